From an optimization exercise on the open Yosys and OpenROAD flow, aimed at low power; shortcuts taken in it are not production practice.
At most, simulation tests tie the RTL to the original design; equivalence was not proved.
Order is by start time. A run may have started before the one above it ended, and the first run may already hold edits.
Not every run is shown, and edits may drop behaviour that the tests do not exercise.
Only the layout flow was run in run 14; the RTL was not checked for function there.

$ cat flow/run.sh
#!/bin/bash
# synth_recipe.tcl (not shown) runs the flow's synth.tcl, then flattens the netlist and writes it again
# the make line also repeats each setting of config.mk as NAME=value (left out here)
make -C /OpenROAD-flow-scripts/flow DESIGN_CONFIG=/design/flow/config.mk WORK_HOME=/design/flow/orfs CLKGATE_MAP_FILE= SYNTH_SCRIPT=/design/flow/synth_recipe.tcl finish
$ cat flow/config.mk
export PLATFORM = sky130hd
export DESIGN_NAME = pipeline_md5
export DESIGN_NICKNAME = pipeline_md5
export VERILOG_FILES = /design/flow/design.v
export SDC_FILE = /design/flow/constraint.sdc
export NUM_CORES = 8
export LEC_CHECK = 0
export CAP_MARGIN = 20
export CORE_MARGIN = 2
export CORE_UTILIZATION = 40
export SLEW_MARGIN = 20
$ cat flow/constraint.sdc
create_clock -name core_clock -period 9.0 [get_ports {clk}]
set_input_delay 1.8000 -clock core_clock [delete_from_list [all_inputs] [get_ports {clk}]]
set_output_delay 1.8000 -clock core_clock [all_outputs]
set_load 0.01 [all_outputs]
$ cat flow/design.v
`timescale 1ns / 1ps
module pipeline_md5(
    input clk,
    input [63:0] num,
    output reg[127:0] answer,
    output reg [63:0] currnum
    );
reg [31:0] a,a0, a1, a2, a3, a4, a5, a6, a7, a8, a9,a10,a11,a12,a13,a14,a15,a16,
              a17,a18,a19,a20,a21,a22,a23,a24,a25,a26,a27,a28,a29,a30,a31,a32,
              a33,a34,a35,a36,a37,a38,a39,a40,a41,a42,a43,a44,a45,a46,a47,a48,
              a49,a50,a51,a52,a53,a54,a55,a56,a57,a58,a59,a60,a61,a62,a63,a64;
reg [31:0] b,b0, b1, b2, b3, b4, b5, b6, b7, b8, b9,b10,b11,b12,b13,b14,b15,b16,
              b17,b18,b19,b20,b21,b22,b23,b24,b25,b26,b27,b28,b29,b30,b31,b32,
              b33,b34,b35,b36,b37,b38,b39,b40,b41,b42,b43,b44,b45,b46,b47,b48,
              b49,b50,b51,b52,b53,b54,b55,b56,b57,b58,b59,b60,b61,b62,b63,b64;
reg [31:0] c,c0, c1, c2, c3, c4, c5, c6, c7, c8, c9,c10,c11,c12,c13,c14,c15,c16,
              c17,c18,c19,c20,c21,c22,c23,c24,c25,c26,c27,c28,c29,c30,c31,c32,
              c33,c34,c35,c36,c37,c38,c39,c40,c41,c42,c43,c44,c45,c46,c47,c48,
              c49,c50,c51,c52,c53,c54,c55,c56,c57,c58,c59,c60,c61,c62,c63,c64;
reg [31:0] d,d0, d1, d2, d3, d4, d5, d6, d7, d8, d9,d10,d11,d12,d13,d14,d15,d16,
              d17,d18,d19,d20,d21,d22,d23,d24,d25,d26,d27,d28,d29,d30,d31,d32,
              d33,d34,d35,d36,d37,d38,d39,d40,d41,d42,d43,d44,d45,d46,d47,d48,
              d49,d50,d51,d52,d53,d54,d55,d56,d57,d58,d59,d60,d61,d62,d63,d64;
reg [63:0] n,n0, n1, n2, n3, n4, n5, n6, n7, n8, n9,n10,n11,n12,n13,n14,n15,n16,
              n17,n18,n19,n20,n21,n22,n23,n24,n25,n26,n27,n28,n29,n30,n31,n32,
              n33,n34,n35,n36,n37,n38,n39,n40,n41,n42,n43,n44,n45,n46,n47,n48,
              n49,n50,n51,n52,n53,n54,n55,n56,n57,n58,n59,n60,n61,n62,n63,n64;
wire [31:0] e0 = 32'h00000080;        
wire [31:0] e1 = 32'h00000040;
always@(posedge clk) begin 
        answer <= {a64[7:0],a64[15:8],a64[23:16],a64[31:24],
                 b64[7:0],b64[15:8],b64[23:16],b64[31:24],
                 c64[7:0],c64[15:8],c64[23:16],c64[31:24],
                 d64[7:0],d64[15:8],d64[23:16],d64[31:24]};
        currnum <= {n64[39:32],n64[47:40],n64[55:48],n64[63:56],
                  n64[7:0],n64[15:8],n64[23:16],n64[31:24]};
        a <= 32'h67452301;
        b <= 32'hefcdab89;
        c <= 32'h98badcfe;
        d <= 32'h10325476;
        n <= {num[39:32],num[47:40],num[55:48],num[63:56],
              num[7:0],num[15:8],num[23:16],num[31:24]};
        a10 <= d9; a9 <= d8; a8 <= d7; a7 <= d6; a6 <= d5; a5 <= d4; a4 <= d3; a3 <= d2; a2 <= d1; a1 <= d0; a0 <= d;
        a20 <= d19; a19 <= d18; a18 <= d17; a17 <= d16; a16 <= d15; a15 <= d14; a14 <= d13; a13 <= d12; a12 <= d11; a11 <= d10;
        a30 <= d29; a29 <= d28; a28 <= d27; a27 <= d26; a26 <= d25; a25 <= d24; a24 <= d23; a23 <= d22; a22 <= d21; a21 <= d20;
        a40 <= d39; a39 <= d38; a38 <= d37; a37 <= d36; a36 <= d35; a35 <= d34; a34 <= d33; a33 <= d32; a32 <= d31; a31 <= d30;
        a50 <= d49; a49 <= d48; a48 <= d47; a47 <= d46; a46 <= d45; a45 <= d44; a44 <= d43; a43 <= d42; a42 <= d41; a41 <= d40;
        a60 <= d59; a59 <= d58; a58 <= d57; a57 <= d56; a56 <= d55; a55 <= d54; a54 <= d53; a53 <= d52; a52 <= d51; a51 <= d50;
        a63 <= d62; a62 <= d61; a61 <= d60;
        c10 <= b9; c9 <= b8; c8 <= b7; c7 <= b6; c6 <= b5; c5 <= b4; c4 <= b3; c3 <= b2; c2 <= b1; c1 <= b0; c0 <= b;
        c20 <= b19; c19 <= b18; c18 <= b17; c17 <= b16; c16 <= b15; c15 <= b14; c14 <= b13; c13 <= b12; c12 <= b11; c11 <= b10;
        c30 <= b29; c29 <= b28; c28 <= b27; c27 <= b26; c26 <= b25; c25 <= b24; c24 <= b23; c23 <= b22; c22 <= b21; c21 <= b20;
        c40 <= b39; c39 <= b38; c38 <= b37; c37 <= b36; c36 <= b35; c35 <= b34; c34 <= b33; c33 <= b32; c32 <= b31; c31 <= b30;
        c50 <= b49; c49 <= b48; c48 <= b47; c47 <= b46; c46 <= b45; c45 <= b44; c44 <= b43; c43 <= b42; c42 <= b41; c41 <= b40;
        c60 <= b59; c59 <= b58; c58 <= b57; c57 <= b56; c56 <= b55; c55 <= b54; c54 <= b53; c53 <= b52; c52 <= b51; c51 <= b50;
        c63 <= b62; c62 <= b61; c61 <= b60;
        d10 <= c9; d9 <= c8; d8 <= c7; d7 <= c6; d6 <= c5; d5 <= c4; d4 <= c3; d3 <= c2; d2 <= c1; d1 <= c0; d0 <= c;
        d20 <= c19; d19 <= c18; d18 <= c17; d17 <= c16; d16 <= c15; d15 <= c14; d14 <= c13; d13 <= c12; d12 <= c11; d11 <= c10;
        d30 <= c29; d29 <= c28; d28 <= c27; d27 <= c26; d26 <= c25; d25 <= c24; d24 <= c23; d23 <= c22; d22 <= c21; d21 <= c20;
        d40 <= c39; d39 <= c38; d38 <= c37; d37 <= c36; d36 <= c35; d35 <= c34; d34 <= c33; d33 <= c32; d32 <= c31; d31 <= c30;
        d50 <= c49; d49 <= c48; d48 <= c47; d47 <= c46; d46 <= c45; d45 <= c44; d44 <= c43; d43 <= c42; d42 <= c41; d41 <= c40;
        d60 <= c59; d59 <= c58; d58 <= c57; d57 <= c56; d56 <= c55; d55 <= c54; d54 <= c53; d53 <= c52; d52 <= c51; d51 <= c50;
        d63 <= c62; d62 <= c61; d61 <= c60;
        n0 <= n;
        n1 <= n0; n2 <= n1; n3 <= n2; n4 <= n3;
        n5 <= n4; n6 <= n5; n7 <= n6; n8 <= n7;
        n9 <= n8; n10 <= n9; n11 <= n10; n12 <= n11;
        n13 <= n12; n14 <= n13; n15 <= n14; n16 <= n15;
        n17 <= n16; n18 <= n17; n19 <= n18; n20 <= n19;
        n30 <= n29; n29 <= n28; n28 <= n27; n27 <= n26; n26 <= n25; n25 <= n24; n24 <= n23; n23 <= n22; n22 <= n21; n21 <= n20;
        n40 <= n39; n39 <= n38; n38 <= n37; n37 <= n36; n36 <= n35; n35 <= n34; n34 <= n33; n33 <= n32; n32 <= n31; n31 <= n30;
        n50 <= n49; n49 <= n48; n48 <= n47; n47 <= n46; n46 <= n45; n45 <= n44; n44 <= n43; n43 <= n42; n42 <= n41; n41 <= n40;
        n60 <= n59; n59 <= n58; n58 <= n57; n57 <= n56; n56 <= n55; n55 <= n54; n54 <= n53; n53 <= n52; n52 <= n51; n51 <= n50;
        n63 <= n62; n62 <= n61; n61 <= n60;
        n64 <= n63;
        b0 <= b + ((((a + ((b&c) | ((~b)&d)) + 32'hd76aa478 + n[63:32])) << 7) | (((a + ((b&c) | ((~b)&d)) + 32'hd76aa478 + n[63:32])) >> 32 - 7));
        b1 <= b0 + ((((a0 + ((b0&c0) | ((~b0)&d0)) + 32'he8c7b756 + n0[31:0])) << 12) | (((a0 + ((b0&c0) | ((~b0)&d0)) + 32'he8c7b756 + n0[31:0])) >> 32 - 12));
        b2 <= b1 + ((((a1 + ((b1&c1) | ((~b1)&d1)) + 32'h242070db + e0)) << 17) | (((a1 + ((b1&c1) | ((~b1)&d1)) + 32'h242070db + e0)) >> 32 - 17));
        b3 <= b2 + ((((a2 + ((b2&c2) | ((~b2)&d2)) + 32'hc1bdceee + 0)) << 22) | (((a2 + ((b2&c2) | ((~b2)&d2)) + 32'hc1bdceee + 0)) >> 32 - 22));
        b4 <= b3 + ((((a3 + ((b3&c3) | ((~b3)&d3)) + 32'hf57c0faf + 0)) << 7) | (((a3 + ((b3&c3) | ((~b3)&d3)) + 32'hf57c0faf + 0)) >> 32 - 7));
        b5 <= b4 + ((((a4 + ((b4&c4) | ((~b4)&d4)) + 32'h4787c62a + 0)) << 12) | (((a4 + ((b4&c4) | ((~b4)&d4)) + 32'h4787c62a + 0)) >> 32 - 12));
        b6 <= b5 + ((((a5 + ((b5&c5) | ((~b5)&d5)) + 32'ha8304613 + 0)) << 17) | (((a5 + ((b5&c5) | ((~b5)&d5)) + 32'ha8304613 + 0)) >> 32 - 17));
        b7 <= b6 + ((((a6 + ((b6&c6) | ((~b6)&d6)) + 32'hfd469501 + 0)) << 22) | (((a6 + ((b6&c6) | ((~b6)&d6)) + 32'hfd469501 + 0)) >> 32 - 22));
        b8 <= b7 + ((((a7 + ((b7&c7) | ((~b7)&d7)) + 32'h698098d8 + 0)) << 7) | (((a7 + ((b7&c7) | ((~b7)&d7)) + 32'h698098d8 + 0)) >> 32 - 7));
        b9 <= b8 + ((((a8 + ((b8&c8) | ((~b8)&d8)) + 32'h8b44f7af + 0)) << 12) | (((a8 + ((b8&c8) | ((~b8)&d8)) + 32'h8b44f7af + 0)) >> 32 - 12));
        b10 <= b9 + ((((a9 + ((b9&c9) | ((~b9)&d9)) + 32'hffff5bb1 + 0)) << 17) | (((a9 + ((b9&c9) | ((~b9)&d9)) + 32'hffff5bb1 + 0)) >> 32 - 17));
        b11 <= b10 + ((((a10 + ((b10&c10) | ((~b10)&d10)) + 32'h895cd7be + 0)) << 22) | (((a10 + ((b10&c10) | ((~b10)&d10)) + 32'h895cd7be + 0)) >> 32 - 22));
        b12 <= b11 + ((((a11 + ((b11&c11) | ((~b11)&d11)) + 32'h6b901122 + 0)) << 7) | (((a11 + ((b11&c11) | ((~b11)&d11)) + 32'h6b901122 + 0)) >> 32 - 7));
        b13 <= b12 + ((((a12 + ((b12&c12) | ((~b12)&d12)) + 32'hfd987193 + 0)) << 12) | (((a12 + ((b12&c12) | ((~b12)&d12)) + 32'hfd987193 + 0)) >> 32 - 12));
        b14 <= b13 + ((((a13 + ((b13&c13) | ((~b13)&d13)) + 32'ha679438e + e1)) << 17) | (((a13 + ((b13&c13) | ((~b13)&d13)) + 32'ha679438e + e1)) >> 32 - 17));
        b15 <= b14 + ((((a14 + ((b14&c14) | ((~b14)&d14)) + 32'h49b40821 + 0)) << 22) | (((a14 + ((b14&c14) | ((~b14)&d14)) + 32'h49b40821 + 0)) >> 32 - 22));
        b16 <= b15 + ((((a15 + ((d15 & b15) | ((~d15) & c15)) + 32'hf61e2562 + n15[31:0])) << 5) | (((a15 + ((d15 & b15) | ((~d15) & c15)) + 32'hf61e2562 + n15[31:0])) >> 32 - 5));  
        b17 <= b16 + ((((a16 + ((d16 & b16) | ((~d16) & c16)) + 32'hc040b340 + 0)) << 9) | (((a16 + ((d16 & b16) | ((~d16) & c16)) + 32'hc040b340 + 0)) >> 32 - 9));
        b18 <= b17 + ((((a17 + ((d17 & b17) | ((~d17) & c17)) + 32'h265e5a51 + 0)) << 14) | (((a17 + ((d17 & b17) | ((~d17) & c17)) + 32'h265e5a51 + 0)) >> 32 - 14));
        b19 <= b18 + ((((a18 + ((d18 & b18) | ((~d18) & c18)) + 32'he9b6c7aa + n18[63:32])) << 20) | (((a18 + ((d18 & b18) | ((~d18) & c18)) + 32'he9b6c7aa + n18[63:32])) >> 32 - 20));  
        b20 <= b19 + ((((a19 + ((d19 & b19) | ((~d19) & c19)) + 32'hd62f105d + 0)) << 5) | (((a19 + ((d19 & b19) | ((~d19) & c19)) + 32'hd62f105d + 0)) >> 32 - 5));
        b21 <= b20 + ((((a20 + ((d20 & b20) | ((~d20) & c20)) + 32'h02441453 + 0)) << 9) | (((a20 + ((d20 & b20) | ((~d20) & c20)) + 32'h02441453 + 0)) >> 32 - 9));
        b22 <= b21 + ((((a21 + ((d21 & b21) | ((~d21) & c21)) + 32'hd8a1e681 + 0)) << 14) | (((a21 + ((d21 & b21) | ((~d21) & c21)) + 32'hd8a1e681 + 0)) >> 32 - 14));
        b23 <= b22 + ((((a22 + ((d22 & b22) | ((~d22) & c22)) + 32'he7d3fbc8 + 0)) << 20) | (((a22 + ((d22 & b22) | ((~d22) & c22)) + 32'he7d3fbc8 + 0)) >> 32 - 20));
        b24 <= b23 + ((((a23 + ((d23 & b23) | ((~d23) & c23)) + 32'h21e1cde6 + 0)) << 5) | (((a23 + ((d23 & b23) | ((~d23) & c23)) + 32'h21e1cde6 + 0)) >> 32 - 5));
        b25 <= b24 + ((((a24 + ((d24 & b24) | ((~d24) & c24)) + 32'hc33707d6 + e1)) << 9) | (((a24 + ((d24 & b24) | ((~d24) & c24)) + 32'hc33707d6 + e1)) >> 32 - 9));
        b26 <= b25 + ((((a25 + ((d25 & b25) | ((~d25) & c25)) + 32'hf4d50d87 + 0)) << 14) | (((a25 + ((d25 & b25) | ((~d25) & c25)) + 32'hf4d50d87 + 0)) >> 32 - 14));
        b27 <= b26 + ((((a26 + ((d26 & b26) | ((~d26) & c26)) + 32'h455a14ed + 0)) << 20) | (((a26 + ((d26 & b26) | ((~d26) & c26)) + 32'h455a14ed + 0)) >> 32 - 20));
        b28 <= b27 + ((((a27 + ((d27 & b27) | ((~d27) & c27)) + 32'ha9e3e905 + 0)) << 5) | (((a27 + ((d27 & b27) | ((~d27) & c27)) + 32'ha9e3e905 + 0)) >> 32 - 5));
        b29 <= b28 + ((((a28 + ((d28 & b28) | ((~d28) & c28)) + 32'hfcefa3f8 + e0)) << 9) | (((a28 + ((d28 & b28) | ((~d28) & c28)) + 32'hfcefa3f8 + e0)) >> 32 - 9));
        b30 <= b29 + ((((a29 + ((d29 & b29) | ((~d29) & c29)) + 32'h676f02d9 + 0)) << 14) | (((a29 + ((d29 & b29) | ((~d29) & c29)) + 32'h676f02d9 + 0)) >> 32 - 14));
        b31 <= b30 + ((((a30 + ((d30 & b30) | ((~d30) & c30)) + 32'h8d2a4c8a + 0)) << 20) | (((a30 + ((d30 & b30) | ((~d30) & c30)) + 32'h8d2a4c8a + 0)) >> 32 - 20));
        b32 <= b31 + ((((a31 + (b31 ^ c31 ^ d31) + 32'hfffa3942 + 0)) << 4) | (((a31 + (b31 ^ c31 ^ d31) + 32'hfffa3942 + 0)) >> 32 - 4)); 
        b33 <= b32 + ((((a32 + (b32 ^ c32 ^ d32) + 32'h8771f681 + 0)) << 11) | (((a32 + (b32 ^ c32 ^ d32) + 32'h8771f681 + 0)) >> 32 - 11));
        b34 <= b33 + ((((a33 + (b33 ^ c33 ^ d33) + 32'h6d9d6122 + 0)) << 16) | (((a33 + (b33 ^ c33 ^ d33) + 32'h6d9d6122 + 0)) >> 32 - 16));
        b35 <= b34 + ((((a34 + (b34 ^ c34 ^ d34) + 32'hfde5380c + e1)) << 23) | (((a34 + (b34 ^ c34 ^ d34) + 32'hfde5380c + e1)) >> 32 - 23));
        b36 <= b35 + ((((a35 + (b35 ^ c35 ^ d35) + 32'ha4beea44 + n35[31:0])) << 4) | (((a35 + (b35 ^ c35 ^ d35) + 32'ha4beea44 + n35[31:0])) >> 32 - 4));   
        b37 <= b36 + ((((a36 + (b36 ^ c36 ^ d36) + 32'h4bdecfa9 + 0)) << 11) | (((a36 + (b36 ^ c36 ^ d36) + 32'h4bdecfa9 + 0)) >> 32 - 11));
        b38 <= b37 + ((((a37 + (b37 ^ c37 ^ d37) + 32'hf6bb4b60 + 0)) << 16) | (((a37 + (b37 ^ c37 ^ d37) + 32'hf6bb4b60 + 0)) >> 32 - 16));
        b39 <= b38 + ((((a38 + (b38 ^ c38 ^ d38) + 32'hbebfbc70 + 0)) << 23) | (((a38 + (b38 ^ c38 ^ d38) + 32'hbebfbc70 + 0)) >> 32 - 23));
        b40 <= b39 + ((((a39 + (b39 ^ c39 ^ d39) + 32'h289b7ec6 + 0)) << 4) | (((a39 + (b39 ^ c39 ^ d39) + 32'h289b7ec6 + 0)) >> 32 - 4));
        b41 <= b40 + ((((a40 + (b40 ^ c40 ^ d40) + 32'heaa127fa + n40[63:32])) << 11) | (((a40 + (b40 ^ c40 ^ d40) + 32'heaa127fa + n40[63:32])) >> 32 - 11));  
        b42 <= b41 + ((((a41 + (b41 ^ c41 ^ d41) + 32'hd4ef3085 + 0)) << 16) | (((a41 + (b41 ^ c41 ^ d41) + 32'hd4ef3085 + 0)) >> 32 - 16));
        b43 <= b42 + ((((a42 + (b42 ^ c42 ^ d42) + 32'h04881d05 + 0)) << 23) | (((a42 + (b42 ^ c42 ^ d42) + 32'h04881d05 + 0)) >> 32 - 23));
        b44 <= b43 + ((((a43 + (b43 ^ c43 ^ d43) + 32'hd9d4d039 + 0)) << 4) | (((a43 + (b43 ^ c43 ^ d43) + 32'hd9d4d039 + 0)) >> 32 - 4));
        b45 <= b44 + ((((a44 + (b44 ^ c44 ^ d44) + 32'he6db99e5 + 0)) << 11) | (((a44 + (b44 ^ c44 ^ d44) + 32'he6db99e5 + 0)) >> 32 - 11)); 
        b46 <= b45 + ((((a45 + (b45 ^ c45 ^ d45) + 32'h1fa27cf8 + 0)) << 16) | (((a45 + (b45 ^ c45 ^ d45) + 32'h1fa27cf8 + 0)) >> 32 - 16));
        b47 <= b46 + ((((a46 + (b46 ^ c46 ^ d46) + 32'hc4ac5665 + e0)) << 23) | (((a46 + (b46 ^ c46 ^ d46) + 32'hc4ac5665 + e0)) >> 32 - 23));
        b48 <= b47 + ((((a47 + (c47 ^ (b47 | (~d47))) + 32'hf4292244 + n47[63:32])) << 6) | (((a47 + (c47 ^ (b47 | (~d47))) + 32'hf4292244 + n47[63:32])) >> 32 - 6));  
        b49 <= b48 + ((((a48 + (c48 ^ (b48 | (~d48))) + 32'h432aff97 + 0)) << 10) | (((a48 + (c48 ^ (b48 | (~d48))) + 32'h432aff97 + 0)) >> 32 - 10));
        b50 <= b49 + ((((a49 + (c49 ^ (b49 | (~d49))) + 32'hab9423a7 + e1)) << 15) | (((a49 + (c49 ^ (b49 | (~d49))) + 32'hab9423a7 + e1)) >> 32 - 15));
        b51 <= b50 + ((((a50 + (c50 ^ (b50 | (~d50))) + 32'hfc93a039 + 0)) << 21) | (((a50 + (c50 ^ (b50 | (~d50))) + 32'hfc93a039 + 0)) >> 32 - 21));
        b52 <= b51 + ((((a51 + (c51 ^ (b51 | (~d51))) + 32'h655b59c3 + 0)) << 6) | (((a51 + (c51 ^ (b51 | (~d51))) + 32'h655b59c3 + 0)) >> 32 - 6)); 
        b53 <= b52 + ((((a52 + (c52 ^ (b52 | (~d52))) + 32'h8f0ccc92 + 0)) << 10) | (((a52 + (c52 ^ (b52 | (~d52))) + 32'h8f0ccc92 + 0)) >> 32 - 10));
        b54 <= b53 + ((((a53 + (c53 ^ (b53 | (~d53))) + 32'hffeff47d + 0)) << 15) | (((a53 + (c53 ^ (b53 | (~d53))) + 32'hffeff47d + 0)) >> 32 - 15));
        b55 <= b54 + ((((a54 + (c54 ^ (b54 | (~d54))) + 32'h85845dd1 + n54[31:0])) << 21) | (((a54 + (c54 ^ (b54 | (~d54))) + 32'h85845dd1 + n54[31:0])) >> 32 - 21));  
        b56 <= b55 + ((((a55 + (c55 ^ (b55 | (~d55))) + 32'h6fa87e4f + 0)) << 6) | (((a55 + (c55 ^ (b55 | (~d55))) + 32'h6fa87e4f + 0)) >> 32 - 6)); 
        b57 <= b56 + ((((a56 + (c56 ^ (b56 | (~d56))) + 32'hfe2ce6e0 + 0)) << 10) | (((a56 + (c56 ^ (b56 | (~d56))) + 32'hfe2ce6e0 + 0)) >> 32 - 10));
        b58 <= b57 + ((((a57 + (c57 ^ (b57 | (~d57))) + 32'ha3014314 + 0)) << 15) | (((a57 + (c57 ^ (b57 | (~d57))) + 32'ha3014314 + 0)) >> 32 - 15));
        b59 <= b58 + ((((a58 + (c58 ^ (b58 | (~d58))) + 32'h4e0811a1 + 0)) << 21) | (((a58 + (c58 ^ (b58 | (~d58))) + 32'h4e0811a1 + 0)) >> 32 - 21)); 
        b60 <= b59 + ((((a59 + (c59 ^ (b59 | (~d59))) + 32'hf7537e82 + 0)) << 6) | (((a59 + (c59 ^ (b59 | (~d59))) + 32'hf7537e82 + 0)) >> 32 - 6)); 
        b61 <= b60 + ((((a60 + (c60 ^ (b60 | (~d60))) + 32'hbd3af235 + 0)) << 10) | (((a60 + (c60 ^ (b60 | (~d60))) + 32'hbd3af235 + 0)) >> 32 - 10));
        b62 <= b61 + ((((a61 + (c61 ^ (b61 | (~d61))) + 32'h2ad7d2bb + e0)) << 15) | (((a61 + (c61 ^ (b61 | (~d61))) + 32'h2ad7d2bb + e0)) >> 32 - 15));
        b63 <= b62 + ((((a62 + (c62 ^ (b62 | (~d62))) + 32'heb86d391 + 0)) << 21) | (((a62 + (c62 ^ (b62 | (~d62))) + 32'heb86d391 + 0)) >> 32 - 21)); 
        a64 <= 32'h67452301 + a63;
        b64 <= 32'hefcdab89 + b63;
        c64 <= 32'h98badcfe + c63;
        d64 <= 32'h10325476 + d63;
end
endmodule
==> run_results.csv, run 1 <==
group,metric,value,unit
yosys,synth-adder-area-share,15.8,%
die,die_w,1.11,mm
final_layout,layout_commonest_cell,"dfxtp_1",
yosys,synth_top_cell_by_area,"dfxtp_1",
route,first_pass_iters,9,
global_routing,antenna_found_initial,144,
run_status,outcome,"no timing/DRC/antenna violations",
die,io_pins,257,
critical_path,regToRegStartpoint,"d15[0]$_DFF_P_",
yosys,synthCells,44400,
flow_run,drv_cap,0,
die,core,1220000,um^2
yosys,synthXorXnorAreaFrac,9.38,%
cts,cts_tree,"done",
die,start_util,40.1,%
yosys,synth_area_leaders,"dfxtp_1 51%, ha_1 14%, xnor2_1 7.1%",
timing,whs,0.247,ns
yosys,synth_area,489000,um^2
global_routing,grtUsageTotal,23.0,%
yosys,ys_ff_latch,12500,
final_layout,fin_nets,52000,
timing,tightest_slew,1.13,ns
route,drt_wl_total,1470,mm
cts,clk_path_buf_depth,6,
timing,rsz0062_at_grt,"no",
final_layout,regMostFlops,"answer",
critical_path,crit_fanout,4,
critical_path,r2r_cells,32,
yosys,synth_top_area_share,51.4,%
final_layout,drive_above_1_share,6.35,%
yosys,synth_top_family_by_area,"adder cells",
timing,min_period,8.53,ns
yosys,synthArstFlopShare,0,%
yosys,synth-main-ff-cell,"dfxtp_1",
die,design.die.area,1230000,um^2
final_layout,fin_util,45.8,%
cts,numCtsBuffers,1365,
route,route.antenna.remaining_nets,0,
global_routing,grt_pass1_vias,313000,
yosys,syn_nets,50400,
global_routing,grt_max_degree,17,
critical_path,crit_start,"d15[0]$_DFF_P_",
cts,ctsHtreeMaxLevel,7,
cts,postCtsSetupBuffers,0,
min_path,hold_start,"n16[32]$_DFF_P_",
final_layout,finalNonFillerCells,63500,
placed_design,numPortBuffers,256,
min_path,hold-path-endpoint,"n17[32]$_DFF_P_",
yosys,ys_types,92,
critical_path,crit_path_end_kind,"flop",
route,drc,0,
min_path,hold_class,"flop to flop",
timing,skew,0.145,ns
yosys,synth-simple-area-share,7.15,%
cts,clk_latency,1.28,ns
yosys,avgSynthCellArea,11.0,um^2
timing,slew_headroom,23.8,%
final_layout,layout_common_cells,"12500 x dfxtp_1, 5663 x ha_1, 4109 x inv_1",
critical_path,r2r_slack,0.47,ns
yosys,synth_compound_area_share,11.1,%
critical_path,startpoint_type,"flop",
route,drt-initial-drc-count,20000,
timing,fin_crit_sh,94.8,%
yosys,synthMuxAreaShare,2.05,%
global_routing,grt-ovfl-total,0,
timing,totalNegativeSetupSlack,0,ns
die,die_h,1.11,mm
timing,timing_hold_violations_final,0,
final_layout,syn_to_final_growth,14.3,%
timing,slew_viol_final,0,
global_routing,grt_first_pass_wirelength,2100,mm
min_path,hold-path-cell-count,0,
route,vias,316000,
yosys,synth-warning-count,1,
yosys,synth-edff-count,0,
cts,cts.sink_count,12500,
route,viasPerCell,4.98,
route,wl_per_cell,23.1,um
cts,clk_pin_slew_worst_paths,0.06,ns
timing,setup_violations,0,
cts,cts-root-buf,"clkbuf_16",
cts,holdBufCountCts,0,
critical_path,critPathKind,"flop to flop",
critical_path,slowest_delay,0.49,ns
critical_path,critPathArrivalTime,9.66,ns
final_layout,largest_register_ffs,128,
placed_design,dp.cells,61000,
placed_design,gp_congestion,0.966,
die,rows,406,
critical_path,slowest_stage,"fa_1",
critical_path,reg2reg_to,"b16[31]$_DFF_P_",
yosys,synth_seq_area_share,51.4,%
placed_design,hpwl,1230,mm
timing,max_freq,117,MHz
critical_path,required,10.13,ns
## stage by stage
step | area (um^2) | setup slack [ns]
after global placement | 512000 | 0.438
after global routing | 559000 | 0.0831
after CTS | 558000 | 0.596
after floorplan | 489000 | 1.87
final | 559000 | 0.472
after detailed placement | 512000 | 0.666
## critical path, delay by kind of cell (launching register included)
family / cells / cell delay (ns)
compound gates: 20 / 5.15
fa+ha+maj: 5 / 1.60
xor+xnor: 2 / 0.48
buf+inv: 3 / 0.39
mux: 1 / 0.35
flops: 1 / 0.33
simple gates: 1 / 0.11
## synthesized netlist by cell type, types with 119 or more instances
| library cell | instances |
|---|---|
| o21ai_0 | 1419 |
| or2_2 | 119 |
| o21a_1 | 593 |
| nor2b_1 | 672 |
| xnor2_1 | 3938 |
| or3_1 | 197 |
| and3_1 | 280 |
| nand3_1 | 587 |
| and2_1 | 142 |
| nand2b_1 | 781 |
| a211oi_1 | 255 |
| nor2_1 | 1982 |
| xor2_1 | 1295 |
| a31oi_1 | 296 |
| nand2_1 | 1276 |
| o21bai_1 | 499 |
| inv_1 | 4109 |
| fa_1 | 309 |
| ha_1 | 5663 |
| mux2_2 | 460 |
| o211ai_1 | 155 |
| o31ai_1 | 127 |
| nor3_1 | 591 |
| dfxtp_1 | 12500 |
| a21o_1 | 1284 |
| nand4_1 | 159 |
| a21oi_1 | 2750 |
| mux2i_1 | 483 |
## area by class of cell
type / instances / area (um^2)
inverter: 4109 / 15400
clock inverter: 605 / 8230
antenna: 143 / 358
sequential: 12500 / 251000
multi-input combinational: 27700 / 222000
fill: 113000 / 661000
tap: 16300 / 20400
clock buffer: 1774 / 38000
timing repair buffer: 312 / 2980
## worst max-delay path by stage
stage	end	slack, ns
3_5_place_dp	b16[31]$_DFF_P_	0.67
5_1_grt	b17[28]$_DFF_P_	0.08
4_1_cts	b16[31]$_DFF_P_	0.60
6_report	b16[31]$_DFF_P_	0.47
2_1_floorplan	b32[30]$_DFF_P_	1.87
3_3_place_gp	b44[30]$_DFF_P_	0.44
## layer usage
metal | up-vias | part of all wire (%) | global-route usage, % | routed length (um)
met3 | 2865 | 4.2 | 2.56 | 61200
met1 | 150000 | 42 | 28.0 | 611000
met4 | 22 | 5.5 | 10.9 | 81200
met5 | - | 0.011 | 0 | 159
li1 | 155000 | - | - | -
met2 | 8297 | 49 | 40.8 | 712000
## logic make-up after synthesis
| logic type | after synthesis |
|---|---|
| flops | 12500 |
| compound gates | 8467 |
| simple gates | 7062 |
| fa+ha+maj | 5974 |
| xor+xnor | 5233 |
| buf+inv | 4154 |
| mux | 943 |
## what timing repair did
| item | in CTS | in global routing |
|---|---|---|
| resized for setup | 0 | 2 |
| endpoints found under the setup margin | 0 | 2 |
| hold endpoints to repair | 0 | 0 |
Power of run 1 is not shown: default switching activity piles up to over one toggle a cycle in this logic, so the estimate is an artifact.
==> inputs of run 2 (changes only) <==
==> flow/design.v (replaced) <==
module pipeline_md5(
    input clk,
    input [63:0] num,
    output reg [127:0] answer,
    output reg [63:0] currnum
    );
function [31:0] add_bk(input [31:0] a, input [31:0] b);
  reg [31:0] G, P, p0; integer i, s;
  begin
    p0 = a ^ b; G = a & b; P = p0;
    for (s = 1; s < 32; s = s * 2)
      for (i = 2 * s - 1; i < 32; i = i + 2 * s) begin
        G[i] = G[i] | (P[i] & G[i - s]); P[i] = P[i] & P[i - s];
      end
    for (s = 8; s >= 1; s = s / 2)
      for (i = 3 * s - 1; i < 32; i = i + 2 * s) begin
        G[i] = G[i] | (P[i] & G[i - s]); P[i] = P[i] & P[i - s];
      end
    add_bk = p0 ^ {G[30:0], 1'b0};
  end
endfunction
function [31:0] add_rc(input [31:0] a, input [31:0] b);
  reg c; integer i; reg [31:0] y;
  begin
    c = 1'b0;
    for (i = 0; i < 32; i = i + 1) begin
      y[i] = a[i] ^ b[i] ^ c;
      c = (a[i] & b[i]) | (a[i] & c) | (b[i] & c);
    end
    add_rc = y;
  end
endfunction
function [31:0] add3_bk(input [31:0] a, input [31:0] b, input [31:0] k);
  begin
    add3_bk = add_bk(a ^ b ^ k, {(a[30:0] & b[30:0]) | (a[30:0] & k[30:0]) | (b[30:0] & k[30:0]), 1'b0});
  end
endfunction
function [31:0] add3_ks(input [31:0] a, input [31:0] b, input [31:0] k);
  begin
    add3_ks = a + b + k;
  end
endfunction
reg [31:0] b0;
reg [31:0] u0;
reg [63:0] n0;
reg [31:0] b1;
reg [31:0] c1;
reg [31:0] u1;
reg [63:0] n1;
reg [31:0] b2;
reg [31:0] c2;
reg [31:0] d2;
reg [31:0] u2;
reg [63:0] n2;
reg [31:0] b3;
reg [31:0] c3;
reg [31:0] d3;
reg [31:0] u3;
reg [63:0] n3;
reg [31:0] b4;
reg [31:0] c4;
reg [31:0] d4;
reg [31:0] u4;
reg [63:0] n4;
reg [31:0] b5;
reg [31:0] c5;
reg [31:0] d5;
reg [31:0] u5;
reg [63:0] n5;
reg [31:0] b6;
reg [31:0] c6;
reg [31:0] d6;
reg [31:0] u6;
reg [63:0] n6;
reg [31:0] b7;
reg [31:0] c7;
reg [31:0] d7;
reg [31:0] u7;
reg [63:0] n7;
reg [31:0] b8;
reg [31:0] c8;
reg [31:0] d8;
reg [31:0] u8;
reg [63:0] n8;
reg [31:0] b9;
reg [31:0] c9;
reg [31:0] d9;
reg [31:0] u9;
reg [63:0] n9;
reg [31:0] b10;
reg [31:0] c10;
reg [31:0] d10;
reg [31:0] u10;
reg [63:0] n10;
reg [31:0] b11;
reg [31:0] c11;
reg [31:0] d11;
reg [31:0] u11;
reg [63:0] n11;
reg [31:0] b12;
reg [31:0] c12;
reg [31:0] d12;
reg [31:0] u12;
reg [63:0] n12;
reg [31:0] b13;
reg [31:0] c13;
reg [31:0] d13;
reg [31:0] u13;
reg [63:0] n13;
reg [31:0] b14;
reg [31:0] c14;
reg [31:0] d14;
reg [31:0] u14;
reg [63:0] n14;
reg [31:0] b15;
reg [31:0] c15;
reg [31:0] d15;
reg [31:0] u15;
reg [63:0] n15;
reg [31:0] b16;
reg [31:0] c16;
reg [31:0] d16;
reg [31:0] u16;
reg [63:0] n16;
reg [31:0] b17;
reg [31:0] c17;
reg [31:0] d17;
reg [31:0] u17;
reg [63:0] n17;
reg [31:0] b18;
reg [31:0] c18;
reg [31:0] d18;
reg [31:0] u18;
reg [63:0] n18;
reg [31:0] b19;
reg [31:0] c19;
reg [31:0] d19;
reg [31:0] u19;
reg [63:0] n19;
reg [31:0] b20;
reg [31:0] c20;
reg [31:0] d20;
reg [31:0] u20;
reg [63:0] n20;
reg [31:0] b21;
reg [31:0] c21;
reg [31:0] d21;
reg [31:0] u21;
reg [63:0] n21;
reg [31:0] b22;
reg [31:0] c22;
reg [31:0] d22;
reg [31:0] u22;
reg [63:0] n22;
reg [31:0] b23;
reg [31:0] c23;
reg [31:0] d23;
reg [31:0] u23;
reg [63:0] n23;
reg [31:0] b24;
reg [31:0] c24;
reg [31:0] d24;
reg [31:0] u24;
reg [63:0] n24;
reg [31:0] b25;
reg [31:0] c25;
reg [31:0] d25;
reg [31:0] u25;
reg [63:0] n25;
reg [31:0] b26;
reg [31:0] c26;
reg [31:0] d26;
reg [31:0] u26;
reg [63:0] n26;
reg [31:0] b27;
reg [31:0] c27;
reg [31:0] d27;
reg [31:0] u27;
reg [63:0] n27;
reg [31:0] b28;
reg [31:0] c28;
reg [31:0] d28;
reg [31:0] u28;
reg [63:0] n28;
reg [31:0] b29;
reg [31:0] c29;
reg [31:0] d29;
reg [31:0] u29;
reg [63:0] n29;
reg [31:0] b30;
reg [31:0] c30;
reg [31:0] d30;
reg [31:0] u30;
reg [63:0] n30;
reg [31:0] b31;
reg [31:0] c31;
reg [31:0] d31;
reg [31:0] u31;
reg [63:0] n31;
reg [31:0] b32;
reg [31:0] c32;
reg [31:0] d32;
reg [31:0] u32;
reg [63:0] n32;
reg [31:0] b33;
reg [31:0] c33;
reg [31:0] d33;
reg [31:0] u33;
reg [63:0] n33;
reg [31:0] b34;
reg [31:0] c34;
reg [31:0] d34;
reg [31:0] u34;
reg [63:0] n34;
reg [31:0] b35;
reg [31:0] c35;
reg [31:0] d35;
reg [31:0] u35;
reg [63:0] n35;
reg [31:0] b36;
reg [31:0] c36;
reg [31:0] d36;
reg [31:0] u36;
reg [63:0] n36;
reg [31:0] b37;
reg [31:0] c37;
reg [31:0] d37;
reg [31:0] u37;
reg [63:0] n37;
reg [31:0] b38;
reg [31:0] c38;
reg [31:0] d38;
reg [31:0] u38;
reg [63:0] n38;
reg [31:0] b39;
reg [31:0] c39;
reg [31:0] d39;
reg [31:0] u39;
reg [63:0] n39;
reg [31:0] b40;
reg [31:0] c40;
reg [31:0] d40;
reg [31:0] u40;
reg [63:0] n40;
reg [31:0] b41;
reg [31:0] c41;
reg [31:0] d41;
reg [31:0] u41;
reg [63:0] n41;
reg [31:0] b42;
reg [31:0] c42;
reg [31:0] d42;
reg [31:0] u42;
reg [63:0] n42;
reg [31:0] b43;
reg [31:0] c43;
reg [31:0] d43;
reg [31:0] u43;
reg [63:0] n43;
reg [31:0] b44;
reg [31:0] c44;
reg [31:0] d44;
reg [31:0] u44;
reg [63:0] n44;
reg [31:0] b45;
reg [31:0] c45;
reg [31:0] d45;
reg [31:0] u45;
reg [63:0] n45;
reg [31:0] b46;
reg [31:0] c46;
reg [31:0] d46;
reg [31:0] u46;
reg [63:0] n46;
reg [31:0] b47;
reg [31:0] c47;
reg [31:0] d47;
reg [31:0] u47;
reg [63:0] n47;
reg [31:0] b48;
reg [31:0] c48;
reg [31:0] d48;
reg [31:0] u48;
reg [63:0] n48;
reg [31:0] b49;
reg [31:0] c49;
reg [31:0] d49;
reg [31:0] u49;
reg [63:0] n49;
reg [31:0] b50;
reg [31:0] c50;
reg [31:0] d50;
reg [31:0] u50;
reg [63:0] n50;
reg [31:0] b51;
reg [31:0] c51;
reg [31:0] d51;
reg [31:0] u51;
reg [63:0] n51;
reg [31:0] b52;
reg [31:0] c52;
reg [31:0] d52;
reg [31:0] u52;
reg [63:0] n52;
reg [31:0] b53;
reg [31:0] c53;
reg [31:0] d53;
reg [31:0] u53;
reg [63:0] n53;
reg [31:0] b54;
reg [31:0] c54;
reg [31:0] d54;
reg [31:0] u54;
reg [63:0] n54;
reg [31:0] b55;
reg [31:0] c55;
reg [31:0] d55;
reg [31:0] u55;
reg [63:0] n55;
reg [31:0] b56;
reg [31:0] c56;
reg [31:0] d56;
reg [31:0] u56;
reg [63:0] n56;
reg [31:0] b57;
reg [31:0] c57;
reg [31:0] d57;
reg [31:0] u57;
reg [63:0] n57;
reg [31:0] b58;
reg [31:0] c58;
reg [31:0] d58;
reg [31:0] u58;
reg [63:0] n58;
reg [31:0] b59;
reg [31:0] c59;
reg [31:0] d59;
reg [31:0] u59;
reg [63:0] n59;
reg [31:0] b60;
reg [31:0] c60;
reg [31:0] d60;
reg [31:0] u60;
reg [63:0] n60;
reg [31:0] b61;
reg [31:0] c61;
reg [31:0] d61;
reg [31:0] u61;
reg [63:0] n61;
reg [31:0] b62;
reg [31:0] c62;
reg [31:0] d62;
reg [31:0] u62;
reg [63:0] n62;
wire [31:0] u0in = add_bk({num[39:32], num[47:40], num[55:48], num[63:56]}, 32'hd76aa477);
wire [31:0] y0 = add_bk(32'hefcdab89, {u0in[24:0], u0in[31:25]});
always @(posedge clk) begin
  b0 <= y0;
  u0 <= add3_bk(32'h10325476, {num[7:0], num[15:8], num[23:16], num[31:24]}, 32'he8c7b756);
  n0 <= num;
end
wire [31:0] f1 = ((b0 & 32'hefcdab89) | (~b0 & 32'h98badcfe));
wire [31:0] t1 = add_bk(u0, f1);
wire [31:0] y1 = add_bk(b0, {t1[19:0], t1[31:20]});
always @(posedge clk) begin
  b1 <= y1;
  c1 <= b0;
  u1 <= add_rc(32'h98badcfe, 32'h2420715b);
  n1 <= n0;
end
wire [31:0] f2 = ((b1 & c1) | (~b1 & 32'hefcdab89));
wire [31:0] t2 = add_bk(u1, f2);
wire [31:0] y2 = add_bk(b1, {t2[14:0], t2[31:15]});
always @(posedge clk) begin
  b2 <= y2;
  c2 <= b1;
  d2 <= c1;
  u2 <= add_rc(32'hefcdab89, 32'hc1bdceee);
  n2 <= n1;
end
wire [31:0] f3 = ((b2 & c2) | (~b2 & d2));
wire [31:0] t3 = add_bk(u2, f3);
wire [31:0] y3 = add_bk(b2, {t3[9:0], t3[31:10]});
always @(posedge clk) begin
  b3 <= y3;
  c3 <= b2;
  d3 <= c2;
  u3 <= add_rc(d2, 32'hf57c0faf);
  n3 <= n2;
end
wire [31:0] f4 = ((b3 & c3) | (~b3 & d3));
wire [31:0] t4 = add_bk(u3, f4);
wire [31:0] y4 = add_bk(b3, {t4[24:0], t4[31:25]});
always @(posedge clk) begin
  b4 <= y4;
  c4 <= b3;
  d4 <= c3;
  u4 <= add_rc(d3, 32'h4787c62a);
  n4 <= n3;
end
wire [31:0] f5 = ((b4 & c4) | (~b4 & d4));
wire [31:0] t5 = add_bk(u4, f5);
wire [31:0] y5 = add_bk(b4, {t5[19:0], t5[31:20]});
always @(posedge clk) begin
  b5 <= y5;
  c5 <= b4;
  d5 <= c4;
  u5 <= add_rc(d4, 32'ha8304613);
  n5 <= n4;
end
wire [31:0] f6 = ((b5 & c5) | (~b5 & d5));
wire [31:0] t6 = add_bk(u5, f6);
wire [31:0] y6 = add_bk(b5, {t6[14:0], t6[31:15]});
always @(posedge clk) begin
  b6 <= y6;
  c6 <= b5;
  d6 <= c5;
  u6 <= add_rc(d5, 32'hfd469501);
  n6 <= n5;
end
wire [31:0] f7 = ((b6 & c6) | (~b6 & d6));
wire [31:0] t7 = add_bk(u6, f7);
wire [31:0] y7 = add_bk(b6, {t7[9:0], t7[31:10]});
always @(posedge clk) begin
  b7 <= y7;
  c7 <= b6;
  d7 <= c6;
  u7 <= add_rc(d6, 32'h698098d8);
  n7 <= n6;
end
wire [31:0] f8 = ((b7 & c7) | (~b7 & d7));
wire [31:0] t8 = add_bk(u7, f8);
wire [31:0] y8 = add_bk(b7, {t8[24:0], t8[31:25]});
always @(posedge clk) begin
  b8 <= y8;
  c8 <= b7;
  d8 <= c7;
  u8 <= add_rc(d7, 32'h8b44f7af);
  n8 <= n7;
end
wire [31:0] f9 = ((b8 & c8) | (~b8 & d8));
wire [31:0] t9 = add_bk(u8, f9);
wire [31:0] y9 = add_bk(b8, {t9[19:0], t9[31:20]});
always @(posedge clk) begin
  b9 <= y9;
  c9 <= b8;
  d9 <= c8;
  u9 <= add_rc(d8, 32'hffff5bb1);
  n9 <= n8;
end
wire [31:0] f10 = ((b9 & c9) | (~b9 & d9));
wire [31:0] t10 = add_bk(u9, f10);
wire [31:0] y10 = add_bk(b9, {t10[14:0], t10[31:15]});
always @(posedge clk) begin
  b10 <= y10;
  c10 <= b9;
  d10 <= c9;
  u10 <= add_rc(d9, 32'h895cd7be);
  n10 <= n9;
end
wire [31:0] f11 = ((b10 & c10) | (~b10 & d10));
wire [31:0] t11 = add_bk(u10, f11);
wire [31:0] y11 = add_bk(b10, {t11[9:0], t11[31:10]});
always @(posedge clk) begin
  b11 <= y11;
  c11 <= b10;
  d11 <= c10;
  u11 <= add_rc(d10, 32'h6b901122);
  n11 <= n10;
end
wire [31:0] f12 = ((b11 & c11) | (~b11 & d11));
wire [31:0] t12 = add_bk(u11, f12);
wire [31:0] y12 = add_bk(b11, {t12[24:0], t12[31:25]});
always @(posedge clk) begin
  b12 <= y12;
  c12 <= b11;
  d12 <= c11;
  u12 <= add_rc(d11, 32'hfd987193);
  n12 <= n11;
end
wire [31:0] f13 = ((b12 & c12) | (~b12 & d12));
wire [31:0] t13 = add_bk(u12, f13);
wire [31:0] y13 = add_bk(b12, {t13[19:0], t13[31:20]});
always @(posedge clk) begin
  b13 <= y13;
  c13 <= b12;
  d13 <= c12;
  u13 <= add_rc(d12, 32'ha67943ce);
  n13 <= n12;
end
wire [31:0] f14 = ((b13 & c13) | (~b13 & d13));
wire [31:0] t14 = add_bk(u13, f14);
wire [31:0] y14 = add_bk(b13, {t14[14:0], t14[31:15]});
always @(posedge clk) begin
  b14 <= y14;
  c14 <= b13;
  d14 <= c13;
  u14 <= add_rc(d13, 32'h49b40821);
  n14 <= n13;
end
wire [31:0] f15 = ((b14 & c14) | (~b14 & d14));
wire [31:0] t15 = add_bk(u14, f15);
wire [31:0] y15 = add_bk(b14, {t15[9:0], t15[31:10]});
always @(posedge clk) begin
  b15 <= y15;
  c15 <= b14;
  d15 <= c14;
  u15 <= add3_bk(d14, {n14[7:0], n14[15:8], n14[23:16], n14[31:24]}, 32'hf61e2562);
  n15 <= n14;
end
wire [31:0] f16 = ((d15 & b15) | (~d15 & c15));
wire [31:0] t16 = add_bk(u15, f16);
wire [31:0] y16 = add_bk(b15, {t16[26:0], t16[31:27]});
always @(posedge clk) begin
  b16 <= y16;
  c16 <= b15;
  d16 <= c15;
  u16 <= add_rc(d15, 32'hc040b340);
  n16 <= n15;
end
wire [31:0] f17 = ((d16 & b16) | (~d16 & c16));
wire [31:0] t17 = add_bk(u16, f17);
wire [31:0] y17 = add_bk(b16, {t17[22:0], t17[31:23]});
always @(posedge clk) begin
  b17 <= y17;
  c17 <= b16;
  d17 <= c16;
  u17 <= add_rc(d16, 32'h265e5a51);
  n17 <= n16;
end
wire [31:0] f18 = ((d17 & b17) | (~d17 & c17));
wire [31:0] t18 = add_bk(u17, f18);
wire [31:0] y18 = add_bk(b17, {t18[17:0], t18[31:18]});
always @(posedge clk) begin
  b18 <= y18;
  c18 <= b17;
  d18 <= c17;
  u18 <= add3_bk(d17, {n17[39:32], n17[47:40], n17[55:48], n17[63:56]}, 32'he9b6c7aa);
  n18 <= n17;
end
wire [31:0] f19 = ((d18 & b18) | (~d18 & c18));
wire [31:0] t19 = add_bk(u18, f19);
wire [31:0] y19 = add_bk(b18, {t19[11:0], t19[31:12]});
always @(posedge clk) begin
  b19 <= y19;
  c19 <= b18;
  d19 <= c18;
  u19 <= add_rc(d18, 32'hd62f105d);
  n19 <= n18;
end
wire [31:0] f20 = ((d19 & b19) | (~d19 & c19));
wire [31:0] t20 = add_bk(u19, f20);
wire [31:0] y20 = add_bk(b19, {t20[26:0], t20[31:27]});
always @(posedge clk) begin
  b20 <= y20;
  c20 <= b19;
  d20 <= c19;
  u20 <= add_rc(d19, 32'h02441453);
  n20 <= n19;
end
wire [31:0] f21 = ((d20 & b20) | (~d20 & c20));
wire [31:0] t21 = add_bk(u20, f21);
wire [31:0] y21 = add_bk(b20, {t21[22:0], t21[31:23]});
always @(posedge clk) begin
  b21 <= y21;
  c21 <= b20;
  d21 <= c20;
  u21 <= add_rc(d20, 32'hd8a1e681);
  n21 <= n20;
end
wire [31:0] f22 = ((d21 & b21) | (~d21 & c21));
wire [31:0] t22 = add_bk(u21, f22);
wire [31:0] y22 = add_bk(b21, {t22[17:0], t22[31:18]});
always @(posedge clk) begin
  b22 <= y22;
  c22 <= b21;
  d22 <= c21;
  u22 <= add_rc(d21, 32'he7d3fbc8);
  n22 <= n21;
end
wire [31:0] f23 = ((d22 & b22) | (~d22 & c22));
wire [31:0] t23 = add_bk(u22, f23);
wire [31:0] y23 = add_bk(b22, {t23[11:0], t23[31:12]});
always @(posedge clk) begin
  b23 <= y23;
  c23 <= b22;
  d23 <= c22;
  u23 <= add_rc(d22, 32'h21e1cde6);
  n23 <= n22;
end
wire [31:0] f24 = ((d23 & b23) | (~d23 & c23));
wire [31:0] t24 = add_bk(u23, f24);
wire [31:0] y24 = add_bk(b23, {t24[26:0], t24[31:27]});
always @(posedge clk) begin
  b24 <= y24;
  c24 <= b23;
  d24 <= c23;
  u24 <= add_rc(d23, 32'hc3370816);
  n24 <= n23;
end
wire [31:0] f25 = ((d24 & b24) | (~d24 & c24));
wire [31:0] t25 = add_bk(u24, f25);
wire [31:0] y25 = add_bk(b24, {t25[22:0], t25[31:23]});
always @(posedge clk) begin
  b25 <= y25;
  c25 <= b24;
  d25 <= c24;
  u25 <= add_rc(d24, 32'hf4d50d87);
  n25 <= n24;
end
wire [31:0] f26 = ((d25 & b25) | (~d25 & c25));
wire [31:0] t26 = add_bk(u25, f26);
wire [31:0] y26 = add_bk(b25, {t26[17:0], t26[31:18]});
always @(posedge clk) begin
  b26 <= y26;
  c26 <= b25;
  d26 <= c25;
  u26 <= add_rc(d25, 32'h455a14ed);
  n26 <= n25;
end
wire [31:0] f27 = ((d26 & b26) | (~d26 & c26));
wire [31:0] t27 = add_bk(u26, f27);
wire [31:0] y27 = add_bk(b26, {t27[11:0], t27[31:12]});
always @(posedge clk) begin
  b27 <= y27;
  c27 <= b26;
  d27 <= c26;
  u27 <= add_rc(d26, 32'ha9e3e905);
  n27 <= n26;
end
wire [31:0] f28 = ((d27 & b27) | (~d27 & c27));
wire [31:0] t28 = add_bk(u27, f28);
wire [31:0] y28 = add_bk(b27, {t28[26:0], t28[31:27]});
always @(posedge clk) begin
  b28 <= y28;
  c28 <= b27;
  d28 <= c27;
  u28 <= add_rc(d27, 32'hfcefa478);
  n28 <= n27;
end
wire [31:0] f29 = ((d28 & b28) | (~d28 & c28));
wire [31:0] t29 = add_bk(u28, f29);
wire [31:0] y29 = add_bk(b28, {t29[22:0], t29[31:23]});
always @(posedge clk) begin
  b29 <= y29;
  c29 <= b28;
  d29 <= c28;
  u29 <= add_rc(d28, 32'h676f02d9);
  n29 <= n28;
end
wire [31:0] f30 = ((d29 & b29) | (~d29 & c29));
wire [31:0] t30 = add_bk(u29, f30);
wire [31:0] y30 = add_bk(b29, {t30[17:0], t30[31:18]});
always @(posedge clk) begin
  b30 <= y30;
  c30 <= b29;
  d30 <= c29;
  u30 <= add_rc(d29, 32'h8d2a4c8a);
  n30 <= n29;
end
wire [31:0] f31 = ((d30 & b30) | (~d30 & c30));
wire [31:0] t31 = add_bk(u30, f31);
wire [31:0] y31 = add_bk(b30, {t31[11:0], t31[31:12]});
always @(posedge clk) begin
  b31 <= y31;
  c31 <= b30;
  d31 <= c30;
  u31 <= add_rc(d30, 32'hfffa3942);
  n31 <= n30;
end
wire [31:0] f32 = (b31 ^ c31 ^ d31);
wire [31:0] t32 = add_bk(u31, f32);
wire [31:0] y32 = add_bk(b31, {t32[27:0], t32[31:28]});
always @(posedge clk) begin
  b32 <= y32;
  c32 <= b31;
  d32 <= c31;
  u32 <= add_rc(d31, 32'h8771f681);
  n32 <= n31;
end
wire [31:0] f33 = (b32 ^ c32 ^ d32);
wire [31:0] t33 = add_bk(u32, f33);
wire [31:0] y33 = add_bk(b32, {t33[20:0], t33[31:21]});
always @(posedge clk) begin
  b33 <= y33;
  c33 <= b32;
  d33 <= c32;
  u33 <= add_rc(d32, 32'h6d9d6122);
  n33 <= n32;
end
wire [31:0] f34 = (b33 ^ c33 ^ d33);
wire [31:0] t34 = add_bk(u33, f34);
wire [31:0] y34 = add_bk(b33, {t34[15:0], t34[31:16]});
always @(posedge clk) begin
  b34 <= y34;
  c34 <= b33;
  d34 <= c33;
  u34 <= add_rc(d33, 32'hfde5384c);
  n34 <= n33;
end
wire [31:0] f35 = (b34 ^ c34 ^ d34);
wire [31:0] t35 = add_bk(u34, f35);
wire [31:0] y35 = add_bk(b34, {t35[8:0], t35[31:9]});
always @(posedge clk) begin
  b35 <= y35;
  c35 <= b34;
  d35 <= c34;
  u35 <= add3_bk(d34, {n34[7:0], n34[15:8], n34[23:16], n34[31:24]}, 32'ha4beea44);
  n35 <= n34;
end
wire [31:0] f36 = (b35 ^ c35 ^ d35);
wire [31:0] t36 = add_bk(u35, f36);
wire [31:0] y36 = add_bk(b35, {t36[27:0], t36[31:28]});
always @(posedge clk) begin
  b36 <= y36;
  c36 <= b35;
  d36 <= c35;
  u36 <= add_rc(d35, 32'h4bdecfa9);
  n36 <= n35;
end
wire [31:0] f37 = (b36 ^ c36 ^ d36);
wire [31:0] t37 = add_bk(u36, f37);
wire [31:0] y37 = add_bk(b36, {t37[20:0], t37[31:21]});
always @(posedge clk) begin
  b37 <= y37;
  c37 <= b36;
  d37 <= c36;
  u37 <= add_rc(d36, 32'hf6bb4b60);
  n37 <= n36;
end
wire [31:0] f38 = (b37 ^ c37 ^ d37);
wire [31:0] t38 = add_bk(u37, f38);
wire [31:0] y38 = add_bk(b37, {t38[15:0], t38[31:16]});
always @(posedge clk) begin
  b38 <= y38;
  c38 <= b37;
  d38 <= c37;
  u38 <= add_rc(d37, 32'hbebfbc70);
  n38 <= n37;
end
wire [31:0] f39 = (b38 ^ c38 ^ d38);
wire [31:0] t39 = add_bk(u38, f39);
wire [31:0] y39 = add_bk(b38, {t39[8:0], t39[31:9]});
always @(posedge clk) begin
  b39 <= y39;
  c39 <= b38;
  d39 <= c38;
  u39 <= add_rc(d38, 32'h289b7ec6);
  n39 <= n38;
end
wire [31:0] f40 = (b39 ^ c39 ^ d39);
wire [31:0] t40 = add_bk(u39, f40);
wire [31:0] y40 = add_bk(b39, {t40[27:0], t40[31:28]});
always @(posedge clk) begin
  b40 <= y40;
  c40 <= b39;
  d40 <= c39;
  u40 <= add3_bk(d39, {n39[39:32], n39[47:40], n39[55:48], n39[63:56]}, 32'heaa127fa);
  n40 <= n39;
end
wire [31:0] f41 = (b40 ^ c40 ^ d40);
wire [31:0] t41 = add_bk(u40, f41);
wire [31:0] y41 = add_bk(b40, {t41[20:0], t41[31:21]});
always @(posedge clk) begin
  b41 <= y41;
  c41 <= b40;
  d41 <= c40;
  u41 <= add_rc(d40, 32'hd4ef3085);
  n41 <= n40;
end
wire [31:0] f42 = (b41 ^ c41 ^ d41);
wire [31:0] t42 = add_bk(u41, f42);
wire [31:0] y42 = add_bk(b41, {t42[15:0], t42[31:16]});
always @(posedge clk) begin
  b42 <= y42;
  c42 <= b41;
  d42 <= c41;
  u42 <= add_rc(d41, 32'h04881d05);
  n42 <= n41;
end
wire [31:0] f43 = (b42 ^ c42 ^ d42);
wire [31:0] t43 = add_bk(u42, f43);
wire [31:0] y43 = add_bk(b42, {t43[8:0], t43[31:9]});
always @(posedge clk) begin
  b43 <= y43;
  c43 <= b42;
  d43 <= c42;
  u43 <= add_rc(d42, 32'hd9d4d039);
  n43 <= n42;
end
wire [31:0] f44 = (b43 ^ c43 ^ d43);
wire [31:0] t44 = add_bk(u43, f44);
wire [31:0] y44 = add_bk(b43, {t44[27:0], t44[31:28]});
always @(posedge clk) begin
  b44 <= y44;
  c44 <= b43;
  d44 <= c43;
  u44 <= add_rc(d43, 32'he6db99e5);
  n44 <= n43;
end
wire [31:0] f45 = (b44 ^ c44 ^ d44);
wire [31:0] t45 = add_bk(u44, f45);
wire [31:0] y45 = add_bk(b44, {t45[20:0], t45[31:21]});
always @(posedge clk) begin
  b45 <= y45;
  c45 <= b44;
  d45 <= c44;
  u45 <= add_rc(d44, 32'h1fa27cf8);
  n45 <= n44;
end
wire [31:0] f46 = (b45 ^ c45 ^ d45);
wire [31:0] t46 = add_bk(u45, f46);
wire [31:0] y46 = add_bk(b45, {t46[15:0], t46[31:16]});
always @(posedge clk) begin
  b46 <= y46;
  c46 <= b45;
  d46 <= c45;
  u46 <= add_rc(d45, 32'hc4ac56e5);
  n46 <= n45;
end
wire [31:0] f47 = (b46 ^ c46 ^ d46);
wire [31:0] t47 = add_bk(u46, f47);
wire [31:0] y47 = add_bk(b46, {t47[8:0], t47[31:9]});
always @(posedge clk) begin
  b47 <= y47;
  c47 <= b46;
  d47 <= c46;
  u47 <= add3_bk(d46, {n46[39:32], n46[47:40], n46[55:48], n46[63:56]}, 32'hf4292244);
  n47 <= n46;
end
wire [31:0] f48 = (c47 ^ (b47 | ~d47));
wire [31:0] t48 = add_bk(u47, f48);
wire [31:0] y48 = add_bk(b47, {t48[25:0], t48[31:26]});
always @(posedge clk) begin
  b48 <= y48;
  c48 <= b47;
  d48 <= c47;
  u48 <= add_rc(d47, 32'h432aff97);
  n48 <= n47;
end
wire [31:0] f49 = (c48 ^ (b48 | ~d48));
wire [31:0] t49 = add_bk(u48, f49);
wire [31:0] y49 = add_bk(b48, {t49[21:0], t49[31:22]});
always @(posedge clk) begin
  b49 <= y49;
  c49 <= b48;
  d49 <= c48;
  u49 <= add_rc(d48, 32'hab9423e7);
  n49 <= n48;
end
wire [31:0] f50 = (c49 ^ (b49 | ~d49));
wire [31:0] t50 = add_bk(u49, f50);
wire [31:0] y50 = add_bk(b49, {t50[16:0], t50[31:17]});
always @(posedge clk) begin
  b50 <= y50;
  c50 <= b49;
  d50 <= c49;
  u50 <= add_rc(d49, 32'hfc93a039);
  n50 <= n49;
end
wire [31:0] f51 = (c50 ^ (b50 | ~d50));
wire [31:0] t51 = add_bk(u50, f51);
wire [31:0] y51 = add_bk(b50, {t51[10:0], t51[31:11]});
always @(posedge clk) begin
  b51 <= y51;
  c51 <= b50;
  d51 <= c50;
  u51 <= add_rc(d50, 32'h655b59c3);
  n51 <= n50;
end
wire [31:0] f52 = (c51 ^ (b51 | ~d51));
wire [31:0] t52 = add_bk(u51, f52);
wire [31:0] y52 = add_bk(b51, {t52[25:0], t52[31:26]});
always @(posedge clk) begin
  b52 <= y52;
  c52 <= b51;
  d52 <= c51;
  u52 <= add_rc(d51, 32'h8f0ccc92);
  n52 <= n51;
end
wire [31:0] f53 = (c52 ^ (b52 | ~d52));
wire [31:0] t53 = add_bk(u52, f53);
wire [31:0] y53 = add_bk(b52, {t53[21:0], t53[31:22]});
always @(posedge clk) begin
  b53 <= y53;
  c53 <= b52;
  d53 <= c52;
  u53 <= add_rc(d52, 32'hffeff47d);
  n53 <= n52;
end
wire [31:0] f54 = (c53 ^ (b53 | ~d53));
wire [31:0] t54 = add_bk(u53, f54);
wire [31:0] y54 = add_bk(b53, {t54[16:0], t54[31:17]});
always @(posedge clk) begin
  b54 <= y54;
  c54 <= b53;
  d54 <= c53;
  u54 <= add3_bk(d53, {n53[7:0], n53[15:8], n53[23:16], n53[31:24]}, 32'h85845dd1);
  n54 <= n53;
end
wire [31:0] f55 = (c54 ^ (b54 | ~d54));
wire [31:0] t55 = add_bk(u54, f55);
wire [31:0] y55 = add_bk(b54, {t55[10:0], t55[31:11]});
always @(posedge clk) begin
  b55 <= y55;
  c55 <= b54;
  d55 <= c54;
  u55 <= add_rc(d54, 32'h6fa87e4f);
  n55 <= n54;
end
wire [31:0] f56 = (c55 ^ (b55 | ~d55));
wire [31:0] t56 = add_bk(u55, f56);
wire [31:0] y56 = add_bk(b55, {t56[25:0], t56[31:26]});
always @(posedge clk) begin
  b56 <= y56;
  c56 <= b55;
  d56 <= c55;
  u56 <= add_rc(d55, 32'hfe2ce6e0);
  n56 <= n55;
end
wire [31:0] f57 = (c56 ^ (b56 | ~d56));
wire [31:0] t57 = add_bk(u56, f57);
wire [31:0] y57 = add_bk(b56, {t57[21:0], t57[31:22]});
always @(posedge clk) begin
  b57 <= y57;
  c57 <= b56;
  d57 <= c56;
  u57 <= add_rc(d56, 32'ha3014314);
  n57 <= n56;
end
wire [31:0] f58 = (c57 ^ (b57 | ~d57));
wire [31:0] t58 = add_bk(u57, f58);
wire [31:0] y58 = add_bk(b57, {t58[16:0], t58[31:17]});
always @(posedge clk) begin
  b58 <= y58;
  c58 <= b57;
  d58 <= c57;
  u58 <= add_rc(d57, 32'h4e0811a1);
  n58 <= n57;
end
wire [31:0] f59 = (c58 ^ (b58 | ~d58));
wire [31:0] t59 = add_bk(u58, f59);
wire [31:0] y59 = add_bk(b58, {t59[10:0], t59[31:11]});
always @(posedge clk) begin
  b59 <= y59;
  c59 <= b58;
  d59 <= c58;
  u59 <= add_rc(d58, 32'hf7537e82);
  n59 <= n58;
end
wire [31:0] f60 = (c59 ^ (b59 | ~d59));
wire [31:0] t60 = add_bk(u59, f60);
wire [31:0] y60 = add_bk(b59, {t60[25:0], t60[31:26]});
always @(posedge clk) begin
  b60 <= y60;
  c60 <= b59;
  d60 <= c59;
  u60 <= add_rc(d59, 32'hbd3af235);
  n60 <= n59;
end
wire [31:0] f61 = (c60 ^ (b60 | ~d60));
wire [31:0] t61 = add_bk(u60, f61);
wire [31:0] y61 = add_bk(b60, {t61[21:0], t61[31:22]});
always @(posedge clk) begin
  b61 <= y61;
  c61 <= b60;
  d61 <= c60;
  u61 <= add_rc(d60, 32'h2ad7d33b);
  n61 <= n60;
end
wire [31:0] f62 = (c61 ^ (b61 | ~d61));
wire [31:0] t62 = add_bk(u61, f62);
wire [31:0] y62 = add_bk(b61, {t62[16:0], t62[31:17]});
always @(posedge clk) begin
  b62 <= y62;
  c62 <= b61;
  d62 <= c61;
  u62 <= add_rc(d61, 32'heb86d391);
  n62 <= n61;
end
wire [31:0] f63 = (c62 ^ (b62 | ~d62));
wire [31:0] t63 = add_bk(u62, f63);
wire [31:0] y63 = add3_bk(b62, {t63[10:0], t63[31:11]}, 32'hefcdab89);
wire [31:0] fa = add_rc(d62, 32'h67452301);
wire [31:0] fc = add_rc(b62, 32'h98badcfe);
wire [31:0] fd = add_rc(c62, 32'h10325476);
always @(posedge clk) begin
  answer <= {fa[7:0], fa[15:8], fa[23:16], fa[31:24],
             y63[7:0], y63[15:8], y63[23:16], y63[31:24],
             fc[7:0], fc[15:8], fc[23:16], fc[31:24],
             fd[7:0], fd[15:8], fd[23:16], fd[31:24]};
  currnum <= n62;
end
endmodule
==> run 2 against run 1 <==
Effect of this change:
- final area fell by 3.1%
- clock-buffer cell count decreased by 4
- area after synthesis decreased by 2.9%
- critical path depth is 6 lower
- synthesized cell count down 8.8%
- critical path type unchanged
- hold slack got worse by 0.044 ns
- still clean
- highest routed layer unchanged
==> run_results.csv, run 2 <==
group,metric,value,unit
yosys,ys_ff_latch,12100,
yosys,synthCells,40500,
yosys,synth_area_leaders,"dfxtp_1 51%, ha_1 15%, fa_1 8.8%",
timing,tightest_slew,1.21,ns
timing,max_freq,122,MHz
die,die_h,1.09,mm
timing,min_period,8.19,ns
die,design.die.area,1200000,um^2
route,drt_wl_total,1330,mm
route,route.antenna.remaining_nets,0,
global_routing,grtUsageTotal,21.8,%
critical_path,critPathKind,"flop to flop",
global_routing,antenna_found_initial,101,
cts,clk_latency,1.30,ns
route,wl_per_cell,22.6,um
cts,ctsHtreeMaxLevel,7,
cts,postCtsSetupBuffers,0,
final_layout,regMostFlops,"answer",
route,first_pass_iters,9,
cts,cts_tree,"done",
route,viasPerCell,4.72,
timing,timing_hold_violations_final,0,
die,die_w,1.09,mm
critical_path,critPathArrivalTime,9.32,ns
flow_run,drv_cap,0,
global_routing,grt_pass1_vias,290000,
timing,whs,0.203,ns
die,core,1180000,um^2
route,vias,277000,
yosys,synth-warning-count,1,
min_path,hold_class,"flop to flop",
run_status,outcome,"no timing/DRC/antenna violations",
yosys,synthArstFlopShare,0,%
yosys,synth-main-ff-cell,"dfxtp_1",
cts,numCtsBuffers,1323,
timing,slew_viol_final,0,
final_layout,layout_commonest_cell,"dfxtp_1",
yosys,synth-edff-count,0,
critical_path,required,10.13,ns
placed_design,gp_congestion,0.954,
global_routing,grt_max_degree,17,
timing,rsz0062_at_grt,"no",
route,drc,0,
yosys,yosysMostFrequentCell,"dfxtp_1",
yosys,synth_top_cell_by_area,"dfxtp_1",
cts,holdBufCountCts,0,
timing,setup_violations,0,
critical_path,startpoint_type,"flop",
placed_design,numPortBuffers,256,
critical_path,crit_path_end_kind,"flop",
global_routing,grt-ovfl-total,0,
critical_path,crit_top_cell,"xnor2_1",
critical_path,slowest_stage,"o21ai_0",
cts,cts_resized,0,
timing,skew,0.140,ns
final_layout,drive_above_1_share,6.20,%
timing,fin_crit_sh,91.0,%
yosys,ys_types,72,
cts,cts.sink_count,12100,
final_layout,syn_to_final_growth,14.1,%
cts,cts-root-buf,"clkbuf_16",
placed_design,hpwl,1120,mm
final_layout,layout_common_cells,"12100 x dfxtp_1, 7298 x inv_1, 5729 x ha_1",
final_layout,fin_nets,50000,
timing,slew_headroom,18.8,%
final_layout,largest_register_ffs,128,
yosys,syn_nets,48400,
critical_path,crit_fanout,3,
yosys,synth_top_area_share,51.2,%
timing,totalNegativeSetupSlack,0,ns
yosys,synth_area,475000,um^2
yosys,synth_commonest_cells,"12100 x dfxtp_1, 7298 x inv_1, 5729 x ha_1, 2967 x xnor2_1, 2081 x fa_1",
die,start_util,40.1,%
yosys,avgSynthCellArea,11.7,um^2
cts,clk_path_buf_depth,6,
yosys,synth_seq_area_share,51.2,%
critical_path,slowest_delay,0.64,ns
final_layout,n_fill_cell,108000,
global_routing,grt_first_pass_wirelength,1920,mm
die,io_pins,257,
die,rows,400,
route,drt-initial-drc-count,15500,
cts,clk_pin_slew_worst_paths,0.06,ns
-- run 2: cell types whose count changed after synthesis, sizes merged, moves of 508 or more --
cell / before / now
nor2: 1982 / 920
xor2: 1295 / 787
a21oi: 2750 / 1591
fa: 309 / 2081
inv: 4109 / 7298
nand2b: 781 / 161
xnor2: 3938 / 2967
o21ai: 1427 / 711
-- run 2: area by class of cell --
cell class,instances,area (um^2),share of cell area [%]
clock buffers,1770,37400,6.91
flip-flops and latches,12100,243000,44.8
clock inverters,513,7120,1.31
diodes,59,148,0.0273
well taps,15700,19600,3.62
inverters,7298,27400,5.06
multi-input cells,21100,204000,37.7
repair buffers,283,2770,0.511
-- run 2: critical path: cells and delay by family (launching register included) --
kind            cells  cell delay, ns
compound gates     12            3.56
simple gates        4            0.91
flops               1            0.43
fa+ha+maj           6            1.94
xor+xnor            4            1.17
-- run 2: kinds of logic after synthesis --
| family | after synthesis | synth area share [%] |
|---|---|---|
| xor+xnor | 3754 | 6.93 |
| fa+ha+maj | 7810 | 23.9 |
| compound gates | 4831 | 6.57 |
| buf+inv | 7298 | 5.77 |
| flops | 12100 | 51.2 |
| simple gates | 3909 | 3.97 |
| mux | 756 | 1.72 |
-- run 2: per-layer routing --
layer  GRT usage, %  wire (um)  up-vias
li1               -          -   134000
met1           27.3     565000   135000
met2           38.3     647000     6220
met3           2.83      57900     2181
met4           8.36      56900       18
met5              0        123        -
-- run 2: worst paths after layout --
kind | start | to | slack, ns | cells past startpoint
hold reg to reg | n7[20]$_DFF_P_ | n8[20]$_DFF_P_ | 0.20 | 0
hold / removal | n7[20]$_DFF_P_ | n8[20]$_DFF_P_ | 0.20 | 0
setup / recovery | b62[0]$_DFF_P_ | answer[71]$_DFF_P_ | 0.81 | 26
setup reg to reg | b62[0]$_DFF_P_ | answer[71]$_DFF_P_ | 0.81 | 26
-- run 2: through the flow --
| step | util [%] | setup slack (ns) | cell area [um^2] | instances |
|---|---|---|---|---|
| 2_1_floorplan | - | 2.50 | 475000 | 40500 |
| 5_1_grt | 45.7 | 0.507 | 542000 | 58700 |
| 3_5_place_dp | 42.0 | 0.982 | 497000 | 56400 |
| 3_3_place_gp | 41.9 | 1.11 | 497000 | 56400 |
| 6_report | 45.7 | 0.810 | 542000 | 58800 |
| 4_1_cts | 45.7 | 0.913 | 541000 | 58700 |
Power of run 2 is left out for the same reason.
==> inputs of run 3 (changes only) <==
--- a/flow/config.mk
+++ b/flow/config.mk
@@ -7,5 +7,6 @@
 export LEC_CHECK = 0
 export CAP_MARGIN = 20
 export CORE_MARGIN = 2
-export CORE_UTILIZATION = 40
+export CORE_UTILIZATION = 65
+export PLACE_DENSITY = 0.75
 export SLEW_MARGIN = 20
==> run 3 against run 2 <==
Effect of this change:
- critical endpoint is now b23[31]$_DFF_P_
- die area shrank 38%
- utilization is 27 points higher
- hold slack better by 0.058 ns
- via count increased by 3.7%
==> run_results.csv, run 3 <==
group,metric,value,unit
critical_path,regToRegStartpoint,"c22[0]$_DFF_P_",
cts,ctsHtreeMaxLevel,7,
cts,holdBufCountCts,0,
placed_design,dp_slack,1.17,ns
final_layout,drive_above_1_share,5.75,%
cts,clk_path_buf_depth,5,
global_routing,grt_busiest_layer,"met2",
critical_path,crit_path_end_kind,"flop",
global_routing,grtUsageTotal,35.7,%
yosys,yosysMostFrequentCell,"dfxtp_1",
critical_path,crit_fanout,3,
timing,setup_slack,0.988,ns
timing,max_freq,125,MHz
die,start_util,65.3,%
yosys,synth-warning-count,1,
timing,totalNegativeSetupSlack,0,ns
yosys,synth_area_leaders,"dfxtp_1 51%, ha_1 15%, fa_1 8.8%",
cts,cts_resized,0,
min_path,hold_class,"flop to flop",
global_routing,antenna_found_initial,119,
global_routing,met1_usage,45.0,%
min_path,hold-path-cell-count,0,
min_path,hold_start,"n56[22]$_DFF_P_",
timing,min_period,8.01,ns
route,route.antenna.remaining_nets,0,
yosys,ys_types,72,
final_layout,fin_nets,49900,
yosys,synth_top_cell_by_area,"dfxtp_1",
final_layout,layout_commonest_cell,"dfxtp_1",
cts,postCtsSetupBuffers,0,
final_layout,syn_to_final_growth,11.7,%
global_routing,grt_max_degree,18,
critical_path,startpoint_type,"flop",
timing,slew_viol_final,0,
placed_design,numPortBuffers,256,
die,io_pins,257,
cts,cts.sink_count,12100,
route,viasPerCell,5.47,
cts,cts-root-buf,"clkbuf_16",
route,drt_wl_total,1340,mm
critical_path,r2r_cells,27,
flow_run,drv_cap,0,
critical_path,critPathArrivalTime,9.13,ns
critical_path,critPathKind,"flop to flop",
global_routing,grtUsageMet3,6.67,%
yosys,synthCells,40500,
placed_design,gp_congestion,1.01,
global_routing,grt_pass1_vias,297000,
yosys,synth_area,475000,um^2
die,design.die.area,737000,um^2
final_layout,largest_register_ffs,128,
yosys,ys_ff_latch,12100,
timing,slew_headroom,12.3,%
yosys,synth-main-ff-cell,"dfxtp_1",
die,core,727000,um^2
route,vias,287000,
global_routing,grt_first_pass_wirelength,1920,mm
timing,rsz0062_at_grt,"no",
yosys,synth_seq_area_share,51.2,%
final_layout,regMostFlops,"answer",
run_status,outcome,"no timing/DRC/antenna violations",
critical_path,crit_start,"c22[0]$_DFF_P_",
yosys,avgSynthCellArea,11.7,um^2
timing,skew,0.0957,ns
final_layout,regArea,243000,um^2
cts,cts_tree,"done",
yosys,synthArstFlopShare,0,%
die,die_h,858,um
route,drc,0,
route,drt-initial-drc-count,22400,
timing,tightest_slew,1.31,ns
final_layout,layout_common_cells,"12100 x dfxtp_1, 7298 x inv_1, 5729 x ha_1",
yosys,synth_top_area_share,51.2,%
yosys,synth-edff-count,0,
die,rows,313,
die,die_w,858,um
final_layout,n_fill_cell,49200,
global_routing,grt_use_met2,58.5,%
route,first_pass_iters,8,
cts,clk_pin_slew_worst_paths,0.06,ns
cts,numCtsBuffers,1237,
route,wl_per_cell,25.5,um
timing,setup_violations,0,
global_routing,grt-ovfl-total,0,
yosys,syn_nets,48400,
timing,timing_hold_violations_final,0,
timing,fin_crit_sh,89.0,%
final_layout,multiInputGateArea,204000,um^2
yosys,synth_commonest_cells,"12100 x dfxtp_1, 7298 x inv_1, 5729 x ha_1, 2967 x xnor2_1, 2081 x fa_1",
cts,clk_latency,1.27,ns
critical_path,required,10.11,ns
placed_design,hpwl,1080,mm
[run 3: cell counts after synthesis]
Identical to the previous run, type by type.
[run 3: cells by family after synthesis]
| group | after synthesis | synth area share (%) |
|---|---|---|
| AO/OA/AOI/OAI | 4831 | 6.57 |
| multiplexers | 756 | 1.72 |
| flip-flops | 12100 | 51.2 |
| AND/OR/NAND/NOR | 3909 | 3.97 |
| buffers and inverters | 7298 | 5.77 |
| XOR/XNOR | 3754 | 6.93 |
| adder cells (fa/ha/maj) | 7810 | 23.9 |
[run 3: final cells by class]
type / instances / share of cell area [%]
Antenna cell: 55 / 0.0260
Multi-Input combinational cell: 21100 / 38.6
Timing Repair Buffer: 273 / 0.507
Inverter: 7298 / 5.17
Tap cell: 9607 / 2.27
Clock inverter: 418 / 1.03
Sequential cell: 12100 / 45.8
Clock buffer: 1705 / 6.66
[run 3: path summary, 6_finish.rpt]
| kind | slack (ns) | end |
|---|---|---|
| setup / recovery | 0.99 | b23[31]$_DFF_P_ |
| hold reg to reg | 0.26 | n57[22]$_DFF_P_ |
| setup reg to reg | 0.99 | b23[31]$_DFF_P_ |
| hold / removal | 0.26 | n57[22]$_DFF_P_ |
[run 3: worst max-delay path, cell delays in order, from the launching register on]
cell      delay, ns
dfxtp_1        0.51
mux2_2         0.22
ha_1           0.13
inv_1          0.05
fa_1           0.43
nor2b_1        0.12
o21ai_0        0.12
a21boi_0       0.32
o22ai_1        0.20
o41a_1         0.53
a21oi_1        0.37
a41oi_1        0.21
a211o_1        0.31
fa_1           0.41
xnor2_1        0.15
xnor2_1        0.68
ha_1           0.30
nand2_1        0.12
or3_1          0.41
a311oi_1       0.36
nand2_1        0.10
o31a_1         0.37
o21a_1         0.28
o21a_1         0.24
o21a_1         0.22
fa_1           0.42
xnor2_1        0.15
xnor2_1        0.18
[run 3: per-layer routing]
layer	part of all wire, %	vias to the layer above	wire (um)
li1	-	133000	-
met1	40	141000	538000
met2	46	9970	620000
met3	6.9	3266	92700
met4	6.5	34	86400
met5	0.016	-	208
[run 3: stage by stage]
step,utilization (%),instance area (um^2),instances,hold WS [ns]
after floorplan,-,475000,40500,0.310
after global placement,67.3,489000,50400,0.310
after detailed placement,67.3,489000,50400,0.312
after CTS,72.9,530000,52500,0.276
after global routing,72.9,530000,52500,0.273
final,72.9,530000,52500,0.261
Power of run 3 is left out for the same reason.
==> inputs of run 4 (changes only) <==
--- a/flow/config.mk
+++ b/flow/config.mk
@@ -7,6 +7,6 @@
 export LEC_CHECK = 0
 export CAP_MARGIN = 20
 export CORE_MARGIN = 2
-export CORE_UTILIZATION = 65
-export PLACE_DENSITY = 0.75
+export CORE_UTILIZATION = 40
+export CTS_BUF_LIST = sky130_fd_sc_hd__clkbuf_4 sky130_fd_sc_hd__clkbuf_8
 export SLEW_MARGIN = 20
==> run 4 against run 3 <==
Effect of this change:
- clock-buffer cell count rose by 1265
- critical endpoint is now answer[71]$_DFF_P_
- non-clock buffer count rose by 10
- critical path type unchanged
- worst setup slack got worse by 0.15 ns
- via count fell by 2.4%
- largest cell class unchanged
- still clean on timing, DRC and antenna
==> run_results.csv, run 4 <==
group,metric,value,unit
timing,max_freq,123,MHz
die,io_pins,257,
global_routing,grtUsageTotal,21.9,%
cts,clk_latency,1.52,ns
yosys,synth_top_cell_by_area,"dfxtp_1",
yosys,synth-warning-count,1,
route,viasPerCell,4.68,
placed_design,gp_congestion,0.954,
cts,holdBufCountCts,0,
critical_path,critPathKind,"flop to flop",
cts,cts-root-buf,"clkbuf_8",
yosys,ys_ff_latch,12100,
placed_design,numPortBuffers,256,
yosys,synthCells,40500,
final_layout,syn_to_final_growth,14.0,%
final_layout,layout_commonest_cell,"dfxtp_1",
cts,ctsHtreeMaxLevel,7,
die,rows,400,
die,core,1180000,um^2
final_layout,drive_above_1_share,9.23,%
cts,clk_path_buf_depth,6,
yosys,synth_top_family_by_area,"adder cells",
yosys,synth-simple-area-share,3.97,%
timing,timing_hold_violations_final,0,
global_routing,grt_max_degree,25,
global_routing,grt-ovfl-total,0,
timing,rsz0062_at_grt,"no",
final_layout,layout_common_cells,"12100 x dfxtp_1, 7298 x inv_1, 5729 x ha_1",
cts,cts_tree,"done",
yosys,yosysMostFrequentCell,"dfxtp_1",
timing,tightest_slew,1.21,ns
route,route.antenna.remaining_nets,0,
route,first_pass_iters,9,
critical_path,required,10.37,ns
global_routing,grt_pass1_vias,294000,
yosys,synth-edff-count,0,
yosys,synth_seq_area_share,51.2,%
final_layout,n_fill_cell,109000,
timing,slew_viol_final,0,
cts,cts.sink_count,12100,
timing,fin_crit_sh,90.7,%
final_layout,fin_nets,50600,
die,design.die.area,1200000,um^2
yosys,synthXorXnorAreaFrac,6.93,%
cts,postCtsSetupBuffers,0,
critical_path,crit_fanout,3,
die,start_util,40.1,%
final_layout,largest_register_ffs,128,
yosys,synth_commonest_cells,"12100 x dfxtp_1, 7298 x inv_1, 5729 x ha_1, 2967 x xnor2_1, 2081 x fa_1",
die,die_h,1.09,mm
critical_path,critPathArrivalTime,9.53,ns
yosys,synthMuxAreaShare,1.72,%
yosys,avgSynthCellArea,11.7,um^2
global_routing,antenna_found_initial,115,
run_status,outcome,"no timing/DRC/antenna violations",
critical_path,crit_path_end_kind,"flop",
cts,numCtsBuffers,1962,
route,wl_per_cell,22.2,um
yosys,synth_area_leaders,"dfxtp_1 51%, ha_1 15%, fa_1 8.8%",
yosys,synth-adder-area-share,23.9,%
timing,setup_violations,0,
min_path,hold-path-cell-count,0,
critical_path,r2r_cells,27,
yosys,synth-main-ff-cell,"dfxtp_1",
yosys,ys_types,72,
cts,clk_pin_slew_worst_paths,0.06,ns
die,die_w,1.09,mm
flow_run,drv_cap,0,
critical_path,startpoint_type,"flop",
yosys,synth_area,475000,um^2
yosys,synth_compound_area_share,6.57,%
route,drt-initial-drc-count,15000,
global_routing,grt_first_pass_wirelength,1930,mm
yosys,synthArstFlopShare,0,%
min_path,hold_class,"flop to flop",
final_layout,regMostFlops,"answer",
placed_design,hpwl,1120,mm
route,vias,281000,
final_layout,regArea,243000,um^2
yosys,synth_top_area_share,51.2,%
yosys,syn_nets,48400,
route,drt_wl_total,1330,mm
timing,slew_headroom,19.1,%
timing,min_period,8.16,ns
final_layout,multiInputGateArea,204000,um^2
cts,cts_resized,0,
route,drc,0,
timing,skew,0.219,ns
timing,totalNegativeSetupSlack,0,ns
[run 4: through the flow]
stage	std cells	worst slack (ns)	area [um^2]	util, %	hold WS, ns
global placement	56400	1.11	497000	41.9	0.310
CTS	59900	0.915	541000	45.6	0.188
global route	60000	0.475	541000	45.6	0.205
detailed placement	56400	0.982	497000	42.0	0.312
floorplan	40500	2.50	475000	-	0.310
finish	60000	0.840	541000	45.7	0.204
[run 4: final cells by class]
cell class / count / area share (%)
repair buffers: 283 / 0.511
clock inverters: 529 / 1.11
well taps: 15700 / 3.63
clock buffers: 2970 / 6.97
flip-flops and latches: 12100 / 44.9
diodes: 71 / 0.0329
inverters: 7298 / 5.07
multi-input cells: 21100 / 37.8
[run 4: metal layers]
layer	vias to the layer above	global-route usage, %	part of all wire (%)
met1	137000	27.1	43
met4	22	8.92	4.4
met3	2503	2.94	4.1
li1	135000	-	-
met2	6490	38.4	49
met5	-	0	0.011
[run 4: critical path: stages, from the launching register on]
cell and delay (ns):
dfxtp_1 0.37, inv_1 0.07, nor2_1 0.15, xnor2_1 0.10
ha_1 0.21, fa_1 0.46, a211oi_1 0.32, o21ai_0 0.29
nand3_1 0.24, a2111oi_0 0.21, o21ai_0 0.66, o22ai_1 0.22
nor4_1 0.46, o31ai_1 0.19, fa_1 0.40, xnor2_1 0.59
ha_1 0.40, ha_1 0.23, a21o_1 0.17, a21oi_1 0.29
nand3_1 0.13, a311o_1 0.39, a41o_1 0.27, o41a_1 0.37
a31oi_1 0.23, fa_1 0.23, xnor2_1 0.08, xnor2_1 0.31
[run 4: worst paths after layout]
path                        end  slack [ns]             from
max          answer[71]$_DFF_P_        0.84   d62[0]$_DFF_P_
min             n36[33]$_DFF_P_        0.20  n35[33]$_DFF_P_
max reg2reg  answer[71]$_DFF_P_        0.84   d62[0]$_DFF_P_
min reg2reg     n36[33]$_DFF_P_        0.20  n35[33]$_DFF_P_
[run 4: cells by family after synthesis]
| logic type | after synthesis |
|---|---|
| flops | 12100 |
| fa+ha+maj | 7810 |
| buf+inv | 7298 |
| compound gates | 4831 |
| simple gates | 3909 |
| xor+xnor | 3754 |
| mux | 756 |
Power of run 4 is left out for the same reason.
==> inputs of run 5 (changes only) <==
--- a/flow/design.v
+++ b/flow/design.v
@@ -40,6 +40,42 @@
     add3_ks = a + b + k;
   end
 endfunction
+function [31:0] add_sk(input [31:0] a, input [31:0] b);
+  reg [31:0] G, P, p0; integer i, l, j;
+  begin
+    p0 = a ^ b; G = a & b; P = p0;
+    for (l = 0; l < 5; l = l + 1)
+      for (i = 0; i < 32; i = i + 1)
+        if ((i >> l) & 1) begin
+          j = ((i >> l) << l) - 1;
+          G[i] = G[i] | (P[i] & G[j]); P[i] = P[i] & P[j];
+        end
+    add_sk = p0 ^ {G[30:0], 1'b0};
+  end
+endfunction
+function [31:0] add_hc(input [31:0] a, input [31:0] b);
+  reg [31:0] G, P, p0; integer i, s;
+  begin
+    p0 = a ^ b; G = a & b; P = p0;
+    for (s = 1; s < 32; s = s * 2)
+      for (i = 31; i >= 1; i = i - 1)
+        if ((i & 1) && i - s >= 0) begin
+          G[i] = G[i] | (P[i] & G[i - s]); P[i] = P[i] & P[i - s];
+        end
+    for (i = 2; i < 32; i = i + 2) begin
+      G[i] = G[i] | (P[i] & G[i - 1]); P[i] = P[i] & P[i - 1];
+    end
+    add_hc = p0 ^ {G[30:0], 1'b0};
+  end
+endfunction
+function [31:0] add_pr(input [31:0] a, input [31:0] b);
+  reg [31:0] p, g; reg [32:0] c; integer i;
+  begin
+    p = a ^ b; g = a & b; c[0] = 1'b0;
+    for (i = 0; i < 32; i = i + 1) c[i + 1] = g[i] | (p[i] & c[i]);
+    add_pr = p ^ c[31:0];
+  end
+endfunction
 reg [31:0] b0;
 reg [31:0] u0;
 reg [63:0] n0;
@@ -194,166 +230,166 @@
 reg [63:0] n30;
 reg [31:0] b31;
 reg [31:0] c31;
-reg [31:0] d31;
+reg [31:0] x31;
 reg [31:0] u31;
 reg [63:0] n31;
 reg [31:0] b32;
 reg [31:0] c32;
-reg [31:0] d32;
+reg [31:0] x32;
 reg [31:0] u32;
 reg [63:0] n32;
 reg [31:0] b33;
 reg [31:0] c33;
-reg [31:0] d33;
+reg [31:0] x33;
 reg [31:0] u33;
 reg [63:0] n33;
 reg [31:0] b34;
 reg [31:0] c34;
-reg [31:0] d34;
+reg [31:0] x34;
 reg [31:0] u34;
 reg [63:0] n34;
 reg [31:0] b35;
 reg [31:0] c35;
-reg [31:0] d35;
+reg [31:0] x35;
 reg [31:0] u35;
 reg [63:0] n35;
 reg [31:0] b36;
 reg [31:0] c36;
-reg [31:0] d36;
+reg [31:0] x36;
 reg [31:0] u36;
 reg [63:0] n36;
 reg [31:0] b37;
 reg [31:0] c37;
-reg [31:0] d37;
+reg [31:0] x37;
 reg [31:0] u37;
 reg [63:0] n37;
 reg [31:0] b38;
 reg [31:0] c38;
-reg [31:0] d38;
+reg [31:0] x38;
 reg [31:0] u38;
 reg [63:0] n38;
 reg [31:0] b39;
 reg [31:0] c39;
-reg [31:0] d39;
+reg [31:0] x39;
 reg [31:0] u39;
 reg [63:0] n39;
 reg [31:0] b40;
 reg [31:0] c40;
-reg [31:0] d40;
+reg [31:0] x40;
 reg [31:0] u40;
 reg [63:0] n40;
 reg [31:0] b41;
 reg [31:0] c41;
-reg [31:0] d41;
+reg [31:0] x41;
 reg [31:0] u41;
 reg [63:0] n41;
 reg [31:0] b42;
 reg [31:0] c42;
-reg [31:0] d42;
+reg [31:0] x42;
 reg [31:0] u42;
 reg [63:0] n42;
 reg [31:0] b43;
 reg [31:0] c43;
-reg [31:0] d43;
+reg [31:0] x43;
 reg [31:0] u43;
 reg [63:0] n43;
 reg [31:0] b44;
 reg [31:0] c44;
-reg [31:0] d44;
+reg [31:0] x44;
 reg [31:0] u44;
 reg [63:0] n44;
 reg [31:0] b45;
 reg [31:0] c45;
-reg [31:0] d45;
+reg [31:0] x45;
 reg [31:0] u45;
 reg [63:0] n45;
 reg [31:0] b46;
 reg [31:0] c46;
-reg [31:0] d46;
+reg [31:0] x46;
 reg [31:0] u46;
 reg [63:0] n46;
 reg [31:0] b47;
 reg [31:0] c47;
-reg [31:0] d47;
+reg [31:0] z47;
 reg [31:0] u47;
 reg [63:0] n47;
 reg [31:0] b48;
 reg [31:0] c48;
-reg [31:0] d48;
+reg [31:0] z48;
 reg [31:0] u48;
 reg [63:0] n48;
 reg [31:0] b49;
 reg [31:0] c49;
-reg [31:0] d49;
+reg [31:0] z49;
 reg [31:0] u49;
 reg [63:0] n49;
 reg [31:0] b50;
 reg [31:0] c50;
-reg [31:0] d50;
+reg [31:0] z50;
 reg [31:0] u50;
 reg [63:0] n50;
 reg [31:0] b51;
 reg [31:0] c51;
-reg [31:0] d51;
+reg [31:0] z51;
 reg [31:0] u51;
 reg [63:0] n51;
 reg [31:0] b52;
 reg [31:0] c52;
-reg [31:0] d52;
+reg [31:0] z52;
 reg [31:0] u52;
 reg [63:0] n52;
 reg [31:0] b53;
 reg [31:0] c53;
-reg [31:0] d53;
+reg [31:0] z53;
 reg [31:0] u53;
 reg [63:0] n53;
 reg [31:0] b54;
 reg [31:0] c54;
-reg [31:0] d54;
+reg [31:0] z54;
 reg [31:0] u54;
 reg [63:0] n54;
 reg [31:0] b55;
 reg [31:0] c55;
-reg [31:0] d55;
+reg [31:0] z55;
 reg [31:0] u55;
 reg [63:0] n55;
 reg [31:0] b56;
 reg [31:0] c56;
-reg [31:0] d56;
+reg [31:0] z56;
 reg [31:0] u56;
 reg [63:0] n56;
 reg [31:0] b57;
 reg [31:0] c57;
-reg [31:0] d57;
+reg [31:0] z57;
 reg [31:0] u57;
 reg [63:0] n57;
 reg [31:0] b58;
 reg [31:0] c58;
-reg [31:0] d58;
+reg [31:0] z58;
 reg [31:0] u58;
 reg [63:0] n58;
 reg [31:0] b59;
 reg [31:0] c59;
-reg [31:0] d59;
+reg [31:0] z59;
 reg [31:0] u59;
 reg [63:0] n59;
 reg [31:0] b60;
 reg [31:0] c60;
-reg [31:0] d60;
+reg [31:0] z60;
 reg [31:0] u60;
 reg [63:0] n60;
 reg [31:0] b61;
 reg [31:0] c61;
-reg [31:0] d61;
+reg [31:0] z61;
 reg [31:0] u61;
 reg [63:0] n61;
 reg [31:0] b62;
 reg [31:0] c62;
-reg [31:0] d62;
+reg [31:0] z62;
 reg [31:0] u62;
 reg [63:0] n62;
-wire [31:0] u0in = add_bk({num[39:32], num[47:40], num[55:48], num[63:56]}, 32'hd76aa477);
-wire [31:0] y0 = add_bk(32'hefcdab89, {u0in[24:0], u0in[31:25]});
+wire [31:0] t0 = add_bk({num[39:32], num[47:40], num[55:48], num[63:56]}, 32'hd76aa477);
+wire [31:0] y0 = add_bk(32'hefcdab89, {t0[24:0], t0[31:25]});
 always @(posedge clk) begin
   b0 <= y0;
   u0 <= add3_bk(32'h10325476, {num[7:0], num[15:8], num[23:16], num[31:24]}, 32'he8c7b756);
@@ -664,324 +700,356 @@
 always @(posedge clk) begin
   b31 <= y31;
   c31 <= b30;
-  d31 <= c30;
+  x31 <= b30 ^ c30;
   u31 <= add_rc(d30, 32'hfffa3942);
   n31 <= n30;
 end
-wire [31:0] f32 = (b31 ^ c31 ^ d31);
+wire [31:0] dd32 = x31 ^ c31;
+wire [31:0] f32 = (b31 ^ x31);
 wire [31:0] t32 = add_bk(u31, f32);
 wire [31:0] y32 = add_bk(b31, {t32[27:0], t32[31:28]});
 always @(posedge clk) begin
   b32 <= y32;
   c32 <= b31;
-  d32 <= c31;
-  u32 <= add_rc(d31, 32'h8771f681);
+  x32 <= b31 ^ c31;
+  u32 <= add_rc(dd32, 32'h8771f681);
   n32 <= n31;
 end
-wire [31:0] f33 = (b32 ^ c32 ^ d32);
+wire [31:0] dd33 = x32 ^ c32;
+wire [31:0] f33 = (b32 ^ x32);
 wire [31:0] t33 = add_bk(u32, f33);
 wire [31:0] y33 = add_bk(b32, {t33[20:0], t33[31:21]});
 always @(posedge clk) begin
   b33 <= y33;
   c33 <= b32;
-  d33 <= c32;
-  u33 <= add_rc(d32, 32'h6d9d6122);
+  x33 <= b32 ^ c32;
+  u33 <= add_rc(dd33, 32'h6d9d6122);
   n33 <= n32;
 end
-wire [31:0] f34 = (b33 ^ c33 ^ d33);
+wire [31:0] dd34 = x33 ^ c33;
+wire [31:0] f34 = (b33 ^ x33);
 wire [31:0] t34 = add_bk(u33, f34);
 wire [31:0] y34 = add_bk(b33, {t34[15:0], t34[31:16]});
 always @(posedge clk) begin
   b34 <= y34;
   c34 <= b33;
-  d34 <= c33;
-  u34 <= add_rc(d33, 32'hfde5384c);
+  x34 <= b33 ^ c33;
+  u34 <= add_rc(dd34, 32'hfde5384c);
   n34 <= n33;
 end
-wire [31:0] f35 = (b34 ^ c34 ^ d34);
+wire [31:0] dd35 = x34 ^ c34;
+wire [31:0] f35 = (b34 ^ x34);
 wire [31:0] t35 = add_bk(u34, f35);
 wire [31:0] y35 = add_bk(b34, {t35[8:0], t35[31:9]});
 always @(posedge clk) begin
   b35 <= y35;
   c35 <= b34;
-  d35 <= c34;
-  u35 <= add3_bk(d34, {n34[7:0], n34[15:8], n34[23:16], n34[31:24]}, 32'ha4beea44);
+  x35 <= b34 ^ c34;
+  u35 <= add3_bk(dd35, {n34[7:0], n34[15:8], n34[23:16], n34[31:24]}, 32'ha4beea44);
   n35 <= n34;
 end
-wire [31:0] f36 = (b35 ^ c35 ^ d35);
+wire [31:0] dd36 = x35 ^ c35;
+wire [31:0] f36 = (b35 ^ x35);
 wire [31:0] t36 = add_bk(u35, f36);
 wire [31:0] y36 = add_bk(b35, {t36[27:0], t36[31:28]});
 always @(posedge clk) begin
   b36 <= y36;
   c36 <= b35;
-  d36 <= c35;
-  u36 <= add_rc(d35, 32'h4bdecfa9);
+  x36 <= b35 ^ c35;
+  u36 <= add_rc(dd36, 32'h4bdecfa9);
   n36 <= n35;
 end
-wire [31:0] f37 = (b36 ^ c36 ^ d36);
+wire [31:0] dd37 = x36 ^ c36;
+wire [31:0] f37 = (b36 ^ x36);
 wire [31:0] t37 = add_bk(u36, f37);
 wire [31:0] y37 = add_bk(b36, {t37[20:0], t37[31:21]});
 always @(posedge clk) begin
   b37 <= y37;
   c37 <= b36;
-  d37 <= c36;
-  u37 <= add_rc(d36, 32'hf6bb4b60);
+  x37 <= b36 ^ c36;
+  u37 <= add_rc(dd37, 32'hf6bb4b60);
   n37 <= n36;
 end
-wire [31:0] f38 = (b37 ^ c37 ^ d37);
+wire [31:0] dd38 = x37 ^ c37;
+wire [31:0] f38 = (b37 ^ x37);
 wire [31:0] t38 = add_bk(u37, f38);
 wire [31:0] y38 = add_bk(b37, {t38[15:0], t38[31:16]});
 always @(posedge clk) begin
   b38 <= y38;
   c38 <= b37;
-  d38 <= c37;
-  u38 <= add_rc(d37, 32'hbebfbc70);
+  x38 <= b37 ^ c37;
+  u38 <= add_rc(dd38, 32'hbebfbc70);
   n38 <= n37;
 end
-wire [31:0] f39 = (b38 ^ c38 ^ d38);
+wire [31:0] dd39 = x38 ^ c38;
+wire [31:0] f39 = (b38 ^ x38);
 wire [31:0] t39 = add_bk(u38, f39);
 wire [31:0] y39 = add_bk(b38, {t39[8:0], t39[31:9]});
 always @(posedge clk) begin
   b39 <= y39;
   c39 <= b38;
-  d39 <= c38;
-  u39 <= add_rc(d38, 32'h289b7ec6);
+  x39 <= b38 ^ c38;
+  u39 <= add_rc(dd39, 32'h289b7ec6);
   n39 <= n38;
 end
-wire [31:0] f40 = (b39 ^ c39 ^ d39);
+wire [31:0] dd40 = x39 ^ c39;
+wire [31:0] f40 = (b39 ^ x39);
 wire [31:0] t40 = add_bk(u39, f40);
 wire [31:0] y40 = add_bk(b39, {t40[27:0], t40[31:28]});
 always @(posedge clk) begin
   b40 <= y40;
   c40 <= b39;
-  d40 <= c39;
-  u40 <= add3_bk(d39, {n39[39:32], n39[47:40], n39[55:48], n39[63:56]}, 32'heaa127fa);
+  x40 <= b39 ^ c39;
+  u40 <= add3_bk(dd40, {n39[39:32], n39[47:40], n39[55:48], n39[63:56]}, 32'heaa127fa);
   n40 <= n39;
 end
-wire [31:0] f41 = (b40 ^ c40 ^ d40);
+wire [31:0] dd41 = x40 ^ c40;
+wire [31:0] f41 = (b40 ^ x40);
 wire [31:0] t41 = add_bk(u40, f41);
 wire [31:0] y41 = add_bk(b40, {t41[20:0], t41[31:21]});
 always @(posedge clk) begin
   b41 <= y41;
   c41 <= b40;
-  d41 <= c40;
-  u41 <= add_rc(d40, 32'hd4ef3085);
+  x41 <= b40 ^ c40;
+  u41 <= add_rc(dd41, 32'hd4ef3085);
   n41 <= n40;
 end
-wire [31:0] f42 = (b41 ^ c41 ^ d41);
+wire [31:0] dd42 = x41 ^ c41;
+wire [31:0] f42 = (b41 ^ x41);
 wire [31:0] t42 = add_bk(u41, f42);
 wire [31:0] y42 = add_bk(b41, {t42[15:0], t42[31:16]});
 always @(posedge clk) begin
   b42 <= y42;
   c42 <= b41;
-  d42 <= c41;
-  u42 <= add_rc(d41, 32'h04881d05);
+  x42 <= b41 ^ c41;
+  u42 <= add_rc(dd42, 32'h04881d05);
   n42 <= n41;
 end
-wire [31:0] f43 = (b42 ^ c42 ^ d42);
+wire [31:0] dd43 = x42 ^ c42;
+wire [31:0] f43 = (b42 ^ x42);
 wire [31:0] t43 = add_bk(u42, f43);
 wire [31:0] y43 = add_bk(b42, {t43[8:0], t43[31:9]});
 always @(posedge clk) begin
   b43 <= y43;
   c43 <= b42;
-  d43 <= c42;
-  u43 <= add_rc(d42, 32'hd9d4d039);
+  x43 <= b42 ^ c42;
+  u43 <= add_rc(dd43, 32'hd9d4d039);
   n43 <= n42;
 end
-wire [31:0] f44 = (b43 ^ c43 ^ d43);
+wire [31:0] dd44 = x43 ^ c43;
+wire [31:0] f44 = (b43 ^ x43);
 wire [31:0] t44 = add_bk(u43, f44);
 wire [31:0] y44 = add_bk(b43, {t44[27:0], t44[31:28]});
 always @(posedge clk) begin
   b44 <= y44;
   c44 <= b43;
-  d44 <= c43;
-  u44 <= add_rc(d43, 32'he6db99e5);
+  x44 <= b43 ^ c43;
+  u44 <= add_rc(dd44, 32'he6db99e5);
   n44 <= n43;
 end
-wire [31:0] f45 = (b44 ^ c44 ^ d44);
+wire [31:0] dd45 = x44 ^ c44;
+wire [31:0] f45 = (b44 ^ x44);
 wire [31:0] t45 = add_bk(u44, f45);
 wire [31:0] y45 = add_bk(b44, {t45[20:0], t45[31:21]});
 always @(posedge clk) begin
   b45 <= y45;
   c45 <= b44;
-  d45 <= c44;
-  u45 <= add_rc(d44, 32'h1fa27cf8);
+  x45 <= b44 ^ c44;
+  u45 <= add_rc(dd45, 32'h1fa27cf8);
   n45 <= n44;
 end
-wire [31:0] f46 = (b45 ^ c45 ^ d45);
+wire [31:0] dd46 = x45 ^ c45;
+wire [31:0] f46 = (b45 ^ x45);
 wire [31:0] t46 = add_bk(u45, f46);
 wire [31:0] y46 = add_bk(b45, {t46[15:0], t46[31:16]});
 always @(posedge clk) begin
   b46 <= y46;
   c46 <= b45;
-  d46 <= c45;
-  u46 <= add_rc(d45, 32'hc4ac56e5);
+  x46 <= b45 ^ c45;
+  u46 <= add_rc(dd46, 32'hc4ac56e5);
   n46 <= n45;
 end
-wire [31:0] f47 = (b46 ^ c46 ^ d46);
+wire [31:0] dd47 = x46 ^ c46;
+wire [31:0] f47 = (b46 ^ x46);
 wire [31:0] t47 = add_bk(u46, f47);
 wire [31:0] y47 = add_bk(b46, {t47[8:0], t47[31:9]});
 always @(posedge clk) begin
   b47 <= y47;
   c47 <= b46;
-  d47 <= c46;
-  u47 <= add3_bk(d46, {n46[39:32], n46[47:40], n46[55:48], n46[63:56]}, 32'hf4292244);
+  z47 <= ~(b46 ^ c46);
+  u47 <= add3_bk(dd47, {n46[39:32], n46[47:40], n46[55:48], n46[63:56]}, 32'hf4292244);
   n47 <= n46;
 end
-wire [31:0] f48 = (c47 ^ (b47 | ~d47));
+wire [31:0] dd48 = ~(z47 ^ c47);
+wire [31:0] f48 = ((b47 & ~c47) | (~b47 & z47));
 wire [31:0] t48 = add_bk(u47, f48);
 wire [31:0] y48 = add_bk(b47, {t48[25:0], t48[31:26]});
 always @(posedge clk) begin
   b48 <= y48;
   c48 <= b47;
-  d48 <= c47;
-  u48 <= add_rc(d47, 32'h432aff97);
+  z48 <= ~(b47 ^ c47);
+  u48 <= add_rc(dd48, 32'h432aff97);
   n48 <= n47;
 end
-wire [31:0] f49 = (c48 ^ (b48 | ~d48));
+wire [31:0] dd49 = ~(z48 ^ c48);
+wire [31:0] f49 = ((b48 & ~c48) | (~b48 & z48));
 wire [31:0] t49 = add_bk(u48, f49);
 wire [31:0] y49 = add_bk(b48, {t49[21:0], t49[31:22]});
 always @(posedge clk) begin
   b49 <= y49;
   c49 <= b48;
-  d49 <= c48;
-  u49 <= add_rc(d48, 32'hab9423e7);
+  z49 <= ~(b48 ^ c48);
+  u49 <= add_rc(dd49, 32'hab9423e7);
   n49 <= n48;
 end
-wire [31:0] f50 = (c49 ^ (b49 | ~d49));
+wire [31:0] dd50 = ~(z49 ^ c49);
+wire [31:0] f50 = ((b49 & ~c49) | (~b49 & z49));
 wire [31:0] t50 = add_bk(u49, f50);
 wire [31:0] y50 = add_bk(b49, {t50[16:0], t50[31:17]});
 always @(posedge clk) begin
   b50 <= y50;
   c50 <= b49;
-  d50 <= c49;
-  u50 <= add_rc(d49, 32'hfc93a039);
+  z50 <= ~(b49 ^ c49);
+  u50 <= add_rc(dd50, 32'hfc93a039);
   n50 <= n49;
 end
-wire [31:0] f51 = (c50 ^ (b50 | ~d50));
+wire [31:0] dd51 = ~(z50 ^ c50);
+wire [31:0] f51 = ((b50 & ~c50) | (~b50 & z50));
 wire [31:0] t51 = add_bk(u50, f51);
 wire [31:0] y51 = add_bk(b50, {t51[10:0], t51[31:11]});
 always @(posedge clk) begin
   b51 <= y51;
   c51 <= b50;
-  d51 <= c50;
-  u51 <= add_rc(d50, 32'h655b59c3);
+  z51 <= ~(b50 ^ c50);
+  u51 <= add_rc(dd51, 32'h655b59c3);
   n51 <= n50;
 end
-wire [31:0] f52 = (c51 ^ (b51 | ~d51));
+wire [31:0] dd52 = ~(z51 ^ c51);
+wire [31:0] f52 = ((b51 & ~c51) | (~b51 & z51));
 wire [31:0] t52 = add_bk(u51, f52);
 wire [31:0] y52 = add_bk(b51, {t52[25:0], t52[31:26]});
 always @(posedge clk) begin
   b52 <= y52;
   c52 <= b51;
-  d52 <= c51;
-  u52 <= add_rc(d51, 32'h8f0ccc92);
+  z52 <= ~(b51 ^ c51);
+  u52 <= add_rc(dd52, 32'h8f0ccc92);
   n52 <= n51;
 end
-wire [31:0] f53 = (c52 ^ (b52 | ~d52));
+wire [31:0] dd53 = ~(z52 ^ c52);
+wire [31:0] f53 = ((b52 & ~c52) | (~b52 & z52));
 wire [31:0] t53 = add_bk(u52, f53);
 wire [31:0] y53 = add_bk(b52, {t53[21:0], t53[31:22]});
 always @(posedge clk) begin
   b53 <= y53;
   c53 <= b52;
-  d53 <= c52;
-  u53 <= add_rc(d52, 32'hffeff47d);
+  z53 <= ~(b52 ^ c52);
+  u53 <= add_rc(dd53, 32'hffeff47d);
   n53 <= n52;
 end
-wire [31:0] f54 = (c53 ^ (b53 | ~d53));
+wire [31:0] dd54 = ~(z53 ^ c53);
+wire [31:0] f54 = ((b53 & ~c53) | (~b53 & z53));
 wire [31:0] t54 = add_bk(u53, f54);
 wire [31:0] y54 = add_bk(b53, {t54[16:0], t54[31:17]});
 always @(posedge clk) begin
   b54 <= y54;
   c54 <= b53;
-  d54 <= c53;
-  u54 <= add3_bk(d53, {n53[7:0], n53[15:8], n53[23:16], n53[31:24]}, 32'h85845dd1);
+  z54 <= ~(b53 ^ c53);
+  u54 <= add3_bk(dd54, {n53[7:0], n53[15:8], n53[23:16], n53[31:24]}, 32'h85845dd1);
   n54 <= n53;
 end
-wire [31:0] f55 = (c54 ^ (b54 | ~d54));
+wire [31:0] dd55 = ~(z54 ^ c54);
+wire [31:0] f55 = ((b54 & ~c54) | (~b54 & z54));
 wire [31:0] t55 = add_bk(u54, f55);
 wire [31:0] y55 = add_bk(b54, {t55[10:0], t55[31:11]});
 always @(posedge clk) begin
   b55 <= y55;
   c55 <= b54;
-  d55 <= c54;
-  u55 <= add_rc(d54, 32'h6fa87e4f);
+  z55 <= ~(b54 ^ c54);
+  u55 <= add_rc(dd55, 32'h6fa87e4f);
   n55 <= n54;
 end
-wire [31:0] f56 = (c55 ^ (b55 | ~d55));
+wire [31:0] dd56 = ~(z55 ^ c55);
+wire [31:0] f56 = ((b55 & ~c55) | (~b55 & z55));
 wire [31:0] t56 = add_bk(u55, f56);
 wire [31:0] y56 = add_bk(b55, {t56[25:0], t56[31:26]});
 always @(posedge clk) begin
   b56 <= y56;
   c56 <= b55;
-  d56 <= c55;
-  u56 <= add_rc(d55, 32'hfe2ce6e0);
+  z56 <= ~(b55 ^ c55);
+  u56 <= add_rc(dd56, 32'hfe2ce6e0);
   n56 <= n55;
 end
-wire [31:0] f57 = (c56 ^ (b56 | ~d56));
+wire [31:0] dd57 = ~(z56 ^ c56);
+wire [31:0] f57 = ((b56 & ~c56) | (~b56 & z56));
 wire [31:0] t57 = add_bk(u56, f57);
 wire [31:0] y57 = add_bk(b56, {t57[21:0], t57[31:22]});
 always @(posedge clk) begin
   b57 <= y57;
   c57 <= b56;
-  d57 <= c56;
-  u57 <= add_rc(d56, 32'ha3014314);
+  z57 <= ~(b56 ^ c56);
+  u57 <= add_rc(dd57, 32'ha3014314);
   n57 <= n56;
 end
-wire [31:0] f58 = (c57 ^ (b57 | ~d57));
+wire [31:0] dd58 = ~(z57 ^ c57);
+wire [31:0] f58 = ((b57 & ~c57) | (~b57 & z57));
 wire [31:0] t58 = add_bk(u57, f58);
 wire [31:0] y58 = add_bk(b57, {t58[16:0], t58[31:17]});
 always @(posedge clk) begin
   b58 <= y58;
   c58 <= b57;
-  d58 <= c57;
-  u58 <= add_rc(d57, 32'h4e0811a1);
+  z58 <= ~(b57 ^ c57);
+  u58 <= add_rc(dd58, 32'h4e0811a1);
   n58 <= n57;
 end
-wire [31:0] f59 = (c58 ^ (b58 | ~d58));
+wire [31:0] dd59 = ~(z58 ^ c58);
+wire [31:0] f59 = ((b58 & ~c58) | (~b58 & z58));
 wire [31:0] t59 = add_bk(u58, f59);
 wire [31:0] y59 = add_bk(b58, {t59[10:0], t59[31:11]});
 always @(posedge clk) begin
   b59 <= y59;
   c59 <= b58;
-  d59 <= c58;
-  u59 <= add_rc(d58, 32'hf7537e82);
+  z59 <= ~(b58 ^ c58);
+  u59 <= add_rc(dd59, 32'hf7537e82);
   n59 <= n58;
 end
-wire [31:0] f60 = (c59 ^ (b59 | ~d59));
+wire [31:0] dd60 = ~(z59 ^ c59);
+wire [31:0] f60 = ((b59 & ~c59) | (~b59 & z59));
 wire [31:0] t60 = add_bk(u59, f60);
 wire [31:0] y60 = add_bk(b59, {t60[25:0], t60[31:26]});
 always @(posedge clk) begin
   b60 <= y60;
   c60 <= b59;
-  d60 <= c59;
-  u60 <= add_rc(d59, 32'hbd3af235);
+  z60 <= ~(b59 ^ c59);
+  u60 <= add_rc(dd60, 32'hbd3af235);
   n60 <= n59;
 end
-wire [31:0] f61 = (c60 ^ (b60 | ~d60));
+wire [31:0] dd61 = ~(z60 ^ c60);
+wire [31:0] f61 = ((b60 & ~c60) | (~b60 & z60));
 wire [31:0] t61 = add_bk(u60, f61);
 wire [31:0] y61 = add_bk(b60, {t61[21:0], t61[31:22]});
 always @(posedge clk) begin
   b61 <= y61;
   c61 <= b60;
-  d61 <= c60;
-  u61 <= add_rc(d60, 32'h2ad7d33b);
+  z61 <= ~(b60 ^ c60);
+  u61 <= add_rc(dd61, 32'h2ad7d33b);
   n61 <= n60;
 end
-wire [31:0] f62 = (c61 ^ (b61 | ~d61));
+wire [31:0] dd62 = ~(z61 ^ c61);
+wire [31:0] f62 = ((b61 & ~c61) | (~b61 & z61));
 wire [31:0] t62 = add_bk(u61, f62);
 wire [31:0] y62 = add_bk(b61, {t62[16:0], t62[31:17]});
 always @(posedge clk) begin
   b62 <= y62;
   c62 <= b61;
-  d62 <= c61;
-  u62 <= add_rc(d61, 32'heb86d391);
+  z62 <= ~(b61 ^ c61);
+  u62 <= add_rc(dd62, 32'heb86d391);
   n62 <= n61;
 end
-wire [31:0] f63 = (c62 ^ (b62 | ~d62));
+wire [31:0] dd63 = ~(z62 ^ c62);
+wire [31:0] f63 = ((b62 & ~c62) | (~b62 & z62));
 wire [31:0] t63 = add_bk(u62, f63);
 wire [31:0] y63 = add3_bk(b62, {t63[10:0], t63[31:11]}, 32'hefcdab89);
-wire [31:0] fa = add_rc(d62, 32'h67452301);
+wire [31:0] fa = add_rc(dd63, 32'h67452301);
 wire [31:0] fc = add_rc(b62, 32'h98badcfe);
 wire [31:0] fd = add_rc(c62, 32'h10325476);
 always @(posedge clk) begin
==> run 5 against run 4 <==
Effect of this change:
- non-clock buffer count shrank 2
- register-to-register slack gained 0.29 ns
- flip-flop and latch count is the same
- highest routed layer unchanged
- synthesized cell count grew 3.0%
- final area grew 2.2%
- final cell count grew 2.6%
- critical path depth shrank 3
- worst setup slack gained 0.29 ns
- maximum frequency grew 3.6%
- area after synthesis grew 2.3%
==> run_results.csv, run 5 <==
group,metric,value,unit
run_status,outcome,"no timing/DRC/antenna violations",
route,vias,293000,
placed_design,dp_slack,1.42,ns
global_routing,met1_usage,25.9,%
timing,skew,0.144,ns
final_layout,layout_commonest_cell,"dfxtp_1",
final_layout,largest_register_ffs,128,
route,route.antenna.remaining_nets,0,
yosys,synth_area,486000,um^2
yosys,synthArstFlopShare,0,%
critical_path,slowest_stage,"a21boi_0",
placed_design,placed_area,508000,um^2
cts,postCtsSetupBuffers,0,
global_routing,antenna_found_initial,130,
timing,slew_headroom,20.9,%
yosys,yosysMostFrequentCell,"dfxtp_1",
die,design.die.area,1220000,um^2
critical_path,crit_path_end_kind,"flop",
global_routing,grt_use_met2,44.1,%
timing,min_period,7.87,ns
final_layout,multiInputGateArea,217000,um^2
yosys,synth_area_leaders,"dfxtp_1 50%, ha_1 15%, fa_1 8.6%",
route,drc,0,
cts,clk_pin_slew_worst_paths,0.06,ns
yosys,synth_top_cell_by_area,"dfxtp_1",
yosys,ys_ff_latch,12100,
cts,cts-root-buf,"clkbuf_8",
min_path,hold-path-endpoint,"n26[38]$_DFF_P_",
route,drt-initial-drc-count,15000,
yosys,syn_nets,49600,
cts,holdBufCountCts,0,
global_routing,grtUsageTotal,23.9,%
yosys,synth_seq_area_share,50.0,%
final_layout,regArea,243000,um^2
cts,clk_path_buf_depth,6,
yosys,synthCells,41700,
final_layout,drive_above_1_share,9.13,%
critical_path,required,10.46,ns
die,rows,404,
placed_design,gp_congestion,0.960,
timing,setup_slack,1.13,ns
global_routing,grt_pass1_vias,313000,
timing,max_freq,127,MHz
route,first_pass_iters,7,
timing,rsz0062_at_grt,"no",
min_path,hold_class,"flop to flop",
critical_path,crit_fanout,4,
cts,cts.sink_count,12100,
route,viasPerCell,4.75,
yosys,synth_commonest_cells,"12100 x dfxtp_1, 6872 x inv_1, 5729 x ha_1, 2539 x xnor2_1, 2239 x xor2_1",
yosys,synth-edff-count,0,
critical_path,worstPathCellList,"inv_1 > a21boi_0 > inv_1 > ha_1 > a211o_1 > o311ai_1 > nand4_1 > a311oi_1 > o21bai_1 > a21oi_1 > o21a_1 > fa_1 > xnor2_1 > xnor2_1 > ha_1 > a21o_1 > a21o_1 > or3_1 > o221a_1 > o41a_1 > a31oi_1 > o21a_1 > fa_1 > inv_1",
global_routing,grtUsageMet3,3.18,%
final_layout,layout_common_cells,"12100 x dfxtp_1, 6872 x inv_1, 5729 x ha_1",
cts,ctsHtreeMaxLevel,7,
yosys,avgSynthCellArea,11.6,um^2
timing,timing_hold_violations_final,0,
critical_path,regToRegStartpoint,"b6[6]$_DFF_P_",
yosys,synth_top_area_share,50.0,%
global_routing,grt_busiest_layer,"met2",
critical_path,critPathKind,"flop to flop",
timing,whs,0.259,ns
route,wl_per_cell,24.2,um
critical_path,r2r_cells,24,
global_routing,grt_first_pass_wirelength,2130,mm
die,die_h,1.11,mm
yosys,synth-main-ff-cell,"dfxtp_1",
final_layout,regMostFlops,"answer",
global_routing,grt_max_degree,22,
timing,tightest_slew,1.18,ns
critical_path,startpoint_type,"flop",
critical_path,r2r_slack,1.13,ns
critical_path,reg2reg_to,"b7[30]$_DFF_P_",
yosys,synth-warning-count,1,
cts,numCtsBuffers,1981,
die,die_w,1.11,mm
cts,cts_resized,0,
yosys,ys_types,85,
final_layout,final_area,553000,um^2
placed_design,numPortBuffers,256,
timing,slew_viol_final,0,
cts,clk_latency,1.57,ns
final_layout,n_fill_cell,112000,
critical_path,crit_top_cell,"inv_1",
final_layout,fin_nets,51800,
route,drt_wl_total,1490,mm
timing,setup_violations,0,
global_routing,grt-ovfl-total,0,
timing,totalNegativeSetupSlack,0,ns
critical_path,critPathArrivalTime,9.33,ns
timing,fin_crit_sh,87.5,%
placed_design,hpwl,1260,mm
final_layout,syn_to_final_growth,13.8,%
die,core,1210000,um^2
min_path,hold_start,"n25[38]$_DFF_P_",
flow_run,drv_cap,0,
die,io_pins,257,
critical_path,slowest_delay,0.85,ns
cts,cts_tree,"done",
die,start_util,40.1,%
min_path,hold-path-cell-count,0,
==> run 5: cell count changes after synthesis, sizes merged, moves of 42 or more <==
cell	before	now
and3	137	71
o2111ai	87	40
a21oi	1591	1886
o311ai	4	46
xor2	787	2239
o21ai	711	777
and2	126	79
xnor2	2967	2539
nor3	203	388
nor2	920	1132
a21boi	101	49
inv	7298	6882
nor2b	414	232
mux2i	292	408
==> run 5: layout make-up <==
class | count | area share, %
Multi-Input combinational cell | 22700 | 39.3
Clock buffer | 3015 | 6.95
Sequential cell | 12100 | 43.9
Clock inverter | 501 | 1.02
Timing Repair Buffer | 281 | 0.497
Inverter | 6882 | 4.67
Antenna cell | 74 | 0.0335
Tap cell | 16000 | 3.63
==> run 5: cells by family (layout without fill, tap and decap cells) <==
family                   after synthesis  after routing  share of synthesized area (%)
flip-flops                         12100          12100                           50.0
adder cells (fa/ha/maj)             7810           7810                           23.3
buffers and inverters               6882          10700                           5.32
AO/OA/AOI/OAI                       5238           5238                           6.99
XOR/XNOR                            4778           4778                           8.62
AND/OR/NAND/NOR                     3979           3979                           3.80
multiplexers                         880            880                           1.94
other                                  0             74                              0
==> run 5: worst max-delay path by stage <==
stage,startpoint,endpoint,depth (start not counted)
global placement,b6[6]$_DFF_P_,b7[30]$_DFF_P_,24
finish,b6[6]$_DFF_P_,b7[30]$_DFF_P_,24
detailed placement,b6[6]$_DFF_P_,b7[30]$_DFF_P_,24
CTS,b6[6]$_DFF_P_,b7[30]$_DFF_P_,24
floorplan,c60[0]$_DFF_P_,u61[31]$_DFF_P_,52
global route,b6[6]$_DFF_P_,b7[30]$_DFF_P_,24
==> run 5: stage by stage <==
step	instances	utilization, %
3_5_place_dp	58000	42.0
4_1_cts	61500	45.7
3_3_place_gp	58000	42.0
2_1_floorplan	41700	-
6_report	61600	45.7
5_1_grt	61600	45.7
==> run 5: worst max-delay path, delay by kind of cell (launching register included) <==
family	cells	cell delay [ns]
XOR/XNOR	2	0.47
adder cells (fa/ha/maj)	4	1.21
AND/OR/NAND/NOR	2	0.69
flip-flops	1	0.38
AO/OA/AOI/OAI	13	4.78
buffers and inverters	3	0.27
==> run 5: layer usage <==
| layer | part of all wire [%] | wire length [um] |
|---|---|---|
| met1 | 38 | 560000 |
| met2 | 51 | 761000 |
| met3 | 3.9 | 58400 |
| met4 | 7.3 | 109000 |
| met5 | 0.016 | 236 |
Power of run 5 is left out for the same reason.
==> inputs of run 6 (changes only) <==
==> flow/flow/run.sh (new file) <==
#!/bin/bash
# The standard layout, with clock tree synthesis told not to add dummy loads
# (the loads only balance the tree, and each one draws clock power).
set -euo pipefail
export CTS_ARGS="-sink_clustering_enable -repair_clock_nets -dont_use_dummy_load -buf_list {sky130_fd_sc_hd__clkbuf_4 sky130_fd_sc_hd__clkbuf_8}"
bash standard.sh > standard.log 2>&1
==> flow/standard.sh (new file) <==
#!/bin/bash
# synth_recipe.tcl (not shown) runs the flow's synth.tcl, then flattens the netlist and writes it again
# the make line also repeats each setting of config.mk as NAME=value (left out here)
make -C /OpenROAD-flow-scripts/flow DESIGN_CONFIG=/design/flow/config.mk WORK_HOME=/design/flow/orfs CLKGATE_MAP_FILE= SYNTH_SCRIPT=/design/flow/synth_recipe.tcl "${@:-finish}"
removed: flow/run.sh
==> run 6 against run 5 <==
Effect of this change:
- still clean
- final cell count decreased by 2.5%
- via count decreased by 1.1%
- sequential share of layout area increased by 1.4 points
- maximum frequency increased by 1.4%
- clock-buffer cell count decreased by 1034
- critical path type unchanged
- highest routed layer unchanged
==> run_results.csv, run 6 <==
group,metric,value,unit
flow_run,drv_cap,0,
die,design.die.area,1220000,um^2
route,drt-initial-drc-count,14800,
critical_path,critPathKind,"flop to flop",
critical_path,crit_buf_inv,3,
timing,setup_violations,0,
cts,clk_latency,1.56,ns
global_routing,grt_max_degree,22,
route,first_pass_iters,6,
critical_path,startpoint_type,"flop",
placed_design,hpwl,1260,mm
yosys,synth_area,486000,um^2
die,die_h,1.11,mm
yosys,ys_ff_latch,12100,
final_layout,regMostFlops,"answer",
final_layout,fin_nets,51800,
run_status,outcome,"no timing/DRC/antenna violations",
timing,slew_viol_final,0,
final_layout,n_fill_cell,113000,
die,die_w,1.11,mm
timing,timing_hold_violations_final,0,
yosys,syn_nets,49600,
placed_design,gp_congestion,0.960,
timing,min_period,7.77,ns
critical_path,crit_path_end_kind,"flop",
die,core,1210000,um^2
critical_path,critPathArrivalTime,9.19,ns
final_layout,multiInputGateArea,217000,um^2
critical_path,slowest_stage,"a21boi_0",
placed_design,numPortBuffers,256,
die,io_pins,257,
route,wl_per_cell,24.6,um
timing,max_freq,129,MHz
yosys,synth_seq_area_share,50.0,%
timing,slew_headroom,25.5,%
global_routing,grt-ovfl-total,0,
route,viasPerCell,4.82,
critical_path,r2r_slack,1.23,ns
cts,postCtsSetupBuffers,0,
route,vias,290000,
timing,fin_crit_sh,86.3,%
cts,clk_path_buf_depth,6,
cts,cts_tree,"done",
cts,cts_resized,0,
timing,skew,0.174,ns
cts,ctsHtreeMaxLevel,7,
yosys,avgSynthCellArea,11.6,um^2
global_routing,grtUsageTotal,23.8,%
cts,holdBufCountCts,0,
die,start_util,40.1,%
cts,cts.sink_count,12100,
final_layout,drive_above_1_share,5.96,%
route,drc,0,
timing,totalNegativeSetupSlack,0,ns
global_routing,grt_pass1_vias,311000,
yosys,synth_top_cell_by_area,"dfxtp_1",
critical_path,required,10.42,ns
yosys,synthArstFlopShare,0,%
yosys,ys_types,85,
yosys,synth-edff-count,0,
critical_path,worstPathCellList,"inv_1 > a21boi_0 > inv_1 > ha_1 > a211o_1 > o311ai_1 > nand4_1 > a311oi_1 > o21bai_1 > a21oi_1 > o21a_1 > fa_1 > xnor2_1 > xnor2_1 > ha_1 > a21o_1 > a21o_1 > or3_1 > o221a_1 > o41a_1 > a31oi_1 > o21a_1 > fa_1 > inv_1",
final_layout,regArea,243000,um^2
critical_path,cpLargestDelayFamily,"compound AO/OA/AOI/OAI gates",
critical_path,crit_fanout,4,
min_path,hold_class,"flop to flop",
yosys,synthCells,41700,
yosys,synth_area_leaders,"dfxtp_1 50%, ha_1 15%, fa_1 8.6%",
critical_path,crit_top_cell,"inv_1",
route,drt_wl_total,1480,mm
final_layout,largest_register_ffs,128,
die,rows,404,
yosys,yosysMostFrequentCell,"dfxtp_1",
timing,tightest_slew,1.11,ns
cts,numCtsBuffers,1981,
final_layout,syn_to_final_growth,10.4,%
final_layout,layout_commonest_cell,"dfxtp_1",
yosys,synth-warning-count,1,
yosys,synth_top_area_share,50.0,%
global_routing,grt_first_pass_wirelength,2110,mm
yosys,synth-main-ff-cell,"dfxtp_1",
route,route.antenna.remaining_nets,0,
yosys,synth_commonest_cells,"12100 x dfxtp_1, 6872 x inv_1, 5729 x ha_1, 2539 x xnor2_1, 2239 x xor2_1",
critical_path,slowest_delay,0.80,ns
final_layout,layout_common_cells,"12100 x dfxtp_1, 6872 x inv_1, 5729 x ha_1",
cts,cts-root-buf,"clkbuf_8",
timing,rsz0062_at_grt,"no",
cts,clk_pin_slew_worst_paths,0.06,ns
global_routing,antenna_found_initial,130,
run 6: layer usage:
metal / GRT usage [%] / vias to the layer above / share of wire [%]
met3: 3.11 / 3366 / 3.8
met5: 0 / - / 0.013
met1: 25.8 / 140000 / 38
met4: 14.8 / 28 / 7.3
li1: - / 138000 / -
met2: 44.0 / 7404 / 51
run 6: cell families after synthesis:
kind of cell,Yosys count,share of synthesized area (%)
flops,12100,50.0
buf+inv,6882,5.32
fa+ha+maj,7810,23.3
mux,880,1.94
simple gates,3979,3.80
xor+xnor,4778,8.62
compound gates,5238,6.99
run 6: stage by stage:
stage,hold WS [ns],utilization [%],setup slack [ns],instance area [um^2],instances
finish,0.249,44.3,1.23,536000,60100
global route,0.228,44.3,0.832,536000,60000
CTS,0.244,44.3,1.35,536000,60000
detailed placement,0.312,42.0,1.42,508000,58000
global placement,0.310,42.0,1.49,508000,58000
floorplan,0.310,-,2.93,486000,41700
run 6: worst register-to-register path, cell delays in order, from the launching register on:
cell and delay (ns):
dfxtp_1 0.38, inv_1 0.10, a21boi_0 0.80, inv_1 0.12
ha_1 0.24, a211o_1 0.34, o311ai_1 0.80, nand4_1 0.34
a311oi_1 0.47, o21bai_1 0.15, a21oi_1 0.29, o21a_1 0.20
fa_1 0.18, xnor2_1 0.08, xnor2_1 0.34, ha_1 0.36
a21o_1 0.19, a21o_1 0.20, or3_1 0.35, o221a_1 0.33
o41a_1 0.38, a31oi_1 0.36, o21a_1 0.21, fa_1 0.42
inv_1 0.07
run 6: area by class of cell:
cell class,instances,area share [%]
diodes,74,0.0346
multi-input cells,22700,40.5
well taps,16000,3.74
clock buffers,1981,5.09
repair buffers,281,0.513
inverters,6882,4.82
flip-flops and latches,12100,45.3
run 6: path summary, 6_finish.rpt:
path	from	endpoint	cells after the start
setup / recovery	b6[6]$_DFF_P_	b7[30]$_DFF_P_	24
hold / removal	n19[47]$_DFF_P_	n20[47]$_DFF_P_	0
setup reg to reg	b6[6]$_DFF_P_	b7[30]$_DFF_P_	24
hold reg to reg	n19[47]$_DFF_P_	n20[47]$_DFF_P_	0
Power of run 6 is left out for the same reason.
==> inputs of run 7 (changes only) <==
==> flow/design.v (replaced) <==
module pipeline_md5(
    input clk,
    input [63:0] num,
    output reg [127:0] answer,
    output reg [63:0] currnum
    );
function [31:0] add_bk(input [31:0] a, input [31:0] b);
  reg [31:0] G, P, p0; integer i, s;
  begin
    p0 = a ^ b; G = a & b; P = p0;
    for (s = 1; s < 32; s = s * 2)
      for (i = 2 * s - 1; i < 32; i = i + 2 * s) begin
        G[i] = G[i] | (P[i] & G[i - s]); P[i] = P[i] & P[i - s];
      end
    for (s = 8; s >= 1; s = s / 2)
      for (i = 3 * s - 1; i < 32; i = i + 2 * s) begin
        G[i] = G[i] | (P[i] & G[i - s]); P[i] = P[i] & P[i - s];
      end
    add_bk = p0 ^ {G[30:0], 1'b0};
  end
endfunction
function [31:0] add_rc(input [31:0] a, input [31:0] b);
  reg c; integer i; reg [31:0] y;
  begin
    c = 1'b0;
    for (i = 0; i < 32; i = i + 1) begin
      y[i] = a[i] ^ b[i] ^ c;
      c = (a[i] & b[i]) | (a[i] & c) | (b[i] & c);
    end
    add_rc = y;
  end
endfunction
function [31:0] add3_bk(input [31:0] a, input [31:0] b, input [31:0] k);
  begin
    add3_bk = add_bk(a ^ b ^ k, {(a[30:0] & b[30:0]) | (a[30:0] & k[30:0]) | (b[30:0] & k[30:0]), 1'b0});
  end
endfunction
function [31:0] add3_ks(input [31:0] a, input [31:0] b, input [31:0] k);
  begin
    add3_ks = a + b + k;
  end
endfunction
function [31:0] add_sk(input [31:0] a, input [31:0] b);
  reg [31:0] G, P, p0; integer i, l, j;
  begin
    p0 = a ^ b; G = a & b; P = p0;
    for (l = 0; l < 5; l = l + 1)
      for (i = 0; i < 32; i = i + 1)
        if ((i >> l) & 1) begin
          j = ((i >> l) << l) - 1;
          G[i] = G[i] | (P[i] & G[j]); P[i] = P[i] & P[j];
        end
    add_sk = p0 ^ {G[30:0], 1'b0};
  end
endfunction
function [31:0] add_hc(input [31:0] a, input [31:0] b);
  reg [31:0] G, P, p0; integer i, s;
  begin
    p0 = a ^ b; G = a & b; P = p0;
    for (s = 1; s < 32; s = s * 2)
      for (i = 31; i >= 1; i = i - 1)
        if ((i & 1) && i - s >= 0) begin
          G[i] = G[i] | (P[i] & G[i - s]); P[i] = P[i] & P[i - s];
        end
    for (i = 2; i < 32; i = i + 2) begin
      G[i] = G[i] | (P[i] & G[i - 1]); P[i] = P[i] & P[i - 1];
    end
    add_hc = p0 ^ {G[30:0], 1'b0};
  end
endfunction
function [31:0] add_pr(input [31:0] a, input [31:0] b);
  reg [31:0] p, g; reg [32:0] c; integer i;
  begin
    p = a ^ b; g = a & b; c[0] = 1'b0;
    for (i = 0; i < 32; i = i + 1) c[i + 1] = g[i] | (p[i] & c[i]);
    add_pr = p ^ c[31:0];
  end
endfunction
function [31:0] add_bkpg(input [31:0] p0, input [31:0] g0);
  reg [31:0] G, P; integer i, s;
  begin
    G = g0; P = p0;
    for (s = 1; s < 32; s = s * 2)
      for (i = 2 * s - 1; i < 32; i = i + 2 * s) begin
        G[i] = G[i] | (P[i] & G[i - s]); P[i] = P[i] & P[i - s];
      end
    for (s = 8; s >= 1; s = s / 2)
      for (i = 3 * s - 1; i < 32; i = i + 2 * s) begin
        G[i] = G[i] | (P[i] & G[i - s]); P[i] = P[i] & P[i - s];
      end
    add_bkpg = p0 ^ {G[30:0], 1'b0};
  end
endfunction
reg [31:0] b0_n;   
wire [31:0] b0 = ~b0_n;
reg [31:0] u0;
reg [63:0] n0;
reg [31:0] b1_n;   
wire [31:0] b1 = ~b1_n;
reg [31:0] c1;
reg [31:0] u1;
reg [63:0] n1;
reg [31:0] b2_n;   
wire [31:0] b2 = ~b2_n;
reg [31:0] c2;
reg [31:0] d2;
reg [31:0] u2;
reg [63:0] n2;
reg [31:0] b3_n;   
wire [31:0] b3 = ~b3_n;
reg [31:0] c3;
reg [31:0] d3;
reg [31:0] u3;
reg [63:0] n3;
reg [31:0] b4_n;   
wire [31:0] b4 = ~b4_n;
reg [31:0] c4;
reg [31:0] d4;
reg [31:0] u4;
reg [63:0] n4;
reg [31:0] b5_n;   
wire [31:0] b5 = ~b5_n;
reg [31:0] c5;
reg [31:0] d5;
reg [31:0] u5;
reg [63:0] n5;
reg [31:0] b6_n;   
wire [31:0] b6 = ~b6_n;
reg [31:0] c6;
reg [31:0] d6;
reg [31:0] u6;
reg [63:0] n6;
reg [31:0] b7_n;   
wire [31:0] b7 = ~b7_n;
reg [31:0] c7;
reg [31:0] d7;
reg [31:0] u7;
reg [63:0] n7;
reg [31:0] b8_n;   
wire [31:0] b8 = ~b8_n;
reg [31:0] c8;
reg [31:0] d8;
reg [31:0] u8;
reg [63:0] n8;
reg [31:0] b9_n;   
wire [31:0] b9 = ~b9_n;
reg [31:0] c9;
reg [31:0] d9;
reg [31:0] u9;
reg [63:0] n9;
reg [31:0] b10_n;   
wire [31:0] b10 = ~b10_n;
reg [31:0] c10;
reg [31:0] d10;
reg [31:0] u10;
reg [63:0] n10;
reg [31:0] b11_n;   
wire [31:0] b11 = ~b11_n;
reg [31:0] c11;
reg [31:0] d11;
reg [31:0] u11;
reg [63:0] n11;
reg [31:0] b12_n;   
wire [31:0] b12 = ~b12_n;
reg [31:0] c12;
reg [31:0] d12;
reg [31:0] u12;
reg [63:0] n12;
reg [31:0] b13_n;   
wire [31:0] b13 = ~b13_n;
reg [31:0] c13;
reg [31:0] d13;
reg [31:0] u13;
reg [63:0] n13;
reg [31:0] b14_n;   
wire [31:0] b14 = ~b14_n;
reg [31:0] c14;
reg [31:0] d14;
reg [31:0] u14;
reg [63:0] n14;
reg [31:0] b15_n;   
wire [31:0] b15 = ~b15_n;
reg [31:0] c15;
reg [31:0] d15;
reg [31:0] u15;
reg [63:0] n15;
reg [31:0] b16_n;   
wire [31:0] b16 = ~b16_n;
reg [31:0] c16;
reg [31:0] d16;
reg [31:0] u16;
reg [63:0] n16;
reg [31:0] b17_n;   
wire [31:0] b17 = ~b17_n;
reg [31:0] c17;
reg [31:0] d17;
reg [31:0] u17;
reg [63:0] n17;
reg [31:0] b18_n;   
wire [31:0] b18 = ~b18_n;
reg [31:0] c18;
reg [31:0] d18;
reg [31:0] u18;
reg [63:0] n18;
reg [31:0] b19_n;   
wire [31:0] b19 = ~b19_n;
reg [31:0] c19;
reg [31:0] d19;
reg [31:0] u19;
reg [63:0] n19;
reg [31:0] b20_n;   
wire [31:0] b20 = ~b20_n;
reg [31:0] c20;
reg [31:0] d20;
reg [31:0] u20;
reg [63:0] n20;
reg [31:0] b21_n;   
wire [31:0] b21 = ~b21_n;
reg [31:0] c21;
reg [31:0] d21;
reg [31:0] u21;
reg [63:0] n21;
reg [31:0] b22_n;   
wire [31:0] b22 = ~b22_n;
reg [31:0] c22;
reg [31:0] d22;
reg [31:0] u22;
reg [63:0] n22;
reg [31:0] b23_n;   
wire [31:0] b23 = ~b23_n;
reg [31:0] c23;
reg [31:0] d23;
reg [31:0] u23;
reg [63:0] n23;
reg [31:0] b24_n;   
wire [31:0] b24 = ~b24_n;
reg [31:0] c24;
reg [31:0] d24;
reg [31:0] u24;
reg [63:0] n24;
reg [31:0] b25_n;   
wire [31:0] b25 = ~b25_n;
reg [31:0] c25;
reg [31:0] d25;
reg [31:0] u25;
reg [63:0] n25;
reg [31:0] b26_n;   
wire [31:0] b26 = ~b26_n;
reg [31:0] c26;
reg [31:0] d26;
reg [31:0] u26;
reg [63:0] n26;
reg [31:0] b27_n;   
wire [31:0] b27 = ~b27_n;
reg [31:0] c27;
reg [31:0] d27;
reg [31:0] u27;
reg [63:0] n27;
reg [31:0] b28_n;   
wire [31:0] b28 = ~b28_n;
reg [31:0] c28;
reg [31:0] d28;
reg [31:0] u28;
reg [63:0] n28;
reg [31:0] b29_n;   
wire [31:0] b29 = ~b29_n;
reg [31:0] c29;
reg [31:0] d29;
reg [31:0] u29;
reg [63:0] n29;
reg [31:0] b30_n;   
wire [31:0] b30 = ~b30_n;
reg [31:0] c30;
reg [31:0] d30;
reg [31:0] u30;
reg [63:0] n30;
reg [31:0] b31_n;   
wire [31:0] b31 = ~b31_n;
reg [31:0] c31;
reg [31:0] x31_n;   
wire [31:0] x31 = ~x31_n;
reg [31:0] u31;
reg [63:0] n31;
reg [31:0] b32_n;   
wire [31:0] b32 = ~b32_n;
reg [31:0] c32;
reg [31:0] x32_n;   
wire [31:0] x32 = ~x32_n;
reg [31:0] u32;
reg [63:0] n32;
reg [31:0] b33_n;   
wire [31:0] b33 = ~b33_n;
reg [31:0] c33;
reg [31:0] x33_n;   
wire [31:0] x33 = ~x33_n;
reg [31:0] u33;
reg [63:0] n33;
reg [31:0] b34_n;   
wire [31:0] b34 = ~b34_n;
reg [31:0] c34;
reg [31:0] x34_n;   
wire [31:0] x34 = ~x34_n;
reg [31:0] u34;
reg [63:0] n34;
reg [31:0] b35_n;   
wire [31:0] b35 = ~b35_n;
reg [31:0] c35;
reg [31:0] x35_n;   
wire [31:0] x35 = ~x35_n;
reg [31:0] u35;
reg [63:0] n35;
reg [31:0] b36_n;   
wire [31:0] b36 = ~b36_n;
reg [31:0] c36;
reg [31:0] x36_n;   
wire [31:0] x36 = ~x36_n;
reg [31:0] u36;
reg [63:0] n36;
reg [31:0] b37_n;   
wire [31:0] b37 = ~b37_n;
reg [31:0] c37;
reg [31:0] x37_n;   
wire [31:0] x37 = ~x37_n;
reg [31:0] u37;
reg [63:0] n37;
reg [31:0] b38_n;   
wire [31:0] b38 = ~b38_n;
reg [31:0] c38;
reg [31:0] x38_n;   
wire [31:0] x38 = ~x38_n;
reg [31:0] u38;
reg [63:0] n38;
reg [31:0] b39_n;   
wire [31:0] b39 = ~b39_n;
reg [31:0] c39;
reg [31:0] x39_n;   
wire [31:0] x39 = ~x39_n;
reg [31:0] u39;
reg [63:0] n39;
reg [31:0] b40_n;   
wire [31:0] b40 = ~b40_n;
reg [31:0] c40;
reg [31:0] x40_n;   
wire [31:0] x40 = ~x40_n;
reg [31:0] u40;
reg [63:0] n40;
reg [31:0] b41_n;   
wire [31:0] b41 = ~b41_n;
reg [31:0] c41;
reg [31:0] x41_n;   
wire [31:0] x41 = ~x41_n;
reg [31:0] u41;
reg [63:0] n41;
reg [31:0] b42_n;   
wire [31:0] b42 = ~b42_n;
reg [31:0] c42;
reg [31:0] x42_n;   
wire [31:0] x42 = ~x42_n;
reg [31:0] u42;
reg [63:0] n42;
reg [31:0] b43_n;   
wire [31:0] b43 = ~b43_n;
reg [31:0] c43;
reg [31:0] x43_n;   
wire [31:0] x43 = ~x43_n;
reg [31:0] u43;
reg [63:0] n43;
reg [31:0] b44_n;   
wire [31:0] b44 = ~b44_n;
reg [31:0] c44;
reg [31:0] x44_n;   
wire [31:0] x44 = ~x44_n;
reg [31:0] u44;
reg [63:0] n44;
reg [31:0] b45_n;   
wire [31:0] b45 = ~b45_n;
reg [31:0] c45;
reg [31:0] x45_n;   
wire [31:0] x45 = ~x45_n;
reg [31:0] u45;
reg [63:0] n45;
reg [31:0] b46_n;   
wire [31:0] b46 = ~b46_n;
reg [31:0] c46;
reg [31:0] x46_n;   
wire [31:0] x46 = ~x46_n;
reg [31:0] u46;
reg [63:0] n46;
reg [31:0] b47_n;   
wire [31:0] b47 = ~b47_n;
reg [31:0] c47;
reg [31:0] z47_n;   
wire [31:0] z47 = ~z47_n;
reg [31:0] u47;
reg [63:0] n47;
reg [31:0] b48_n;   
wire [31:0] b48 = ~b48_n;
reg [31:0] c48;
reg [31:0] z48_n;   
wire [31:0] z48 = ~z48_n;
reg [31:0] u48;
reg [63:0] n48;
reg [31:0] b49_n;   
wire [31:0] b49 = ~b49_n;
reg [31:0] c49;
reg [31:0] z49_n;   
wire [31:0] z49 = ~z49_n;
reg [31:0] u49;
reg [63:0] n49;
reg [31:0] b50_n;   
wire [31:0] b50 = ~b50_n;
reg [31:0] c50;
reg [31:0] z50_n;   
wire [31:0] z50 = ~z50_n;
reg [31:0] u50;
reg [63:0] n50;
reg [31:0] b51_n;   
wire [31:0] b51 = ~b51_n;
reg [31:0] c51;
reg [31:0] z51_n;   
wire [31:0] z51 = ~z51_n;
reg [31:0] u51;
reg [63:0] n51;
reg [31:0] b52_n;   
wire [31:0] b52 = ~b52_n;
reg [31:0] c52;
reg [31:0] z52_n;   
wire [31:0] z52 = ~z52_n;
reg [31:0] u52;
reg [63:0] n52;
reg [31:0] b53_n;   
wire [31:0] b53 = ~b53_n;
reg [31:0] c53;
reg [31:0] z53_n;   
wire [31:0] z53 = ~z53_n;
reg [31:0] u53;
reg [63:0] n53;
reg [31:0] b54_n;   
wire [31:0] b54 = ~b54_n;
reg [31:0] c54;
reg [31:0] z54_n;   
wire [31:0] z54 = ~z54_n;
reg [31:0] u54;
reg [63:0] n54;
reg [31:0] b55_n;   
wire [31:0] b55 = ~b55_n;
reg [31:0] c55;
reg [31:0] z55_n;   
wire [31:0] z55 = ~z55_n;
reg [31:0] u55;
reg [63:0] n55;
reg [31:0] b56_n;   
wire [31:0] b56 = ~b56_n;
reg [31:0] c56;
reg [31:0] z56_n;   
wire [31:0] z56 = ~z56_n;
reg [31:0] u56;
reg [63:0] n56;
reg [31:0] b57_n;   
wire [31:0] b57 = ~b57_n;
reg [31:0] c57;
reg [31:0] z57_n;   
wire [31:0] z57 = ~z57_n;
reg [31:0] u57;
reg [63:0] n57;
reg [31:0] b58_n;   
wire [31:0] b58 = ~b58_n;
reg [31:0] c58;
reg [31:0] z58_n;   
wire [31:0] z58 = ~z58_n;
reg [31:0] u58;
reg [63:0] n58;
reg [31:0] b59_n;   
wire [31:0] b59 = ~b59_n;
reg [31:0] c59;
reg [31:0] z59_n;   
wire [31:0] z59 = ~z59_n;
reg [31:0] u59;
reg [63:0] n59;
reg [31:0] b60_n;   
wire [31:0] b60 = ~b60_n;
reg [31:0] c60;
reg [31:0] z60_n;   
wire [31:0] z60 = ~z60_n;
reg [31:0] u60;
reg [63:0] n60;
reg [31:0] b61_n;   
wire [31:0] b61 = ~b61_n;
reg [31:0] c61;
reg [31:0] z61_n;   
wire [31:0] z61 = ~z61_n;
reg [31:0] u61;
reg [63:0] n61;
reg [31:0] b62_n;   
wire [31:0] b62 = ~b62_n;
reg [31:0] c62;
reg [31:0] z62_n;   
wire [31:0] z62 = ~z62_n;
reg [31:0] u62;
reg [63:0] n62;
wire [31:0] t0 = add_bk({num[39:32], num[47:40], num[55:48], num[63:56]}, 32'hd76aa477);
wire [31:0] y0 = add_bk(32'hefcdab89, {t0[24:0], t0[31:25]});
always @(posedge clk) begin
  b0_n <= ~(y0);
  u0 <= add3_bk(32'h10325476, {num[7:0], num[15:8], num[23:16], num[31:24]}, 32'he8c7b756);
  n0 <= num;
end
wire [31:0] f1 = ((b0 & 32'hefcdab89) | (~b0 & 32'h98badcfe));
wire [31:0] t1 = add_bk(u0, f1);
wire [31:0] y1 = add_bk(b0, {t1[19:0], t1[31:20]});
wire [31:0] un1 = add_rc(32'h98badcfe, 32'h2420715b);
always @(posedge clk) begin
  b1_n <= ~(y1);
  c1 <= b0;
  u1 <= un1;
  n1 <= n0;
end
wire [31:0] f2 = ((b1 & c1) | (~b1 & 32'hefcdab89));
wire [31:0] t2 = add_bk(u1, f2);
wire [31:0] y2 = add_bk(b1, {t2[14:0], t2[31:15]});
wire [31:0] un2 = add_rc(32'hefcdab89, 32'hc1bdceee);
always @(posedge clk) begin
  b2_n <= ~(y2);
  c2 <= b1;
  d2 <= c1;
  u2 <= un2;
  n2 <= n1;
end
wire [31:0] f3 = ((b2 & c2) | (~b2 & d2));
wire [31:0] t3 = add_bk(u2, f3);
wire [31:0] y3 = add_bk(b2, {t3[9:0], t3[31:10]});
wire [31:0] un3 = add_rc(d2, 32'hf57c0faf);
always @(posedge clk) begin
  b3_n <= ~(y3);
  c3 <= b2;
  d3 <= c2;
  u3 <= un3;
  n3 <= n2;
end
wire [31:0] f4 = ((b3 & c3) | (~b3 & d3));
wire [31:0] t4 = add_bk(u3, f4);
wire [31:0] y4 = add_bk(b3, {t4[24:0], t4[31:25]});
wire [31:0] un4 = add_rc(d3, 32'h4787c62a);
always @(posedge clk) begin
  b4_n <= ~(y4);
  c4 <= b3;
  d4 <= c3;
  u4 <= un4;
  n4 <= n3;
end
wire [31:0] f5 = ((b4 & c4) | (~b4 & d4));
wire [31:0] t5 = add_bk(u4, f5);
wire [31:0] y5 = add_bk(b4, {t5[19:0], t5[31:20]});
wire [31:0] un5 = add_rc(d4, 32'ha8304613);
always @(posedge clk) begin
  b5_n <= ~(y5);
  c5 <= b4;
  d5 <= c4;
  u5 <= un5;
  n5 <= n4;
end
wire [31:0] f6 = ((b5 & c5) | (~b5 & d5));
wire [31:0] t6 = add_bk(u5, f6);
wire [31:0] y6 = add_bk(b5, {t6[14:0], t6[31:15]});
wire [31:0] un6 = add_rc(d5, 32'hfd469501);
always @(posedge clk) begin
  b6_n <= ~(y6);
  c6 <= b5;
  d6 <= c5;
  u6 <= un6;
  n6 <= n5;
end
wire [31:0] f7 = ((b6 & c6) | (~b6 & d6));
wire [31:0] t7 = add_bk(u6, f7);
wire [31:0] y7 = add_bk(b6, {t7[9:0], t7[31:10]});
wire [31:0] un7 = add_rc(d6, 32'h698098d8);
always @(posedge clk) begin
  b7_n <= ~(y7);
  c7 <= b6;
  d7 <= c6;
  u7 <= un7;
  n7 <= n6;
end
wire [31:0] f8 = ((b7 & c7) | (~b7 & d7));
wire [31:0] t8 = add_bk(u7, f8);
wire [31:0] y8 = add_bk(b7, {t8[24:0], t8[31:25]});
wire [31:0] un8 = add_rc(d7, 32'h8b44f7af);
always @(posedge clk) begin
  b8_n <= ~(y8);
  c8 <= b7;
  d8 <= c7;
  u8 <= un8;
  n8 <= n7;
end
wire [31:0] f9 = ((b8 & c8) | (~b8 & d8));
wire [31:0] t9 = add_bk(u8, f9);
wire [31:0] y9 = add_bk(b8, {t9[19:0], t9[31:20]});
wire [31:0] un9 = add_rc(d8, 32'hffff5bb1);
always @(posedge clk) begin
  b9_n <= ~(y9);
  c9 <= b8;
  d9 <= c8;
  u9 <= un9;
  n9 <= n8;
end
wire [31:0] f10 = ((b9 & c9) | (~b9 & d9));
wire [31:0] t10 = add_bk(u9, f10);
wire [31:0] y10 = add_bk(b9, {t10[14:0], t10[31:15]});
wire [31:0] un10 = add_rc(d9, 32'h895cd7be);
always @(posedge clk) begin
  b10_n <= ~(y10);
  c10 <= b9;
  d10 <= c9;
  u10 <= un10;
  n10 <= n9;
end
wire [31:0] f11 = ((b10 & c10) | (~b10 & d10));
wire [31:0] t11 = add_bk(u10, f11);
wire [31:0] y11 = add_bk(b10, {t11[9:0], t11[31:10]});
wire [31:0] un11 = add_rc(d10, 32'h6b901122);
always @(posedge clk) begin
  b11_n <= ~(y11);
  c11 <= b10;
  d11 <= c10;
  u11 <= un11;
  n11 <= n10;
end
wire [31:0] f12 = ((b11 & c11) | (~b11 & d11));
wire [31:0] t12 = add_bk(u11, f12);
wire [31:0] y12 = add_bk(b11, {t12[24:0], t12[31:25]});
wire [31:0] un12 = add_rc(d11, 32'hfd987193);
always @(posedge clk) begin
  b12_n <= ~(y12);
  c12 <= b11;
  d12 <= c11;
  u12 <= un12;
  n12 <= n11;
end
wire [31:0] f13 = ((b12 & c12) | (~b12 & d12));
wire [31:0] t13 = add_bk(u12, f13);
wire [31:0] y13 = add_bk(b12, {t13[19:0], t13[31:20]});
wire [31:0] un13 = add_rc(d12, 32'ha67943ce);
always @(posedge clk) begin
  b13_n <= ~(y13);
  c13 <= b12;
  d13 <= c12;
  u13 <= un13;
  n13 <= n12;
end
wire [31:0] f14 = ((b13 & c13) | (~b13 & d13));
wire [31:0] t14 = add_bk(u13, f14);
wire [31:0] y14 = add_bk(b13, {t14[14:0], t14[31:15]});
wire [31:0] un14 = add_rc(d13, 32'h49b40821);
always @(posedge clk) begin
  b14_n <= ~(y14);
  c14 <= b13;
  d14 <= c13;
  u14 <= un14;
  n14 <= n13;
end
wire [31:0] f15 = ((b14 & c14) | (~b14 & d14));
wire [31:0] t15 = add_bk(u14, f15);
wire [31:0] y15 = add_bk(b14, {t15[9:0], t15[31:10]});
wire [31:0] un15 = add3_bk(d14, {n14[7:0], n14[15:8], n14[23:16], n14[31:24]}, 32'hf61e2562);
always @(posedge clk) begin
  b15_n <= ~(y15);
  c15 <= b14;
  d15 <= c14;
  u15 <= un15;
  n15 <= n14;
end
wire [31:0] f16 = ((d15 & b15) | (~d15 & c15));
wire [31:0] t16 = add_bk(u15, f16);
wire [31:0] y16 = add_bk(b15, {t16[26:0], t16[31:27]});
wire [31:0] un16 = add_rc(d15, 32'hc040b340);
always @(posedge clk) begin
  b16_n <= ~(y16);
  c16 <= b15;
  d16 <= c15;
  u16 <= un16;
  n16 <= n15;
end
wire [31:0] f17 = ((d16 & b16) | (~d16 & c16));
wire [31:0] t17 = add_bk(u16, f17);
wire [31:0] y17 = add_bk(b16, {t17[22:0], t17[31:23]});
wire [31:0] un17 = add_rc(d16, 32'h265e5a51);
always @(posedge clk) begin
  b17_n <= ~(y17);
  c17 <= b16;
  d17 <= c16;
  u17 <= un17;
  n17 <= n16;
end
wire [31:0] f18 = ((d17 & b17) | (~d17 & c17));
wire [31:0] t18 = add_bk(u17, f18);
wire [31:0] y18 = add_bk(b17, {t18[17:0], t18[31:18]});
wire [31:0] un18 = add3_bk(d17, {n17[39:32], n17[47:40], n17[55:48], n17[63:56]}, 32'he9b6c7aa);
always @(posedge clk) begin
  b18_n <= ~(y18);
  c18 <= b17;
  d18 <= c17;
  u18 <= un18;
  n18 <= n17;
end
wire [31:0] f19 = ((d18 & b18) | (~d18 & c18));
wire [31:0] t19 = add_bk(u18, f19);
wire [31:0] y19 = add_bk(b18, {t19[11:0], t19[31:12]});
wire [31:0] un19 = add_rc(d18, 32'hd62f105d);
always @(posedge clk) begin
  b19_n <= ~(y19);
  c19 <= b18;
  d19 <= c18;
  u19 <= un19;
  n19 <= n18;
end
wire [31:0] f20 = ((d19 & b19) | (~d19 & c19));
wire [31:0] t20 = add_bk(u19, f20);
wire [31:0] y20 = add_bk(b19, {t20[26:0], t20[31:27]});
wire [31:0] un20 = add_rc(d19, 32'h02441453);
always @(posedge clk) begin
  b20_n <= ~(y20);
  c20 <= b19;
  d20 <= c19;
  u20 <= un20;
  n20 <= n19;
end
wire [31:0] f21 = ((d20 & b20) | (~d20 & c20));
wire [31:0] t21 = add_bk(u20, f21);
wire [31:0] y21 = add_bk(b20, {t21[22:0], t21[31:23]});
wire [31:0] un21 = add_rc(d20, 32'hd8a1e681);
always @(posedge clk) begin
  b21_n <= ~(y21);
  c21 <= b20;
  d21 <= c20;
  u21 <= un21;
  n21 <= n20;
end
wire [31:0] f22 = ((d21 & b21) | (~d21 & c21));
wire [31:0] t22 = add_bk(u21, f22);
wire [31:0] y22 = add_bk(b21, {t22[17:0], t22[31:18]});
wire [31:0] un22 = add_rc(d21, 32'he7d3fbc8);
always @(posedge clk) begin
  b22_n <= ~(y22);
  c22 <= b21;
  d22 <= c21;
  u22 <= un22;
  n22 <= n21;
end
wire [31:0] f23 = ((d22 & b22) | (~d22 & c22));
wire [31:0] t23 = add_bk(u22, f23);
wire [31:0] y23 = add_bk(b22, {t23[11:0], t23[31:12]});
wire [31:0] un23 = add_rc(d22, 32'h21e1cde6);
always @(posedge clk) begin
  b23_n <= ~(y23);
  c23 <= b22;
  d23 <= c22;
  u23 <= un23;
  n23 <= n22;
end
wire [31:0] f24 = ((d23 & b23) | (~d23 & c23));
wire [31:0] t24 = add_bk(u23, f24);
wire [31:0] y24 = add_bk(b23, {t24[26:0], t24[31:27]});
wire [31:0] un24 = add_rc(d23, 32'hc3370816);
always @(posedge clk) begin
  b24_n <= ~(y24);
  c24 <= b23;
  d24 <= c23;
  u24 <= un24;
  n24 <= n23;
end
wire [31:0] f25 = ((d24 & b24) | (~d24 & c24));
wire [31:0] t25 = add_bk(u24, f25);
wire [31:0] y25 = add_bk(b24, {t25[22:0], t25[31:23]});
wire [31:0] un25 = add_rc(d24, 32'hf4d50d87);
always @(posedge clk) begin
  b25_n <= ~(y25);
  c25 <= b24;
  d25 <= c24;
  u25 <= un25;
  n25 <= n24;
end
wire [31:0] f26 = ((d25 & b25) | (~d25 & c25));
wire [31:0] t26 = add_bk(u25, f26);
wire [31:0] y26 = add_bk(b25, {t26[17:0], t26[31:18]});
wire [31:0] un26 = add_rc(d25, 32'h455a14ed);
always @(posedge clk) begin
  b26_n <= ~(y26);
  c26 <= b25;
  d26 <= c25;
  u26 <= un26;
  n26 <= n25;
end
wire [31:0] f27 = ((d26 & b26) | (~d26 & c26));
wire [31:0] t27 = add_bk(u26, f27);
wire [31:0] y27 = add_bk(b26, {t27[11:0], t27[31:12]});
wire [31:0] un27 = add_rc(d26, 32'ha9e3e905);
always @(posedge clk) begin
  b27_n <= ~(y27);
  c27 <= b26;
  d27 <= c26;
  u27 <= un27;
  n27 <= n26;
end
wire [31:0] f28 = ((d27 & b27) | (~d27 & c27));
wire [31:0] t28 = add_bk(u27, f28);
wire [31:0] y28 = add_bk(b27, {t28[26:0], t28[31:27]});
wire [31:0] un28 = add_rc(d27, 32'hfcefa478);
always @(posedge clk) begin
  b28_n <= ~(y28);
  c28 <= b27;
  d28 <= c27;
  u28 <= un28;
  n28 <= n27;
end
wire [31:0] f29 = ((d28 & b28) | (~d28 & c28));
wire [31:0] t29 = add_bk(u28, f29);
wire [31:0] y29 = add_bk(b28, {t29[22:0], t29[31:23]});
wire [31:0] un29 = add_rc(d28, 32'h676f02d9);
always @(posedge clk) begin
  b29_n <= ~(y29);
  c29 <= b28;
  d29 <= c28;
  u29 <= un29;
  n29 <= n28;
end
wire [31:0] f30 = ((d29 & b29) | (~d29 & c29));
wire [31:0] t30 = add_bk(u29, f30);
wire [31:0] y30 = add_bk(b29, {t30[17:0], t30[31:18]});
wire [31:0] un30 = add_rc(d29, 32'h8d2a4c8a);
always @(posedge clk) begin
  b30_n <= ~(y30);
  c30 <= b29;
  d30 <= c29;
  u30 <= un30;
  n30 <= n29;
end
wire [31:0] f31 = ((d30 & b30) | (~d30 & c30));
wire [31:0] t31 = add_bk(u30, f31);
wire [31:0] y31 = add_bk(b30, {t31[11:0], t31[31:12]});
wire [31:0] un31 = add_rc(d30, 32'hfffa3942);
always @(posedge clk) begin
  b31_n <= ~(y31);
  c31 <= b30;
  x31_n <= ~(b30 ^ c30);
  u31 <= un31;
  n31 <= n30;
end
wire [31:0] dd32 = x31 ^ c31;
wire [31:0] f32 = (b31 ^ x31);
wire [31:0] t32 = add_bk(u31, f32);
wire [31:0] y32 = add_bk(b31, {t32[27:0], t32[31:28]});
wire [31:0] un32 = add_rc(dd32, 32'h8771f681);
always @(posedge clk) begin
  b32_n <= ~(y32);
  c32 <= b31;
  x32_n <= ~(b31 ^ c31);
  u32 <= un32;
  n32 <= n31;
end
wire [31:0] dd33 = x32 ^ c32;
wire [31:0] f33 = (b32 ^ x32);
wire [31:0] t33 = add_bk(u32, f33);
wire [31:0] y33 = add_bk(b32, {t33[20:0], t33[31:21]});
wire [31:0] un33 = add_rc(dd33, 32'h6d9d6122);
always @(posedge clk) begin
  b33_n <= ~(y33);
  c33 <= b32;
  x33_n <= ~(b32 ^ c32);
  u33 <= un33;
  n33 <= n32;
end
wire [31:0] dd34 = x33 ^ c33;
wire [31:0] f34 = (b33 ^ x33);
wire [31:0] t34 = add_bk(u33, f34);
wire [31:0] y34 = add_bk(b33, {t34[15:0], t34[31:16]});
wire [31:0] un34 = add_rc(dd34, 32'hfde5384c);
always @(posedge clk) begin
  b34_n <= ~(y34);
  c34 <= b33;
  x34_n <= ~(b33 ^ c33);
  u34 <= un34;
  n34 <= n33;
end
wire [31:0] dd35 = x34 ^ c34;
wire [31:0] f35 = (b34 ^ x34);
wire [31:0] t35 = add_bk(u34, f35);
wire [31:0] y35 = add_bk(b34, {t35[8:0], t35[31:9]});
wire [31:0] un35 = add3_bk(dd35, {n34[7:0], n34[15:8], n34[23:16], n34[31:24]}, 32'ha4beea44);
always @(posedge clk) begin
  b35_n <= ~(y35);
  c35 <= b34;
  x35_n <= ~(b34 ^ c34);
  u35 <= un35;
  n35 <= n34;
end
wire [31:0] dd36 = x35 ^ c35;
wire [31:0] f36 = (b35 ^ x35);
wire [31:0] t36 = add_bk(u35, f36);
wire [31:0] y36 = add_bk(b35, {t36[27:0], t36[31:28]});
wire [31:0] un36 = add_rc(dd36, 32'h4bdecfa9);
always @(posedge clk) begin
  b36_n <= ~(y36);
  c36 <= b35;
  x36_n <= ~(b35 ^ c35);
  u36 <= un36;
  n36 <= n35;
end
wire [31:0] dd37 = x36 ^ c36;
wire [31:0] f37 = (b36 ^ x36);
wire [31:0] t37 = add_bk(u36, f37);
wire [31:0] y37 = add_bk(b36, {t37[20:0], t37[31:21]});
wire [31:0] un37 = add_rc(dd37, 32'hf6bb4b60);
always @(posedge clk) begin
  b37_n <= ~(y37);
  c37 <= b36;
  x37_n <= ~(b36 ^ c36);
  u37 <= un37;
  n37 <= n36;
end
wire [31:0] dd38 = x37 ^ c37;
wire [31:0] f38 = (b37 ^ x37);
wire [31:0] t38 = add_bk(u37, f38);
wire [31:0] y38 = add_bk(b37, {t38[15:0], t38[31:16]});
wire [31:0] un38 = add_rc(dd38, 32'hbebfbc70);
always @(posedge clk) begin
  b38_n <= ~(y38);
  c38 <= b37;
  x38_n <= ~(b37 ^ c37);
  u38 <= un38;
  n38 <= n37;
end
wire [31:0] dd39 = x38 ^ c38;
wire [31:0] f39 = (b38 ^ x38);
wire [31:0] t39 = add_bk(u38, f39);
wire [31:0] y39 = add_bk(b38, {t39[8:0], t39[31:9]});
wire [31:0] un39 = add_rc(dd39, 32'h289b7ec6);
always @(posedge clk) begin
  b39_n <= ~(y39);
  c39 <= b38;
  x39_n <= ~(b38 ^ c38);
  u39 <= un39;
  n39 <= n38;
end
wire [31:0] dd40 = x39 ^ c39;
wire [31:0] f40 = (b39 ^ x39);
wire [31:0] t40 = add_bk(u39, f40);
wire [31:0] y40 = add_bk(b39, {t40[27:0], t40[31:28]});
wire [31:0] un40 = add3_bk(dd40, {n39[39:32], n39[47:40], n39[55:48], n39[63:56]}, 32'heaa127fa);
always @(posedge clk) begin
  b40_n <= ~(y40);
  c40 <= b39;
  x40_n <= ~(b39 ^ c39);
  u40 <= un40;
  n40 <= n39;
end
wire [31:0] dd41 = x40 ^ c40;
wire [31:0] f41 = (b40 ^ x40);
wire [31:0] t41 = add_bk(u40, f41);
wire [31:0] y41 = add_bk(b40, {t41[20:0], t41[31:21]});
wire [31:0] un41 = add_rc(dd41, 32'hd4ef3085);
always @(posedge clk) begin
  b41_n <= ~(y41);
  c41 <= b40;
  x41_n <= ~(b40 ^ c40);
  u41 <= un41;
  n41 <= n40;
end
wire [31:0] dd42 = x41 ^ c41;
wire [31:0] f42 = (b41 ^ x41);
wire [31:0] t42 = add_bk(u41, f42);
wire [31:0] y42 = add_bk(b41, {t42[15:0], t42[31:16]});
wire [31:0] un42 = add_rc(dd42, 32'h04881d05);
always @(posedge clk) begin
  b42_n <= ~(y42);
  c42 <= b41;
  x42_n <= ~(b41 ^ c41);
  u42 <= un42;
  n42 <= n41;
end
wire [31:0] dd43 = x42 ^ c42;
wire [31:0] f43 = (b42 ^ x42);
wire [31:0] t43 = add_bk(u42, f43);
wire [31:0] y43 = add_bk(b42, {t43[8:0], t43[31:9]});
wire [31:0] un43 = add_rc(dd43, 32'hd9d4d039);
always @(posedge clk) begin
  b43_n <= ~(y43);
  c43 <= b42;
  x43_n <= ~(b42 ^ c42);
  u43 <= un43;
  n43 <= n42;
end
wire [31:0] dd44 = x43 ^ c43;
wire [31:0] f44 = (b43 ^ x43);
wire [31:0] t44 = add_bk(u43, f44);
wire [31:0] y44 = add_bk(b43, {t44[27:0], t44[31:28]});
wire [31:0] un44 = add_rc(dd44, 32'he6db99e5);
always @(posedge clk) begin
  b44_n <= ~(y44);
  c44 <= b43;
  x44_n <= ~(b43 ^ c43);
  u44 <= un44;
  n44 <= n43;
end
wire [31:0] dd45 = x44 ^ c44;
wire [31:0] f45 = (b44 ^ x44);
wire [31:0] t45 = add_bk(u44, f45);
wire [31:0] y45 = add_bk(b44, {t45[20:0], t45[31:21]});
wire [31:0] un45 = add_rc(dd45, 32'h1fa27cf8);
always @(posedge clk) begin
  b45_n <= ~(y45);
  c45 <= b44;
  x45_n <= ~(b44 ^ c44);
  u45 <= un45;
  n45 <= n44;
end
wire [31:0] dd46 = x45 ^ c45;
wire [31:0] f46 = (b45 ^ x45);
wire [31:0] t46 = add_bk(u45, f46);
wire [31:0] y46 = add_bk(b45, {t46[15:0], t46[31:16]});
wire [31:0] un46 = add_rc(dd46, 32'hc4ac56e5);
always @(posedge clk) begin
  b46_n <= ~(y46);
  c46 <= b45;
  x46_n <= ~(b45 ^ c45);
  u46 <= un46;
  n46 <= n45;
end
wire [31:0] dd47 = x46 ^ c46;
wire [31:0] f47 = (b46 ^ x46);
wire [31:0] t47 = add_bk(u46, f47);
wire [31:0] y47 = add_bk(b46, {t47[8:0], t47[31:9]});
wire [31:0] un47 = add3_bk(dd47, {n46[39:32], n46[47:40], n46[55:48], n46[63:56]}, 32'hf4292244);
always @(posedge clk) begin
  b47_n <= ~(y47);
  c47 <= b46;
  z47_n <= ~(~(b46 ^ c46));
  u47 <= un47;
  n47 <= n46;
end
wire [31:0] dd48 = ~(z47 ^ c47);
wire [31:0] f48 = ((b47 & ~c47) | (~b47 & z47));
wire [31:0] t48 = add_bk(u47, f48);
wire [31:0] y48 = add_bk(b47, {t48[25:0], t48[31:26]});
wire [31:0] un48 = add_rc(dd48, 32'h432aff97);
always @(posedge clk) begin
  b48_n <= ~(y48);
  c48 <= b47;
  z48_n <= ~(~(b47 ^ c47));
  u48 <= un48;
  n48 <= n47;
end
wire [31:0] dd49 = ~(z48 ^ c48);
wire [31:0] f49 = ((b48 & ~c48) | (~b48 & z48));
wire [31:0] t49 = add_bk(u48, f49);
wire [31:0] y49 = add_bk(b48, {t49[21:0], t49[31:22]});
wire [31:0] un49 = add_rc(dd49, 32'hab9423e7);
always @(posedge clk) begin
  b49_n <= ~(y49);
  c49 <= b48;
  z49_n <= ~(~(b48 ^ c48));
  u49 <= un49;
  n49 <= n48;
end
wire [31:0] dd50 = ~(z49 ^ c49);
wire [31:0] f50 = ((b49 & ~c49) | (~b49 & z49));
wire [31:0] t50 = add_bk(u49, f50);
wire [31:0] y50 = add_bk(b49, {t50[16:0], t50[31:17]});
wire [31:0] un50 = add_rc(dd50, 32'hfc93a039);
always @(posedge clk) begin
  b50_n <= ~(y50);
  c50 <= b49;
  z50_n <= ~(~(b49 ^ c49));
  u50 <= un50;
  n50 <= n49;
end
wire [31:0] dd51 = ~(z50 ^ c50);
wire [31:0] f51 = ((b50 & ~c50) | (~b50 & z50));
wire [31:0] t51 = add_bk(u50, f51);
wire [31:0] y51 = add_bk(b50, {t51[10:0], t51[31:11]});
wire [31:0] un51 = add_rc(dd51, 32'h655b59c3);
always @(posedge clk) begin
  b51_n <= ~(y51);
  c51 <= b50;
  z51_n <= ~(~(b50 ^ c50));
  u51 <= un51;
  n51 <= n50;
end
wire [31:0] dd52 = ~(z51 ^ c51);
wire [31:0] f52 = ((b51 & ~c51) | (~b51 & z51));
wire [31:0] t52 = add_bk(u51, f52);
wire [31:0] y52 = add_bk(b51, {t52[25:0], t52[31:26]});
wire [31:0] un52 = add_rc(dd52, 32'h8f0ccc92);
always @(posedge clk) begin
  b52_n <= ~(y52);
  c52 <= b51;
  z52_n <= ~(~(b51 ^ c51));
  u52 <= un52;
  n52 <= n51;
end
wire [31:0] dd53 = ~(z52 ^ c52);
wire [31:0] f53 = ((b52 & ~c52) | (~b52 & z52));
wire [31:0] t53 = add_bk(u52, f53);
wire [31:0] y53 = add_bk(b52, {t53[21:0], t53[31:22]});
wire [31:0] un53 = add_rc(dd53, 32'hffeff47d);
always @(posedge clk) begin
  b53_n <= ~(y53);
  c53 <= b52;
  z53_n <= ~(~(b52 ^ c52));
  u53 <= un53;
  n53 <= n52;
end
wire [31:0] dd54 = ~(z53 ^ c53);
wire [31:0] f54 = ((b53 & ~c53) | (~b53 & z53));
wire [31:0] t54 = add_bk(u53, f54);
wire [31:0] y54 = add_bk(b53, {t54[16:0], t54[31:17]});
wire [31:0] un54 = add3_bk(dd54, {n53[7:0], n53[15:8], n53[23:16], n53[31:24]}, 32'h85845dd1);
always @(posedge clk) begin
  b54_n <= ~(y54);
  c54 <= b53;
  z54_n <= ~(~(b53 ^ c53));
  u54 <= un54;
  n54 <= n53;
end
wire [31:0] dd55 = ~(z54 ^ c54);
wire [31:0] f55 = ((b54 & ~c54) | (~b54 & z54));
wire [31:0] t55 = add_bk(u54, f55);
wire [31:0] y55 = add_bk(b54, {t55[10:0], t55[31:11]});
wire [31:0] un55 = add_rc(dd55, 32'h6fa87e4f);
always @(posedge clk) begin
  b55_n <= ~(y55);
  c55 <= b54;
  z55_n <= ~(~(b54 ^ c54));
  u55 <= un55;
  n55 <= n54;
end
wire [31:0] dd56 = ~(z55 ^ c55);
wire [31:0] f56 = ((b55 & ~c55) | (~b55 & z55));
wire [31:0] t56 = add_bk(u55, f56);
wire [31:0] y56 = add_bk(b55, {t56[25:0], t56[31:26]});
wire [31:0] un56 = add_rc(dd56, 32'hfe2ce6e0);
always @(posedge clk) begin
  b56_n <= ~(y56);
  c56 <= b55;
  z56_n <= ~(~(b55 ^ c55));
  u56 <= un56;
  n56 <= n55;
end
wire [31:0] dd57 = ~(z56 ^ c56);
wire [31:0] f57 = ((b56 & ~c56) | (~b56 & z56));
wire [31:0] t57 = add_bk(u56, f57);
wire [31:0] y57 = add_bk(b56, {t57[21:0], t57[31:22]});
wire [31:0] un57 = add_rc(dd57, 32'ha3014314);
always @(posedge clk) begin
  b57_n <= ~(y57);
  c57 <= b56;
  z57_n <= ~(~(b56 ^ c56));
  u57 <= un57;
  n57 <= n56;
end
wire [31:0] dd58 = ~(z57 ^ c57);
wire [31:0] f58 = ((b57 & ~c57) | (~b57 & z57));
wire [31:0] t58 = add_bk(u57, f58);
wire [31:0] y58 = add_bk(b57, {t58[16:0], t58[31:17]});
wire [31:0] un58 = add_rc(dd58, 32'h4e0811a1);
always @(posedge clk) begin
  b58_n <= ~(y58);
  c58 <= b57;
  z58_n <= ~(~(b57 ^ c57));
  u58 <= un58;
  n58 <= n57;
end
wire [31:0] dd59 = ~(z58 ^ c58);
wire [31:0] f59 = ((b58 & ~c58) | (~b58 & z58));
wire [31:0] t59 = add_bk(u58, f59);
wire [31:0] y59 = add_bk(b58, {t59[10:0], t59[31:11]});
wire [31:0] un59 = add_rc(dd59, 32'hf7537e82);
always @(posedge clk) begin
  b59_n <= ~(y59);
  c59 <= b58;
  z59_n <= ~(~(b58 ^ c58));
  u59 <= un59;
  n59 <= n58;
end
wire [31:0] dd60 = ~(z59 ^ c59);
wire [31:0] f60 = ((b59 & ~c59) | (~b59 & z59));
wire [31:0] t60 = add_bk(u59, f60);
wire [31:0] y60 = add_bk(b59, {t60[25:0], t60[31:26]});
wire [31:0] un60 = add_rc(dd60, 32'hbd3af235);
always @(posedge clk) begin
  b60_n <= ~(y60);
  c60 <= b59;
  z60_n <= ~(~(b59 ^ c59));
  u60 <= un60;
  n60 <= n59;
end
wire [31:0] dd61 = ~(z60 ^ c60);
wire [31:0] f61 = ((b60 & ~c60) | (~b60 & z60));
wire [31:0] t61 = add_bk(u60, f61);
wire [31:0] y61 = add_bk(b60, {t61[21:0], t61[31:22]});
wire [31:0] un61 = add_rc(dd61, 32'h2ad7d33b);
always @(posedge clk) begin
  b61_n <= ~(y61);
  c61 <= b60;
  z61_n <= ~(~(b60 ^ c60));
  u61 <= un61;
  n61 <= n60;
end
wire [31:0] dd62 = ~(z61 ^ c61);
wire [31:0] f62 = ((b61 & ~c61) | (~b61 & z61));
wire [31:0] t62 = add_bk(u61, f62);
wire [31:0] y62 = add_bk(b61, {t62[16:0], t62[31:17]});
wire [31:0] un62 = add_rc(dd62, 32'heb86d391);
always @(posedge clk) begin
  b62_n <= ~(y62);
  c62 <= b61;
  z62_n <= ~(~(b61 ^ c61));
  u62 <= un62;
  n62 <= n61;
end
wire [31:0] dd63 = ~(z62 ^ c62);
wire [31:0] f63 = ((b62 & ~c62) | (~b62 & z62));
wire [31:0] t63 = add_bk(u62, f63);
wire [31:0] y63 = add3_bk(b62, {t63[10:0], t63[31:11]}, 32'hefcdab89);
wire [31:0] fa = add_rc(dd63, 32'h67452301);
wire [31:0] fc = add_rc(b62, 32'h98badcfe);
wire [31:0] fd = add_rc(c62, 32'h10325476);
always @(posedge clk) begin
  answer <= {fa[7:0], fa[15:8], fa[23:16], fa[31:24],
             y63[7:0], y63[15:8], y63[23:16], y63[31:24],
             fc[7:0], fc[15:8], fc[23:16], fc[31:24],
             fd[7:0], fd[15:8], fd[23:16], fd[31:24]};
  currnum <= n62;
end
endmodule
==> flow/flow/run.sh (replaced) <==
#!/bin/bash
# The standard layout, with clock tree synthesis told not to add dummy loads
# (the loads only balance the tree, and each one draws clock power) and to
# cluster more flip-flops on each leaf buffer.
set -euo pipefail
export CTS_ARGS="-sink_clustering_enable -repair_clock_nets -dont_use_dummy_load -sink_clustering_size 16 -sink_clustering_max_diameter 50 -buf_list {sky130_fd_sc_hd__clkbuf_8}"
bash standard.sh > standard.log 2>&1
--- a/flow/config.mk
+++ b/flow/config.mk
@@ -8,5 +8,4 @@
 export CAP_MARGIN = 20
 export CORE_MARGIN = 2
 export CORE_UTILIZATION = 40
-export CTS_BUF_LIST = sky130_fd_sc_hd__clkbuf_4 sky130_fd_sc_hd__clkbuf_8
 export SLEW_MARGIN = 20
==> run 7 against run 6 <==
Effect of this change:
- still clean
- routed wire length fell by 8.8%
- hold slack got worse by 0.012 ns
- via count fell by 3.7%
- register-to-register slack improved by 0.20 ns
- first-iteration DRC count fell by 8.1%
- die area fell by 0.29%
- clock skew fell by 0.026 ns
- critical path depth rose by 4
- final cell count fell by 2.1%
- highest routed layer unchanged
==> run_results.csv, run 7 <==
group,metric,value,unit
yosys,synth_top_cell_by_area,"dfxtp_1",
timing,min_period,7.57,ns
critical_path,slowest_stage,"o41ai_1",
final_layout,largest_register_ffs,128,
critical_path,startpoint_type,"flop",
placed_design,placed_area,507000,um^2
yosys,synth-edff-count,0,
final_layout,finalNonFillerCells,58800,
yosys,synthArstFlopShare,0,%
cts,cts.sink_count,12100,
cts,holdBufCountCts,0,
yosys,synth_area_leaders,"dfxtp_1 50%, ha_1 15%, fa_1 8.6%",
global_routing,grt_max_degree,17,
route,drc,0,
critical_path,r2r_cells,28,
final_layout,layout_common_cells,"12100 x dfxtp_1, 6946 x inv_1, 5729 x ha_1",
final_layout,syn_to_final_growth,8.68,%
critical_path,slowest_delay,0.58,ns
flow_run,drv_cap,0,
yosys,synthCells,41000,
final_layout,layout_commonest_cell,"dfxtp_1",
yosys,synth_area,484000,um^2
route,first_pass_iters,6,
run_status,outcome,"no timing/DRC/antenna violations",
cts,cts_tree,"done",
critical_path,crit_path_end_kind,"flop",
die,die_h,1.10,mm
placed_design,numPortBuffers,256,
min_path,hold_class,"flop to flop",
final_layout,final_area,526000,um^2
cts,cts-root-buf,"clkbuf_8",
timing,setup_violations,0,
timing,totalNegativeSetupSlack,0,ns
final_layout,drive_above_1_share,4.77,%
timing,skew,0.148,ns
global_routing,grt_pass1_vias,299000,
critical_path,cpLargestDelayFamily,"compound AO/OA/AOI/OAI gates",
cts,ctsHtreeMaxLevel,7,
yosys,synth_top_area_share,50.1,%
cts,postCtsSetupBuffers,0,
die,design.die.area,1220000,um^2
placed_design,hpwl,1160,mm
critical_path,crit_fanout,3,
route,wl_per_cell,23.0,um
timing,timing_hold_violations_final,0,
timing,rsz0062_at_grt,"no",
route,viasPerCell,4.75,
global_routing,grtUsageTotal,21.8,%
route,route.antenna.remaining_nets,0,
timing,slew_viol_final,0,
timing,tightest_slew,1.14,ns
yosys,avgSynthCellArea,11.8,um^2
yosys,yosysMostFrequentCell,"dfxtp_1",
global_routing,grt-ovfl-total,0,
cts,cts_resized,0,
cts,numCtsBuffers,1387,
critical_path,crit_top_cell,"fa_1",
critical_path,required,10.28,ns
critical_path,r2r_slack,1.43,ns
route,drt-initial-drc-count,13600,
cts,clk_pin_slew_worst_paths,0.09,ns
final_layout,fin_util,43.5,%
timing,max_freq,132,MHz
cts,clk_latency,1.50,ns
die,core,1210000,um^2
timing,fin_crit_sh,84.1,%
critical_path,crit_buf_inv,2,
yosys,ys_ff_latch,12100,
placed_design,gp_congestion,0.934,
die,start_util,40.1,%
yosys,synth_seq_area_share,50.1,%
placed_design,dp.cells,57400,
critical_path,worstSetupPathDepth,28,
die,rows,404,
global_routing,grt_first_pass_wirelength,1960,mm
critical_path,critPathArrivalTime,8.84,ns
route,vias,279000,
final_layout,fin_nets,50600,
final_layout,regMostFlops,"answer",
die,io_pins,257,
yosys,ys_types,83,
route,drt_wl_total,1350,mm
critical_path,critPathKind,"flop to flop",
timing,slew_headroom,23.8,%
cts,clk_path_buf_depth,6,
yosys,syn_nets,48900,
yosys,synth-main-ff-cell,"dfxtp_1",
yosys,synth-warning-count,1,
die,die_w,1.10,mm
yosys,synth_commonest_cells,"12100 x dfxtp_1, 6946 x inv_1, 5729 x ha_1, 2736 x xor2_1, 2081 x fa_1",
global_routing,antenna_found_initial,104,
min_path,hold-path-cell-count,0,
[run 7: per-layer routing]
metal	vias up	share of wire, %	GRT usage (%)
met5	-	0.011	0
met4	22	4.1	7.82
met3	2349	3.5	2.42
met2	5413	51	39.9
met1	136000	42	26.3
li1	135000	-	-
[run 7: cell type report]
class	instances	area (um^2)
Tap cell	16000	20100
Antenna cell	52	130
Inverter	6952	26100
Sequential cell	12100	243000
Multi-Input combinational cell	22000	215000
Fill cell	113000	682000
Timing Repair Buffer	279	2740
Clock buffer	1387	19100
[run 7: logic make-up (layout without fill, tap and decap cells)]
group	count (synthesis)	in the layout	synth area share, %
other	0	52	0
and+or+nand+nor	3318	3318	3.22
adders and majority gates	7810	7810	23.4
xor gates and xnor gates	4778	4778	8.64
buffers and inverters	6952	8618	5.39
DFF	12100	12100	50.1
AOI/OAI and AO/OA	4899	4899	6.69
muxes	1151	1151	2.50
[run 7: worst paths after layout]
path | start | endpoint
hold / removal | n30[25]$_DFF_P_ | n31[25]$_DFF_P_
setup / recovery | d24[0]$_DFF_P_ | b25_n[31]$_DFF_P_
setup reg to reg | d24[0]$_DFF_P_ | b25_n[31]$_DFF_P_
hold reg to reg | n30[25]$_DFF_P_ | n31[25]$_DFF_P_
[run 7: worst register-to-register path: cells and delay by family, from the launching register on]
kind | cells | cell delay [ns]
buffers and inverters | 2 | 0.13
AND/OR/NAND/NOR | 5 | 1.13
XOR/XNOR | 3 | 0.64
multiplexers | 1 | 0.34
adder cells (fa/ha/maj) | 6 | 2.00
AO/OA/AOI/OAI | 11 | 2.80
flip-flops | 1 | 0.31
[run 7: through the flow]
stage               setup slack, ns  hold WS [ns]
CTS                            1.41         0.220
global route                  0.975         0.231
detailed placement             1.52         0.312
finish                         1.43         0.237
floorplan                      2.66         0.310
global placement               1.46         0.310
Power of run 7 is left out for the same reason.
==> inputs of run 8 (changes only) <==
==> flow/flow/run.sh (replaced) <==
#!/bin/bash
# The standard layout, with clock tree synthesis told not to add dummy loads
# (the loads only balance the tree, and each one draws clock power) and to
# cluster more flip-flops on each leaf buffer; then gates off the critical
# paths are downsized after global routing (RECOVER_POWER).
set -euo pipefail
export CTS_ARGS="-sink_clustering_enable -repair_clock_nets -dont_use_dummy_load -sink_clustering_size 16 -sink_clustering_max_diameter 50 -buf_list {sky130_fd_sc_hd__clkbuf_8}"
export RECOVER_POWER=100
bash standard.sh > standard.log 2>&1
==> run 8 against run 7 <==
Effect of this change:
- now fails the layout checks on max-capacitance violations, max-slew violations
- register-to-register slack got worse by 0.57 ns
- via count is essentially flat
- worst setup slack got worse by 0.57 ns
- hold slack improved by 0.00054 ns
- routed wire length barely moved
- clock skew about the same
- area after synthesis stayed put
- die area unchanged
- flip-flop and latch count unchanged
- utilization is essentially flat
- largest cell class unchanged
- global-route usage unchanged
- maximum frequency decreased by 7.0%
==> run_results.csv, run 8 <==
group,metric,value,unit
run_status,outcome,"failed layout checks",
run_status,so_faults,"max-capacitance violations, max-slew violations",
final_layout,drive_above_1_share,4.61,%
final_layout,regMostFlops,"answer",
final_layout,multiInputGateArea,215000,um^2
die,start_util,40.1,%
global_routing,grt-ovfl-total,0,
final_layout,n_fill_cell,113000,
die,core,1210000,um^2
placed_design,hpwl,1160,mm
placed_design,gp_congestion,0.934,
die,design.die.area,1220000,um^2
global_routing,antenna_found_initial,107,
critical_path,startpoint_type,"flop",
cts,cts_tree,"done",
route,viasPerCell,4.75,
timing,setup_violations,0,
critical_path,required,10.36,ns
timing,skew,0.147,ns
critical_path,crit_path_end_kind,"flop",
route,wl_per_cell,23.0,um
placed_design,numPortBuffers,256,
route,route.antenna.remaining_nets,0,
critical_path,critPathKind,"flop to flop",
timing,setup_slack,0.863,ns
die,io_pins,257,
final_layout,layout_commonest_cell,"dfxtp_1",
cts,postCtsSetupBuffers,0,
yosys,synth_commonest_cells,"12100 x dfxtp_1, 6946 x inv_1, 5729 x ha_1, 2736 x xor2_1, 2081 x fa_1",
final_layout,layout_common_cells,"12100 x dfxtp_1, 6952 x inv_1, 5729 x ha_1",
cts,cts.sink_count,12100,
cts,cts_resized,0,
yosys,synth-main-ff-cell,"dfxtp_1",
route,vias,279000,
placed_design,dp_slack,1.52,ns
yosys,synth_top_area_share,50.1,%
cts,cts-root-buf,"clkbuf_8",
die,die_w,1.10,mm
global_routing,grt_pass1_vias,299000,
cts,holdBufCountCts,0,
route,drc,0,
yosys,synth-edff-count,0,
route,drt_wl_total,1350,mm
timing,slew_headroom,-11.7,%
yosys,avgSynthCellArea,11.8,um^2
die,rows,404,
critical_path,worstPathCellList,"mux2i_1 > inv_1 > ha_1 > and4_1 > nand3_1 > o21ai_0 > o31ai_1 > o211a_1 > a211o_1 > o21a_1 > fa_1 > xor2_1 > xor2_1 > ha_1 > o21ai_0 > a32oi_1 > a31o_1 > o31a_1 > a41o_1 > o41ai_1 > o21a_1 > fa_1 > xor2_1 > xnor2_1",
timing,fin_crit_sh,90.4,%
cts,numCtsBuffers,1387,
timing,min_period,8.14,ns
timing,max_freq,123,MHz
timing,timing_hold_violations_final,0,
yosys,yosysMostFrequentCell,"dfxtp_1",
final_layout,fin_nets,50600,
yosys,synth_top_cell_by_area,"dfxtp_1",
critical_path,slowest_stage,"xor2_1",
critical_path,cpLargestDelayFamily,"compound AO/OA/AOI/OAI gates",
cts,clk_path_buf_depth,6,
route,drt-initial-drc-count,13500,
yosys,synth-warning-count,1,
yosys,ys_ff_latch,12100,
yosys,synth_seq_area_share,50.1,%
critical_path,critPathArrivalTime,9.50,ns
final_layout,largest_register_ffs,128,
critical_path,slowest_delay,0.85,ns
timing,rsz0062_at_grt,"no",
yosys,syn_nets,48900,
timing,totalNegativeSetupSlack,0,ns
yosys,synth_area_leaders,"dfxtp_1 50%, ha_1 15%, fa_1 8.6%",
cts,ctsHtreeMaxLevel,7,
critical_path,crit_fanout,4,
cts,clk_latency,1.50,ns
yosys,ys_types,83,
yosys,synthArstFlopShare,0,%
final_layout,syn_to_final_growth,8.63,%
critical_path,crit_top_cell,"xor2_1",
final_layout,regArea,243000,um^2
flow_run,drv_cap,1,
timing,slew_viol_final,5,
global_routing,grt_first_pass_wirelength,1960,mm
critical_path,crit_buf_inv,1,
route,first_pass_iters,8,
yosys,synthCells,41000,
global_routing,grt_max_degree,17,
yosys,synth_area,484000,um^2
min_path,hold_class,"flop to flop",
timing,tightest_slew,1.65,ns
die,die_h,1.10,mm
global_routing,grtUsageTotal,21.8,%
cts,clk_pin_slew_worst_paths,0.09,ns
## run 8: cell types whose count changed in the layout (fill, tap and decap cells not counted), moves of 10 or more
cell / delta
clkbuf_1: +21
o21ai_1: -37
diode_2: -10
dlygate4sd3_1: +242
clkdlybuf4s50_1: -242
a31o_2: -18
buf_4: -21
a31o_1: +18
o21ai_0: +37
## run 8: path summary, 6_finish.rpt
| path | from | cells past startpoint | end | slack (ns) |
|---|---|---|---|---|
| worst max-delay path | b3_n[14]$_DFF_P_ | 24 | b4_n[31]$_DFF_P_ | 0.86 |
| worst min-delay path | n30[25]$_DFF_P_ | 0 | n31[25]$_DFF_P_ | 0.24 |
| worst max register to register | b3_n[14]$_DFF_P_ | 24 | b4_n[31]$_DFF_P_ | 0.86 |
| worst min register to register | n30[25]$_DFF_P_ | 0 | n31[25]$_DFF_P_ | 0.24 |
## run 8: cell type report
class / instances / area share (%)
Tap cell: 16000 / 3.82
Multi-Input combinational cell: 22000 / 40.9
Clock buffer: 1387 / 3.63
Antenna cell: 42 / 0.0200
Sequential cell: 12100 / 46.2
Inverter: 6952 / 4.96
Timing Repair Buffer: 279 / 0.505
## run 8: routing by layer
metal | vias up | global-route usage (%) | routed length, um
li1 | 135000 | - | -
met1 | 136000 | 26.3 | 564000
met2 | 5409 | 39.9 | 684000
met3 | 2332 | 2.42 | 45900
met4 | 26 | 7.82 | 54800
met5 | - | 0 | 178
## run 8: cells by family (layout without fill, tap and decap cells)
family          Yosys count  in the layout  synth area share (%)
compound gates         4899           4899                  6.69
xor+xnor               4778           4778                  8.64
fa+ha+maj              7810           7810                  23.4
buf+inv                6952           8618                  5.39
flops                 12100          12100                  50.1
mux                    1151           1151                  2.50
other cells               0             42                     0
simple gates           3318           3318                  3.22
## run 8: per-stage QoR
step / utilization [%] / hold WS [ns] / instance area (um^2) / std cells
2_1_floorplan: - / 0.310 / 484000 / 41000
3_3_place_gp: 41.9 / 0.310 / 507000 / 57400
3_5_place_dp: 41.9 / 0.312 / 507000 / 57400
4_1_cts: 43.5 / 0.220 / 526000 / 58700
5_1_grt: 43.5 / 0.231 / 526000 / 58700
6_report: 43.5 / 0.238 / 526000 / 58800
Power of run 8 is left out for the same reason.
==> inputs of run 9 (changes only) <==
==> flow/flow/run.sh (replaced) <==
#!/bin/bash
# The standard layout, with clock tree synthesis told not to add dummy loads
# (the loads only balance the tree, and each one draws clock power) and to
# cluster more flip-flops on each leaf buffer.
set -euo pipefail
export CTS_ARGS="-sink_clustering_enable -repair_clock_nets -dont_use_dummy_load -sink_clustering_size 20 -sink_clustering_max_diameter 50 -buf_list {sky130_fd_sc_hd__clkbuf_8}"
bash standard.sh > standard.log 2>&1
==> run 9 against run 8 <==
Effect of this change:
- the run now finishes clean
- hold slack got worse by 0.0022 ns
- final cell count about the same
- flip-flop and latch count unchanged
- routed wire length about the same
- synthesized cell count unchanged
- critical endpoint unchanged
- largest cell class unchanged
- highest routed layer unchanged
==> run_results.csv, run 9 <==
group,metric,value,unit
yosys,synth_compound_area_share,6.69,%
route,viasPerCell,4.75,
yosys,synth-adder-area-share,23.4,%
placed_design,hpwl,1160,mm
timing,skew,0.155,ns
timing,min_period,7.56,ns
yosys,synthMuxAreaShare,2.50,%
timing,setup_violations,0,
yosys,synth-edff-count,0,
final_layout,layout_common_cells,"12100 x dfxtp_1, 6946 x inv_1, 5729 x ha_1",
yosys,synth_commonest_cells,"12100 x dfxtp_1, 6946 x inv_1, 5729 x ha_1, 2736 x xor2_1, 2081 x fa_1",
run_status,outcome,"no timing/DRC/antenna violations",
yosys,ys_ff_latch,12100,
cts,numCtsBuffers,1354,
route,wl_per_cell,23.0,um
final_layout,finalNonFillerCells,58800,
critical_path,startpoint_type,"flop",
cts,cts_resized,0,
die,core,1210000,um^2
yosys,synth_top_area_share,50.1,%
critical_path,crit_fanout,4,
timing,setup_slack,1.44,ns
timing,max_freq,132,MHz
yosys,ys_types,83,
timing,slew_headroom,31.2,%
flow_run,drv_cap,0,
yosys,yosysMostFrequentCell,"dfxtp_1",
yosys,synthCells,41000,
critical_path,slowest_delay,0.81,ns
die,io_pins,257,
global_routing,grt-ovfl-total,0,
route,first_pass_iters,6,
yosys,synth_top_family_by_area,"adder cells",
yosys,synth_top_cell_by_area,"dfxtp_1",
yosys,synthXorXnorAreaFrac,8.64,%
global_routing,grt_pass1_vias,298000,
cts,cts_tree,"done",
final_layout,fin_nets,50500,
critical_path,crit_path_end_kind,"flop",
placed_design,dp.cells,57400,
yosys,synth_area,484000,um^2
yosys,syn_nets,48900,
cts,cts.sink_count,12100,
cts,cts-root-buf,"clkbuf_8",
route,drt_wl_total,1350,mm
global_routing,grt_first_pass_wirelength,1960,mm
yosys,synthArstFlopShare,0,%
placed_design,numPortBuffers,256,
cts,ctsHtreeMaxLevel,7,
yosys,synth_area_leaders,"dfxtp_1 50%, ha_1 15%, fa_1 8.6%",
global_routing,grt_max_degree,21,
min_path,hold_class,"flop to flop",
final_layout,fin_util,43.5,%
die,die_w,1.10,mm
final_layout,layout_commonest_cell,"dfxtp_1",
global_routing,grtUsageTotal,21.8,%
route,vias,279000,
critical_path,critPathArrivalTime,8.86,ns
timing,timing_hold_violations_final,0,
die,die_h,1.10,mm
timing,slew_viol_final,0,
route,drc,0,
critical_path,slowest_stage,"xor2_1",
yosys,synth-main-ff-cell,"dfxtp_1",
timing,fin_crit_sh,84.0,%
cts,clk_path_buf_depth,6,
cts,clk_pin_slew_worst_paths,0.10,ns
final_layout,drive_above_1_share,4.69,%
die,rows,404,
route,route.antenna.remaining_nets,0,
cts,clk_latency,1.48,ns
timing,tightest_slew,1.02,ns
critical_path,critPathKind,"flop to flop",
critical_path,crit_buf_inv,1,
timing,rsz0062_at_grt,"no",
placed_design,dp_slack,1.52,ns
yosys,synth_seq_area_share,50.1,%
route,drt-initial-drc-count,13700,
timing,totalNegativeSetupSlack,0,ns
die,design.die.area,1220000,um^2
cts,postCtsSetupBuffers,0,
die,start_util,40.1,%
final_layout,regMostFlops,"answer",
yosys,avgSynthCellArea,11.8,um^2
critical_path,required,10.29,ns
placed_design,gp_congestion,0.934,
critical_path,cpLargestDelayFamily,"compound AO/OA/AOI/OAI gates",
final_layout,syn_to_final_growth,8.59,%
cts,holdBufCountCts,0,
final_layout,largest_register_ffs,128,
global_routing,antenna_found_initial,106,
yosys,synth-warning-count,1,
yosys,synth-simple-area-share,3.22,%
## run 9: cell counts after synthesis
No cell type changed its count.
## run 9: final timing paths
check	slack [ns]	start	cells past startpoint	endpoint
setup reg to reg	1.44	b3_n[0]$_DFF_P_	26	b4_n[31]$_DFF_P_
hold / removal	0.24	n42[1]$_DFF_P_	0	n43[1]$_DFF_P_
setup / recovery	1.44	b3_n[0]$_DFF_P_	26	b4_n[31]$_DFF_P_
hold reg to reg	0.24	n42[1]$_DFF_P_	0	n43[1]$_DFF_P_
## run 9: stage by stage
stage	instance area (um^2)	hold WS (ns)
after global routing	526000	0.231
after detailed placement	507000	0.312
after floorplan	484000	0.310
final	526000	0.236
after CTS	526000	0.233
after global placement	507000	0.310
## run 9: worst reg2reg max path: stages (launching register included)
cell and delay, ns:
dfxtp_1 0.32, mux2_2 0.22, ha_1 0.14, inv_1 0.05, fa_1 0.40, nor2b_1 0.11, o21ai_0 0.10, o211a_1 0.26
o21ai_1 0.55, o31ai_1 0.27, o211a_1 0.29, a211o_1 0.31, o21a_1 0.21, fa_1 0.37, xor2_1 0.17, xor2_1 0.81
ha_1 0.39, o21ai_0 0.17, a32oi_1 0.16, a31o_2 0.37, o31a_1 0.34, a41o_1 0.30, o41ai_2 0.44, o21a_1 0.22
fa_1 0.18, xor2_1 0.17, xnor2_1 0.13
## run 9: logic make-up after synthesis
group,count (synthesis)
mux,1151
compound gates,4899
fa+ha+maj,7810
flops,12100
simple gates,3318
xor+xnor,4778
buf+inv,6952
## run 9: layer usage
layer / wire (um) / GRT usage (%)
met1: 563000 / 26.3
met2: 682000 / 39.8
met3: 46600 / 2.31
met4: 57300 / 8.05
met5: 106 / 0
## run 9: area by class of cell
type	count	area [um^2]
fill	113000	683000
sequential	12100	243000
multi-input combinational	22000	215000
inverter	6952	26100
tap	16000	20100
clock buffer	1354	18600
timing repair buffer	279	2740
antenna	49	123
Power of run 9 is left out for the same reason.
==> inputs of run 10 (changes only) <==
==> flow/flow/run.sh (replaced) <==
#!/bin/bash
# The standard layout, with clock tree synthesis told not to add dummy loads
# (the loads only balance the tree, and each one draws clock power) and to
# cluster more flip-flops on each leaf buffer.
set -euo pipefail
export CTS_ARGS="-sink_clustering_enable -repair_clock_nets -dont_use_dummy_load -sink_clustering_size 24 -sink_clustering_max_diameter 50 -buf_list {sky130_fd_sc_hd__clkbuf_16}"
bash standard.sh > standard.log 2>&1
==> run 10 against run 9 <==
Effect of this change:
- final cell count barely moved
- area after synthesis unchanged
- worst setup slack improved by 0.027 ns
- register-to-register slack improved by 0.03 ns
- maximum frequency increased by 0.36%
- die area did not move
==> run_results.csv, run 10 <==
group,metric,value,unit
run_status,outcome,"no timing/DRC/antenna violations",
timing,setup_violations,0,
yosys,synth_top_cell_by_area,"dfxtp_1",
timing,whs,0.255,ns
final_layout,fin_nets,50500,
final_layout,drive_above_1_share,4.69,%
yosys,synthCells,41000,
critical_path,r2r_cells,26,
timing,timing_hold_violations_final,0,
route,drc,0,
critical_path,r2r_slack,1.46,ns
critical_path,crit_fanout,4,
yosys,ys_ff_latch,12100,
cts,postCtsSetupBuffers,0,
cts,numCtsBuffers,1352,
critical_path,required,10.15,ns
route,vias,280000,
yosys,yosysMostFrequentCell,"dfxtp_1",
yosys,synth-edff-count,0,
final_layout,regArea,243000,um^2
timing,skew,0.133,ns
timing,max_freq,133,MHz
critical_path,startpoint_type,"flop",
timing,slew_headroom,25.4,%
final_layout,multiInputGateArea,215000,um^2
die,rows,404,
placed_design,placed_area,507000,um^2
final_layout,layout_common_cells,"12100 x dfxtp_1, 6946 x inv_1, 5729 x ha_1",
cts,cts_resized,0,
cts,ctsHtreeMaxLevel,7,
die,design.die.area,1220000,um^2
timing,min_period,7.54,ns
final_layout,n_fill_cell,111000,
yosys,synth-warning-count,1,
cts,holdBufCountCts,0,
cts,cts_tree,"done",
final_layout,final_area,541000,um^2
critical_path,reg2reg_to,"b4_n[31]$_DFF_P_",
die,die_h,1.10,mm
global_routing,antenna_found_initial,103,
route,route.antenna.remaining_nets,0,
die,core,1210000,um^2
die,start_util,40.1,%
die,io_pins,257,
min_path,hold_class,"flop to flop",
route,wl_per_cell,23.0,um
cts,cts.sink_count,12100,
yosys,synth_area_leaders,"dfxtp_1 50%, ha_1 15%, fa_1 8.6%",
yosys,syn_nets,48900,
yosys,synth-main-ff-cell,"dfxtp_1",
final_layout,finalNonFillerCells,58700,
yosys,synthArstFlopShare,0,%
yosys,synth_top_area_share,50.1,%
global_routing,grt_first_pass_wirelength,1960,mm
yosys,ys_types,83,
min_path,hold-path-cell-count,0,
critical_path,critPathKind,"flop to flop",
yosys,synth_seq_area_share,50.1,%
global_routing,grt_max_degree,25,
final_layout,layout_commonest_cell,"dfxtp_1",
route,drt_wl_total,1350,mm
min_path,hold-path-endpoint,"n33[60]$_DFF_P_",
placed_design,hpwl,1160,mm
cts,cts-root-buf,"clkbuf_16",
timing,tightest_slew,1.11,ns
global_routing,grtUsageTotal,21.8,%
min_path,hold_start,"n32[60]$_DFF_P_",
yosys,avgSynthCellArea,11.8,um^2
yosys,synth_commonest_cells,"12100 x dfxtp_1, 6946 x inv_1, 5729 x ha_1, 2736 x xor2_1, 2081 x fa_1",
timing,slew_viol_final,0,
flow_run,drv_cap,0,
route,viasPerCell,4.76,
timing,rsz0062_at_grt,"no",
cts,clk_path_buf_depth,6,
placed_design,numPortBuffers,256,
final_layout,regMostFlops,"answer",
critical_path,crit_start,"b3_n[0]$_DFF_P_",
cts,clk_pin_slew_worst_paths,0.07,ns
placed_design,dp.cells,57400,
critical_path,regToRegStartpoint,"b3_n[0]$_DFF_P_",
yosys,synth_area,484000,um^2
die,die_w,1.10,mm
critical_path,crit_path_end_kind,"flop",
critical_path,critPathArrivalTime,8.69,ns
route,first_pass_iters,6,
cts,clk_latency,1.28,ns
timing,totalNegativeSetupSlack,0,ns
global_routing,grt-ovfl-total,0,
route,drt-initial-drc-count,14000,
placed_design,gp_congestion,0.934,
final_layout,largest_register_ffs,128,
global_routing,grt_pass1_vias,300000,
final_layout,syn_to_final_growth,11.7,%
timing,fin_crit_sh,83.7,%
==> run 10: cell types whose count changed in the layout (fill, tap and decap cells not counted) <==
cell | before | now
clkbuf_16 | 0 | 1352
clkbuf_8 | 1354 | 0
diode_2 | 49 | 36
==> run 10: logic make-up after synthesis <==
family                     share of synthesized area (%)
AOI/OAI and AO/OA                                   6.69
xor gates and xnor gates                            8.64
adders and majority gates                           23.4
buffers and inverters                               5.39
DFF                                                 50.1
muxes                                               2.50
and+or+nand+nor                                     3.22
==> run 10: worst max path at each step <==
stage,depth (start not counted),slack (ns),endpoint
2_1_floorplan,28,2.66,b26_n[31]$_DFF_P_
6_report,26,1.46,b4_n[31]$_DFF_P_
5_1_grt,26,1.01,b52_n[31]$_DFF_P_
4_1_cts,28,1.47,b25_n[31]$_DFF_P_
3_3_place_gp,51,1.46,u51[31]$_DFF_P_
3_5_place_dp,25,1.52,b40_n[31]$_DFF_P_
==> run 10: cell type report <==
class	instances	share of cell area [%]
inverter	6952	4.82
timing repair buffer	279	0.506
tap	16000	3.71
multi-input combinational	22000	39.8
antenna	36	0.0167
sequential	12100	44.9
clock buffer	1352	6.25
==> run 10: per-layer routing <==
| layer | track usage (%) | vias to the layer above | wire [um] | share of wire [%] |
|---|---|---|---|---|
| met1 | 26.3 | 137000 | 563000 | 42 |
| met3 | 2.42 | 2363 | 46900 | 3.5 |
| met5 | 0 | - | 118 | 0.0087 |
| li1 | - | 135000 | - | - |
| met4 | 7.74 | 18 | 54900 | 4.1 |
| met2 | 40.1 | 5411 | 687000 | 51 |
==> run 10: metrics by stage <==
step	util (%)	setup slack [ns]
after floorplan	-	2.66
after global placement	41.9	1.46
after detailed placement	41.9	1.52
after CTS	44.7	1.47
after global routing	44.7	1.01
final	44.8	1.46
==> run 10: worst max-delay path, stage by stage (launching register included) <==
cell and delay, ns:
dfxtp_1 0.32, mux2_2 0.22, ha_1 0.14, inv_1 0.05, fa_1 0.40, nor2b_1 0.11, o21ai_0 0.10, o211a_1 0.25
o21ai_1 0.58, o31ai_1 0.28, o211a_1 0.29, a211o_1 0.32, o21a_1 0.21, fa_1 0.37, xor2_1 0.17, xor2_1 0.76
ha_1 0.37, o21ai_0 0.17, a32oi_1 0.17, a31o_2 0.38, o31a_1 0.33, a41o_1 0.29, o41ai_2 0.43, o21a_1 0.22
fa_1 0.18, xor2_1 0.17, xnor2_1 0.13
Power of run 10 is left out for the same reason.
==> inputs of run 11 (changes only) <==
==> flow/flow/run.sh (replaced) <==
#!/bin/bash
# The standard layout, with clock tree synthesis told not to add dummy loads
# (the loads only balance the tree, and each one draws clock power) and to
# cluster more flip-flops on each leaf buffer.
set -euo pipefail
export CTS_ARGS="-sink_clustering_enable -repair_clock_nets -dont_use_dummy_load -sink_clustering_size 16 -sink_clustering_max_diameter 50 -buf_list {sky130_fd_sc_hd__clkbuf_8}"
bash standard.sh > standard.log 2>&1
--- a/flow/config.mk
+++ b/flow/config.mk
@@ -8,4 +8,7 @@
 export CAP_MARGIN = 20
 export CORE_MARGIN = 2
 export CORE_UTILIZATION = 40
+export GPL_ROUTABILITY_DRIVEN = 0
+export GPL_TIMING_DRIVEN = 0
+export PLACE_DENSITY = 0.9
 export SLEW_MARGIN = 20
==> run 11 against run 10 <==
Effect of this change:
- critical endpoint is now b30_n[31]$_DFF_P_
- still clean on timing, DRC and antenna
- final cell count down 0.82%
- clock-buffer cell count down 468
- routed wire length down 14%
==> run_results.csv, run 11 <==
group,metric,value,unit
critical_path,crit_top_cell,"fa_1",
die,start_util,40.1,%
route,wl_per_cell,19.9,um
cts,holdBufCountCts,0,
yosys,ys_types,83,
cts,clk_path_buf_depth,5,
yosys,synthCells,41000,
route,first_pass_iters,12,
yosys,synth_area,484000,um^2
route,drt-initial-drc-count,20400,
timing,timing_hold_violations_final,0,
global_routing,grt_use_met2,31.8,%
route,vias,288000,
global_routing,grtUsageTotal,18.5,%
yosys,synth_area_leaders,"dfxtp_1 50%, ha_1 15%, fa_1 8.6%",
critical_path,crit_buf_inv,0,
yosys,synth_commonest_cells,"12100 x dfxtp_1, 6946 x inv_1, 5729 x ha_1, 2736 x xor2_1, 2081 x fa_1",
cts,cts_resized,0,
die,design.die.area,1220000,um^2
timing,skew,0.180,ns
global_routing,grt_pass1_vias,306000,
global_routing,grtUsageMet3,3.83,%
global_routing,antenna_found_initial,89,
cts,clk_latency,1.37,ns
cts,cts.sink_count,12100,
yosys,synth-main-ff-cell,"dfxtp_1",
timing,tightest_slew,1.10,ns
yosys,synthArstFlopShare,0,%
placed_design,placed_area,507000,um^2
die,die_h,1.10,mm
die,io_pins,257,
timing,slew_headroom,25.9,%
timing,totalNegativeSetupSlack,0,ns
final_layout,layout_commonest_cell,"dfxtp_1",
die,core,1210000,um^2
timing,slew_viol_final,0,
global_routing,grt-ovfl-total,0,
final_layout,fin_nets,50100,
yosys,synth-warning-count,1,
critical_path,crit_path_end_kind,"flop",
placed_design,hpwl,965,mm
placed_design,numPortBuffers,256,
yosys,avgSynthCellArea,11.8,um^2
critical_path,startpoint_type,"flop",
cts,numCtsBuffers,884,
cts,cts-root-buf,"clkbuf_8",
timing,setup_violations,0,
final_layout,regMostFlops,"answer",
global_routing,grt_first_pass_wirelength,1740,mm
timing,fin_crit_sh,88.6,%
final_layout,final_area,519000,um^2
route,viasPerCell,4.95,
cts,clk_pin_slew_worst_paths,0.10,ns
final_layout,layout_common_cells,"12100 x dfxtp_1, 6946 x inv_1, 5729 x ha_1",
global_routing,met1_usage,19.8,%
cts,ctsHtreeMaxLevel,6,
critical_path,crit_fanout,4,
yosys,yosysMostFrequentCell,"dfxtp_1",
yosys,synth-edff-count,0,
critical_path,critPathKind,"flop to flop",
min_path,hold_class,"flop to flop",
flow_run,drv_cap,0,
critical_path,slowest_stage,"xnor2_1",
route,route.antenna.remaining_nets,0,
die,rows,404,
cts,cts_tree,"done",
timing,min_period,7.97,ns
critical_path,critPathArrivalTime,9.19,ns
route,drc,0,
yosys,syn_nets,48900,
yosys,synth_top_area_share,50.1,%
yosys,synth_top_cell_by_area,"dfxtp_1",
route,drt_wl_total,1160,mm
timing,max_freq,125,MHz
cts,postCtsSetupBuffers,0,
final_layout,largest_register_ffs,128,
final_layout,syn_to_final_growth,7.21,%
yosys,synth_seq_area_share,50.1,%
global_routing,grt_max_degree,21,
critical_path,cpLargestDelayFamily,"compound AO/OA/AOI/OAI gates",
global_routing,grt_busiest_layer,"met2",
run_status,outcome,"no timing/DRC/antenna violations",
timing,rsz0062_at_grt,"no",
yosys,ys_ff_latch,12100,
final_layout,drive_above_1_share,3.57,%
die,die_w,1.10,mm
critical_path,slowest_delay,0.71,ns
critical_path,required,10.22,ns
## run 11: final timing paths
path	from	endpoint	slack [ns]	cells past startpoint
worst max-delay path	c29[0]$_DFF_P_	b30_n[31]$_DFF_P_	1.03	27
worst min-delay path	n19[12]$_DFF_P_	n20[12]$_DFF_P_	0.22	0
worst max register to register	c29[0]$_DFF_P_	b30_n[31]$_DFF_P_	1.03	27
worst min register to register	n19[12]$_DFF_P_	n20[12]$_DFF_P_	0.22	0
## run 11: worst register-to-register path: stages (launching register included)
cell and delay, ns:
dfxtp_1 0.32, nor2_1 0.10, a21oi_1 0.05, ha_1 0.20
fa_1 0.45, a21o_1 0.20, a41oi_1 0.36, a211oi_1 0.19
a211o_1 0.37, o31a_1 0.38, a41o_1 0.29, nor4_1 0.32
o41ai_1 0.20, fa_1 0.43, xor2_1 0.18, xnor2_1 0.71
ha_1 0.42, a21o_1 0.18, a21oi_1 0.14, nor2b_1 0.06
or4_1 0.62, o31a_1 0.36, a41o_1 0.29, o41ai_2 0.37
o21a_1 0.22, fa_1 0.18, xor2_1 0.18, xnor2_1 0.14
## run 11: cells by family after synthesis
logic type	synth area share, %
xor gates and xnor gates	8.64
muxes	2.50
buffers and inverters	5.39
AOI/OAI and AO/OA	6.69
DFF	50.1
and+or+nand+nor	3.22
adders and majority gates	23.4
## run 11: metrics by stage
stage	setup slack [ns]	std cells	hold slack [ns]	utilization, %
after floorplan	2.66	41000	0.310	-
after global placement	1.28	57300	0.310	41.9
final	1.03	58300	0.223	42.9
after CTS	1.10	58200	0.210	42.9
after detailed placement	1.19	57300	0.312	41.9
after global routing	0.554	58200	0.210	42.9
## run 11: cell type report
class,count,area (um^2)
clock buffers,884,12200
fillers,105000,690000
repair buffers,256,2560
diodes,43,108
well taps,16000,20100
multi-input cells,22000,215000
inverters,6952,26100
flip-flops and latches,12100,243000
## run 11: layer usage
| metal | wire length [um] | vias up |
|---|---|---|
| li1 | - | 134000 |
| met1 | 418000 | 138000 |
| met2 | 546000 | 11400 |
| met3 | 84700 | 4830 |
| met4 | 112000 | 46 |
| met5 | 350 | - |
Power of run 11 is left out for the same reason.
==> inputs of run 12 (changes only) <==
--- a/flow/config.mk
+++ b/flow/config.mk
@@ -10,5 +10,4 @@
 export CORE_UTILIZATION = 40
 export GPL_ROUTABILITY_DRIVEN = 0
 export GPL_TIMING_DRIVEN = 0
-export PLACE_DENSITY = 0.9
 export SLEW_MARGIN = 20
==> run 12 against run 11 <==
Effect of this change:
- global-route usage up 1.7 points
- critical path depth up 1
- clock skew fell by 0.0038 ns
- maximum frequency decreased by 1.1%
- hold slack improved by 0.011 ns
- utilization rose by 0.51 points
- critical path type unchanged
==> run_results.csv, run 12 <==
group,metric,value,unit
cts,cts-root-buf,"clkbuf_8",
die,io_pins,257,
cts,holdBufCountCts,0,
yosys,syn_nets,48900,
final_layout,finalNonFillerCells,58700,
run_status,outcome,"no timing/DRC/antenna violations",
final_layout,layout_commonest_cell,"dfxtp_1",
route,first_pass_iters,6,
yosys,synth_area,484000,um^2
global_routing,met1_usage,23.4,%
cts,postCtsSetupBuffers,0,
timing,rsz0062_at_grt,"no",
timing,min_period,8.07,ns
yosys,synth_top_area_share,50.1,%
global_routing,grtUsageTotal,20.2,%
placed_design,hpwl,1060,mm
route,drt-initial-drc-count,14300,
route,drc,0,
timing,fin_crit_sh,89.6,%
global_routing,grt-ovfl-total,0,
timing,tightest_slew,1.22,ns
global_routing,grt_use_met2,36.2,%
cts,cts_resized,0,
yosys,avgSynthCellArea,11.8,um^2
timing,skew,0.176,ns
die,die_h,1.10,mm
yosys,synth-warning-count,1,
critical_path,startpoint_type,"flop",
timing,totalNegativeSetupSlack,0,ns
cts,ctsHtreeMaxLevel,7,
die,core,1210000,um^2
timing,max_freq,124,MHz
critical_path,slowest_stage,"o41ai_1",
critical_path,slowest_delay,0.77,ns
cts,clk_path_buf_depth,6,
global_routing,grt_pass1_vias,301000,
final_layout,final_area,525000,um^2
placed_design,placed_area,507000,um^2
route,drt_wl_total,1250,mm
critical_path,required,10.36,ns
timing,slew_viol_final,0,
critical_path,crit_fanout,3,
route,wl_per_cell,21.3,um
flow_run,drv_cap,0,
critical_path,critPathKind,"flop to flop",
global_routing,grtUsageMet3,2.95,%
yosys,synth_area_leaders,"dfxtp_1 50%, ha_1 15%, fa_1 8.6%",
critical_path,critPathArrivalTime,9.43,ns
global_routing,grt_busiest_layer,"met2",
critical_path,crit_path_end_kind,"flop",
yosys,synthCells,41000,
final_layout,fin_nets,50500,
min_path,hold_class,"flop to flop",
timing,setup_violations,0,
route,vias,280000,
yosys,synth-main-ff-cell,"dfxtp_1",
yosys,synthArstFlopShare,0,%
final_layout,syn_to_final_growth,8.48,%
timing,setup_slack,0.934,ns
final_layout,layout_common_cells,"12100 x dfxtp_1, 6946 x inv_1, 5729 x ha_1",
global_routing,antenna_found_initial,101,
cts,numCtsBuffers,1326,
yosys,yosysMostFrequentCell,"dfxtp_1",
timing,timing_hold_violations_final,0,
final_layout,largest_register_ffs,128,
yosys,synth_top_cell_by_area,"dfxtp_1",
placed_design,dp_slack,1.03,ns
placed_design,dp.cells,57300,
yosys,ys_ff_latch,12100,
cts,clk_pin_slew_worst_paths,0.09,ns
final_layout,drive_above_1_share,4.58,%
global_routing,grt_first_pass_wirelength,1850,mm
final_layout,regMostFlops,"answer",
cts,cts_tree,"done",
die,design.die.area,1220000,um^2
yosys,ys_types,83,
die,rows,404,
cts,clk_latency,1.48,ns
placed_design,numPortBuffers,256,
yosys,synth-edff-count,0,
timing,slew_headroom,18.1,%
die,start_util,40.1,%
die,die_w,1.10,mm
route,route.antenna.remaining_nets,0,
cts,cts.sink_count,12100,
yosys,synth_seq_area_share,50.1,%
critical_path,crit_top_cell,"fa_1",
global_routing,grt_max_degree,18,
route,viasPerCell,4.77,
yosys,synth_commonest_cells,"12100 x dfxtp_1, 6946 x inv_1, 5729 x ha_1, 2736 x xor2_1, 2081 x fa_1",
run 12: kinds of logic after synthesis:
group                    synth area share, %
AO/OA/AOI/OAI                           6.69
XOR/XNOR                                8.64
AND/OR/NAND/NOR                         3.22
multiplexers                            2.50
flip-flops                              50.1
buffers and inverters                   5.39
adder cells (fa/ha/maj)                 23.4
run 12: path summary, 6_finish.rpt:
check	start	to	slack, ns	depth (start not counted)
max reg2reg	d24[0]$_DFF_P_	b25_n[31]$_DFF_P_	0.93	28
min reg2reg	n7[59]$_DFF_P_	n8[59]$_DFF_P_	0.23	0
max	d24[0]$_DFF_P_	b25_n[31]$_DFF_P_	0.93	28
min	n7[59]$_DFF_P_	n8[59]$_DFF_P_	0.23	0
run 12: metal layers:
| metal | share of wire (%) | vias to the layer above | wire length (um) |
|---|---|---|---|
| li1 | - | 135000 | - |
| met1 | 40 | 136000 | 503000 |
| met2 | 50 | 6400 | 620000 |
| met3 | 4.5 | 2898 | 55900 |
| met4 | 5.8 | 48 | 73200 |
| met5 | 0.025 | - | 309 |
run 12: metrics by stage:
stage | utilization [%] | hold WS, ns
CTS | 43.4 | 0.215
global placement | 41.9 | 0.310
finish | 43.5 | 0.234
floorplan | - | 0.310
global route | 43.4 | 0.221
detailed placement | 41.9 | 0.312
run 12: area by class of cell:
| class | count | area, um^2 |
|---|---|---|
| inverters | 6952 | 26100 |
| multi-input cells | 22000 | 215000 |
| flip-flops and latches | 12100 | 243000 |
| clock buffers | 1326 | 18300 |
| fillers | 112000 | 683000 |
| repair buffers | 256 | 2560 |
| diodes | 67 | 168 |
| well taps | 16000 | 20100 |
run 12: critical path, delay by kind of cell, from the launching register on:
kind / cells / cell delay, ns
AO/OA/AOI/OAI: 11 / 3.12
XOR/XNOR: 3 / 0.87
buffers and inverters: 2 / 0.15
multiplexers: 1 / 0.35
flip-flops: 1 / 0.31
AND/OR/NAND/NOR: 5 / 1.10
adder cells (fa/ha/maj): 6 / 2.05
Power of run 12 is left out for the same reason.
==> inputs of run 13 (changes only) <==
==> flow/flow/run.sh (replaced) <==
#!/bin/bash
# The standard layout, with clock tree synthesis told not to add dummy loads
# (the loads only balance the tree, and each one draws clock power) and to
# cluster more flip-flops on each leaf buffer.
set -euo pipefail
export CTS_ARGS="-sink_clustering_enable -repair_clock_nets -dont_use_dummy_load -sink_clustering_size 14 -sink_clustering_max_diameter 50 -buf_list {sky130_fd_sc_hd__clkbuf_8}"
bash standard.sh > standard.log 2>&1
--- a/flow/config.mk
+++ b/flow/config.mk
@@ -10,4 +10,5 @@
 export CORE_UTILIZATION = 40
 export GPL_ROUTABILITY_DRIVEN = 0
 export GPL_TIMING_DRIVEN = 0
+export PLACE_DENSITY = 0.9
 export SLEW_MARGIN = 20
==> run 13 against run 12 <==
Effect of this change:
- utilization is 0.40 points lower
- routed wire length decreased by 6.8%
- non-clock buffer count unchanged
- die area did not move
- clock-buffer cell count shrank 345
- critical path depth down 1
- first-iteration DRC count rose by 40%
- maximum frequency rose by 1.8%
==> run_results.csv, run 13 <==
group,metric,value,unit
run_status,outcome,"no timing/DRC/antenna violations",
cts,cts_tree,"done",
die,core,1210000,um^2
timing,max_freq,126,MHz
final_layout,fin_nets,50100,
yosys,synthXorXnorAreaFrac,8.64,%
cts,ctsHtreeMaxLevel,6,
yosys,synth-warning-count,1,
critical_path,crit_path_end_kind,"flop",
cts,numCtsBuffers,981,
timing,slew_viol_final,0,
global_routing,grt-ovfl-total,0,
route,wl_per_cell,20.0,um
die,die_w,1.10,mm
global_routing,grt_pass1_vias,307000,
critical_path,startpoint_type,"flop",
global_routing,antenna_found_initial,93,
final_layout,finalNonFillerCells,58400,
timing,min_period,7.93,ns
timing,slew_headroom,27.4,%
critical_path,required,10.27,ns
cts,cts.sink_count,12100,
die,rows,404,
yosys,avgSynthCellArea,11.8,um^2
route,route.antenna.remaining_nets,0,
yosys,yosysMostFrequentCell,"dfxtp_1",
yosys,synth_area,484000,um^2
yosys,ys_ff_latch,12100,
critical_path,crit_fanout,4,
route,drt-initial-drc-count,20000,
cts,clk_path_buf_depth,5,
final_layout,final_area,520000,um^2
yosys,synth-adder-area-share,23.4,%
yosys,ys_types,83,
yosys,synth-edff-count,0,
final_layout,layout_commonest_cell,"dfxtp_1",
yosys,synth_top_family_by_area,"adder cells",
placed_design,numPortBuffers,256,
final_layout,fin_util,43.1,%
timing,timing_hold_violations_final,0,
final_layout,layout_common_cells,"12100 x dfxtp_1, 6946 x inv_1, 5729 x ha_1",
final_layout,regMostFlops,"answer",
critical_path,critPathArrivalTime,9.19,ns
final_layout,largest_register_ffs,128,
die,design.die.area,1220000,um^2
cts,clk_latency,1.39,ns
yosys,synth_area_leaders,"dfxtp_1 50%, ha_1 15%, fa_1 8.6%",
cts,cts_resized,0,
final_layout,drive_above_1_share,3.79,%
route,vias,289000,
route,drc,0,
yosys,synth_compound_area_share,6.69,%
yosys,synth_commonest_cells,"12100 x dfxtp_1, 6946 x inv_1, 5729 x ha_1, 2736 x xor2_1, 2081 x fa_1",
timing,rsz0062_at_grt,"no",
final_layout,n_fill_cell,105000,
yosys,synth-main-ff-cell,"dfxtp_1",
yosys,synth_top_cell_by_area,"dfxtp_1",
global_routing,grtUsageTotal,18.6,%
yosys,synth-simple-area-share,3.22,%
placed_design,hpwl,965,mm
placed_design,placed_area,507000,um^2
timing,totalNegativeSetupSlack,0,ns
yosys,synthCells,41000,
final_layout,syn_to_final_growth,7.49,%
timing,fin_crit_sh,88.1,%
yosys,synth_seq_area_share,50.1,%
cts,holdBufCountCts,0,
route,drt_wl_total,1170,mm
critical_path,critPathKind,"flop to flop",
timing,setup_violations,0,
placed_design,dp.cells,57300,
timing,tightest_slew,1.08,ns
cts,cts-root-buf,"clkbuf_8",
global_routing,grt_max_degree,24,
die,io_pins,257,
global_routing,grt_first_pass_wirelength,1750,mm
yosys,syn_nets,48900,
route,first_pass_iters,8,
die,die_h,1.10,mm
die,start_util,40.1,%
yosys,synthArstFlopShare,0,%
cts,postCtsSetupBuffers,0,
yosys,synthMuxAreaShare,2.50,%
min_path,hold_class,"flop to flop",
route,viasPerCell,4.96,
flow_run,drv_cap,0,
timing,skew,0.215,ns
yosys,synth_top_area_share,50.1,%
cts,clk_pin_slew_worst_paths,0.10,ns
## run 13: cell counts after synthesis
Identical to the previous run, type by type.
## run 13: final cells by class
cell class | count | area (um^2) | share of cell area [%]
sequential | 12100 | 243000 | 46.6
antenna | 44 | 110 | 0.0212
clock buffer | 981 | 13500 | 2.59
tap | 16000 | 20100 | 3.86
timing repair buffer | 256 | 2560 | 0.492
inverter | 6952 | 26100 | 5.01
multi-input combinational | 22000 | 215000 | 41.4
## run 13: logic make-up (layout without fill, tap and decap cells)
logic type / count (synthesis) / count (layout)
DFF: 12100 / 12100
adders and majority gates: 7810 / 7810
buffers and inverters: 6952 / 8189
AOI/OAI and AO/OA: 4899 / 4899
xor gates and xnor gates: 4778 / 4778
and+or+nand+nor: 3318 / 3318
muxes: 1151 / 1151
other: 0 / 44
## run 13: path summary, 6_finish.rpt
check,from,end,slack (ns),cells after the start
hold / removal,n9[55]$_DFF_P_,n10[55]$_DFF_P_,0.16,0
setup / recovery,c29[0]$_DFF_P_,b30_n[31]$_DFF_P_,1.07,27
hold reg to reg,n9[55]$_DFF_P_,n10[55]$_DFF_P_,0.16,0
setup reg to reg,c29[0]$_DFF_P_,b30_n[31]$_DFF_P_,1.07,27
## run 13: stage by stage
step | hold WS [ns] | worst slack, ns
2_1_floorplan | 0.310 | 2.66
3_3_place_gp | 0.310 | 1.28
3_5_place_dp | 0.312 | 1.19
4_1_cts | 0.140 | 1.11
5_1_grt | 0.168 | 0.525
6_report | 0.158 | 1.07
## run 13: per-layer routing
layer / routed length [um] / part of all wire, % / GRT usage [%]
met1: 417000 / 36 / 19.8
met2: 550000 / 47 / 31.9
met3: 88000 / 7.5 / 4.09
met4: 112000 / 9.6 / 14.9
met5: 301 / 0.026 / 0
## run 13: critical path, stage by stage (launching register included)
cell,delay [ns]
dfxtp_1,0.32
nor2_1,0.10
a21oi_1,0.05
ha_1,0.20
fa_1,0.45
a21o_1,0.20
a41oi_1,0.37
a211oi_1,0.20
a211o_1,0.36
o31a_1,0.38
a41o_1,0.29
nor4_1,0.32
o41ai_1,0.20
fa_1,0.43
xor2_1,0.18
xnor2_1,0.68
ha_1,0.42
a21o_1,0.18
a21oi_1,0.14
nor2b_1,0.06
or4_1,0.62
o31a_1,0.35
a41o_1,0.29
o41ai_2,0.37
o21a_1,0.22
fa_1,0.18
xor2_1,0.19
xnor2_1,0.14
Power of run 13 is left out for the same reason.
==> inputs of run 14 (changes only) <==
--- a/flow/design.v
+++ b/flow/design.v
@@ -277,113 +277,97 @@
 reg [31:0] b31_n;   
 wire [31:0] b31 = ~b31_n;
 reg [31:0] c31;
-reg [31:0] x31_n;   
-wire [31:0] x31 = ~x31_n;
+reg [31:0] w31;
 reg [31:0] u31;
 reg [63:0] n31;
 reg [31:0] b32_n;   
 wire [31:0] b32 = ~b32_n;
 reg [31:0] c32;
-reg [31:0] x32_n;   
-wire [31:0] x32 = ~x32_n;
+reg [31:0] w32;
 reg [31:0] u32;
 reg [63:0] n32;
 reg [31:0] b33_n;   
 wire [31:0] b33 = ~b33_n;
 reg [31:0] c33;
-reg [31:0] x33_n;   
-wire [31:0] x33 = ~x33_n;
+reg [31:0] w33;
 reg [31:0] u33;
 reg [63:0] n33;
 reg [31:0] b34_n;   
 wire [31:0] b34 = ~b34_n;
 reg [31:0] c34;
-reg [31:0] x34_n;   
-wire [31:0] x34 = ~x34_n;
+reg [31:0] w34;
 reg [31:0] u34;
 reg [63:0] n34;
 reg [31:0] b35_n;   
 wire [31:0] b35 = ~b35_n;
 reg [31:0] c35;
-reg [31:0] x35_n;   
-wire [31:0] x35 = ~x35_n;
+reg [31:0] w35;
 reg [31:0] u35;
 reg [63:0] n35;
 reg [31:0] b36_n;   
 wire [31:0] b36 = ~b36_n;
 reg [31:0] c36;
-reg [31:0] x36_n;   
-wire [31:0] x36 = ~x36_n;
+reg [31:0] w36;
 reg [31:0] u36;
 reg [63:0] n36;
 reg [31:0] b37_n;   
 wire [31:0] b37 = ~b37_n;
 reg [31:0] c37;
-reg [31:0] x37_n;   
-wire [31:0] x37 = ~x37_n;
+reg [31:0] w37;
 reg [31:0] u37;
 reg [63:0] n37;
 reg [31:0] b38_n;   
 wire [31:0] b38 = ~b38_n;
 reg [31:0] c38;
-reg [31:0] x38_n;   
-wire [31:0] x38 = ~x38_n;
+reg [31:0] w38;
 reg [31:0] u38;
 reg [63:0] n38;
 reg [31:0] b39_n;   
 wire [31:0] b39 = ~b39_n;
 reg [31:0] c39;
-reg [31:0] x39_n;   
-wire [31:0] x39 = ~x39_n;
+reg [31:0] w39;
 reg [31:0] u39;
 reg [63:0] n39;
 reg [31:0] b40_n;   
 wire [31:0] b40 = ~b40_n;
 reg [31:0] c40;
-reg [31:0] x40_n;   
-wire [31:0] x40 = ~x40_n;
+reg [31:0] w40;
 reg [31:0] u40;
 reg [63:0] n40;
 reg [31:0] b41_n;   
 wire [31:0] b41 = ~b41_n;
 reg [31:0] c41;
-reg [31:0] x41_n;   
-wire [31:0] x41 = ~x41_n;
+reg [31:0] w41;
 reg [31:0] u41;
 reg [63:0] n41;
 reg [31:0] b42_n;   
 wire [31:0] b42 = ~b42_n;
 reg [31:0] c42;
-reg [31:0] x42_n;   
-wire [31:0] x42 = ~x42_n;
+reg [31:0] w42;
 reg [31:0] u42;
 reg [63:0] n42;
 reg [31:0] b43_n;   
 wire [31:0] b43 = ~b43_n;
 reg [31:0] c43;
-reg [31:0] x43_n;   
-wire [31:0] x43 = ~x43_n;
+reg [31:0] w43;
 reg [31:0] u43;
 reg [63:0] n43;
 reg [31:0] b44_n;   
 wire [31:0] b44 = ~b44_n;
 reg [31:0] c44;
-reg [31:0] x44_n;   
-wire [31:0] x44 = ~x44_n;
+reg [31:0] w44;
 reg [31:0] u44;
 reg [63:0] n44;
 reg [31:0] b45_n;   
 wire [31:0] b45 = ~b45_n;
 reg [31:0] c45;
-reg [31:0] x45_n;   
-wire [31:0] x45 = ~x45_n;
+reg [31:0] w45;
 reg [31:0] u45;
 reg [63:0] n45;
 reg [31:0] b46_n;   
 wire [31:0] b46 = ~b46_n;
 reg [31:0] c46;
-reg [31:0] x46_n;   
-wire [31:0] x46 = ~x46_n;
+reg [31:0] w46;
 reg [31:0] u46;
 reg [63:0] n46;
 reg [31:0] b47_n;   
@@ -841,193 +825,193 @@
 always @(posedge clk) begin
   b31_n <= ~(y31);
   c31 <= b30;
-  x31_n <= ~(b30 ^ c30);
+  w31 <= un31 ^ b30 ^ c30;
   u31 <= un31;
   n31 <= n30;
 end
-wire [31:0] dd32 = x31 ^ c31;
-wire [31:0] f32 = (b31 ^ x31);
-wire [31:0] t32 = add_bk(u31, f32);
+wire [31:0] dd32 = w31 ^ u31 ^ c31;
+wire [31:0] p32 = b31 ^ w31;
+wire [31:0] t32 = add_bkpg(p32, u31 & ~p32);
 wire [31:0] y32 = add_bk(b31, {t32[27:0], t32[31:28]});
 wire [31:0] un32 = add_rc(dd32, 32'h8771f681);
 always @(posedge clk) begin
   b32_n <= ~(y32);
   c32 <= b31;
-  x32_n <= ~(b31 ^ c31);
+  w32 <= un32 ^ b31 ^ c31;
   u32 <= un32;
   n32 <= n31;
 end
-wire [31:0] dd33 = x32 ^ c32;
-wire [31:0] f33 = (b32 ^ x32);
-wire [31:0] t33 = add_bk(u32, f33);
+wire [31:0] dd33 = w32 ^ u32 ^ c32;
+wire [31:0] p33 = b32 ^ w32;
+wire [31:0] t33 = add_bkpg(p33, u32 & ~p33);
 wire [31:0] y33 = add_bk(b32, {t33[20:0], t33[31:21]});
 wire [31:0] un33 = add_rc(dd33, 32'h6d9d6122);
 always @(posedge clk) begin
   b33_n <= ~(y33);
   c33 <= b32;
-  x33_n <= ~(b32 ^ c32);
+  w33 <= un33 ^ b32 ^ c32;
   u33 <= un33;
   n33 <= n32;
 end
-wire [31:0] dd34 = x33 ^ c33;
-wire [31:0] f34 = (b33 ^ x33);
-wire [31:0] t34 = add_bk(u33, f34);
+wire [31:0] dd34 = w33 ^ u33 ^ c33;
+wire [31:0] p34 = b33 ^ w33;
+wire [31:0] t34 = add_bkpg(p34, u33 & ~p34);
 wire [31:0] y34 = add_bk(b33, {t34[15:0], t34[31:16]});
 wire [31:0] un34 = add_rc(dd34, 32'hfde5384c);
 always @(posedge clk) begin
   b34_n <= ~(y34);
   c34 <= b33;
-  x34_n <= ~(b33 ^ c33);
+  w34 <= un34 ^ b33 ^ c33;
   u34 <= un34;
   n34 <= n33;
 end
-wire [31:0] dd35 = x34 ^ c34;
-wire [31:0] f35 = (b34 ^ x34);
-wire [31:0] t35 = add_bk(u34, f35);
+wire [31:0] dd35 = w34 ^ u34 ^ c34;
+wire [31:0] p35 = b34 ^ w34;
+wire [31:0] t35 = add_bkpg(p35, u34 & ~p35);
 wire [31:0] y35 = add_bk(b34, {t35[8:0], t35[31:9]});
 wire [31:0] un35 = add3_bk(dd35, {n34[7:0], n34[15:8], n34[23:16], n34[31:24]}, 32'ha4beea44);
 always @(posedge clk) begin
   b35_n <= ~(y35);
   c35 <= b34;
-  x35_n <= ~(b34 ^ c34);
+  w35 <= un35 ^ b34 ^ c34;
   u35 <= un35;
   n35 <= n34;
 end
-wire [31:0] dd36 = x35 ^ c35;
-wire [31:0] f36 = (b35 ^ x35);
-wire [31:0] t36 = add_bk(u35, f36);
+wire [31:0] dd36 = w35 ^ u35 ^ c35;
+wire [31:0] p36 = b35 ^ w35;
+wire [31:0] t36 = add_bkpg(p36, u35 & ~p36);
 wire [31:0] y36 = add_bk(b35, {t36[27:0], t36[31:28]});
 wire [31:0] un36 = add_rc(dd36, 32'h4bdecfa9);
 always @(posedge clk) begin
   b36_n <= ~(y36);
   c36 <= b35;
-  x36_n <= ~(b35 ^ c35);
+  w36 <= un36 ^ b35 ^ c35;
   u36 <= un36;
   n36 <= n35;
 end
-wire [31:0] dd37 = x36 ^ c36;
-wire [31:0] f37 = (b36 ^ x36);
-wire [31:0] t37 = add_bk(u36, f37);
+wire [31:0] dd37 = w36 ^ u36 ^ c36;
+wire [31:0] p37 = b36 ^ w36;
+wire [31:0] t37 = add_bkpg(p37, u36 & ~p37);
 wire [31:0] y37 = add_bk(b36, {t37[20:0], t37[31:21]});
 wire [31:0] un37 = add_rc(dd37, 32'hf6bb4b60);
 always @(posedge clk) begin
   b37_n <= ~(y37);
   c37 <= b36;
-  x37_n <= ~(b36 ^ c36);
+  w37 <= un37 ^ b36 ^ c36;
   u37 <= un37;
   n37 <= n36;
 end
-wire [31:0] dd38 = x37 ^ c37;
-wire [31:0] f38 = (b37 ^ x37);
-wire [31:0] t38 = add_bk(u37, f38);
+wire [31:0] dd38 = w37 ^ u37 ^ c37;
+wire [31:0] p38 = b37 ^ w37;
+wire [31:0] t38 = add_bkpg(p38, u37 & ~p38);
 wire [31:0] y38 = add_bk(b37, {t38[15:0], t38[31:16]});
 wire [31:0] un38 = add_rc(dd38, 32'hbebfbc70);
 always @(posedge clk) begin
   b38_n <= ~(y38);
   c38 <= b37;
-  x38_n <= ~(b37 ^ c37);
+  w38 <= un38 ^ b37 ^ c37;
   u38 <= un38;
   n38 <= n37;
 end
-wire [31:0] dd39 = x38 ^ c38;
-wire [31:0] f39 = (b38 ^ x38);
-wire [31:0] t39 = add_bk(u38, f39);
+wire [31:0] dd39 = w38 ^ u38 ^ c38;
+wire [31:0] p39 = b38 ^ w38;
+wire [31:0] t39 = add_bkpg(p39, u38 & ~p39);
 wire [31:0] y39 = add_bk(b38, {t39[8:0], t39[31:9]});
 wire [31:0] un39 = add_rc(dd39, 32'h289b7ec6);
 always @(posedge clk) begin
   b39_n <= ~(y39);
   c39 <= b38;
-  x39_n <= ~(b38 ^ c38);
+  w39 <= un39 ^ b38 ^ c38;
   u39 <= un39;
   n39 <= n38;
 end
-wire [31:0] dd40 = x39 ^ c39;
-wire [31:0] f40 = (b39 ^ x39);
-wire [31:0] t40 = add_bk(u39, f40);
+wire [31:0] dd40 = w39 ^ u39 ^ c39;
+wire [31:0] p40 = b39 ^ w39;
+wire [31:0] t40 = add_bkpg(p40, u39 & ~p40);
 wire [31:0] y40 = add_bk(b39, {t40[27:0], t40[31:28]});
 wire [31:0] un40 = add3_bk(dd40, {n39[39:32], n39[47:40], n39[55:48], n39[63:56]}, 32'heaa127fa);
 always @(posedge clk) begin
   b40_n <= ~(y40);
   c40 <= b39;
-  x40_n <= ~(b39 ^ c39);
+  w40 <= un40 ^ b39 ^ c39;
   u40 <= un40;
   n40 <= n39;
 end
-wire [31:0] dd41 = x40 ^ c40;
-wire [31:0] f41 = (b40 ^ x40);
-wire [31:0] t41 = add_bk(u40, f41);
+wire [31:0] dd41 = w40 ^ u40 ^ c40;
+wire [31:0] p41 = b40 ^ w40;
+wire [31:0] t41 = add_bkpg(p41, u40 & ~p41);
 wire [31:0] y41 = add_bk(b40, {t41[20:0], t41[31:21]});
 wire [31:0] un41 = add_rc(dd41, 32'hd4ef3085);
 always @(posedge clk) begin
   b41_n <= ~(y41);
   c41 <= b40;
-  x41_n <= ~(b40 ^ c40);
+  w41 <= un41 ^ b40 ^ c40;
   u41 <= un41;
   n41 <= n40;
 end
-wire [31:0] dd42 = x41 ^ c41;
-wire [31:0] f42 = (b41 ^ x41);
-wire [31:0] t42 = add_bk(u41, f42);
+wire [31:0] dd42 = w41 ^ u41 ^ c41;
+wire [31:0] p42 = b41 ^ w41;
+wire [31:0] t42 = add_bkpg(p42, u41 & ~p42);
 wire [31:0] y42 = add_bk(b41, {t42[15:0], t42[31:16]});
 wire [31:0] un42 = add_rc(dd42, 32'h04881d05);
 always @(posedge clk) begin
   b42_n <= ~(y42);
   c42 <= b41;
-  x42_n <= ~(b41 ^ c41);
+  w42 <= un42 ^ b41 ^ c41;
   u42 <= un42;
   n42 <= n41;
 end
-wire [31:0] dd43 = x42 ^ c42;
-wire [31:0] f43 = (b42 ^ x42);
-wire [31:0] t43 = add_bk(u42, f43);
+wire [31:0] dd43 = w42 ^ u42 ^ c42;
+wire [31:0] p43 = b42 ^ w42;
+wire [31:0] t43 = add_bkpg(p43, u42 & ~p43);
 wire [31:0] y43 = add_bk(b42, {t43[8:0], t43[31:9]});
 wire [31:0] un43 = add_rc(dd43, 32'hd9d4d039);
 always @(posedge clk) begin
   b43_n <= ~(y43);
   c43 <= b42;
-  x43_n <= ~(b42 ^ c42);
+  w43 <= un43 ^ b42 ^ c42;
   u43 <= un43;
   n43 <= n42;
 end
-wire [31:0] dd44 = x43 ^ c43;
-wire [31:0] f44 = (b43 ^ x43);
-wire [31:0] t44 = add_bk(u43, f44);
+wire [31:0] dd44 = w43 ^ u43 ^ c43;
+wire [31:0] p44 = b43 ^ w43;
+wire [31:0] t44 = add_bkpg(p44, u43 & ~p44);
 wire [31:0] y44 = add_bk(b43, {t44[27:0], t44[31:28]});
 wire [31:0] un44 = add_rc(dd44, 32'he6db99e5);
 always @(posedge clk) begin
   b44_n <= ~(y44);
   c44 <= b43;
-  x44_n <= ~(b43 ^ c43);
+  w44 <= un44 ^ b43 ^ c43;
   u44 <= un44;
   n44 <= n43;
 end
-wire [31:0] dd45 = x44 ^ c44;
-wire [31:0] f45 = (b44 ^ x44);
-wire [31:0] t45 = add_bk(u44, f45);
+wire [31:0] dd45 = w44 ^ u44 ^ c44;
+wire [31:0] p45 = b44 ^ w44;
+wire [31:0] t45 = add_bkpg(p45, u44 & ~p45);
 wire [31:0] y45 = add_bk(b44, {t45[20:0], t45[31:21]});
 wire [31:0] un45 = add_rc(dd45, 32'h1fa27cf8);
 always @(posedge clk) begin
   b45_n <= ~(y45);
   c45 <= b44;
-  x45_n <= ~(b44 ^ c44);
+  w45 <= un45 ^ b44 ^ c44;
   u45 <= un45;
   n45 <= n44;
 end
-wire [31:0] dd46 = x45 ^ c45;
-wire [31:0] f46 = (b45 ^ x45);
-wire [31:0] t46 = add_bk(u45, f46);
+wire [31:0] dd46 = w45 ^ u45 ^ c45;
+wire [31:0] p46 = b45 ^ w45;
+wire [31:0] t46 = add_bkpg(p46, u45 & ~p46);
 wire [31:0] y46 = add_bk(b45, {t46[15:0], t46[31:16]});
 wire [31:0] un46 = add_rc(dd46, 32'hc4ac56e5);
 always @(posedge clk) begin
   b46_n <= ~(y46);
   c46 <= b45;
-  x46_n <= ~(b45 ^ c45);
+  w46 <= un46 ^ b45 ^ c45;
   u46 <= un46;
   n46 <= n45;
 end
-wire [31:0] dd47 = x46 ^ c46;
-wire [31:0] f47 = (b46 ^ x46);
-wire [31:0] t47 = add_bk(u46, f47);
+wire [31:0] dd47 = w46 ^ u46 ^ c46;
+wire [31:0] p47 = b46 ^ w46;
+wire [31:0] t47 = add_bkpg(p47, u46 & ~p47);
 wire [31:0] y47 = add_bk(b46, {t47[8:0], t47[31:9]});
 wire [31:0] un47 = add3_bk(dd47, {n46[39:32], n46[47:40], n46[55:48], n46[63:56]}, 32'hf4292244);
 always @(posedge clk) begin
==> run 14 against run 13 <==
Effect of this change:
- the layout now fails its checks (antenna violations)
- final area up 0.17%
- register-to-register slack worse by 0.87 ns
- critical path depth is 7 higher
- first-iteration DRC count increased by 0.81%
- non-clock buffer count increased by 63
- via count shrank 0.48%
- final cell count rose by 0.44%
- flip-flop and latch count unchanged
- area after synthesis fell by 0.24%
- sequential share of layout area shrank 0.075 points
- critical endpoint is now b52_n[31]$_DFF_P_
==> run_results.csv, run 14 <==
group,metric,value,unit
critical_path,crit_fanout,3,
die,start_util,40.1,%
final_layout,drive_above_1_share,4.47,%
yosys,synth-main-ff-cell,"dfxtp_1",
yosys,synth_top_cell_by_area,"dfxtp_1",
yosys,synth_seq_area_share,50.3,%
final_layout,n_fill_cell,104000,
die,die_w,1.10,mm
timing,skew,0.138,ns
timing,max_freq,114,MHz
critical_path,critPathArrivalTime,10.03,ns
critical_path,required,10.23,ns
run_status,outcome,"failed layout checks",
min_path,hold_class,"flop to flop",
die,die_h,1.10,mm
cts,cts_tree,"done",
route,route.antenna.remaining_nets,1,
die,design.die.area,1220000,um^2
yosys,yosysMostFrequentCell,"dfxtp_1",
cts,cts-root-buf,"clkbuf_8",
final_layout,layout_common_cells,"12100 x dfxtp_1, 6730 x inv_1, 5264 x ha_1",
final_layout,fin_util,43.3,%
cts,clk_pin_slew_worst_paths,0.09,ns
die,rows,403,
yosys,synth-edff-count,0,
critical_path,r2r_slack,0.20,ns
cts,cts.sink_count,12100,
critical_path,startpoint_type,"flop",
route,wl_per_cell,20.1,um
final_layout,final_area,521000,um^2
timing,whs,0.217,ns
global_routing,antenna_found_initial,110,
yosys,synth_area,483000,um^2
final_layout,layout_commonest_cell,"dfxtp_1",
yosys,synth_area_leaders,"dfxtp_1 50%, ha_1 14%, fa_1 7.6%",
global_routing,grt-ovfl-total,0,
cts,clk_path_buf_depth,5,
timing,slew_viol_final,0,
global_routing,grt_first_pass_wirelength,1750,mm
yosys,ys_ff_latch,12100,
route,first_pass_iters,12,
yosys,ys_types,80,
timing,tightest_slew,1.24,ns
critical_path,critPathKind,"flop to flop",
cts,ctsHtreeMaxLevel,6,
timing,timing_hold_violations_final,0,
yosys,synthArstFlopShare,0,%
critical_path,slowest_stage,"o41a_1",
final_layout,fin_nets,49700,
cts,clk_latency,1.42,ns
route,drt-initial-drc-count,20200,
final_layout,syn_to_final_growth,7.93,%
final_layout,regMostFlops,"answer",
route,vias,288000,
global_routing,grt_pass1_vias,307000,
yosys,synth_commonest_cells,"12100 x dfxtp_1, 6736 x inv_1, 5265 x ha_1, 3725 x xnor2_1, 2310 x xor2_1",
yosys,avgSynthCellArea,11.7,um^2
route,viasPerCell,4.92,
flow_run,drv_cap,0,
timing,slew_headroom,16.8,%
placed_design,placed_area,506000,um^2
run_status,so_faults,"antenna violations",
critical_path,slowest_delay,0.47,ns
yosys,synth_top_area_share,50.3,%
timing,fin_crit_sh,97.8,%
yosys,synth-warning-count,1,
timing,setup_violations,0,
yosys,syn_nets,48400,
die,core,1200000,um^2
global_routing,grtUsageTotal,18.8,%
placed_design,numPortBuffers,256,
final_layout,multiInputGateArea,217000,um^2
final_layout,largest_register_ffs,128,
die,io_pins,257,
cts,numCtsBuffers,974,
timing,min_period,8.80,ns
yosys,synthCells,41300,
route,drc,0,
critical_path,crit_path_end_kind,"flop",
route,drt_wl_total,1180,mm
final_layout,regArea,243000,um^2
global_routing,grt_max_degree,22,
placed_design,hpwl,958,mm
[run 14: cell types whose count changed after synthesis, sizes merged, moves of 74 or more]
cell / previous run / this run
xnor2: 2042 / 3726
xor2: 2736 / 2310
ha: 5729 / 5265
fa: 2081 / 1825
a41o: 85 / 11
nand2b: 132 / 273
a21oi: 1544 / 1329
a21o: 1181 / 1089
nor2b: 167 / 276
nor3: 313 / 236
nor2: 958 / 1089
nand2: 884 / 782
a41oi: 137 / 46
inv: 6952 / 6736
[run 14: critical path, delay by kind of cell (launching register included)]
family | cells | cell delay, ns
XOR/XNOR | 4 | 0.85
flip-flops | 1 | 0.35
AND/OR/NAND/NOR | 1 | 0.15
multiplexers | 1 | 0.13
adder cells (fa/ha/maj) | 5 | 1.90
buffers and inverters | 1 | 0.16
AO/OA/AOI/OAI | 22 | 5.11
[run 14: kinds of logic after synthesis]
family / count (synthesis) / synth area share, %
AO/OA/AOI/OAI: 4515 / 6.15
multiplexers: 1224 / 2.66
flip-flops: 12100 / 50.3
buffers and inverters: 6736 / 5.24
XOR/XNOR: 6036 / 10.9
AND/OR/NAND/NOR: 3541 / 3.54
adder cells (fa/ha/maj): 7090 / 21.2
[run 14: worst paths after layout]
path                                     endpoint              from  cells past startpoint
worst max-delay path            b52_n[31]$_DFF_P_  b51_n[0]$_DFF_P_                     34
worst min-delay path              n20[32]$_DFF_P_   n19[32]$_DFF_P_                      0
worst max register to register  b52_n[31]$_DFF_P_  b51_n[0]$_DFF_P_                     34
worst min register to register    n20[32]$_DFF_P_   n19[32]$_DFF_P_                      0
[run 14: what timing repair did]
item / 4_1_cts / 5_1_grt
endpoints found under the setup margin: 133 / 167
hold buffers: 0 / 0
gates resized for setup: 132 / 211
setup buffers: 19 / 43
pin swaps: 40 / 93
[run 14: cell type report]
class	instances	share of cell area [%]
multi-input combinational	22400	41.6
inverter	6736	4.85
clock buffer	974	2.57
tap	16000	3.84
sequential	12100	46.6
timing repair buffer	319	0.587
antenna	48	0.0230
[run 14: layer usage]
metal	vias up	GRT usage (%)	share of wire, %
met5	-	0	0.031
met4	52	16.1	10
met3	5066	4.22	7.6
met2	11500	32.1	47
met1	138000	19.6	35
li1	134000	-	-
[run 14: metrics by stage]
step,setup WS (ns),std cells,TNS (ns)
detailed placement,-1.50,57500,-32.24
global placement,-1.05,57500,-15.33
CTS,-0.0980,58500,-0.0980
finish,0.200,58600,0
floorplan,1.24,41300,0
global route,-0.150,58600,-0.815
Power of run 14 is left out for the same reason.

static timing again, ports no longer ideal:
In the flow no input, the clock included, has a driving cell. The finished layouts below were timed again as built, in two steps. Step 1, drivers: a clkbuf_16 drives clk and a buf_2 each remaining input, both assumed. Step 2 adds t to the input delays and takes it off the output delays; t is the mean of the earliest and latest rising clock arrival at the registers after step 1. Input paths then give back, and output paths get back, about the clock's delay inside the block. Slacks: ideal ports / drivers / drivers and shift; pairs: ideal ports / drivers.
run	t (ns)	slack for setup (ns)	clock arrival spread, ns
run 1	1.380	0.472 / 0.472 / 0.472	0.195 / 0.194
run 2	1.391	0.810 / 0.810 / 0.810	0.142 / 0.142
run 3	1.389	0.988 / 0.988 / 0.988	0.112 / 0.111
run 4	1.589	0.840 / 0.840 / 0.840	0.252 / 0.252
run 5	1.670	1.127 / 1.127 / 1.127	0.176 / 0.176
run 6	1.643	1.233 / 1.233 / 1.233	0.191 / 0.191
run 7	1.585	1.431 / 1.431 / 1.431	0.161 / 0.161
run 8	1.587	0.863 / 0.863 / 0.863	0.157 / 0.157
run 9	1.582	1.438 / 1.438 / 1.438	0.178 / 0.178
run 10	1.380	1.464 / 1.464 / 1.464	0.146 / 0.146
run 11	1.452	1.026 / 1.026 / 1.026	0.204 / 0.204
run 12	1.544	0.934 / 0.934 / 0.934	0.210 / 0.210
run 13	1.444	1.073 / 1.073 / 1.073	0.282 / 0.281
run 14	1.465	0.200 / 0.200 / 0.108	0.182 / 0.182
For run 14, which loses most, drivers alone change the setup slack by 0.000 ns; drivers and shift together by -0.092 ns.
